From an optimization exercise on the open Yosys and OpenROAD flow, aimed at a short achievable clock period and few clock cycles; shortcuts taken in it are not production practice. Function was checked by simulation only, so behaviour that the tests miss may differ from the original. The runs stand in the order in which they began. Some may have run side by side, so a run need not build on the results above it, and the first need not be the original design. Some runs may be left out. An edit can pass the tests and still lose a function that they never use. Power figures rest on the tool's default switching activity, not on a simulated workload.

<file path="config.mk">
export PLATFORM = sky130hd
export DESIGN_NAME = BSV32I_SSC
export DESIGN_NICKNAME = BSV32I_SSC
export VERILOG_FILES = /design/flow/design.v
export SDC_FILE = /design/flow/constraint.sdc
export NUM_CORES = 4
export LEC_CHECK = 0
export CAP_MARGIN = 20
export CORE_MARGIN = 2
export CORE_UTILIZATION = 40
export SETUP_SLACK_MARGIN = 2.5
export SLEW_MARGIN = 20
</file>
<file path="constraint.sdc">
create_clock -name core_clock -period 9.0 [get_ports {clock}]
set_input_delay 1.8000 -clock core_clock [delete_from_list [all_inputs] [get_ports {clock}]]
set_output_delay 1.8000 -clock core_clock [all_outputs]
set_load 0.01 [all_outputs]
</file>
<file path="design.v">
`timescale 1ns / 1ps
module ALU#(parameter DataWidth=32)
(
    input [DataWidth-1:0]operand_A,
    input [DataWidth-1:0]operand_B,
    input [5:0]ALU_Control,
    output logic [DataWidth-1:0]ALU_result
);
wire [4:0]shamt = operand_B[4:0];
   assign ALU_result   = 
            (ALU_Control == 6'b000_000)? operand_A + operand_B:                 
            (ALU_Control == 6'b001_000)? operand_A - operand_B:                 
            (ALU_Control == 6'b000_100)? operand_A ^ operand_B:                 
            (ALU_Control == 6'b000_110)? operand_A | operand_B:                 
            (ALU_Control == 6'b000_111)? operand_A & operand_B:                 
            (ALU_Control == 6'b000_010)? {31'd0,($signed(operand_A) < $signed(operand_B))}:  
            (ALU_Control == 6'b000_011)? {31'd0,(operand_A < operand_B)}:                 
            (ALU_Control == 6'b000_001)? operand_A << shamt:                    
            (ALU_Control == 6'b000_101)? operand_A >> shamt:                    
            (ALU_Control == 6'b001_101)? $unsigned($signed(operand_A) >>> shamt):   
            (ALU_Control == 6'b011_111)? operand_A:                             
            (ALU_Control == 6'b010_000)? {31'd0,(operand_A == operand_B)}:              
            (ALU_Control == 6'b010_001)? {31'd0,(operand_A != operand_B)}:              
            (ALU_Control == 6'b010_100)? {31'd0,(operand_A < operand_B)}:               
            (ALU_Control == 6'b010_101)? {31'd0,(operand_A >= operand_B)}:              
            (ALU_Control == 6'b010_110)? {31'd0,(operand_A < operand_B)}:               
            (ALU_Control == 6'b010_111)? {31'd0,(operand_A >= operand_B)}: 32'd0;           
endmodule
`timescale 1ns / 1ps
module ALU_Control
(
    input [2:0]func3,
    input [1:0] func7,
    input [2:0]ALU_Operation,
    output logic [5:0]ALU_Control
);
always_comb begin   
     ALU_Control = (ALU_Operation == 3'b011)? 
               6'b011_111 :       
               (ALU_Operation == 3'b010)? 
               {3'b010,func3} :  
               ({ALU_Operation, func7} == {3'b000, 2'b00})? 
               {3'b000,func3} : 
               ({ALU_Operation, func7} == {3'b000, 2'b01})? 
               {3'b001,func3} :
               ({ALU_Operation, func3, func7} == {3'b001, 3'b101, 2'b00})? 
               {3'b000,func3} : 
               ({ALU_Operation, func3, func7} == {3'b001, 3'b101, 2'b01})? 
               {3'b001,func3} : 
               ({ALU_Operation, func3} == {3'b001, 3'b101})? 
               {3'b000,func3} : 
               (ALU_Operation == 3'b001)?                  
               {3'b000,func3} : 
               6'b000_000;       
 end
endmodule
`timescale 1ns / 1ps
module Branch_Controller_Unit#(parameter DataWidth=32)
(
    input [2:0]function3,
    input [DataWidth-1:0]SRC_1,
    input [DataWidth-1:0]SRC_2,
    output logic Branch
);
always_comb begin
    if(function3 == 3'b000) 
       if (SRC_1 == SRC_2)                             
          Branch = 1'b1;
       else
          Branch = 1'b0;
    else
    if((function3 == 3'b001) && (SRC_1 != SRC_2))                             
        Branch = 1'b1;
    else
    if((function3 == 3'b100) && ($signed(SRC_1) <  $signed(SRC_2)))           
        Branch = 1'b1;
    else
    if((function3 == 3'b101) && ($signed(SRC_1) >= $signed(SRC_2)))           
        Branch = 1'b1;
    else
    if((function3 == 3'b110) && ($unsigned(SRC_1) <  $unsigned(SRC_2)))       
        Branch =1'b1;
    else
    if((function3 == 3'b111) && ($unsigned(SRC_1) >= $unsigned(SRC_2)))       
        Branch =1'b1;
    else
        Branch =1'b0;
end
endmodule
`timescale 1ns / 1ps
module control_unit (
    input [6:0] opcode,
    output logic branch_op,memRead,memtoReg,memWrite,regWriteEn,operand_B_sel,
    output logic [1:0] next_PC_sel,operand_A_sel, 
    output logic [2:0] ALUOp,
    output logic [1:0] extend_sel
);
    localparam      R_TYPE  = 7'b0110011, 
                    I_TYPE  = 7'b0010011, 
                    STORE   = 7'b0100011,
                    LOAD    = 7'b0000011,
                    BRANCH  = 7'b1100011,
                    JALR    = 7'b1100111,
                    JAL     = 7'b1101111,
                    AUIPC   = 7'b0010111,
                    LUI     = 7'b0110111;
    assign regWriteEn    = ((opcode == R_TYPE) | (opcode == I_TYPE) | (opcode == LOAD)
                            | (opcode == JALR) | (opcode == JAL) | (opcode == AUIPC) 
                            | (opcode == LUI))? 1'b1 : 1'b0; 
    assign memWrite      = (opcode == STORE)?   1'b1 : 1'b0; 
    assign branch_op     = (opcode == BRANCH)?  1'b1 : 1'b0; 
    assign memRead       = (opcode == LOAD)?    1'b1 : 1'b0; 
    assign memtoReg      = (opcode == LOAD)?    1'b1 : 1'b0; 
    assign ALUOp         = (opcode == R_TYPE)?  3'b000 : 
                           (opcode == I_TYPE)?  3'b001 :
                           (opcode == STORE)?   3'b101 :   
                           (opcode == LOAD)?    3'b100 : 
                           (opcode == BRANCH)?  3'b010 : 
                           ((opcode == JALR)  | (opcode == JAL))? 3'b011 :
                           ((opcode == AUIPC) | (opcode == LUI))? 3'b110 : 3'b000; 
    assign operand_A_sel = (opcode == AUIPC)?  2'b01 : 
                           (opcode == LUI)?    2'b11 : 
                           ((opcode == JALR)  | (opcode == JAL))?  2'b10 : 2'b00; 
    assign operand_B_sel = ((opcode == I_TYPE) | (opcode == STORE)| 
                           (opcode == LOAD) | (opcode == AUIPC) | | 
			   (opcode == JALR) | 
                           (opcode == LUI))? 1'b1 : 1'b0; 
    assign extend_sel    = ((opcode == I_TYPE)  | (opcode == JALR) | (opcode == LOAD))?  2'b00 : 
                           (opcode == STORE)?   2'b01  : 
                           ((opcode == AUIPC) | (opcode == LUI))? 2'b10 : 2'b00;
    assign next_PC_sel   =(opcode == BRANCH)?  2'b01  : 
                           (opcode == JAL)?     2'b10 : 
                           (opcode == JALR)?    2'b11 : 2'b00; 
endmodule
`timescale 1ns / 1ps
module ImmGen#(
parameter DataWidth=32
)
(
    input [DataWidth-1:0]pc,
    input [(DataWidth-1)-7:0]instruction,
    output logic [DataWidth-1:0]i_type,
    output logic [DataWidth-1:0]u_type,
    output logic [DataWidth-1:0]s_type,
    output logic [DataWidth-1:0]sb_type,
    output logic [DataWidth-1:0]uj_type
);
logic [11:0] I_type;
logic [19:0] U_type;
logic [11:0] S_type;
logic [12:0] SB_type;
logic [20:0] UJ_type;
always_comb begin
    I_type  = instruction[24:13];
    U_type  = instruction[24:5];
    S_type  = {instruction[24:18],instruction[4:0]};
    SB_type = {instruction[24],instruction[0],instruction[23:18],instruction[4:1],1'b0};
    UJ_type = {instruction[24],instruction[12:5],instruction[13],instruction[23:14],1'b0};
    u_type  = {U_type ,12'b0 };
    i_type  = {I_type [11]  ? 20'hFFFFF : 20'd0,I_type };
    s_type  = {S_type [11]  ? 20'hFFFFF : 20'd0,S_type };
    sb_type = {SB_type[12]  ? 19'h7FFFF : 19'd0,SB_type} + pc;
    uj_type = {UJ_type[20]  ? 11'h7FF   : 11'd0,UJ_type} + pc;
end
endmodule
`timescale 1ns / 1ps
module Forwarding_Unit#
(
parameter DataWidth = 32, 
parameter RegAddrWidth = 5
)
(   
    input Reg_File_EN_Memory_stage,
    input Reg_File_EN_WrBk_stage,
    input Reg_File_EN_EXE_stage,
    input Mem_Read_EN,
    input [RegAddrWidth-1:0]WriteBack_reg_Memory_stage,
    input [RegAddrWidth-1:0]WriteBack_reg_WrBk_stage,
    input [RegAddrWidth-1:0]WriteBack_reg_EXE_stage,
    input [RegAddrWidth-1:0]ID_EX_RS1,
    input [RegAddrWidth-1:0]ID_EX_RS2,
    output logic [2:0]Operand_A_control,
    output logic [2:0]Operand_B_control   
);
always_comb begin
    if ((WriteBack_reg_EXE_stage == ID_EX_RS1) && Reg_File_EN_EXE_stage == 1'b1 && ID_EX_RS1 != 5'd0)
        Operand_A_control = 3'b011;
    else
    if((WriteBack_reg_Memory_stage == ID_EX_RS1) && (Reg_File_EN_Memory_stage == 1'b1) && (Mem_Read_EN == 1'b0) && ID_EX_RS1 != 5'd0)
        Operand_A_control = 3'b001;
    else
    if ((WriteBack_reg_Memory_stage == ID_EX_RS1) && (Reg_File_EN_Memory_stage == 1'b1) && (Mem_Read_EN == 1'b1) && ID_EX_RS1 != 5'd0)
        Operand_A_control = 3'b110;
    else
    if ((WriteBack_reg_WrBk_stage == ID_EX_RS1) && Reg_File_EN_WrBk_stage == 1'b1 && ID_EX_RS1 != 5'd0)
        Operand_A_control = 3'b010;
    else
        Operand_A_control = 3'b000;
end
always_comb begin
    if ((WriteBack_reg_EXE_stage == ID_EX_RS2) && Reg_File_EN_EXE_stage == 1'b1 && ID_EX_RS2 != 5'd0)
        Operand_B_control = 3'b011;
    else
    if((WriteBack_reg_Memory_stage == ID_EX_RS2) && (Reg_File_EN_Memory_stage == 1'b1) && (Mem_Read_EN == 1'b0) && ID_EX_RS2 != 5'd0)
        Operand_B_control = 3'b001;
    else
    if ((WriteBack_reg_Memory_stage == ID_EX_RS2) && (Reg_File_EN_Memory_stage == 1'b1) && (Mem_Read_EN == 1'b1) && ID_EX_RS2 != 5'd0)
        Operand_B_control = 3'b110;
    else
    if ((WriteBack_reg_WrBk_stage == ID_EX_RS2) && Reg_File_EN_WrBk_stage == 1'b1 && ID_EX_RS2 != 5'd0)
        Operand_B_control = 3'b010;
    else
        Operand_B_control = 3'b000;
end
endmodule
`timescale 1ns / 1ps
module regFile#(
parameter DataWidth=32,
parameter Registers=32,
parameter AddrRegWidth=5
)
(
    input clock,
    input reset,
    input writeEn,
    input [AddrRegWidth-1:0]source1,
    input [AddrRegWidth-1:0]source2,
    input [AddrRegWidth-1:0]writeDataSel,
    input [DataWidth-1:0]writeData,
    output logic [DataWidth-1:0]readData1,
    output logic [DataWidth-1:0]readData2 ,
    output logic [DataWidth-1:0]Reg_Out
);
localparam number_of_registers = 2**AddrRegWidth;
logic [DataWidth-1:0]regs [0:(number_of_registers)-1];
integer i;
always @ (posedge clock)begin
    if (reset==1'b1) begin
        for (i=0;i<(number_of_registers);i=i+1)
            regs[i]<=0;
        end
    else if (reset==1'b0 && writeEn==1'b1)begin
            if (writeDataSel==5'd0)
                regs[0]<=32'h00000000;
            else
                regs[writeDataSel]<=writeData;       
        end
end
assign readData1 = regs[source1];
assign readData2 = regs[source2];
assign Reg_Out   = regs[7];
endmodule
`timescale 1ns / 1ps
module Fetch#(
parameter DataWidth=32,
parameter AddrWidth=10
)
(
    input clock,
    input reset,
    input [1:0]next_PC_sel,
    input Branch,flush,stall,
    input [DataWidth-1:0]Branch_target,
    input [DataWidth-1:0]Jal_target,
    input [DataWidth-1:0]Jalr_target,
    output [AddrWidth-1:0]Inst_mem_address,
    output logic [DataWidth-1:0]PC_OUT 
);
logic [DataWidth-1:0]PC_reg;
logic [DataWidth-1:0]PC;
always @ (posedge clock)begin
    if (reset)
        PC_reg <= 32'b0;  
    else if (stall)
        PC_reg <= PC_reg;           
    else begin
        if (next_PC_sel == 2'b10) begin                
            PC_reg <=  Jal_target;
	end
        else if (next_PC_sel == 2'b11)begin            
            PC_reg <=  Jalr_target;
	end
        else if (next_PC_sel == 2'b01) begin      
                  if (Branch == 1'b1) begin
                      PC_reg <= Branch_target;
		  end
                  else begin
                      PC_reg <= PC_reg + 32'd4;
		  end 
        end
        else if (next_PC_sel == 2'b00)begin       
                  PC_reg <= PC_reg + 32'd4;
        end
	else begin
		  PC_reg <= PC_reg + 32'd4;
	end
    end
end
assign PC = PC_reg;
assign Inst_mem_address  = PC[11:2];
    always@(posedge clock)begin
        if(flush)begin
            PC_OUT <= 32'd0;
        end
	else if(reset)begin
	    PC_OUT <= 32'd0;
	end
        else if(stall)begin
            PC_OUT <= PC_OUT;
        end
        else begin
            PC_OUT <= PC;
        end    
    end  
endmodule
`timescale 1ns / 1ps
module Decode#(
parameter DataWidth=32,
parameter RegAddrWidth=5
)
(
    input clock,
    input reset,
    input regEN_EX,regEN_MEM,regEN_WB,Memory_Read_EN,
    input [RegAddrWidth-1:0]destReg_EX,destReg_MEM,destReg_WB,
    input [DataWidth-1:0]Forwarded_Data_EX,Forwarded_Data_MEM1,Forwarded_Data_MEM2,Forwarded_Data_WB,
    input [DataWidth-1:0]Instruction_IN,
    input [DataWidth-1:0]PC,
    input [DataWidth-1:0]writeBackData,                  
    output logic Branch,
    output logic regWriteEn,
    output logic [RegAddrWidth-1:0]writeBackReg,    
    output logic memRead,memtoReg,memWrite,FLUSH_REG,
    output logic stall,                             
    output logic [2:0] ALUOp,
    output logic [1:0]next_PC_sel,
    output logic [2:0]function3,
    output logic [1:0]function7,
    output logic [DataWidth-1:0]BRANCH_TARGET,JAL_TARGET,JALR_TARGET,
    output logic [DataWidth-1:0]alu_src1,
    output logic [DataWidth-1:0]alu_src2,
    output logic [DataWidth-1:0]Mem_Data,
    output logic [DataWidth-1:0]RegOut
);
logic [DataWidth-1:0]Instruction;
logic [DataWidth-1:0]ImmOUT;
logic Branch_controller;
logic Branch_control_unit;
logic [DataWidth-1:0]readData1;
logic [DataWidth-1:0]readData2;
logic [RegAddrWidth-1:0]SRC_Reg_1;
logic [RegAddrWidth-1:0]SRC_Reg_2;
logic [1:0]ImmSel;
logic [31:0]SOURCE_A;
logic [31:0]SOURCE_B;
logic [31:0]Forwarded_SOURCE_A;
logic [31:0]Forwarded_SOURCE_B;
logic [1:0]OPERAND_A_SEL;
logic OPERAND_B_SEL;
logic [2:0]func3;
logic [1:0]func7;
logic mem_Read,mem_write;
logic regFileWriteEn,memtoRegister;
logic [2:0]ALU_Op;
logic [RegAddrWidth-1:0]destReg;
logic [6:0]opcode;
logic [DataWidth-1:0]I_imm;
logic [DataWidth-1:0]S_imm;
logic [DataWidth-1:0]U_imm;
logic [(DataWidth-1)-7:0]instruction_imm;  
logic [2:0]op_A_sel;
logic [2:0]op_B_sel;
logic [1:0]next_PC_sel_dec;
assign opcode    = Instruction[6:0];
assign destReg   = Instruction[11:7];
assign SRC_Reg_1 = Instruction[19:15];
assign SRC_Reg_2 = Instruction[24:20];
assign func3     = Instruction[14:12];
assign func7     = Instruction[31:30];
localparam No_of_registers = 32;
 always_comb begin
    if (next_PC_sel == 2'b10 || next_PC_sel == 2'b11)
        FLUSH_REG = 1'b1;
    else if (next_PC_sel == 2'b01 && Branch == 1'b1)
	FLUSH_REG = 1'b1;
    else 
	FLUSH_REG = 1'b0;
 end
assign stall = memRead & regWriteEn & (writeBackReg != 5'd0) &
               ((writeBackReg == SRC_Reg_1) | (writeBackReg == SRC_Reg_2));
assign next_PC_sel = stall ? 2'b00 : next_PC_sel_dec;
always @(posedge clock)begin
	if (reset)
	      Instruction <=32'd0;
	else if (stall)
	      Instruction <= Instruction;
	else if (FLUSH_REG == 1'b1)
	      Instruction <=32'd0;
        else
	      Instruction <= Instruction_IN;
end
always @(posedge clock)begin
    if (reset)begin
        function3         <= 3'b0;
        function7         <= 2'b0;
        regWriteEn        <= 1'b0;
        memRead           <= 1'b0;
        memWrite          <= 1'b0;
        memtoReg          <= 1'b0;
        ALUOp		  <= 3'b0;
        writeBackReg      <= 5'b0;
        alu_src1          <= 32'b0;
        alu_src2          <= 32'b0; 
        Mem_Data          <= 32'b0;
    end
    else begin
        writeBackReg      <= destReg;
        function3         <= func3;
        function7         <= func7;
        regWriteEn        <= regFileWriteEn & ~stall;
        memRead           <= mem_Read & ~stall;
        memWrite          <= mem_write & ~stall;
        memtoReg          <= memtoRegister;
        ALUOp		  <= ALU_Op;
        alu_src1          <= SOURCE_A;
        alu_src2          <= SOURCE_B;
        Mem_Data          <= Forwarded_SOURCE_B;
    end
end
regFile #(DataWidth,No_of_registers,RegAddrWidth) RegisterFile
     (
        .clock(clock),
        .reset(reset),
        .writeEn(regEN_WB),
        .source1(SRC_Reg_1),
        .source2(SRC_Reg_2),
        .writeDataSel(destReg_WB),
        .writeData(writeBackData),
        .readData1(readData1),
        .readData2(readData2),
        .Reg_Out(RegOut)
     );
control_unit Control (
        .opcode(opcode),
        .branch_op(Branch_control_unit),
        .memRead(mem_Read),
        .memtoReg(memtoRegister),
        .memWrite(mem_write),
        .regWriteEn(regFileWriteEn),
        .next_PC_sel(next_PC_sel_dec),
        .operand_A_sel(OPERAND_A_SEL),
        .operand_B_sel(OPERAND_B_SEL),
        .ALUOp(ALU_Op),
        .extend_sel(ImmSel)
    );
ImmGen #(DataWidth) ImmediateGeneration
    (
        .pc(PC),
        .instruction(instruction_imm),
        .i_type(I_imm),
        .u_type(U_imm),
        .s_type(S_imm),
        .sb_type(BRANCH_TARGET),
        .uj_type(JAL_TARGET)        
    );
assign ImmOUT = (ImmSel==2'b00) ? I_imm:
                (ImmSel==2'b01) ? S_imm:
                (ImmSel==2'b10) ? U_imm: 32'd0 ;
assign instruction_imm = Instruction[31:7];
assign JALR_TARGET = (ImmOUT + Forwarded_SOURCE_A) & 32'hfffffffe;
Forwarding_Unit#(DataWidth,RegAddrWidth) Forwarding_For_Data_Hazard
(   
     .Reg_File_EN_Memory_stage(regEN_MEM),
     .Reg_File_EN_WrBk_stage(regEN_WB),
     .Reg_File_EN_EXE_stage(regEN_EX),
     .Mem_Read_EN(Memory_Read_EN),
     .WriteBack_reg_EXE_stage(destReg_EX),
     .WriteBack_reg_Memory_stage(destReg_MEM),
     .WriteBack_reg_WrBk_stage(destReg_WB),
     .ID_EX_RS1(SRC_Reg_1),
     .ID_EX_RS2(SRC_Reg_2),
     .Operand_A_control(op_A_sel),
     .Operand_B_control(op_B_sel)  
);
always_comb begin
    SOURCE_A = (OPERAND_A_SEL==2'b01)? PC :
               (OPERAND_A_SEL==2'b10)? PC + 32'd4 :
               (OPERAND_A_SEL==2'b11)? 32'd0 : Forwarded_SOURCE_A;    
    SOURCE_B = (OPERAND_B_SEL==1'b1)?ImmOUT : Forwarded_SOURCE_B;          
end
always_comb begin
	Forwarded_SOURCE_A = op_A_sel == 3'b001 ?  Forwarded_Data_MEM1:
                             op_A_sel == 3'b010 ?  Forwarded_Data_WB  :
                             op_A_sel == 3'b011 ?  Forwarded_Data_EX  :
		             op_A_sel == 3'b110 ?  Forwarded_Data_MEM2:
                             readData1;
        Forwarded_SOURCE_B = op_B_sel == 3'b001 ?  Forwarded_Data_MEM1:
                             op_B_sel == 3'b010 ?  Forwarded_Data_WB  :
                             op_B_sel == 3'b011 ?  Forwarded_Data_EX  : 
		             op_B_sel == 3'b110 ?  Forwarded_Data_MEM2:
                             readData2;
end
Branch_Controller_Unit#(DataWidth) Branch_Controller_Unit
( 
    .function3(func3),
    .SRC_1(Forwarded_SOURCE_A),
    .SRC_2(Forwarded_SOURCE_B),
    .Branch(Branch_controller)
);
assign Branch = Branch_control_unit & Branch_controller;
endmodule
`timescale 1ns / 1ps
module Execute #(
parameter DataWidth=32,
parameter AddrWidth=10,
parameter RegAddrWidth=5
)
(	
    input   clock,reset,
    input  [DataWidth-1:0]DataMemDataIn,
    input  [DataWidth-1:0]Operand_A,
    input  [DataWidth-1:0]Operand_B,
    input  [2:0]Func3,
    input  [1:0]Func7,
    input  [2:0]ALU_op,
    input  memtoreg,writeEn,readEn,regfileEN,
    input  [RegAddrWidth-1:0]writeBack_reg,
    output logic [2:0]Func_3,
    output logic Reg_EN,MEM_READ,MEM_WRITE,MEM_to_REG,
    output logic [RegAddrWidth-1:0]WB_REG,
    output logic [DataWidth-1:0]ALU_Result,
    output logic [DataWidth-1:0]ALU_result_delay,
    output logic [AddrWidth-1:0]D_MEM_ADDR,
    output logic [DataWidth-1:0]DataIN_MEM
);
logic [5:0]ALU_MUX_CONTROL;
logic [AddrWidth-1:0]Mem_addr;
ALU #(DataWidth)alu
(
    .operand_A(Operand_A),  
    .operand_B(Operand_B),
    .ALU_Control(ALU_MUX_CONTROL),
    .ALU_result(ALU_Result)
);
ALU_Control aluControl
(
    .func3(Func3),
    .func7(Func7),
    .ALU_Operation(ALU_op),
    .ALU_Control(ALU_MUX_CONTROL)
);
assign Mem_addr = ALU_Result[9:0] ;   
always @(posedge clock)begin
    if(reset)begin
        Reg_EN    	 <= 1'b0;
        WB_REG    	 <= 5'b0;
        MEM_READ  	 <= 1'b0;
        MEM_WRITE 	 <= 1'b0;
        MEM_to_REG	 <= 1'b0;
        ALU_result_delay <= 32'd0;
        D_MEM_ADDR	 <= 10'd0;
        DataIN_MEM	 <= 32'd0;
        Func_3           <= 3'd0;
    end
    else begin
        Reg_EN           <= regfileEN;
        WB_REG     	 <= writeBack_reg;
        MEM_READ    	 <= readEn;
        MEM_WRITE  	 <= writeEn;
        MEM_to_REG 	 <= memtoreg;
        ALU_result_delay <= ALU_Result;
        D_MEM_ADDR	 <= Mem_addr;
        DataIN_MEM	 <= DataMemDataIn;
        Func_3           <= Func3;
    end
end
endmodule
`timescale 1ns / 1ps
module MEM_WB#(
parameter DataWidth = 32,
parameter RegAddrWidth = 5
)
(
    input clock,
    input reset,
    input RegEn_IN,
    input [DataWidth-1:0]ALU_result_IN,
    input [DataWidth-1:0]Mem_Data_IN,
    input [RegAddrWidth-1:0]WB_REG_IN,
    input Mem_to_Reg_IN,
    output logic RegEn_OUT,
    output logic [DataWidth-1:0]ALU_result_OUT,
    output logic [DataWidth-1:0]Mem_Data_OUT,
    output logic [RegAddrWidth-1:0]WB_REG_OUT,
    output logic Mem_to_Reg_OUT
 );
always @ (posedge clock)begin
    if (reset)begin
        ALU_result_OUT  <= 32'd0;
        Mem_Data_OUT    <= 32'd0;
        WB_REG_OUT      <= 5'd0;
        Mem_to_Reg_OUT  <= 1'b0;
        RegEn_OUT       <= 1'b0;      
    end
    else begin
        ALU_result_OUT  <= ALU_result_IN;
        Mem_Data_OUT    <= Mem_Data_IN;
        WB_REG_OUT      <= WB_REG_IN;
        Mem_to_Reg_OUT  <= Mem_to_Reg_IN;
        RegEn_OUT       <= RegEn_IN;
    end
end
endmodule
`timescale 1ns / 1ps
module WriteBack#(
parameter DataWidth=32,
parameter RegAddrWidth=10
)
(
    input [RegAddrWidth-1:0]writeback_reg,
    input memtoreg,
    input [DataWidth-1:0]Data_from_ALU,
    input [DataWidth-1:0]Data_from_Mem,
    output logic [DataWidth-1:0]WriteBackData,
    output logic [RegAddrWidth-1:0]writeBack_reg
);
always_comb begin
    if(memtoreg)
        WriteBackData = Data_from_Mem;
    else
        WriteBackData = Data_from_ALU;
end
assign writeBack_reg = writeback_reg;
endmodule
`timescale 1ns / 1ps
module BSV32I_SSC#(
parameter DataWidth=32,
parameter AddrWidth=10,
parameter RegAddrWidth=5
)
(
    input  clock,
    input  reset,
    input  [DataWidth-1:0]program_in,
    input  [AddrWidth-1:0]address_in,
    input  [DataWidth-1:0]Inst_mem_dataOut,Data_mem_dataOut,
    output logic [DataWidth-1:0]Inst_mem_dataIn,Data_mem_dataIn,
    output logic [AddrWidth-1:0]Inst_mem_address,Data_mem_address,
    output logic Inst_mem_read_en,Data_mem_read_en,
    output logic Inst_mem_write_en,Data_mem_write_en,
    output logic [2:0]func3,
    output logic [DataWidth-1:0]reg_out
);
logic [DataWidth-1:0]Mem_WB_Data;
logic [1:0]NEXT_PC_SEL;
logic  BRANCH;
logic [DataWidth-1:0]ALUresult;
logic [DataWidth-1:0]PROGRAM_COUNTER;
logic [DataWidth-1:0]BRANCH_TARG;
logic [DataWidth-1:0]JAL_TARG;
logic [DataWidth-1:0]JALR_TARG;
logic [DataWidth-1:0]WB_DATA;
logic [RegAddrWidth-1:0]WB_REG;
logic [RegAddrWidth-1:0]DEST_REG;
logic [RegAddrWidth-1:0]DEST_REGISTER;
logic [DataWidth-1:0]SOURCE1;
logic [DataWidth-1:0]SOURCE2;
logic MEM_TO_REG_DEC_EX;
logic MEM_READ_EN_DEC_EX;
logic MEM_WRITE_EN_DEC_EX;
logic [DataWidth-1:0]aluOutput;
logic [2:0]ALU_OPCODE;
logic [2:0]FUNC_3;
logic [1:0]FUNC_7;
logic RF_EN_DEC_to_EX;           
logic RF_EN_EX_to_WB;            
logic FLUSH;
logic mem_to_register;
logic [DataWidth-1:0]Mem_Data_WB;
logic [DataWidth-1:0]ALU_RESULT;
logic [RegAddrWidth-1:0]reg_WB;
logic EN_reg_file;
logic Mem2Reg;
logic STALL;
Fetch #(DataWidth,AddrWidth) Fetch_unit
(
     .clock(clock),
     .reset(reset),
     .next_PC_sel(NEXT_PC_SEL),
     .Branch(BRANCH),
     .flush(FLUSH),
     .stall(STALL),
     .Branch_target(BRANCH_TARG),
     .Jal_target(JAL_TARG),
     .Jalr_target(JALR_TARG),
     .Inst_mem_address(Inst_mem_address),
     .PC_OUT(PROGRAM_COUNTER) 
);
Decode #(DataWidth,RegAddrWidth) Decode_unit
(
     .clock(clock),
     .reset(reset),
     .regEN_EX(RF_EN_DEC_to_EX),
     .regEN_MEM(RF_EN_EX_to_WB),
     .regEN_WB(EN_reg_file),
     .Instruction_IN(Inst_mem_dataOut),
     .Memory_Read_EN(Data_mem_read_en),
     .destReg_EX(DEST_REG),
     .destReg_MEM(DEST_REGISTER),
     .destReg_WB(reg_WB),
     .Forwarded_Data_EX(ALU_RESULT),
     .Forwarded_Data_MEM1(aluOutput),    
     .Forwarded_Data_MEM2(Data_mem_dataOut),
     .Forwarded_Data_WB(WB_DATA),
     .PC(PROGRAM_COUNTER),
     .writeBackData(WB_DATA),      
     .writeBackReg(DEST_REG),      
     .alu_src1(SOURCE1),
     .alu_src2(SOURCE2),
     .memRead(MEM_READ_EN_DEC_EX),
     .memtoReg(MEM_TO_REG_DEC_EX),
     .memWrite(MEM_WRITE_EN_DEC_EX),
     .FLUSH_REG(FLUSH),
     .stall(STALL),
     .Branch(BRANCH),
     .next_PC_sel(NEXT_PC_SEL),
     .ALUOp(ALU_OPCODE),
     .BRANCH_TARGET(BRANCH_TARG),
     .JAL_TARGET(JAL_TARG),
     .JALR_TARGET(JALR_TARG),
     .function3(FUNC_3),
     .function7(FUNC_7),
     .regWriteEn(RF_EN_DEC_to_EX),
     .Mem_Data(Mem_WB_Data),
     .RegOut(reg_out)
);
Execute #(DataWidth,AddrWidth,RegAddrWidth) Execute_unit
(
     .clock(clock),
     .reset(reset),
     .DataMemDataIn(Mem_WB_Data),
     .Operand_A(SOURCE1), 
     .Operand_B(SOURCE2),
     .Func3(FUNC_3),
     .Func7(FUNC_7),
     .ALU_op(ALU_OPCODE),
     .memtoreg(MEM_TO_REG_DEC_EX),
     .writeEn(MEM_WRITE_EN_DEC_EX),
     .readEn(MEM_READ_EN_DEC_EX),
     .regfileEN(RF_EN_DEC_to_EX),
     .writeBack_reg(DEST_REG), 
     .Func_3(func3),
     .MEM_to_REG(mem_to_register),
     .MEM_WRITE(Data_mem_write_en),
     .MEM_READ(Data_mem_read_en),
     .Reg_EN(RF_EN_EX_to_WB),
     .D_MEM_ADDR(Data_mem_address),            
     .ALU_Result(ALU_RESULT),
     .ALU_result_delay(aluOutput),
     .WB_REG(DEST_REGISTER),
     .DataIN_MEM(Data_mem_dataIn)
);
MEM_WB#(DataWidth,RegAddrWidth)MEM_WB_REG       
(
     .clock(clock),
     .reset(reset),
     .ALU_result_IN(aluOutput),
     .Mem_Data_IN(Data_mem_dataOut),
     .WB_REG_IN(DEST_REGISTER),
     .Mem_to_Reg_IN(mem_to_register),
     .RegEn_IN(RF_EN_EX_to_WB),
     .ALU_result_OUT(ALUresult),
     .Mem_Data_OUT(Mem_Data_WB),
     .WB_REG_OUT(reg_WB),
     .Mem_to_Reg_OUT(Mem2Reg),
     .RegEn_OUT(EN_reg_file)
);
WriteBack#(DataWidth,RegAddrWidth) WriteBack_unit
( 
     .writeback_reg(reg_WB),
     .memtoreg(Mem2Reg),
     .Data_from_ALU(ALUresult),
     .Data_from_Mem(Mem_Data_WB), 
     .WriteBackData(WB_DATA),
     .writeBack_reg(WB_REG)
);
assign Inst_mem_read_en  =  1'b1;
assign Inst_mem_write_en =  1'b0;
assign Inst_mem_dataIn   =  32'd0;
endmodule
</file>
<file path="run.sh">
#!/bin/bash
# synth_recipe.tcl (not shown) runs the flow's synth.tcl, then flattens the netlist and writes it again
# the make line also repeats each setting of config.mk as NAME=value (left out here)
make -C /OpenROAD-flow-scripts/flow DESIGN_CONFIG=/design/flow/config.mk WORK_HOME=/design/flow/orfs CLKGATE_MAP_FILE= SYNTH_SCRIPT=/design/flow/synth_recipe.tcl finish
</file>
==> summary.txt, run 1 <==
* Placer congestion estimate at 0.990
* Maximum number of pins on one net before global-route repair at 80
* Pin slew with the least headroom to its limit at 1460 ps
* Reported leakage power at 33.3 nW
* Summed negative setup slack over all endpoints at 0 ps
* Commonest cells in the synthesized netlist: 1439 x nor2_1, 1024 x edfxtp_1, 682 x mux4_2
* Antenna violation net count after detailed routing at 0
* Kind of start point of the critical path: register
* Cell chosen for the clock root: clkbuf_16
* Floorplan row count at 166
* Via count of the first global-routing pass at 64072
* Maximum clock frequency at 0.147 GHz
* CTS sink cnt at 1390
* Height of the die at 456 um
* Flip-flop count of the largest register after layout at 1024
* Worst-path fanout max at 8
* Total iterations of the first detailed-routing run at 8
* Post-synthesis cell type with the largest combined area: edfxtp_1
* First-pass GRT wire length at 474000 um
* Path category of the worst min-delay check: register to register
* Critical path's slowest cell: dfxtp_4
* Cts-stage hold buffer count at 0
* Result of the run: finished clean
* Post-Route Skew at 89.6 ps
* Area share of the leading cell type in the synthesized netlist at 37.5%
* Post-Synth XOR/XNOR Area at 1.76%
* Power per Cell Area at 182 nW/um^2
* Maximum root-to-sink buffer count at 3
* Most frequent cell after synthesis: nor2_1
* Syn Inst Count at 7252
* Htree depth at 4
* Final-report setup violation count at 0
* Total Nets Final at 7684
* Routed WL per cell at 33.3 um
* Dominant cells by area after synthesis: edfxtp_1 38%, mux4_2 19%, dfxtp_1 8.9%, nor2_1 6.6%, ha_1 3.1%
* Antenna violations before repair at 13
* Multiplexer share of the synthesized area at 20.8%
* Final global-route overflow total at 0
* Fraction of the mapped netlist area in compound gates at 10.9%
* Max Transition Viols Final at 0
* Crit share post-route at 75.7%
* Distinct cell type count after synthesis at 94
* Area of the multi-input gates at 43500 sq um
* Starting Density at 40.1%
* Die Area at 208000 sq um
* Register cell area after layout at 38200 sq um
* Max Cap Viol at 0
* Number of vias per cell at 6.44
* Largest family of logic cells by synthesized area: multiplexers
* Register ranked first by flip-flop count: Decode_unit.RegisterFile.regs
* Total CTS buffers at 154
* EDFF count, synth at 1024
* Simple-gate share of the synthesized area at 12.7%
* Adder-cell area share of the yosys netlist at 3.24%
* Average size of a mapped cell at 11.3 sq um
* Dominant cell type by count on the critical path: buf_12
* Total power consumption of the routed design at 0.0175 W
* Relative slew slack at 1.89%
* Width of the die at 456 um
* Max VDD drop at 0.214 mV
* Post-detailed-routing wire length at 338000 um
* Min Tclk post-route at 6820 ps
* Share of post-route cells with drive strength above 1 at 25.0%
* Required @ worst endpoint at 9770 ps
* Area grow syn2layout at 17.9%
* Category of the worst setup path capture point: register
* Overall routing resource usage at 31.7%
* Slowest stage delay, CP at 490 ps
* Total via count in the routed design at 65566
* RSZ-0062 raised after global routing: yes
* Skew-Pair Late Insertion Delay at 870 ps
* Post-CTS clock slew at the launch and capture registers of the worst setup and hold paths at 70 ps
* CTS tree: yes
* Syn. warnings at 10
* Flip-flop cell with the highest count after synthesis: edfxtp_1
* Number of inserted filler cells in the final layout at 18288
* Post-synthesis register bit count at 1390
* Crit path kind: register to register
* Port-buffer cells at 154
* Standard cell core area at 204000 sq um
* Proportion of synthesized chip area in sequential cells at 46.5%
* Boundary Pins at 231
* Worst Path Arrival at 7590 ps
* Initial detailed-routing violation count at 8403
* Summed instance area of the synthesized netlist at 81900 sq um
* Hold violation count in the final report at 0
* DRC viols at 0
* Async set or reset register ratio after synthesis at 0%
* Total half-perimeter wirelength after legalization and detailed placement at 218000 um
==> layer usage <==
metal	vias up	part of all wire, %	global-route usage, %
met5	-	0.025	0
met4	10	7.4	20.2
met3	950	10	6.59
met2	4161	47	50.7
met1	33144	36	39.1
li1	27301	-	-
==> worst max-delay path, delay by kind of cell, from the launching register on <==
family                     cells  cell delay, ps
buffers and inverters          6            1030
adders and majority gates      1             310
and+or+nand+nor                6             810
DFF                            1             490
AOI/OAI and AO/OA             12            3380
muxes                          3             690
==> stage by stage <==
stage / instances / utilization [%] / hold slack (ps) / setup slack [ps] / cell area (sq um)
detailed placement: 9723 / 42.8 / 426 / 886 / 87400
global placement: 9723 / 42.8 / 420 / 767 / 87400
CTS: 10099 / 46.3 / 422 / 2360 / 94500
global route: 10177 / 47.3 / 458 / 2030 / 96500
finish: 10179 / 47.3 / 435 / 2180 / 96500
floorplan: 7316 / - / 414 / 2510 / 82300
==> layout by cell type (no fill, tap or decap), types with 66 or more instances in the layout <==
cell	netlist	final
nor3_1	95	83
nand2_1	454	372
mux4_2	682	682
buf_4	54	330
mux2i_1	141	98
o211ai_1	81	81
edfxtp_1	1024	1024
nor2_1	1439	1422
clkbuf_16	0	167
inv_1	137	129
nand3_1	76	67
ha_1	204	169
a21o_1	82	79
a21oi_2	0	75
clkdlybuf4s50_1	0	153
dfxtp_1	366	321
a211oi_1	135	111
xnor2_1	98	98
a21oi_1	404	320
o21ai_0	283	229
nor2b_1	153	153
conb_1	2	66
==> where the power goes <==
part           switching [W]  internal, W  leakage [nW]  total [W]
Sequential          0.000272      0.00714          13.6    0.00741
Combinational        0.00230      0.00152          17.3    0.00382
Clock                0.00284      0.00347          2.41    0.00632
Total                0.00541       0.0121          33.3     0.0175
==> kinds of logic after synthesis <==
kind of cell    count (synthesis)
compound gates               1375
xor+xnor                      165
fa+ha+maj                     209
buf+inv                       830
flops                        1390
mux                           845
other cells                     2
simple gates                 2436
==> final timing paths <==
| check | from | cells past startpoint | slack [ps] | end |
|---|---|---|---|---|
| worst max-delay path | Decode_unit.alu_src2[1]$_SDFF_PP0_ | 28 | 2180 | register |
| worst min-delay path | Decode_unit.Mem_Data[21]$_SDFF_PP0_ | 1 | 440 | Execute_unit.DataIN_MEM[21]$_SDFF_PP0_ |
| worst max register to register | Decode_unit.alu_src2[1]$_SDFF_PP0_ | 28 | 2180 | register |
| worst min register to register | Decode_unit.Mem_Data[21]$_SDFF_PP0_ | 1 | 440 | Execute_unit.DataIN_MEM[21]$_SDFF_PP0_ |
==> final cells by class <==
cell class                 instances  area share (%)
antenna                            5          0.0130
clock buffer                     192            4.25
clock inverter                    83           0.889
inverter                         140           0.554
multi-input combinational       5097            45.0
sequential                      1390            39.6
tap                             2688            3.48
timing repair buffer             584            6.21
==> what timing repair did <==
item	CTS	global route
endpoints found under the setup margin	106	106
pin swaps	68	128
buffers inserted	94	47
gates resized for setup	294	247
cloned	7	9
Testbench counts, summed over its fixed seeds: cycles 63,016.
==> inputs of run 2 (changes only) <==
==> design.v (replaced) <==
`timescale 1ns / 1ps
module ALU (
    input  logic [31:0] a,
    input  logic [31:0] b_x,
    input  logic        sub,
    input  logic        s_add, s_xor, s_or, s_and, s_slt, s_sltu, s_sll, s_sr, s_link,
    input  logic        sra,
    input  logic [31:0] link,
    output logic [31:0] result,
    output logic [31:0] sum,
    output logic        eq, lt, ltu
);
logic [32:0] sum33;
logic [31:0] sll_r, sr_r;
logic [32:0] sr33;
logic [4:0]  sh;
assign sum33 = {1'b0, a} + {1'b0, b_x} + {32'd0, sub};
assign sum   = sum33[31:0];
assign ltu   = ~sum33[32];
assign lt    = (a[31] == b_x[31]) ? a[31] : sum33[31];
assign eq    = &(a ^ b_x);
assign sh    = b_x[4:0];
assign sll_r = a << sh;
assign sr33  = $signed({sra & a[31], a}) >>> sh;
assign sr_r  = sr33[31:0];
assign result = ({32{s_add}}  & sum)
              | ({32{s_xor}}  & (a ^ b_x))
              | ({32{s_or}}   & (a | b_x))
              | ({32{s_and}}  & (a & b_x))
              | ({32{s_slt}}  & {31'd0, lt})
              | ({32{s_sltu}} & {31'd0, ltu})
              | ({32{s_sll}}  & sll_r)
              | ({32{s_sr}}   & sr_r)
              | ({32{s_link}} & link);
endmodule
`timescale 1ns / 1ps
module BSV32I_SSC#(
parameter DataWidth=32,
parameter AddrWidth=10,
parameter RegAddrWidth=5
)
(
    input  clock,
    input  reset,
    input  [DataWidth-1:0]program_in,
    input  [AddrWidth-1:0]address_in,
    input  [DataWidth-1:0]Inst_mem_dataOut,Data_mem_dataOut,
    output logic [DataWidth-1:0]Inst_mem_dataIn,Data_mem_dataIn,
    output logic [AddrWidth-1:0]Inst_mem_address,Data_mem_address,
    output logic Inst_mem_read_en,Data_mem_read_en,
    output logic Inst_mem_write_en,Data_mem_write_en,
    output logic [2:0]func3,
    output logic [DataWidth-1:0]reg_out
);
localparam [4:0] OP_LUI   = 5'b01101,
                 OP_AUIPC = 5'b00101,
                 OP_JAL   = 5'b11011,
                 OP_JALR  = 5'b11001,
                 OP_BR    = 5'b11000,
                 OP_LD    = 5'b00000,
                 OP_ST    = 5'b01000,
                 OP_OPI   = 5'b00100,
                 OP_OP    = 5'b01100;
logic [9:0]  pcF;                        
logic [31:0] IR;                         
logic [9:0]  pcD;
logic        validD, predD;
logic [31:0] aE, bxE, sdE, linkE;        
logic [9:0]  altE;
logic [4:0]  rdE;
logic [2:0]  f3E;
logic        rwE, ldE, stE, brE, jalrE, predE, subE, sraE;
logic        s_addE, s_xorE, s_orE, s_andE, s_sltE, s_sltuE, s_sllE, s_srE, s_linkE;
logic [31:0] resM;                       
logic [4:0]  rdM;
logic        rwM;
logic [31:0] regs [1:31];
logic [31:0] resE, sumE;
logic        eqE, ltE, ltuE, takenE, redirect;
logic [9:0]  redirPC;
ALU alu (
    .a(aE), .b_x(bxE), .sub(subE),
    .s_add(s_addE), .s_xor(s_xorE), .s_or(s_orE), .s_and(s_andE),
    .s_slt(s_sltE), .s_sltu(s_sltuE), .s_sll(s_sllE), .s_sr(s_srE), .s_link(s_linkE),
    .sra(sraE), .link(linkE),
    .result(resE), .sum(sumE), .eq(eqE), .lt(ltE), .ltu(ltuE)
);
assign takenE   = f3E[2] ? ((f3E[1] ? ltuE : ltE) ^ f3E[0]) : (eqE ^ f3E[0]);
assign redirect = (brE & (takenE ^ predE)) | jalrE;
assign redirPC  = jalrE ? sumE[11:2] : altE;
logic [31:0] wdataM;
assign wdataM = Data_mem_read_en ? Data_mem_dataOut : resM;
logic [4:0]  opc, rs1, rs2, rd;
logic [2:0]  f3;
logic        isLUI, isAUIPC, isJAL, isJALR, isBR, isLD, isST, isOPI, isOP;
logic        uses1, uses2, writes, stall, subD, useImmB;
logic [31:0] immI, immS, immU, imm;
logic [31:0] rf1, rf2, fw1, fw2, aBase, aNext, bNext;
logic        fE1, fE2, fM1, fM2;
logic [9:0]  offB, brTgtD, pcD1;
logic [10:0] link11;
assign opc = IR[6:2];
assign rd  = IR[11:7];
assign rs1 = IR[19:15];
assign rs2 = IR[24:20];
assign f3  = IR[14:12];
assign isLUI   = (opc == OP_LUI);
assign isAUIPC = (opc == OP_AUIPC);
assign isJAL   = (opc == OP_JAL);
assign isJALR  = (opc == OP_JALR);
assign isBR    = (opc == OP_BR);
assign isLD    = (opc == OP_LD);
assign isST    = (opc == OP_ST);
assign isOPI   = (opc == OP_OPI);
assign isOP    = (opc == OP_OP);
assign uses1  = isJALR | isBR | isLD | isST | isOPI | isOP;
assign uses2  = isBR | isST | isOP;
assign writes = (isLUI | isAUIPC | isJAL | isJALR | isLD | isOPI | isOP) & (rd != 5'd0);
assign immI = {{20{IR[31]}}, IR[31:20]};
assign immS = {{20{IR[31]}}, IR[31:25], IR[11:7]};
assign immU = {IR[31:12], 12'd0};
assign imm  = (isLUI | isAUIPC) ? immU : isST ? immS : immI;
assign useImmB = ~(isOP | isBR);
assign stall = validD & ldE & rwE & (((rdE == rs1) & uses1) | ((rdE == rs2) & uses2));
assign rf1 = (rs1 == 5'd0) ? 32'd0 : regs[rs1];
assign rf2 = (rs2 == 5'd0) ? 32'd0 : regs[rs2];
assign fE1 = rwE & (rdE == rs1);
assign fE2 = rwE & (rdE == rs2);
assign fM1 = rwM & (rdM == rs1);
assign fM2 = rwM & (rdM == rs2);
assign fw1 = fE1 ? resE : fM1 ? wdataM : rf1;
assign fw2 = fE2 ? resE : fM2 ? wdataM : rf2;
assign pcD1   = pcD + 10'd1;
assign link11 = {1'b0, pcD} + 11'd1;
assign offB   = {IR[7], IR[30:25], IR[11:9]};
assign brTgtD = pcD + offB;
assign aBase = isLUI ? 32'd0 : {20'd0, pcD, 2'b00};
assign aNext = (isLUI | isAUIPC) ? aBase : fw1;
assign bNext = useImmB ? imm : fw2;
assign subD = isBR | ((isOP | isOPI) & ((f3 == 3'b010) | (f3 == 3'b011)))
                   | (isOP & (f3 == 3'b000) & IR[30]);
always_ff @(posedge clock) begin
    aE    <= aNext;
    bxE   <= bNext ^ {32{subD}};
    sdE   <= fw2;
    linkE <= {19'd0, link11, 2'b00};
    altE  <= predD ? pcD1 : brTgtD;
    f3E   <= f3;
    rdE   <= rd;
    subE  <= subD;
    sraE  <= IR[30];
    s_addE  <= ((isOP | isOPI) & (f3 == 3'b000)) | isLD | isST | isLUI | isAUIPC;
    s_xorE  <= (isOP | isOPI) & (f3 == 3'b100);
    s_orE   <= (isOP | isOPI) & (f3 == 3'b110);
    s_andE  <= (isOP | isOPI) & (f3 == 3'b111);
    s_sltE  <= (isOP | isOPI) & (f3 == 3'b010);
    s_sltuE <= (isOP | isOPI) & (f3 == 3'b011);
    s_sllE  <= (isOP | isOPI) & (f3 == 3'b001);
    s_srE   <= (isOP | isOPI) & (f3 == 3'b101);
    s_linkE <= isJAL | isJALR;
    predE   <= predD;
    if (reset | redirect | stall | ~validD) begin
        rwE   <= 1'b0;
        ldE   <= 1'b0;
        stE   <= 1'b0;
        brE   <= 1'b0;
        jalrE <= 1'b0;
    end else begin
        rwE   <= writes;
        ldE   <= isLD;
        stE   <= isST;
        brE   <= isBR;
        jalrE <= isJALR;
    end
end
logic [31:0] inst;
logic        predF;
logic [9:0]  offJ, offBF, tgtJ, tgtB, pcF1;
assign inst  = Inst_mem_dataOut;
assign offJ  = {inst[20], inst[30:22]};
assign offBF = {inst[7], inst[30:25], inst[11:9]};
assign tgtJ  = pcF + offJ;
assign tgtB  = pcF + offBF;
assign pcF1  = pcF + 10'd1;
assign predF = (inst[6:2] == OP_JAL) | ((inst[6:2] == OP_BR) & inst[31]);
always_ff @(posedge clock) begin
    if (reset)
        pcF <= 10'd0;
    else if (redirect)
        pcF <= redirPC;
    else if (stall)
        pcF <= pcF;
    else if (predF)
        pcF <= inst[2] ? tgtJ : tgtB;
    else
        pcF <= pcF1;
end
always_ff @(posedge clock) begin
    if (reset | redirect)
        validD <= 1'b0;
    else if (!stall)
        validD <= 1'b1;
    if (!stall) begin
        IR    <= inst;
        pcD   <= pcF;
        predD <= predF;
    end
end
always_ff @(posedge clock) begin
    if (reset) begin
        Data_mem_write_en <= 1'b0;
        Data_mem_read_en  <= 1'b0;
        Data_mem_address  <= 10'd0;
        Data_mem_dataIn   <= 32'd0;
        func3             <= 3'd0;
        rwM               <= 1'b0;
    end else begin
        Data_mem_write_en <= stE;
        Data_mem_read_en  <= ldE;
        Data_mem_address  <= sumE[9:0];
        Data_mem_dataIn   <= sdE;
        func3             <= f3E;
        rwM               <= rwE;
    end
    rdM  <= rdE;
    resM <= resE;
end
integer i;
always_ff @(posedge clock) begin
    if (reset) begin
        for (i = 1; i < 32; i = i + 1)
            regs[i] <= 32'd0;
    end else if (rwM) begin
        regs[rdM] <= wdataM;
    end
end
assign reg_out = regs[7];
assign Inst_mem_address  = pcF;
assign Inst_mem_read_en  = 1'b1;
assign Inst_mem_write_en = 1'b0;
assign Inst_mem_dataIn   = 32'd0;
endmodule
--- a/config.mk
+++ b/config.mk
@@ -7,2 +7,3 @@
 export LEC_CHECK = 0
+export ABC_CLOCK_PERIOD_IN_PS = 3000
 export CAP_MARGIN = 20
@@ -10,3 +11,3 @@
 export CORE_UTILIZATION = 40
-export SETUP_SLACK_MARGIN = 2.5
+export SETUP_SLACK_MARGIN = 5
 export SLEW_MARGIN = 20
==> run 2 against run 1 <==
Non-clock buffer count fell by 258. Via count shrank 26%. Clock skew fell by 48 ps. Clock power shrank 5.5%. Largest cell class is now flip-flops and latches. Highest routed layer unchanged.
==> summary.txt, run 2 <==
* Maximum root-to-sink buffer count at 3
* Area grow syn2layout at 13.9%
* Required @ worst endpoint at 9430 ps
* Post-Synth XOR/XNOR Area at 1.12%
* Most frequent standard cell in the layout excluding fill and tap cells: nor2_1
* Async set or reset register ratio after synthesis at 0%
* Total half-perimeter wirelength after legalization and detailed placement at 161000 um
* Antenna violation net count after detailed routing at 0
* Depth of the worst hold-timing path at 0
* Min Tclk post-route at 4010 ps
* Crit share post-route at 44.5%
* EDFF count, synth at 1065
* Floorplan row count at 153
* Most frequent cell after synthesis: nor2_1
* Maximum number of pins on one net before global-route repair at 112
* Reported leakage power at 27.4 nW
* CTS tree: yes
* Cell chosen for the clock root: clkbuf_16
* Starting Density at 40.2%
* Antenna violations before repair at 6
* Commonest cells in the synthesized netlist: 1174 x nor2_1, 1065 x edfxtp_1, 715 x mux4_2
* Proportion of synthesized chip area in sequential cells at 52.9%
* Final global-route overflow total at 0
* Overall routing resource usage at 27.8%
* Largest family of logic cells by synthesized area: multiplexers
* Distinct cell type count after synthesis at 83
* Routed WL per cell at 32.9 um
* CTS sink cnt at 1313
* Post-route worst setup slack at 4990 ps
* Path category of the worst min-delay check: register to register
* Via count of the first global-routing pass at 47503
* Max Transition Viols Final at 0
* Cells along the critical path: buf_2 -> nor2b_1 -> nand2_1 -> nor2_1 -> buf_4 -> nand2_2 -> buf_4 -> nand2_2 -> buf_4
* Max VDD drop at 0.172 mV
* Adder-cell area share of the yosys netlist at 1.62%
* Worst Path Arrival at 4440 ps
* Area share of the leading cell type in the synthesized netlist at 45.8%
* Port-buffer cells at 152
* Total CTS buffers at 143
* Kind of start point of the critical path: input pin
* Dominant cell type by count on the critical path: buf_4
* Skew-Pair Late Insertion Delay at 810 ps
* Post-Route Skew at 42.1 ps
* Height of the die at 422 um
* Max Cap Viol at 0
* Final-report setup violation count at 0
* Total iterations of the first detailed-routing run at 7
* First-pass GRT wire length at 354000 um
* Logic depth of the worst register-to-register path at 10
* Syn. warnings at 1
* Fraction of the mapped netlist area in compound gates at 5.23%
* Post-synthesis register bit count at 1313
* Multiplexer share of the synthesized area at 25.6%
* Slowest stage delay, CP at 580 ps
* Syn Inst Count at 5222
* Number of inserted filler cells in the final layout at 15324
* Total via count in the routed design at 48227
* Hold violation count in the final report at 0
* Average size of a mapped cell at 13.4 sq um
* Most frequent cells in the layout: 1172 x nor2_1, 1065 x edfxtp_1, 715 x mux4_2, 227 x dfxtp_1, 148 x clkdlybuf4s50_1
* Final antenna diode count at 0
* Post-detailed-routing wire length at 251000 um
* Flip-flop cell with the highest count after synthesis: edfxtp_1
* Relative slew slack at 27.6%
* Boundary Pins at 231
* Summed negative setup slack over all endpoints at 0 ps
* Simple-gate share of the synthesized area at 9.60%
* Worst R2R Setup Slack at 5030 ps
* Placer congestion estimate at 0.985
* Logic depth of the worst path, buffers included at 9
* RSZ-0062 raised after global routing: no
* Standard cell core area at 174000 sq um
* Critical path's slowest cell: nand2_2
* Flip-flop count of the largest register after layout at 1024
* Share of post-route cells with drive strength above 1 at 24.9%
* Post-synthesis cell type with the largest combined area: edfxtp_1
* Number of vias per cell at 6.31
* Htree depth at 4
* Dominant cells by area after synthesis: edfxtp_1 46%, mux4_2 23%, dfxtp_1 7.1%, nor2_1 6.3%, mux2i_1 2.1%
* Result of the run: finished clean
* Crit path kind: input pin to register
* Power per Cell Area at 200 nW/um^2
* Width of the die at 422 um
* Register ranked first by flip-flop count: regs
* Category of the worst setup path capture point: register
* Buffer and inverter count on the worst path at 4
* Initial detailed-routing violation count at 6631
* Summed instance area of the synthesized netlist at 69800 sq um
* Total Nets Final at 5397
* Largest delay share family, worst path: simple AND/OR/NAND/NOR gates
* DRC viols at 0
* Die Area at 178000 sq um
* Post-CTS clock slew at the launch and capture registers of the worst setup and hold paths at 60 ps
* Maximum clock frequency at 0.250 GHz
* Dpl ws at 3750 ps
* Pin slew with the least headroom to its limit at 1080 ps
* Worst-path fanout max at 33
[run 2: changes by cell type after synthesis, moves of 60 or more]
cell and change:
a211oi_1 -99, ha_1 -120, o21ai_0 -174, clkbuf_1 -147, o211ai_1 -60, a21oi_1 -286, nor2b_1 -98, nor2_1 -265
nand2_1 -247, dfxtp_1 -118, a21o_1 -64
[run 2: final cells by class]
type / count / area [sq um] / area share, %
flip-flops and latches: 1313 / 37000 / 46.5
repair buffers: 326 / 3210 / 4.04
multi-input cells: 3275 / 31200 / 39.2
inverters: 142 / 533 / 0.670
clock inverters: 76 / 851 / 1.07
clock buffers: 182 / 3850 / 4.84
well taps: 2325 / 2910 / 3.66
[run 2: timing repair]
item	in CTS	in global routing
setup buffers	8	4
pin swaps	2	9
cloned	0	1
gates resized for setup	42	36
hold buffers	0	0
setup endpoints to repair	144	35
[run 2: power by group]
group / leakage (nW) / internal [W] / switching (W) / total (W)
sequential: 13.0 / 0.00684 / 0.000302 / 0.00714
clock: 2.28 / 0.00338 / 0.00259 / 0.00597
combinational: 12.1 / 0.00110 / 0.00166 / 0.00276
total: 27.4 / 0.0113 / 0.00455 / 0.0159
[run 2: cells by family (layout without fill, tap and decap cells)]
family | Yosys count | in the layout
buffers and inverters | 666 | 726
XOR/XNOR | 89 | 89
multiplexers | 887 | 887
other | 2 | 34
AO/OA/AOI/OAI | 546 | 546
adder cells (fa/ha/maj) | 88 | 88
AND/OR/NAND/NOR | 1631 | 1631
flip-flops | 1313 | 1313
[run 2: layer usage]
metal / vias up / global-route usage [%] / part of all wire (%)
li1: 19672 / - / -
met1: 24959 / 35.0 / 36
met2: 2968 / 45.5 / 48
met3: 622 / 5.57 / 9.5
met4: 6 / 14.9 / 6.3
met5: - / 0 / 0.014
[run 2: final timing paths]
path / to / start
max: regs[1][16]$_SDFFCE_PN0P_ / reset
min: rdM[4]$_DFF_P_ / rdE[4]$_DFF_P_
min reg2reg: rdM[4]$_DFF_P_ / rdE[4]$_DFF_P_
max reg2reg: bxE[0]$_DFF_P_ / bxE[1]$_DFF_P_
[run 2: metrics by stage]
stage | util, % | power [W] | instances | hold slack, ps | area (sq um)
6_report | 45.8 | 0.0159 | 7639 | 395 | 79500
5_1_grt | 45.8 | 0.0163 | 7639 | 386 | 79500
4_1_cts | 45.5 | 0.0158 | 7624 | 385 | 79100
3_5_place_dp | 42.7 | 0.00988 | 7358 | 383 | 74100
3_3_place_gp | 42.6 | 0.00986 | 7357 | 380 | 74000
2_1_floorplan | - | 0.00879 | 5254 | 362 | 70000
Testbench counts for the RTL of run 2, summed over its fixed seeds: cycles 63,072.
==> inputs of run 3 (changes only) <==
--- a/design.v
+++ b/design.v
@@ -12,2 +12,14 @@
 );
+function automatic [32:0] add32(input [31:0] x, input [31:0] y, input cin);
+    logic [31:0] g, p, G, P;
+    g = x & y;
+    p = x ^ y;
+    G = {g[31:1], g[0] | (p[0] & cin)};
+    P = p;
+    for (int d = 1; d < 32; d = d * 2) begin
+        G = G | (P & (G << d));
+        P = P & ((P << d) | ((32'd1 << d) - 32'd1));
+    end
+    add32 = {G[31], p ^ {G[30:0], cin}};
+endfunction
 logic [32:0] sum33;
@@ -16,3 +28,3 @@
 logic [4:0]  sh;
-assign sum33 = {1'b0, a} + {1'b0, b_x} + {32'd0, sub};
+assign sum33 = add32(a, b_x, sub);
 assign sum   = sum33[31:0];
@@ -67,2 +79,4 @@
 logic        validD, predD;
+logic [31:0] rf1D, rf2D;
+logic        fE1D, fE2D, fM1D, fM2D;
 logic [31:0] aE, bxE, sdE, linkE;        
@@ -75,3 +89,3 @@
 logic [4:0]  rdM;
-logic        rwM;
+logic        rwM, ldM;            
 logic [31:0] regs [1:31];
@@ -91,3 +105,3 @@
 logic [31:0] wdataM;
-assign wdataM = Data_mem_read_en ? Data_mem_dataOut : resM;
+assign wdataM = ldM ? Data_mem_dataOut : resM;
 logic [4:0]  opc, rs1, rs2, rd;
@@ -124,8 +138,8 @@
 assign stall = validD & ldE & rwE & (((rdE == rs1) & uses1) | ((rdE == rs2) & uses2));
-assign rf1 = (rs1 == 5'd0) ? 32'd0 : regs[rs1];
-assign rf2 = (rs2 == 5'd0) ? 32'd0 : regs[rs2];
-assign fE1 = rwE & (rdE == rs1);
-assign fE2 = rwE & (rdE == rs2);
-assign fM1 = rwM & (rdM == rs1);
-assign fM2 = rwM & (rdM == rs2);
+assign rf1 = rf1D;
+assign rf2 = rf2D;
+assign fE1 = fE1D;
+assign fE2 = fE2D;
+assign fM1 = fM1D;
+assign fM2 = fM2D;
 assign fw1 = fE1 ? resE : fM1 ? wdataM : rf1;
@@ -139,2 +153,55 @@
 assign bNext = useImmB ? imm : fw2;
+function automatic addeq(input [31:0] a, input [31:0] b, input cin, input [31:0] k);
+    logic [31:0] c;
+    c = {((a[30:0] & b[30:0]) | ((a[30:0] | b[30:0]) & ~k[30:0])), cin};
+    addeq = &(~(a ^ b ^ k ^ c));
+endfunction
+function automatic ltu32(input [31:0] x, input [31:0] y);
+    logic [31:0] g, p, G, P;
+    g = x & ~y;
+    p = x ^ ~y;
+    G = {g[31:1], g[0] | p[0]};
+    P = p;
+    for (int d = 1; d < 32; d = d * 2) begin
+        G = G | (P & (G << d));
+        P = P & ((P << d) | ((32'd1 << d) - 32'd1));
+    end
+    ltu32 = ~G[31];
+endfunction
+logic [9:0]  altD;
+logic        earlyOK, eqD, ltD, ltuD, takenD, redirectD;
+logic        early1, early2, earlyEq;
+logic        eqRR, eqMR, eqRM, luRR, luMR, luRM, ltRR, ltMR, ltRM, aeR1, aeR2, aeM;
+logic        m1, m2;
+assign early1  = ~fE1 & ~(ldM & fM1);          
+assign early2  = ~fE2 & ~(ldM & fM2);
+assign earlyEq = validD & isBR & ~f3[2] & ~f3[1] & s_addE & ~stall &
+                 ((fE1 & early2) | (fE2 & early1) | (fE1 & fE2));
+assign earlyOK = (validD & isBR & early1 & early2) | earlyEq;
+assign eqRR = (rf1D == rf2D);
+assign eqMR = (resM == rf2D);
+assign eqRM = (rf1D == resM);
+assign luRR = ltu32(rf1D, rf2D);
+assign luMR = ltu32(resM, rf2D);
+assign luRM = ltu32(rf1D, resM);
+assign ltRR = (rf1D[31] != rf2D[31]) ? rf1D[31] : luRR;
+assign ltMR = (resM[31] != rf2D[31]) ? resM[31] : luMR;
+assign ltRM = (rf1D[31] != resM[31]) ? rf1D[31] : luRM;
+assign aeR1 = addeq(aE, bxE, subE, rf1D);
+assign aeR2 = addeq(aE, bxE, subE, rf2D);
+assign aeM  = addeq(aE, bxE, subE, resM);
+assign m1 = fM1 & ~fE1;
+assign m2 = fM2 & ~fE2;
+always_comb begin
+    if (fE1 & fE2)    begin eqD = 1'b1;  ltuD = 1'b0; ltD = 1'b0; end
+    else if (fE1)     begin eqD = m2 ? aeM : aeR2; ltuD = 1'b0; ltD = 1'b0; end
+    else if (fE2)     begin eqD = m1 ? aeM : aeR1; ltuD = 1'b0; ltD = 1'b0; end
+    else if (m1 & m2) begin eqD = 1'b1;  ltuD = 1'b0; ltD = 1'b0; end
+    else if (m1)      begin eqD = eqMR;  ltuD = luMR; ltD = ltMR; end
+    else if (m2)      begin eqD = eqRM;  ltuD = luRM; ltD = ltRM; end
+    else              begin eqD = eqRR;  ltuD = luRR; ltD = ltRR; end
+end
+assign takenD = f3[2] ? ((f3[1] ? ltuD : ltD) ^ f3[0]) : (eqD ^ f3[0]);
+assign redirectD = earlyOK & (takenD ^ predD) & ~redirect;
+assign altD = predD ? pcD1 : brTgtD;
 assign subD = isBR | ((isOP | isOPI) & ((f3 == 3'b010) | (f3 == 3'b011)))
@@ -146,3 +213,3 @@
     linkE <= {19'd0, link11, 2'b00};
-    altE  <= predD ? pcD1 : brTgtD;
+    altE  <= altD;
     f3E   <= f3;
@@ -171,3 +238,3 @@
         stE   <= isST;
-        brE   <= isBR;
+        brE   <= isBR & ~earlyOK;
         jalrE <= isJALR;
@@ -175,5 +242,18 @@
 end
+function automatic [9:0] add10(input [9:0] x, input [9:0] y);
+    logic [9:0] g, p, g1, p1, g2, p2, g3, p3, g4;
+    g = x & y;
+    p = x ^ y;
+    g1 = g | (p & {g[8:0], 1'b0});
+    p1 = p & {p[8:0], 1'b0};
+    g2 = g1 | (p1 & {g1[7:0], 2'b0});
+    p2 = p1 & {p1[7:0], 2'b0};
+    g3 = g2 | (p2 & {g2[5:0], 4'b0});
+    p3 = p2 & {p2[5:0], 4'b0};
+    g4 = g3 | (p3 & {g3[1:0], 8'b0});
+    add10 = p ^ {g4[8:0], 1'b0};
+endfunction
 logic [31:0] inst;
-logic        predF;
-logic [9:0]  offJ, offBF, tgtJ, tgtB, pcF1;
+logic        predF, predTake;
+logic [9:0]  offJ, offBF, tgtJ, tgtB, pcF1, tgtF, pcSeq;
 assign inst  = Inst_mem_dataOut;
@@ -181,6 +261,9 @@
 assign offBF = {inst[7], inst[30:25], inst[11:9]};
-assign tgtJ  = pcF + offJ;
-assign tgtB  = pcF + offBF;
+assign tgtJ  = add10(pcF, offJ);
+assign tgtB  = add10(pcF, offBF);
+assign tgtF  = inst[2] ? tgtJ : tgtB;
 assign pcF1  = pcF + 10'd1;
 assign predF = (inst[6:2] == OP_JAL) | ((inst[6:2] == OP_BR) & inst[31]);
+assign predTake = predF & ~redirect & ~redirectD & ~stall;
+assign pcSeq = redirect ? redirPC : redirectD ? altD : stall ? pcF : pcF1;
 always_ff @(posedge clock) begin
@@ -188,13 +271,35 @@
         pcF <= 10'd0;
-    else if (redirect)
-        pcF <= redirPC;
-    else if (stall)
-        pcF <= pcF;
-    else if (predF)
-        pcF <= inst[2] ? tgtJ : tgtB;
     else
-        pcF <= pcF1;
+        pcF <= predTake ? tgtF : pcSeq;
 end
+logic [4:0]  rs1F, rs2F;
+logic [31:0] rdF1, rdF2;
+assign rs1F = inst[19:15];
+assign rs2F = inst[24:20];
+assign rdF1 = (rs1F == 5'd0) ? 32'd0 : regs[rs1F];
+assign rdF2 = (rs2F == 5'd0) ? 32'd0 : regs[rs2F];
 always_ff @(posedge clock) begin
-    if (reset | redirect)
+    if (!stall) begin
+        fE1D <= validD & writes & (rd == rs1F);
+        fE2D <= validD & writes & (rd == rs2F);
+        fM1D <= rwE & (rdE == rs1F);
+        fM2D <= rwE & (rdE == rs2F);
+    end else begin
+        fE1D <= 1'b0;
+        fE2D <= 1'b0;
+        fM1D <= rwE & (rdE == rs1);
+        fM2D <= rwE & (rdE == rs2);
+    end
+end
+always_ff @(posedge clock) begin
+    if (!stall) begin
+        rf1D <= (rwM & (rdM == rs1F)) ? wdataM : rdF1;
+        rf2D <= (rwM & (rdM == rs2F)) ? wdataM : rdF2;
+    end else begin
+        if (fM1) rf1D <= wdataM;
+        if (fM2) rf2D <= wdataM;
+    end
+end
+always_ff @(posedge clock) begin
+    if (reset | redirect | redirectD)
         validD <= 1'b0;
@@ -216,2 +321,3 @@
         rwM               <= 1'b0;
+        ldM               <= 1'b0;
     end else begin
@@ -223,2 +329,3 @@
         rwM               <= rwE;
+        ldM               <= ldE & rwE;
     end
@@ -236,3 +343,12 @@
 end
-assign reg_out = regs[7];
+logic [31:0] x7_out;
+always_ff @(posedge clock) begin
+    if (reset)
+        x7_out <= 32'd0;
+    else if (rwM & (rdM == 5'd7))
+        x7_out <= wdataM;
+    else
+        x7_out <= regs[7];
+end
+assign reg_out = x7_out;
 assign Inst_mem_address  = pcF;
==> flow/run.sh (new file) <==
#!/bin/bash
set -o pipefail
bash standard.sh SETUP_SLACK_MARGIN=7 finish > make_flow.log 2>&1
==> standard.sh (new file) <==
#!/bin/bash
# synth_recipe.tcl (not shown) runs the flow's synth.tcl, then flattens the netlist and writes it again
# the make line also repeats each setting of config.mk as NAME=value (left out here)
make -C /OpenROAD-flow-scripts/flow DESIGN_CONFIG=/design/flow/config.mk WORK_HOME=/design/flow/orfs CLKGATE_MAP_FILE= SYNTH_SCRIPT=/design/flow/synth_recipe.tcl "${@:-finish}"
--- a/config.mk
+++ b/config.mk
@@ -7,3 +7,3 @@
 export LEC_CHECK = 0
-export ABC_CLOCK_PERIOD_IN_PS = 3000
+export ABC_CLOCK_PERIOD_IN_PS = 2500
 export CAP_MARGIN = 20
@@ -13 +13,2 @@
 export SLEW_MARGIN = 20
+export TNS_END_PERCENT = 20
removed: run.sh
==> run 3 against run 2 <==
The layout now fails its checks (capacitance limit, slew limit). Worst setup slack got worse by 200 ps. Sequential share of layout area fell by 11 points. Maximum frequency shrank 4.7%. Via count increased by 54%. Clock skew up 65 ps. Combinational power increased by 130%. Clock-buffer cell count is 23 higher. Synthesized cell count is 41% higher. Design area up 40%. Critical endpoint is now rf2D[26]$_DFF_P_. Largest power group unchanged.
==> summary.txt, run 3 <==
* EDFF count, synth at 1065
* Final global-route overflow total at 0
* Die Area at 206000 sq um
* Area share of the leading cell type in the synthesized netlist at 39.5%
* Reasons for failing layout checks: capacitance limit, slew limit
* Kind of start point of the critical path: input pin
* Post-Route Skew at 107 ps
* Cell chosen for the clock root: clkbuf_16
* Antenna violations before repair at 12
* Cts-stage hold buffer count at 0
* Total power consumption of the routed design at 0.0204 W
* Most frequent cell after synthesis: nor2_1
* Number of inserted filler cells in the final layout at 16230
* Routed WL per cell at 38.9 um
* Average size of a mapped cell at 11.0 sq um
* Summed negative setup slack over all endpoints at 0 ps
* Flip-flop count of the largest register after layout at 1024
* Flip-flop cell with the highest count after synthesis: edfxtp_1
* Port-buffer cells at 152
* Simple-gate share of the synthesized area at 10.7%
* Min Tclk post-route at 4210 ps
* Power per Cell Area at 183 nW/um^2
* Initial detailed-routing violation count at 12735
* Fraction of the mapped netlist area in compound gates at 12.1%
* Path category of the worst min-delay check: register to register
* Busiest grt layer: met2
* Async set or reset register ratio after synthesis at 0%
* Post-synthesis cell type with the largest combined area: edfxtp_1
* Summed instance area of the synthesized netlist at 81000 sq um
* Pin slew with the least headroom to its limit at 1700 ps
* Skew-Pair Late Insertion Delay at 900 ps
* Most frequent standard cell in the layout excluding fill and tap cells: nor2_1
* Met3 Use GR at 11.7%
* Max Transition Viols Final at 4
* Syn Inst Count at 7344
* Number of vias per cell at 6.77
* Result of the run: complete, but fails checks
* Relative slew slack at -14.1%
* Htree depth at 4
* Register ranked first by flip-flop count: regs
* Post-CTS clock slew at the launch and capture registers of the worst setup and hold paths at 60 ps
* RSZ-0062 raised after global routing: yes
* Dominant cells by area after synthesis: edfxtp_1 39%, mux4_2 9.0%, dfxtp_1 8.4%, mux2i_1 6.8%, nor2_1 6.8%
* Post-detailed-routing wire length at 426000 um
* Height of the die at 454 um
* Floorplan row count at 165
* Maximum root-to-sink buffer count at 3
* Max VDD drop at 0.219 mV
* Hold violation count in the final report at 0
* CTS tree: yes
* Syn. warnings at 2
* Category of the worst setup path capture point: register
* Final-report setup violation count at 0
* Total Nets Final at 8546
* GRT met1 Usage at 44.0%
* Multiplexer share of the synthesized area at 16.8%
* Worst Path Arrival at 5030 ps
* Via count of the first global-routing pass at 68330
* Post-synthesis register bit count at 1404
* CTS sink cnt at 1404
* Area grow syn2layout at 37.6%
* Max Cap Viol at 2
* Worst-path fanout max at 18
* Boundary Pins at 231
* Distinct cell type count after synthesis at 93
* Met2 Use GR at 57.8%
* Total iterations of the first detailed-routing run at 7
* Placer congestion estimate at 1.01
* Post-Synth XOR/XNOR Area at 2.65%
* Antenna violation net count after detailed routing at 0
* Overall routing resource usage at 38.0%
* Crit share post-route at 46.7%
* Standard cell core area at 202000 sq um
* Total CTS buffers at 155
* Most frequent cells in the layout: 1402 x nor2_1, 1065 x edfxtp_1, 527 x buf_4, 466 x mux2i_1, 322 x mux4_2
* Crit path kind: input pin to register
* Starting Density at 40.1%
* Required @ worst endpoint at 9820 ps
* Reported leakage power at 42.2 nW
* Maximum number of pins on one net before global-route repair at 90
* DRC viols at 0
* Width of the die at 454 um
* Share of post-route cells with drive strength above 1 at 35.3%
* Adder-cell area share of the yosys netlist at 5.24%
* Proportion of synthesized chip area in sequential cells at 47.9%
* Maximum clock frequency at 0.238 GHz
* Total half-perimeter wirelength after legalization and detailed placement at 219000 um
* Commonest cells in the synthesized netlist: 1457 x nor2_1, 1065 x edfxtp_1, 550 x mux2i_1
* First-pass GRT wire length at 544000 um
* Largest family of logic cells by synthesized area: multiplexers
* Total via count in the routed design at 74218
-- run 3: cell types whose count changed after synthesis, moves of 107 or more --
| cell | delta |
|---|---|
| a22oi_1 | +120 |
| mux4_2 | -393 |
| o21ai_0 | +206 |
| clkbuf_1 | +107 |
| a221oi_1 | +214 |
| nor2_1 | +283 |
| inv_1 | +123 |
| mux2i_1 | +407 |
| a21oi_1 | +253 |
-- run 3: final cells by class --
cell class | count | area, sq um | area share, %
antenna | 11 | 27.5 | 0.0247
clock buffer | 205 | 4310 | 3.87
clock inverter | 70 | 626 | 0.562
inverter | 269 | 1120 | 1.01
multi-input combinational | 5071 | 45900 | 41.2
sequential | 1404 | 39100 | 35.1
tap | 2672 | 3340 | 3.00
timing repair buffer | 1252 | 16900 | 15.2
timing repair inverter | 5 | 43.8 | 0.0393
-- run 3: per-stage QoR --
step	cell area, sq um	utilization, %	hold slack (ps)	worst slack (ps)	instances
5_1_grt	111000	55.2	440	4860	10950
3_5_place_dp	86100	42.7	421	3230	9726
2_1_floorplan	83000	-	346	4740	7376
3_3_place_gp	86100	42.7	423	3280	9725
6_report	111000	55.2	433	4790	10959
4_1_cts	105000	52.3	436	5280	10602
-- run 3: final timing paths --
check                                          start                             end  slack, ps  cells past startpoint
worst max-delay path            Inst_mem_dataOut[21]                rf2D[26]$_DFF_P_       4790                     12
worst min-delay path                 sdE[25]$_DFF_P_  Data_mem_dataIn[25]$_SDFF_PP0_        430                      1
worst max register to register         aE[7]$_DFF_P_             pcF[8]$_SDFFE_PP0P_       5130                     13
worst min register to register       sdE[25]$_DFF_P_  Data_mem_dataIn[25]$_SDFF_PP0_        430                      1
-- run 3: report_power, final --
part	leakage [nW]	total (W)	switching [W]	internal, W
sequential	13.9	0.00774	0.000428	0.00731
combinational	25.9	0.00624	0.00371	0.00253
clock	2.42	0.00640	0.00291	0.00349
-- run 3: layer usage --
layer / part of all wire (%) / routed length [um] / up-vias
li1: - / - / 28890
met1: 32 / 136000 / 36243
met2: 42 / 179000 / 6779
met3: 14 / 61000 / 2293
met4: 12 / 50500 / 13
met5: 0.076 / 323 / -
-- run 3: kinds of logic (layout without fill, tap and decap cells) --
family                     after synthesis  count (layout)
xor gates and xnor gates               245             245
other                                    2              45
AOI/OAI and AO/OA                     1488            1490
and+or+nand+nor                       2060            2073
buffers and inverters                  916            1801
adders and majority gates              280             280
DFF                                   1404            1404
muxes                                  949             949
-- run 3: critical path, cell delays in order --
cell and delay [ps]:
buf_16 130, nor2b_4 160, buf_12 160, buf_12 140, buf_16 220, a221oi_4 310, nor2_1 80, o211ai_1 1320
o21ai_1 220, o22ai_1 240, nor2_2 100, a21oi_2 100
-- run 3: timing repair --
item,in CTS,in global routing
gates cloned,141,50
setup endpoints to repair,2479,2478
setup buffers,460,293
pin swaps,300,337
gates resized for setup,1388,918
Testbench counts for the RTL of run 3, summed over its fixed seeds: cycles 59,681.
==> inputs of run 4 (changes only) <==
--- a/design.v
+++ b/design.v
@@ -81,2 +81,3 @@
 logic        fE1D, fE2D, fM1D, fM2D;
+logic        bE1D, bE2D, bM1D, bM2D;     
 logic [31:0] aE, bxE, sdE, linkE;        
@@ -175,6 +176,6 @@
 logic        m1, m2;
-assign early1  = ~fE1 & ~(ldM & fM1);          
-assign early2  = ~fE2 & ~(ldM & fM2);
+assign early1  = ~bE1D & ~(ldM & bM1D);          
+assign early2  = ~bE2D & ~(ldM & bM2D);
 assign earlyEq = validD & isBR & ~f3[2] & ~f3[1] & s_addE & ~stall &
-                 ((fE1 & early2) | (fE2 & early1) | (fE1 & fE2));
+                 ((bE1D & early2) | (bE2D & early1) | (bE1D & bE2D));
 assign earlyOK = (validD & isBR & early1 & early2) | earlyEq;
@@ -192,8 +193,8 @@
 assign aeM  = addeq(aE, bxE, subE, resM);
-assign m1 = fM1 & ~fE1;
-assign m2 = fM2 & ~fE2;
+assign m1 = bM1D & ~bE1D;
+assign m2 = bM2D & ~bE2D;
 always_comb begin
-    if (fE1 & fE2)    begin eqD = 1'b1;  ltuD = 1'b0; ltD = 1'b0; end
-    else if (fE1)     begin eqD = m2 ? aeM : aeR2; ltuD = 1'b0; ltD = 1'b0; end
-    else if (fE2)     begin eqD = m1 ? aeM : aeR1; ltuD = 1'b0; ltD = 1'b0; end
+    if (bE1D & bE2D)    begin eqD = 1'b1;  ltuD = 1'b0; ltD = 1'b0; end
+    else if (bE1D)     begin eqD = m2 ? aeM : aeR2; ltuD = 1'b0; ltD = 1'b0; end
+    else if (bE2D)     begin eqD = m1 ? aeM : aeR1; ltuD = 1'b0; ltD = 1'b0; end
     else if (m1 & m2) begin eqD = 1'b1;  ltuD = 1'b0; ltD = 1'b0; end
@@ -275,4 +276,6 @@
 logic [4:0]  rs1F, rs2F;
+logic        brF;
 logic [31:0] rdF1, rdF2;
 assign rs1F = inst[19:15];
+assign brF  = (inst[6:2] == OP_BR);
 assign rs2F = inst[24:20];
@@ -286,3 +289,11 @@
         fM2D <= rwE & (rdE == rs2F);
+        bE1D <= validD & writes & (rd == rs1F) & brF;
+        bE2D <= validD & writes & (rd == rs2F) & brF;
+        bM1D <= rwE & (rdE == rs1F) & brF;
+        bM2D <= rwE & (rdE == rs2F) & brF;
     end else begin
+        bE1D <= 1'b0;
+        bE2D <= 1'b0;
+        bM1D <= rwE & (rdE == rs1) & isBR;
+        bM2D <= rwE & (rdE == rs2) & isBR;
         fE1D <= 1'b0;
--- a/config.mk
+++ b/config.mk
@@ -8,3 +8,3 @@
 export ABC_CLOCK_PERIOD_IN_PS = 2500
-export CAP_MARGIN = 20
+export CAP_MARGIN = 40
 export CORE_MARGIN = 2
@@ -12,3 +12,2 @@
 export SETUP_SLACK_MARGIN = 5
-export SLEW_MARGIN = 20
-export TNS_END_PERCENT = 20
+export SLEW_MARGIN = 40
==> run 4 against run 3 <==
The run now fails in global routing (5_1_grt). Synthesized cell count shrank 4.1%. Synthesized area is essentially flat.
==> summary.txt, run 4 <==
* Height of the die at 454 um
* Most frequent cell after synthesis: nor2_1
* Post-synthesis cell type with the largest combined area: edfxtp_1
* Async set or reset register ratio after synthesis at 0%
* Area share of the leading cell type in the synthesized netlist at 39.5%
* Total CTS buffers at 156
* Maximum root-to-sink buffer count at 3
* Summed instance area of the synthesized netlist at 81000 sq um
* Proportion of synthesized chip area in sequential cells at 48.0%
* Final global-route overflow total at 8
* Flip-flop cell with the highest count after synthesis: edfxtp_1
* Cts-stage hold buffer count at 0
* First error: [ERROR GRT-0232] Routing congestion too high. Check the congestion heatmap in the GUI.
* Starting Density at 40.2%
* Syn Inst Count at 7044
* Boundary Pins at 231
* Htree depth at 4
* Cell chosen for the clock root: clkbuf_16
* Result of the run: did not finish
* CTS sink cnt at 1408
* Overall routing resource usage at 60.4%
* Post-synthesis register bit count at 1408
* Port-buffer cells at 152
* Placer congestion estimate at 1.03
* Last flow stage reached: global routing (5_1_grt)
* Average size of a mapped cell at 11.5 sq um
* Total half-perimeter wirelength after legalization and detailed placement at 225000 um
* Maximum number of pins on one net before global-route repair at 87
* Width of the die at 454 um
* Syn. warnings at 2
* Floorplan row count at 165
* Dominant cells by area after synthesis: edfxtp_1 39%, mux4_2 12%, dfxtp_1 8.5%, nor2_1 6.6%, mux2i_1 5.8%
* Distinct cell type count after synthesis at 101
* Commonest cells in the synthesized netlist: 1420 x nor2_1, 1065 x edfxtp_1, 466 x mux2i_1
* EDFF count, synth at 1065
-- run 4: cell types whose count changed after synthesis, sizes merged, moves of 27 or more --
cell    change
a22oi      -64
mux4      +112
o21ai     -125
o211ai     -31
mux2i      -84
o221ai     +27
clkbuf     -34
nor2       -38
a21oi      -72
a221oi     -42
-- run 4: logic make-up after synthesis --
logic type	count (synthesis)	synth area share, %
buffers and inverters	878	4.44
AO/OA/AOI/OAI	1226	10.4
flip-flops	1408	48.0
AND/OR/NAND/NOR	2054	10.7
XOR/XNOR	244	2.64
other	2	0.00927
multiplexers	952	18.5
adder cells (fa/ha/maj)	280	5.23
-- run 4: per-layer routing --
layer	GRT usage [%]	GRT overflow
met1	58.7	0
met2	72.8	3
met3	51.5	2
met4	58.0	3
met5	34.7	0
-- run 4: what timing repair did --
item | 4_1_cts
pin swaps | 341
resized for setup | 3081
buffers inserted | 856
cloned | 331
endpoints found under the setup margin | 2483
-- run 4: worst max-delay path by stage --
stage	start	to	slack, ps	depth (start not counted)
after detailed placement	Inst_mem_dataOut[15]	rf1D[8]$_DFF_P_	3470	10
after floorplan	Inst_mem_dataOut[23]	pcF[8]$_SDFFE_PP0P_	4680	15
after CTS	bxE[25]$_DFF_P_	pcF[5]$_SDFFE_PP0P_	5310	11
after global placement	Inst_mem_dataOut[15]	rf1D[8]$_DFF_P_	3440	10
-- run 4: power groups by stage --
stage               clock network [W]  registers (W)  logic (W)
floorplan                           0        0.00769    0.00268
global placement                    0        0.00786    0.00409
detailed placement                  0        0.00788    0.00412
CTS                           0.00652        0.00773    0.00636
-- run 4: metrics by stage --
stage,cell area (sq um),setup slack (ps),hold slack [ps],cells,utilization (%)
after floorplan,85700,4680,346,7076,-
after global placement,87000,3440,421,9457,43.1
after detailed placement,87100,3470,421,9458,43.2
after CTS,119000,5310,436,10926,59.1
Testbench counts for the RTL of run 4, summed over its fixed seeds: cycles 59,681.
==> inputs of run 5 (changes only) <==
==> run.sh (new file) <==
#!/bin/bash
# synth_recipe.tcl (not shown) runs the flow's synth.tcl, then flattens the netlist and writes it again
# the make line also repeats each setting of config.mk as NAME=value (left out here)
make -C /OpenROAD-flow-scripts/flow DESIGN_CONFIG=/design/flow/config.mk WORK_HOME=/design/flow/orfs CLKGATE_MAP_FILE= SYNTH_SCRIPT=/design/flow/synth_recipe.tcl finish
--- a/config.mk
+++ b/config.mk
@@ -8,3 +8,3 @@
 export ABC_CLOCK_PERIOD_IN_PS = 2500
-export CAP_MARGIN = 40
+export CAP_MARGIN = 30
 export CORE_MARGIN = 2
@@ -12,2 +12,2 @@
 export SETUP_SLACK_MARGIN = 5
-export SLEW_MARGIN = 40
+export SLEW_MARGIN = 30
removed: flow/run.sh
removed: standard.sh
==> run 5 against run 4 <==
The run now finishes clean. Synthesized area unchanged. Synthesized cell count unchanged.
==> summary.txt, run 5 <==
* Flip-flop cell with the highest count after synthesis: edfxtp_1
* Post-Route Skew at 76.4 ps
* Most frequent cell after synthesis: nor2_1
* Placed instance count at 9467
* DRC viols at 0
* Post-CTS clock slew at the launch and capture registers of the worst setup and hold paths at 60 ps
* Syn Inst Count at 7044
* Area grow syn2layout at 14.5%
* CTS tree: yes
* R2R Path End: bxE[22]$_DFF_P_
* Crit share post-route at 47.0%
* Cell area after layout at 92800 sq um
* Via count of the first global-routing pass at 60717
* First-pass GRT wire length at 463000 um
* Proportion of synthesized chip area in sequential cells at 48.0%
* Capture endpoint of the worst hold path: Data_mem_dataIn[27]$_SDFF_PP0_
* Maximum number of pins on one net before global-route repair at 107
* Multiplexer share of the synthesized area at 18.5%
* Number of vias per cell at 6.45
* Boundary Pins at 231
* Die Area at 206000 sq um
* Register ranked first by flip-flop count: regs
* Distinct cell type count after synthesis at 101
* Post-synthesis register bit count at 1408
* Reported leakage power at 33.8 nW
* Simple-gate share of the synthesized area at 10.7%
* Flip-flop count of the largest register after layout at 1024
* Path category of the worst min-delay check: register to register
* CTS sink cnt at 1408
* Total CTS buffers at 156
* Min Tclk post-route at 4230 ps
* Max Transition Viols Final at 0
* Port-buffer cells at 152
* Area of the multi-input gates at 40200 sq um
* Syn. warnings at 2
* Summed instance area of the synthesized netlist at 81000 sq um
* Cts-stage hold buffer count at 0
* Cell chosen for the clock root: clkbuf_16
* Most frequent cells in the layout: 1413 x nor2_1, 1065 x edfxtp_1, 434 x mux4_2, 428 x mux2i_1, 304 x dfxtp_1
* Width of the die at 454 um
* Share of post-route cells with drive strength above 1 at 17.6%
* Dominant cells by area after synthesis: edfxtp_1 39%, mux4_2 12%, dfxtp_1 8.5%, nor2_1 6.6%, mux2i_1 5.8%
* Worst Path Arrival at 4910 ps
* Depth of the worst hold-timing path at 1
* Required @ worst endpoint at 9680 ps
* Most frequent standard cell in the layout excluding fill and tap cells: nor2_1
* Placer congestion estimate at 1.02
* Overall routing resource usage at 31.8%
* Total placed instance area at 85600 sq um
* Floorplan row count at 165
* Number of inserted filler cells in the final layout at 18315
* Standard cell core area at 202000 sq um
* Total power consumption of the routed design at 0.0186 W
* Final non-filler cell total at 9800
* Register cell area after layout at 38900 sq um
* Largest family of logic cells by synthesized area: multiplexers
* Commonest cells in the synthesized netlist: 1420 x nor2_1, 1065 x edfxtp_1, 466 x mux2i_1
* Max VDD drop at 0.204 mV
* Power per Cell Area at 201 nW/um^2
* Antenna violations before repair at 7
* Crit path kind: register to register
* Logic depth of the worst register-to-register path at 11
* Total half-perimeter wirelength after legalization and detailed placement at 215000 um
* Pin slew with the least headroom to its limit at 954 ps
* Htree depth at 4
* Relative slew slack at 36.4%
* Post-synthesis cell type with the largest combined area: edfxtp_1
* Kind of start point of the critical path: register
* Final-report setup violation count at 0
* Initial detailed-routing violation count at 9092
* Worst reg2reg startpoint: bxE[0]$_DFF_P_
* Average size of a mapped cell at 11.5 sq um
* Skew-Pair Late Insertion Delay at 860 ps
* Result of the run: finished clean
* Post-detailed-routing wire length at 336000 um
* Final global-route overflow total at 0
* Routed WL per cell at 34.3 um
* Summed negative setup slack over all endpoints at 0 ps
* Starting Density at 40.2%
* RSZ-0062 raised after global routing: yes
* Worst-path fanout max at 24
* Height of the die at 454 um
* Maximum root-to-sink buffer count at 3
* Adder-cell area share of the yosys netlist at 5.23%
* Post-Synth XOR/XNOR Area at 2.64%
* Category of the worst setup path capture point: register
* Worst R2R Setup Slack at 4770 ps
* Total Nets Final at 7384
* Max Cap Viol at 0
* Total iterations of the first detailed-routing run at 6
* EDFF count, synth at 1065
* Area share of the leading cell type in the synthesized netlist at 39.5%
* Async set or reset register ratio after synthesis at 0%
* Worst Hold Launch: sdE[27]$_DFF_P_
* Antenna violation net count after detailed routing at 0
* Total via count in the routed design at 63178
* Fraction of the mapped netlist area in compound gates at 10.4%
* Final Hold Slack at 428 ps
* Hold violation count in the final report at 0
* Maximum clock frequency at 0.236 GHz
[run 5: cell counts after synthesis]
Identical to the previous run, type by type.
[run 5: layer usage]
layer	track usage (%)	vias to the layer above	share of wire, %
li1	-	26013	-
met1	39.5	31740	36
met2	50.0	4462	46
met3	7.19	961	11
met4	20.6	2	7.7
met5	0	-	0.0036
[run 5: worst max-delay path by stage]
stage / to / cells after the start / from
floorplan: pcF[8]$_SDFFE_PP0P_ / 15 / Inst_mem_dataOut[23]
global placement: rf2D[14]$_DFF_P_ / 10 / Inst_mem_dataOut[20]
detailed placement: rf2D[14]$_DFF_P_ / 10 / Inst_mem_dataOut[20]
CTS: bxE[22]$_DFF_P_ / 11 / bxE[1]$_DFF_P_
global route: bxE[22]$_DFF_P_ / 11 / bxE[0]$_DFF_P_
finish: bxE[22]$_DFF_P_ / 11 / bxE[0]$_DFF_P_
[run 5: kinds of logic (layout without fill, tap and decap cells)]
logic type | Yosys count | after routing
other cells | 2 | 42
compound gates | 1226 | 1226
xor+xnor | 244 | 244
simple gates | 2054 | 2055
mux | 952 | 952
fa+ha+maj | 280 | 280
flops | 1408 | 1408
buf+inv | 878 | 921
[run 5: final cells by class]
cell class / instances / share of cell area [%]
Clock inverter: 86 / 1.10
Sequential cell: 1408 / 42.0
Tap cell: 2672 / 3.60
Multi-Input combinational cell: 4791 / 43.3
Timing Repair Buffer: 380 / 4.44
Antenna cell: 8 / 0.0216
Clock buffer: 196 / 4.49
Inverter: 259 / 1.05
[run 5: report_power, final]
part / leakage, nW / switching, W / total, W / internal, W
Combinational: 17.4 / 0.00271 / 0.00429 / 0.00158
Clock: 2.51 / 0.00283 / 0.00659 / 0.00376
Sequential: 13.8 / 0.000417 / 0.00773 / 0.00731
Total: 33.8 / 0.00595 / 0.0186 / 0.0127
[run 5: repair_timing]
item | CTS | global route
cloned | 8 | 8
setup buffers | 13 | 13
resized for setup | 181 | 106
pin swaps | 19 | 24
setup endpoints to repair | 388 | 277
[run 5: critical path: stages, from the launching register on]
cell       delay, ps
dfxtp_4          450
buf_8            280
mux4_2           550
mux2_2           290
nand2_1           60
o21ai_0          130
o21ai_0          610
o2111ai_1        250
a221oi_2         510
mux2i_1          340
a221oi_2         450
xnor2_1          120
[run 5: metrics by stage]
step,setup slack (ps),utilization [%]
2_1_floorplan,4680,-
3_3_place_gp,3300,42.4
3_5_place_dp,3330,42.5
4_1_cts,4820,45.6
5_1_grt,4860,46.0
6_report,4770,46.0
==> inputs of run 6 (changes only) <==
--- a/design.v
+++ b/design.v
@@ -205,4 +205,13 @@
 assign takenD = f3[2] ? ((f3[1] ? ltuD : ltD) ^ f3[0]) : (eqD ^ f3[0]);
-assign redirectD = earlyOK & (takenD ^ predD) & ~redirect;
-assign altD = predD ? pcD1 : brTgtD;
+logic [11:0] jS, jC, jT, jTR, jTM, jTE;
+logic        jalrOK;
+assign jalrOK = validD & isJALR & ~stall & (bE1D ? s_addE : ~(ldM & bM1D));
+assign jS  = aE[11:0] ^ bxE[11:0] ^ immI[11:0];
+assign jC  = {(aE[10:0] & bxE[10:0]) | (aE[10:0] & immI[10:0]) | (bxE[10:0] & immI[10:0]), subE};
+assign jTE = jS + jC;
+assign jTM = resM[11:0] + immI[11:0];
+assign jTR = rf1D[11:0] + immI[11:0];
+assign jT  = bE1D ? jTE : bM1D ? jTM : jTR;
+assign redirectD = ((earlyOK & (takenD ^ predD)) | jalrOK) & ~redirect;
+assign altD = isJALR ? jT[11:2] : predD ? pcD1 : brTgtD;
 assign subD = isBR | ((isOP | isOPI) & ((f3 == 3'b010) | (f3 == 3'b011)))
@@ -240,3 +249,3 @@
         brE   <= isBR & ~earlyOK;
-        jalrE <= isJALR;
+        jalrE <= isJALR & ~jalrOK;
     end
@@ -279,3 +288,3 @@
 assign rs1F = inst[19:15];
-assign brF  = (inst[6:2] == OP_BR);
+assign brF  = (inst[6:2] == OP_BR) | (inst[6:2] == OP_JALR);
 assign rs2F = inst[24:20];
@@ -296,4 +305,4 @@
         bE2D <= 1'b0;
-        bM1D <= rwE & (rdE == rs1) & isBR;
-        bM2D <= rwE & (rdE == rs2) & isBR;
+        bM1D <= rwE & (rdE == rs1) & (isBR | isJALR);
+        bM2D <= rwE & (rdE == rs2) & (isBR | isJALR);
         fE1D <= 1'b0;
==> flow/run.sh (new file) <==
#!/bin/bash
set -o pipefail
bash standard.sh SETUP_SLACK_MARGIN=6 finish > make_flow.log 2>&1
==> standard.sh (new file) <==
#!/bin/bash
# synth_recipe.tcl (not shown) runs the flow's synth.tcl, then flattens the netlist and writes it again
# the make line also repeats each setting of config.mk as NAME=value (left out here)
make -C /OpenROAD-flow-scripts/flow DESIGN_CONFIG=/design/flow/config.mk WORK_HOME=/design/flow/orfs CLKGATE_MAP_FILE= SYNTH_SCRIPT=/design/flow/synth_recipe.tcl "${@:-finish}"
--- a/config.mk
+++ b/config.mk
@@ -10,3 +10,3 @@
 export CORE_MARGIN = 2
-export CORE_UTILIZATION = 40
+export CORE_UTILIZATION = 35
 export SETUP_SLACK_MARGIN = 5
removed: run.sh
==> run 6 against run 5 <==
Global-route usage rose by 0.19 points. Design area rose by 18%. Wire length rose by 17%. Combinational power rose by 44%. Clock-buffer cell count rose by 11. Hold slack got worse by 10 ps. Maximum frequency rose by 3.3%. Synthesized area rose by 1.2%. Worst setup slack improved by 130 ps. Clock power rose by 0.9%. Critical endpoint is now pcF[2]$_SDFFE_PP0P_.
==> summary.txt, run 6 <==
* Worst Path Arrival at 4800 ps
* Critical path's slowest cell: nor4_4
* Cell chosen for the clock root: clkbuf_16
* Total half-perimeter wirelength after legalization and detailed placement at 226000 um
* Post-CTS clock slew at the launch and capture registers of the worst setup and hold paths at 70 ps
* CTS sink cnt at 1408
* Crit share post-route at 45.5%
* Min Tclk post-route at 4100 ps
* DRC viols at 0
* Number of vias per cell at 6.28
* Routed WL per cell at 34.9 um
* Required @ worst endpoint at 9700 ps
* Commonest cells in the synthesized netlist: 1472 x nor2_1, 1065 x edfxtp_1, 586 x mux2i_1
* Post-route worst setup slack at 4900 ps
* Reported leakage power at 40.4 nW
* Final-report setup violation count at 0
* Depth of the worst hold-timing path at 1
* Logic depth of the worst register-to-register path at 15
* Category of the worst setup path capture point: register
* Post-synthesis register bit count at 1408
* Dominant cells by area after synthesis: edfxtp_1 39%, dfxtp_1 8.4%, mux4_2 8.1%, mux2i_1 7.2%, nor2_1 6.7%
* R2R Path End: pcF[2]$_SDFFE_PP0P_
* Boundary Pins at 231
* Most frequent cell after synthesis: nor2_1
* Port-buffer cells at 152
* Max Transition Viols Final at 0
* Post-detailed-routing wire length at 394000 um
* EDFF count, synth at 1065
* Final global-route overflow total at 0
* Overall routing resource usage at 32.0%
* Number of inserted filler cells in the final layout at 20507
* Antenna violation net count after detailed routing at 0
* First-pass GRT wire length at 534000 um
* Flip-flop count of the largest register after layout at 1024
* Post-layout utilization of the core at 46.8%
* Hold violation count in the final report at 0
* Placer congestion estimate at 0.980
* Maximum root-to-sink buffer count at 3
* Maximum clock frequency at 0.244 GHz
* Standard cell core area at 233000 sq um
* Starting Density at 35.2%
* Die Area at 238000 sq um
* Width of the die at 488 um
* Worst R2R Setup Slack at 4900 ps
* Antenna violations before repair at 15
* Most frequent cells in the layout: 1428 x nor2_1, 1065 x edfxtp_1, 511 x mux2i_1, 332 x buf_4, 295 x mux4_2
* Maximum number of pins on one net before global-route repair at 100
* Post-synthesis cell type with the largest combined area: edfxtp_1
* Flip-flop cell with the highest count after synthesis: edfxtp_1
* Async set or reset register ratio after synthesis at 0%
* Crit path kind: register to register
* Total CTS buffers at 156
* Worst-path fanout max at 5
* Buffer and inverter count on the worst path at 4
* Total iterations of the first detailed-routing run at 6
* Summed negative setup slack over all endpoints at 0 ps
* Max VDD drop at 0.196 mV
* Height of the die at 488 um
* Worst reg2reg startpoint: resM[31]$_DFF_P_
* Register ranked first by flip-flop count: regs
* Cell area after layout at 109000 sq um
* Cts-stage hold buffer count at 0
* Average size of a mapped cell at 10.9 sq um
* Area share of the leading cell type in the synthesized netlist at 39.0%
* Total via count in the routed design at 71039
* RSZ-0062 raised after global routing: yes
* Total placed instance area at 88200 sq um
* Distinct cell type count after synthesis at 93
* Total Nets Final at 8461
* Dpl ws at 3290 ps
* Worst Hold Launch: sdE[6]$_DFF_P_
* Syn. warnings at 2
* Max Cap Viol at 0
* Cells along the critical path: inv_1 -> ha_1 -> nand4_1 -> nor4_4 -> o2111ai_1 -> a31oi_1 -> o31ai_4 -> a21oi_4 -> buf_12 -> buf_12 -> mux2i_4 -> buf_4 -> nand2_4 -> a311oi_1 -> a31oi_1
* Capture endpoint of the worst hold path: Data_mem_dataIn[6]$_SDFF_PP0_
* Summed instance area of the synthesized netlist at 82000 sq um
* Power per Cell Area at 189 nW/um^2
* Share of post-route cells with drive strength above 1 at 33.4%
* Slowest stage delay, CP at 550 ps
* Pin slew with the least headroom to its limit at 1290 ps
* Floorplan row count at 177
* Relative slew slack at 13.4%
* Result of the run: finished clean
* Most frequent standard cell in the layout excluding fill and tap cells: nor2_1
* Skew-Pair Late Insertion Delay at 880 ps
* Path category of the worst min-delay check: register to register
* Largest delay share family, worst path: compound AO/OA/AOI/OAI gates
* Kind of start point of the critical path: register
* Htree depth at 4
* Initial detailed-routing violation count at 9652
* Area grow syn2layout at 33.0%
* Proportion of synthesized chip area in sequential cells at 47.4%
* Syn Inst Count at 7536
* Post-Route Skew at 75.0 ps
* CTS tree: yes
* Via count of the first global-routing pass at 68575
==> run 6: changes by cell type in the layout (fill, tap and decap cells not counted), moves of 95 or more <==
cell,previous run,this run
buf_6,19,263
buf_4,170,332
dfxtp_1,304,154
mux4_2,434,295
a21oi_2,9,104
clkdlybuf4s50_1,137,42
==> run 6: cell type report <==
type / count / area [sq um] / share of cell area (%)
diodes: 8 / 20.0 / 0.0184
clock buffers: 207 / 4280 / 3.92
clock inverters: 82 / 943 / 0.865
inverters: 256 / 1030 / 0.947
multi-input cells: 5285 / 47300 / 43.4
flip-flops and latches: 1408 / 39300 / 36.0
well taps: 3132 / 3920 / 3.59
repair buffers: 934 / 12200 / 11.2
repair inverters: 1 / 8.76 / 0.00803
==> run 6: worst max-delay path by stage <==
stage,from,endpoint,slack [ps],cells after the start
5_1_grt,rf1D[22]$_DFF_P_,pcF[7]$_SDFFE_PP0P_,4940,17
4_1_cts,rf1D[20]$_DFF_P_,pcF[1]$_SDFFE_PP0P_,5000,16
3_5_place_dp,Inst_mem_dataOut[16],rf1D[12]$_DFF_P_,3290,10
3_3_place_gp,Inst_mem_dataOut[16],rf1D[14]$_DFF_P_,3300,10
6_report,resM[31]$_DFF_P_,pcF[2]$_SDFFE_PP0P_,4900,15
2_1_floorplan,Inst_mem_dataOut[23],pcF[8]$_SDFFE_PP0P_,5010,17
==> run 6: cells by family after synthesis <==
group	count (synthesis)	synth area share, %
other	2	0.00916
multiplexers	975	16.6
XOR/XNOR	260	2.78
buffers and inverters	901	4.34
AO/OA/AOI/OAI	1549	12.3
flip-flops	1408	47.4
adder cells (fa/ha/maj)	311	5.74
AND/OR/NAND/NOR	2130	10.9
==> run 6: routing by layer <==
metal  up-vias  routed length (um)  track usage, %
li1      28926                   -               -
met1     35421              137000            37.9
met2      5206              172000            48.4
met3      1472               44800            8.89
met4        14               39900            26.6
met5         -                 202               0
==> run 6: power by group <==
group,leakage [nW],switching (W),internal [W]
Combinational,24.0,0.00367,0.00251
Sequential,13.9,0.000433,0.00734
Clock,2.53,0.00295,0.00371
==> run 6: timing repair <==
item,CTS,global route
resized for setup,1806,574
pin swaps,345,389
setup endpoints to repair,1681,446
cloned,106,10
buffers inserted,380,149
==> run 6: stage by stage <==
stage	hold slack [ps]	total power (W)	cells
final	418	0.0206	11313
after global routing	441	0.0211	11305
after CTS	427	0.0200	11146
after detailed placement	420	0.0123	10371
after global placement	430	0.0122	10371
after floorplan	346	0.0105	7568
Testbench counts for the RTL of run 6, summed over its fixed seeds: cycles 59,379.
==> inputs of run 7 (changes only) <==
--- a/design.v
+++ b/design.v
@@ -275,3 +275,4 @@
 assign pcF1  = pcF + 10'd1;
-assign predF = (inst[6:2] == OP_JAL) | ((inst[6:2] == OP_BR) & inst[31]);
+assign predF = (inst[6:2] == OP_JAL) |
+               ((inst[6:2] == OP_BR) & (inst[31] | (inst[14:12] == 3'b001)));
 assign predTake = predF & ~redirect & ~redirectD & ~stall;
--- a/config.mk
+++ b/config.mk
@@ -8,6 +8,6 @@
 export ABC_CLOCK_PERIOD_IN_PS = 2500
-export CAP_MARGIN = 30
+export CAP_MARGIN = 40
 export CORE_MARGIN = 2
-export CORE_UTILIZATION = 35
+export CORE_UTILIZATION = 40
 export SETUP_SLACK_MARGIN = 5
-export SLEW_MARGIN = 30
+export SLEW_MARGIN = 40
==> run 7 against run 6 <==
Still clean on timing, DRC and antenna. Power rose by 1.6%. Critical path depth fell by 1. Final cell count fell by 3.2%. Highest routed layer unchanged.
==> summary.txt, run 7 <==
* Result of the run: finished clean
* Most frequent cells in the layout: 1402 x nor2_1, 1065 x edfxtp_1, 491 x mux2i_1, 428 x buf_4, 326 x mux4_2
* Post-detailed-routing wire length at 416000 um
* Summed instance area of the synthesized netlist at 81800 sq um
* Number of inserted filler cells in the final layout at 16484
* Min Tclk post-route at 4070 ps
* Crit path kind: input pin to register
* Syn Inst Count at 7439
* Overall routing resource usage at 36.9%
* Width of the die at 456 um
* Commonest cells in the synthesized netlist: 1450 x nor2_1, 1065 x edfxtp_1, 568 x mux2i_1
* Cell area after layout at 111000 sq um
* Floorplan row count at 165
* Cells along the critical path: buf_16 -> buf_16 -> nor2_4 -> buf_12 -> buf_12 -> buf_16 -> buf_12 -> a221oi_4 -> nor2_1 -> o211ai_1 -> o21ai_4 -> o22ai_2 -> nor2_1 -> a21oi_1
* Maximum root-to-sink buffer count at 3
* Dominant cells by area after synthesis: edfxtp_1 39%, mux4_2 9.0%, dfxtp_1 8.4%, mux2i_1 7.0%, nor2_1 6.7%
* Most frequent standard cell in the layout excluding fill and tap cells: nor2_1
* Die Area at 208000 sq um
* Crit share post-route at 45.2%
* Average size of a mapped cell at 11.0 sq um
* Relative slew slack at 15.5%
* Total placed instance area at 87400 sq um
* Power per Cell Area at 188 nW/um^2
* Crit. Startpoint: Inst_mem_dataOut[17]
* Max Transition Viols Final at 0
* Total iterations of the first detailed-routing run at 10
* Largest delay share family, worst path: compound AO/OA/AOI/OAI gates
* Summed negative setup slack over all endpoints at 0 ps
* Worst Path Arrival at 4780 ps
* Area grow syn2layout at 36.3%
* Number of vias per cell at 6.67
* Cell chosen for the clock root: clkbuf_16
* Starting Density at 40.3%
* Antenna violations before repair at 15
* Initial detailed-routing violation count at 11602
* Total Nets Final at 8553
* Register ranked first by flip-flop count: regs
* Flip-flop cell with the highest count after synthesis: edfxtp_1
* Total via count in the routed design at 72980
* Async set or reset register ratio after synthesis at 0%
* Boundary Pins at 231
* Skew-Pair Late Insertion Delay at 870 ps
* Post-synthesis cell type with the largest combined area: edfxtp_1
* Total CTS buffers at 157
* Maximum clock frequency at 0.246 GHz
* Critical path's slowest cell: o211ai_1
* Proportion of synthesized chip area in sequential cells at 47.5%
* Final-report setup violation count at 0
* Syn. warnings at 2
* Kind of start point of the critical path: input pin
* CTS tree: yes
* Hold violation count in the final report at 0
* Height of the die at 456 um
* Flip-flop count of the largest register after layout at 1024
* Area share of the leading cell type in the synthesized netlist at 39.1%
* Max VDD drop at 0.218 mV
* Most frequent cell after synthesis: nor2_1
* Via count of the first global-routing pass at 68304
* Worst-path fanout max at 6
* First-pass GRT wire length at 539000 um
* Htree depth at 4
* Maximum number of pins on one net before global-route repair at 97
* Distinct cell type count after synthesis at 80
* Category of the worst setup path capture point: register
* Post-CTS clock slew at the launch and capture registers of the worst setup and hold paths at 60 ps
* Worst Hold Launch: sdE[0]$_DFF_P_
* Slowest stage delay, CP at 990 ps
* CTS sink cnt at 1408
* Cts-stage hold buffer count at 0
* Post-synthesis register bit count at 1408
* EDFF count, synth at 1065
* Standard cell core area at 203000 sq um
* Reported leakage power at 42.0 nW
* Post-Route Skew at 88.6 ps
* Required @ worst endpoint at 9720 ps
* Routed WL per cell at 38.0 um
* Placer congestion estimate at 0.981
* Final global-route overflow total at 0
* Max Cap Viol at 0
* Path category of the worst min-delay check: register to register
* Port-buffer cells at 152
* Worst reg2reg startpoint: aE[0]$_SDFF_PP0_
* RSZ-0062 raised after global routing: yes
* Buffer and inverter count on the worst path at 6
* Antenna violation net count after detailed routing at 0
* DRC viols at 0
* Share of post-route cells with drive strength above 1 at 33.9%
* Total half-perimeter wirelength after legalization and detailed placement at 221000 um
* Pin slew with the least headroom to its limit at 1260 ps
==> run 7: cell count changes in the layout (fill, tap and decap cells not counted), moves of 29 or more <==
cell	change
a21oi_1	+37
buf_6	-39
dfxtp_1	+46
a221oi_2	-38
a21oi_2	-38
inv_1	+29
buf_12	+50
xor2_1	+37
mux4_2	+31
a221oi_4	+59
buf_4	+96
dfxtp_4	-44
==> run 7: timing repair <==
item / in CTS / in global routing
gates cloned: 120 / 51
pin swaps: 331 / 389
gates resized for setup: 1749 / 615
endpoints found under the setup margin: 2137 / 1265
setup buffers: 398 / 255
hold endpoints to repair: 0 / 0
==> run 7: per-layer routing <==
layer / global-route usage, % / share of wire (%) / vias up
li1: - / - / 29012
met2: 56.4 / 43 / 6094
met5: 0.505 / 0.084 / -
met4: 31.2 / 12 / 16
met1: 42.5 / 33 / 35892
met3: 11.0 / 13 / 1966
==> run 7: through the flow <==
stage / hold slack, ps / util, % / setup WS, ps / std cells / total power, W
after floorplan: 346 / - / 4820 / 7471 / 0.0105
final: 413 / 55.0 / 4930 / 10949 / 0.0209
after global placement: 427 / 43.1 / 3150 / 9820 / 0.0122
after detailed placement: 422 / 43.1 / 3140 / 9822 / 0.0123
after CTS: 413 / 52.0 / 4970 / 10634 / 0.0201
after global routing: 429 / 55.0 / 4880 / 10942 / 0.0214
==> run 7: kinds of logic after synthesis <==
group | count (synthesis) | synth area share, %
AND/OR/NAND/NOR | 2081 | 10.6
AO/OA/AOI/OAI | 1487 | 11.9
flip-flops | 1408 | 47.5
multiplexers | 965 | 16.9
buffers and inverters | 911 | 4.40
adder cells (fa/ha/maj) | 311 | 5.76
XOR/XNOR | 274 | 2.93
other | 2 | 0.00918
==> run 7: layout make-up <==
cell class / count / area [sq um] / area share, %
Timing Repair inverter: 2 / 17.5 / 0.0157
Inverter: 267 / 1100 / 0.991
Sequential cell: 1408 / 39100 / 35.1
Timing Repair Buffer: 1091 / 14500 / 13.0
Antenna cell: 8 / 20.0 / 0.0180
Multi-Input combinational cell: 5207 / 48000 / 43.0
Clock buffer: 219 / 4410 / 3.95
Clock inverter: 75 / 978 / 0.878
Tap cell: 2672 / 3340 / 3.00
==> run 7: report_power, final <==
part	switching (W)	internal [W]	leakage [nW]	total (W)
Combinational	0.00378	0.00258	25.5	0.00636
Sequential	0.000424	0.00733	13.9	0.00775
Clock	0.00295	0.00387	2.61	0.00682
Total	0.00716	0.0138	42.0	0.0209
==> run 7: worst paths after layout <==
kind | endpoint | slack (ps) | depth (start not counted)
hold reg to reg | Data_mem_dataIn[0]$_SDFF_PP0_ | 410 | 1
setup / recovery | rf1D[15]$_DFF_P_ | 4930 | 14
hold / removal | Data_mem_dataIn[0]$_SDFF_PP0_ | 410 | 1
setup reg to reg | pcF[6]$_SDFFE_PP0P_ | 4940 | 18
Testbench counts for the RTL of run 7, summed over its fixed seeds: cycles 58,910.
==> inputs of run 8 (changes only) <==
==> flow/run.sh (replaced) <==
#!/bin/bash
set -o pipefail
bash standard.sh SETUP_SLACK_MARGIN=7 finish > make_flow.log 2>&1
--- a/config.mk
+++ b/config.mk
@@ -8,6 +8,6 @@
 export ABC_CLOCK_PERIOD_IN_PS = 2500
-export CAP_MARGIN = 40
+export CAP_MARGIN = 30
 export CORE_MARGIN = 2
-export CORE_UTILIZATION = 40
+export CORE_UTILIZATION = 35
 export SETUP_SLACK_MARGIN = 5
-export SLEW_MARGIN = 40
+export SLEW_MARGIN = 30
==> run 8 against run 7 <==
The flow now stops in global routing (5_1_grt). Synthesized area did not move. Synthesized cell count did not move.
==> summary.txt, run 8 <==
* Dominant cells by area after synthesis: edfxtp_1 39%, mux4_2 9.0%, dfxtp_1 8.4%, mux2i_1 7.0%, nor2_1 6.7%
* Total half-perimeter wirelength after legalization and detailed placement at 222000 um
* Worst endpoint after global-route timing repair: pcF[6]$_SDFFE_PP0P_/D
* Floorplan row count at 177
* Total CTS buffers at 158
* Cell chosen for the clock root: clkbuf_16
* Htree depth at 4
* Result of the run: did not finish
* Average size of a mapped cell at 11.0 sq um
* Maximum root-to-sink buffer count at 3
* Overall routing resource usage at 60.4%
* Syn. warnings at 2
* Placer congestion estimate at 0.961
* Most frequent cell after synthesis: nor2_1
* Summed instance area of the synthesized netlist at 81800 sq um
* Kind of pin the worst path terminates on: register data pin
* Syn Inst Count at 7439
* Final global-route overflow total at 136
* First error: [ERROR GRT-0232] Routing congestion too high. Check the congestion heatmap in the GUI.
* Total placed instance area at 88400 sq um
* Maximum number of pins on one net before global-route repair at 96
* Commonest cells in the synthesized netlist: 1450 x nor2_1, 1065 x edfxtp_1, 568 x mux2i_1
* Flip-flop cell with the highest count after synthesis: edfxtp_1
* Distinct cell type count after synthesis at 80
* Antenna violations before repair at 74
* Post-synthesis cell type with the largest combined area: edfxtp_1
* Height of the die at 487 um
* Boundary Pins at 231
* Port-buffer cells at 152
* Placed instance count at 10166
* Last flow stage reached: global routing (5_1_grt)
* Starting Density at 35.2%
* Proportion of synthesized chip area in sequential cells at 47.5%
* EDFF count, synth at 1065
* Async set or reset register ratio after synthesis at 0%
* Post-synthesis register bit count at 1408
* Area share of the leading cell type in the synthesized netlist at 39.1%
* Width of the die at 487 um
* CTS sink cnt at 1408
-- run 8: layer usage --
layer / GRT usage (%) / GRT overflow
met4: 56.8 / 61
met3: 53.9 / 5
met2: 71.1 / 65
met1: 58.5 / 5
met5: 41.2 / 0
-- run 8: worst max-delay path by stage --
stage | startpoint | endpoint | slack, ps | cells past startpoint
4_1_cts | aE[0]$_SDFF_PP0_ | bxE[18]$_DFF_P_ | 5110 | 15
3_5_place_dp | Inst_mem_dataOut[15] | rf1D[1]$_DFF_P_ | 3230 | 11
3_3_place_gp | Inst_mem_dataOut[17] | rf1D[21]$_DFF_P_ | 3170 | 11
2_1_floorplan | Inst_mem_dataOut[23] | pcF[6]$_SDFFE_PP0P_ | 4820 | 16
-- run 8: repair_timing --
action,4_1_cts
hold buffers,0
setup endpoints to repair,2479
resized for setup,3269
gates cloned,367
buffers inserted,804
pin swaps,423
-- run 8: metrics by stage --
| step | setup WS [ps] | hold slack [ps] | total power [W] |
|---|---|---|---|
| 4_1_cts | 5110 | 388 | 0.0209 |
| 3_3_place_gp | 3170 | 432 | 0.0123 |
| 2_1_floorplan | 4820 | 346 | 0.0106 |
| 3_5_place_dp | 3230 | 426 | 0.0123 |
-- run 8: power groups by stage --
stage	Combinational, W	Sequential (W)	Clock, W
2_1_floorplan	0.00289	0.00771	0
3_3_place_gp	0.00438	0.00790	0
3_5_place_dp	0.00440	0.00792	0
4_1_cts	0.00648	0.00774	0.00670
-- run 8: kinds of logic after synthesis --
kind of cell    after synthesis  share of synthesized area (%)
compound gates             1487                           11.9
xor+xnor                    274                           2.93
fa+ha+maj                   311                           5.76
buf+inv                     911                           4.40
flops                      1408                           47.5
mux                         965                           16.9
other cells                   2                        0.00918
simple gates               2081                           10.6
==> inputs of run 9 (changes only) <==
==> flow/run.sh (replaced) <==
#!/bin/bash
set -o pipefail
bash standard.sh SETUP_SLACK_MARGIN=6 finish > make_flow.log 2>&1
--- a/config.mk
+++ b/config.mk
@@ -8,6 +8,7 @@
 export ABC_CLOCK_PERIOD_IN_PS = 2500
-export CAP_MARGIN = 30
+export CAP_MARGIN = 40
 export CORE_MARGIN = 2
-export CORE_UTILIZATION = 35
+export CORE_UTILIZATION = 45
+export PLACE_DENSITY = 0.65
 export SETUP_SLACK_MARGIN = 5
-export SLEW_MARGIN = 30
+export SLEW_MARGIN = 40
==> run 9 against run 8 <==
The run now finishes clean. Synthesized cell count unchanged. Synthesized area stayed put.
==> summary.txt, run 9 <==
* Dominant cells by area after synthesis: edfxtp_1 39%, mux4_2 9.0%, dfxtp_1 8.4%, mux2i_1 7.0%, nor2_1 6.7%
* Number of vias per cell at 6.92
* Worst Path Arrival at 4840 ps
* Distinct cell type count after synthesis at 80
* Net Switching at 0.00705 W
* Summed negative setup slack over all endpoints at 0 ps
* Summed instance area of the synthesized netlist at 81800 sq um
* Kind of start point of the critical path: input pin
* Placer congestion estimate at 1.04
* Maximum clock frequency at 0.246 GHz
* Power per Cell Area at 190 nW/um^2
* Final-report setup violation count at 0
* Internal at 0.0136 W
* Max Cap Viol at 0
* Antenna violations before repair at 10
* Pin slew with the least headroom to its limit at 1220 ps
* Overall routing resource usage at 40.6%
* Met2 Use GR at 61.1%
* Standard cell core area at 181000 sq um
* GRT met1 Usage at 45.8%
* Antenna violation net count after detailed routing at 0
* Initial detailed-routing violation count at 12127
* Via count of the first global-routing pass at 68705
* Post-synthesis register bit count at 1408
* Syn Inst Count at 7439
* EDFF count, synth at 1065
* Share of post-route cells with drive strength above 1 at 32.3%
* DRC viols at 0
* Total half-perimeter wirelength after legalization and detailed placement at 212000 um
* Busiest grt layer: met2
* Total via count in the routed design at 72684
* Syn. warnings at 2
* Port-buffer cells at 152
* Most frequent cells in the layout: 1413 x nor2_1, 1065 x edfxtp_1, 497 x mux2i_1, 381 x buf_4, 326 x mux4_2
* Cell chosen for the clock root: clkbuf_16
* Total placed instance area at 86900 sq um
* Height of the die at 430 um
* Most frequent standard cell in the layout excluding fill and tap cells: nor2_1
* Path category of the worst min-delay check: register to register
* Area grow syn2layout at 32.4%
* Flip-flop cell with the highest count after synthesis: edfxtp_1
* Htree depth at 4
* Area share of the leading cell type in the synthesized netlist at 39.1%
* First-pass GRT wire length at 527000 um
* Max Transition Viols Final at 0
* Die Area at 185000 sq um
* Skew-Pair Late Insertion Delay at 880 ps
* Total Nets Final at 8414
* Met3 Use GR at 13.3%
* CTS tree: yes
* Clock power frac at 32.7%
* Worst-path fanout max at 4
* Width of the die at 430 um
* Post-Route Skew at 116 ps
* Category of the worst setup path capture point: register
* Required @ worst endpoint at 9770 ps
* Min Tclk post-route at 4070 ps
* CTS sink cnt at 1408
* Sequential share of power at 37.6%
* Total CTS buffers at 157
* Hold violation count in the final report at 0
* Total iterations of the first detailed-routing run at 8
* Maximum number of pins on one net before global-route repair at 102
* Crit share post-route at 45.2%
* Average size of a mapped cell at 11.0 sq um
* Max VDD drop at 0.202 mV
* Number of inserted filler cells in the final layout at 13916
* Flip-flop count of the largest register after layout at 1024
* Final global-route overflow total at 0
* Crit path kind: input pin to register
* Cts-stage hold buffer count at 0
* Register ranked first by flip-flop count: regs
* Reported leakage power at 40.6 nW
* Combinational fraction of design power at 29.7%
* Proportion of total power due to net switching at 34.2%
* Most frequent cell after synthesis: nor2_1
* Post-CTS clock slew at the launch and capture registers of the worst setup and hold paths at 60 ps
* Result of the run: finished clean
* Floorplan row count at 156
* Proportion of synthesized chip area in sequential cells at 47.5%
* Relative slew slack at 18.5%
* Boundary Pins at 231
* Post-synthesis cell type with the largest combined area: edfxtp_1
* Async set or reset register ratio after synthesis at 0%
* Worst R2R Setup Slack at 4990 ps
* Routed WL per cell at 37.9 um
* Commonest cells in the synthesized netlist: 1450 x nor2_1, 1065 x edfxtp_1, 568 x mux2i_1
* Maximum root-to-sink buffer count at 3
* Starting Density at 45.3%
* RSZ-0062 raised after global routing: yes
* Post-detailed-routing wire length at 398000 um
* Cell area after layout at 108000 sq um
[run 9: cell counts after synthesis]
No cell type changed its count.
[run 9: cell type report]
type	count	area [sq um]	area share (%)
well taps	2370	2970	2.74
multi-input cells	5189	46900	43.3
repair buffers	971	12800	11.8
clock inverters	76	933	0.862
inverters	267	1090	1.01
clock buffers	211	4360	4.03
diodes	12	30.0	0.0277
flip-flops and latches	1408	39200	36.2
repair inverters	1	6.26	0.00578
[run 9: worst paths after layout]
check	startpoint	to	cells past startpoint
setup reg to reg	bE2D$_SDFF_PP0_	pcF[2]$_SDFFE_PP0P_	15
setup / recovery	Inst_mem_dataOut[22]	rf2D[10]$_DFF_P_	15
hold / removal	sdE[17]$_DFF_P_	Data_mem_dataIn[17]$_SDFF_PP0_	1
hold reg to reg	sdE[17]$_DFF_P_	Data_mem_dataIn[17]$_SDFF_PP0_	1
[run 9: power by group through the flow]
stage | logic [W] | registers, W | clock network, W
finish | 0.00611 | 0.00776 | 0.00674
global route | 0.00626 | 0.00777 | 0.00695
CTS | 0.00532 | 0.00773 | 0.00667
detailed placement | 0.00431 | 0.00789 | 0
global placement | 0.00425 | 0.00787 | 0
floorplan | 0.00279 | 0.00769 | 0
[run 9: cells by family (layout without fill, tap and decap cells)]
| family | after synthesis | count (layout) | share of synthesized area, % |
|---|---|---|---|
| and+or+nand+nor | 2081 | 2118 | 10.6 |
| AOI/OAI and AO/OA | 1487 | 1487 | 11.9 |
| DFF | 1408 | 1408 | 47.5 |
| muxes | 965 | 965 | 16.9 |
| buffers and inverters | 911 | 1526 | 4.40 |
| adders and majority gates | 311 | 311 | 5.76 |
| xor gates and xnor gates | 274 | 274 | 2.93 |
| other | 2 | 46 | 0.00918 |
[run 9: per-stage QoR]
stage               utilization (%)  instances  worst slack (ps)  hold slack (ps)  power, W
CTS                            56.9      10237              5090              421    0.0197
finish                         59.9      10505              4930              417    0.0206
detailed placement             48.1       9490              3220              428    0.0122
floorplan                         -       7471              4820              346    0.0105
global route                   59.9      10494              4920              430    0.0210
global placement               48.0       9489              3180              428    0.0121
[run 9: repair_timing]
item                        CTS  global route
buffers inserted            342           224
gates cloned                118            27
gates resized for setup    1526           649
pin swaps                   297           343
setup endpoints to repair  2350           637
[run 9: worst max-delay path, cell delays in order]
cell and delay [ps]:
buf_12 80, buf_12 120, buf_16 130, nor2b_4 50
buf_6 110, buf_12 130, buf_12 130, buf_6 130
a221oi_4 300, nor2_1 90, o211ai_1 950, o21ai_4 280
o22ai_1 250, nor2_1 110, a21oi_1 130
[run 9: metal layers]
| layer | part of all wire [%] | vias up | wire (um) |
|---|---|---|---|
| met5 | 0.17 | - | 683 |
| li1 | - | 28653 | - |
| met4 | 12 | 16 | 48500 |
| met2 | 43 | 6414 | 170000 |
| met3 | 14 | 2144 | 53800 |
| met1 | 31 | 35457 | 125000 |
==> inputs of run 10 (changes only) <==
--- a/design.v
+++ b/design.v
@@ -214,3 +214,3 @@
 assign jT  = bE1D ? jTE : bM1D ? jTM : jTR;
-assign redirectD = ((earlyOK & (takenD ^ predD)) | jalrOK) & ~redirect;
+assign redirectD = (earlyOK & (takenD ^ predD)) | jalrOK;    
 assign altD = isJALR ? jT[11:2] : predD ? pcD1 : brTgtD;
@@ -266,4 +266,4 @@
 logic [31:0] inst;
-logic        predF, predTake;
-logic [9:0]  offJ, offBF, tgtJ, tgtB, pcF1, tgtF, pcSeq;
+logic        predF;
+logic [9:0]  offJ, offBF, tgtJ, tgtB, pcF1, tgtF, fetchNext;
 assign inst  = Inst_mem_dataOut;
@@ -277,4 +277,3 @@
                ((inst[6:2] == OP_BR) & (inst[31] | (inst[14:12] == 3'b001)));
-assign predTake = predF & ~redirect & ~redirectD & ~stall;
-assign pcSeq = redirect ? redirPC : redirectD ? altD : stall ? pcF : pcF1;
+assign fetchNext = stall ? pcF : predF ? tgtF : pcF1;
 always_ff @(posedge clock) begin
@@ -283,3 +282,3 @@
     else
-        pcF <= predTake ? tgtF : pcSeq;
+        pcF <= redirect ? redirPC : redirectD ? altD : fetchNext;
 end
--- a/config.mk
+++ b/config.mk
@@ -10,4 +10,3 @@
 export CORE_MARGIN = 2
-export CORE_UTILIZATION = 45
-export PLACE_DENSITY = 0.65
+export CORE_UTILIZATION = 40
 export SETUP_SLACK_MARGIN = 5
==> run 10 against run 9 <==
Now fails the layout checks on capacitance limit, slew limit. Flip-flop and latch count unchanged. Hold slack better by 5.4 ps. Synthesized cell count up 0.97%. Sequential power about the same. Final cell count up 3.5%. Critical path depth down 2. Clock skew down 30 ps. Clock power about the same. Largest cell class unchanged.
==> summary.txt, run 10 <==
* Logic depth of the worst register-to-register path at 16
* Total CTS buffers at 160
* Starting Density at 40.1%
* Proportion of synthesized chip area in sequential cells at 47.5%
* Area share of the leading cell type in the synthesized netlist at 39.1%
* Post-synthesis register bit count at 1408
* Antenna violation net count after detailed routing at 0
* Htree depth at 4
* Worst R2R Setup Slack at 5070 ps
* Antenna violations before repair at 12
* Distinct cell type count after synthesis at 91
* Port-buffer cells at 152
* Standard cell core area at 204000 sq um
* Final non-filler cell total at 10869
* R2R Path End: pcF[1]$_SDFFE_PP0P_
* Clock power frac at 32.3%
* Summed instance area of the synthesized netlist at 81900 sq um
* Crit path kind: input pin to register
* Worst-path fanout max at 7
* Proportion of total power due to net switching at 34.4%
* Net Switching at 0.00715 W
* Skew-Pair Late Insertion Delay at 850 ps
* Flip-flop cell with the highest count after synthesis: edfxtp_1
* Required @ worst endpoint at 9740 ps
* Reported leakage power at 40.7 nW
* Total via count in the routed design at 71954
* Die Area at 208000 sq um
* Async set or reset register ratio after synthesis at 0%
* Via count of the first global-routing pass at 68439
* Height of the die at 456 um
* Result of the run: complete, but fails checks
* Post-CTS clock slew at the launch and capture registers of the worst setup and hold paths at 60 ps
* Worst reg2reg startpoint: bxE[0]$_DFF_P_
* Post-synthesis cell type with the largest combined area: edfxtp_1
* Cts-stage hold buffer count at 0
* Crit path capture: rf2D[2]$_DFF_P_
* Dominant cells by area after synthesis: edfxtp_1 39%, dfxtp_1 8.4%, mux4_2 8.1%, mux2i_1 7.2%, nor2_1 6.7%
* Routed WL per cell at 38.3 um
* EDFF count, synth at 1065
* Combinational fraction of design power at 30.1%
* Area grow syn2layout at 33.3%
* Overall routing resource usage at 37.9%
* Final global-route overflow total at 0
* Total Nets Final at 8460
* Syn. warnings at 2
* Power per Cell Area at 190 nW/um^2
* Kind of start point of the critical path: input pin
* Commonest cells in the synthesized netlist: 1460 x nor2_1, 1065 x edfxtp_1, 592 x mux2i_1
* Hold violation count in the final report at 0
* Crit. Startpoint: Inst_mem_dataOut[22]
* Max VDD drop at 0.156 mV
* Final-report setup violation count at 0
* Max Cap Viol at 1
* Average size of a mapped cell at 10.9 sq um
* Most frequent cell after synthesis: nor2_1
* CTS tree: yes
* Crit share post-route at 49.8%
* CTS sink cnt at 1408
* Initial detailed-routing violation count at 10561
* Maximum root-to-sink buffer count at 3
* Syn Inst Count at 7511
* Min Tclk post-route at 4480 ps
* Post-Route Skew at 85.5 ps
* Most frequent cells in the layout: 1420 x nor2_1, 1065 x edfxtp_1, 512 x mux2i_1, 375 x buf_4, 293 x mux4_2
* Register ranked first by flip-flop count: regs
* Maximum clock frequency at 0.223 GHz
* Summed negative setup slack over all endpoints at 0 ps
* Worst Path Arrival at 5220 ps
* Boundary Pins at 231
* First-pass GRT wire length at 550000 um
* RSZ-0062 raised after global routing: yes
* Reasons for failing layout checks: capacitance limit, slew limit
* Most frequent standard cell in the layout excluding fill and tap cells: nor2_1
* Sequential share of power at 37.5%
* Cell chosen for the clock root: clkbuf_16
* Maximum number of pins on one net before global-route repair at 94
* Share of post-route cells with drive strength above 1 at 32.4%
* Pin slew with the least headroom to its limit at 2140 ps
* Total half-perimeter wirelength after legalization and detailed placement at 230000 um
* DRC viols at 0
* Number of vias per cell at 6.62
* Relative slew slack at -43.2%
* Width of the die at 456 um
* Dpl ws at 3420 ps
* Post-route worst setup slack at 4520 ps
* Max Transition Viols Final at 2
* Placed instance count at 9897
* Flip-flop count of the largest register after layout at 1024
* Total iterations of the first detailed-routing run at 7
* Post-detailed-routing wire length at 416000 um
* Path category of the worst min-delay check: register to register
* Placer congestion estimate at 0.983
* Category of the worst setup path capture point: register
* Internal at 0.0136 W
* Floorplan row count at 166
run 10: routing by layer:
layer / share of wire (%) / GRT usage (%)
met5: 0.015 / 0.115
met3: 12 / 11.3
met1: 33 / 43.4
met4: 11 / 32.8
met2: 44 / 58.0
run 10: cell families after synthesis:
kind of cell,share of synthesized area (%)
multiplexers,16.3
other,0.00917
buffers and inverters,4.40
XOR/XNOR,2.91
AO/OA/AOI/OAI,12.4
adder cells (fa/ha/maj),5.75
flip-flops,47.5
AND/OR/NAND/NOR,10.7
run 10: power groups by stage:
stage	logic (W)	clock network, W	registers (W)
2_1_floorplan	0.00280	0	0.00769
3_3_place_gp	0.00437	0	0.00792
3_5_place_dp	0.00441	0	0.00793
4_1_cts	0.00548	0.00670	0.00776
5_1_grt	0.00644	0.00695	0.00781
6_report	0.00626	0.00671	0.00779
run 10: worst max-delay path, cell delays in order:
cell and delay (ps):
buf_16 130, buf_16 130, nor2_4 40, buf_12 140, buf_16 170, buf_4 160, a221oi_4 300, nor2_1 80
o211ai_1 1620, o21ai_2 190, o22ai_1 220, nor2_1 60, a21oi_1 130
run 10: how the worst min path moves through the flow:
stage / from / endpoint / slack (ps) / cells past startpoint
5_1_grt: sdE[1]$_DFF_P_ / Data_mem_dataIn[1]$_SDFF_PP0_ / 430 / 1
3_5_place_dp: sdE[20]$_DFF_P_ / Data_mem_dataIn[20]$_SDFF_PP0_ / 430 / 1
4_1_cts: sdE[25]$_DFF_P_ / Data_mem_dataIn[25]$_SDFF_PP0_ / 420 / 1
2_1_floorplan: IR[12]$_DFFE_PN_ / f3E[0]$_DFF_P_ / 350 / 0
6_report: sdE[4]$_DFF_P_ / Data_mem_dataIn[4]$_SDFF_PP0_ / 420 / 1
3_3_place_gp: sdE[6]$_DFF_P_ / Data_mem_dataIn[6]$_SDFF_PP0_ / 430 / 1
run 10: metrics by stage:
step	hold WS (ps)	total power [W]	area (sq um)	util, %
global placement	431	0.0123	87400	42.8
detailed placement	426	0.0123	87500	42.9
finish	423	0.0208	109000	53.5
CTS	420	0.0199	104000	50.9
global route	433	0.0212	109000	53.5
floorplan	346	0.0105	85100	-
run 10: cell type report:
type / count / area (sq um)
fill: 17002 / 94900
multi-input combinational: 5238 / 47200
timing repair inverter: 3 / 26.3
clock inverter: 67 / 676
inverter: 274 / 1160
sequential: 1408 / 39200
clock buffer: 228 / 4650
timing repair buffer: 956 / 12700
antenna: 7 / 17.5
tap: 2688 / 3360
run 10: repair_timing:
item,in CTS,in global routing
resized for setup,1609,639
endpoints found under the setup margin,1600,1028
setup buffers,317,208
pin swaps,300,349
gates cloned,116,23
hold endpoints to repair,0,0
Testbench counts for the RTL of run 10, summed over its fixed seeds: cycles 58,910.
==> inputs of run 11 (changes only) <==
--- a/config.mk
+++ b/config.mk
@@ -8,6 +8,7 @@
 export ABC_CLOCK_PERIOD_IN_PS = 2500
-export CAP_MARGIN = 40
+export CAP_MARGIN = 45
 export CORE_MARGIN = 2
-export CORE_UTILIZATION = 40
+export CORE_UTILIZATION = 45
+export PLACE_DENSITY = 0.65
 export SETUP_SLACK_MARGIN = 5
-export SLEW_MARGIN = 40
+export SLEW_MARGIN = 45
==> run 11 against run 10 <==
The run now finishes clean. First-iteration DRC count grew 18%. Synthesized cell count is the same. Critical endpoint is now bxE[20]$_DFF_P_. Via count grew 3.0%. Synthesized area did not move. Register-to-register slack worse by 120 ps.
==> summary.txt, run 11 <==
* Result of the run: finished clean
* Worst-path fanout max at 2
* Placed instance count at 9583
* Commonest cells in the synthesized netlist: 1460 x nor2_1, 1065 x edfxtp_1, 592 x mux2i_1
* RSZ-0062 raised after global routing: yes
* Final global-route overflow total at 0
* Logic depth of the worst register-to-register path at 16
* Crit path kind: register to register
* Distinct cell type count after synthesis at 91
* Area share of the leading cell type in the synthesized netlist at 39.1%
* Number of inserted filler cells in the final layout at 13893
* Cts-stage hold buffer count at 0
* Max Cap Viol at 0
* Syn. warnings at 2
* Port-buffer cells at 152
* Via count of the first global-routing pass at 70009
* Final-report setup violation count at 0
* Register ranked first by flip-flop count: regs
* Category of the worst setup path capture point: register
* Total Nets Final at 8476
* First-pass GRT wire length at 543000 um
* CTS sink cnt at 1408
* Maximum root-to-sink buffer count at 3
* Relative slew slack at 31.8%
* Worst reg2reg startpoint: subE$_DFF_P_
* Total half-perimeter wirelength after legalization and detailed placement at 227000 um
* Total CTS buffers at 156
* Hold violation count in the final report at 0
* Max Transition Viols Final at 0
* Placer congestion estimate at 1.03
* Final Hold Slack at 437 ps
* Initial detailed-routing violation count at 12496
* Number of vias per cell at 7.01
* Share of post-route cells with drive strength above 1 at 33.4%
* Standard cell core area at 181000 sq um
* Worst Hold Launch: sdE[3]$_DFF_P_
* Average size of a mapped cell at 10.9 sq um
* Kind of start point of the critical path: register
* Path category of the worst min-delay check: register to register
* Register cell area after layout at 39200 sq um
* CTS tree: yes
* Post-layout utilization of the core at 59.9%
* Area grow syn2layout at 32.2%
* Async set or reset register ratio after synthesis at 0%
* Area of the multi-input gates at 46900 sq um
* Flip-flop cell with the highest count after synthesis: edfxtp_1
* Height of the die at 431 um
* Depth of the worst hold-timing path at 1
* Pin slew with the least headroom to its limit at 1020 ps
* Htree depth at 4
* Post-synthesis register bit count at 1408
* Maximum number of pins on one net before global-route repair at 87
* Die Area at 185000 sq um
* Post-detailed-routing wire length at 413000 um
* Most frequent cell after synthesis: nor2_1
* Capture endpoint of the worst hold path: Data_mem_dataIn[3]$_SDFF_PP0_
* Skew-Pair Late Insertion Delay at 870 ps
* Post-Route Skew at 95.8 ps
* Power per Cell Area at 190 nW/um^2
* Worst R2R Setup Slack at 4950 ps
* Worst Path Arrival at 4700 ps
* Maximum clock frequency at 0.247 GHz
* Proportion of synthesized chip area in sequential cells at 47.5%
* Cell chosen for the clock root: clkbuf_16
* Total iterations of the first detailed-routing run at 13
* Summed negative setup slack over all endpoints at 0 ps
* Reported leakage power at 40.7 nW
* Post-CTS clock slew at the launch and capture registers of the worst setup and hold paths at 60 ps
* Most frequent standard cell in the layout excluding fill and tap cells: nor2_1
* Most frequent cells in the layout: 1411 x nor2_1, 1065 x edfxtp_1, 496 x mux2i_1, 392 x buf_4, 293 x mux4_2
* Boundary Pins at 231
* R2R Path End: bxE[20]$_DFF_P_
* Overall routing resource usage at 42.1%
* Total via count in the routed design at 74111
* DRC viols at 0
* Final non-filler cell total at 10566
* Min Tclk post-route at 4050 ps
* EDFF count, synth at 1065
* Total power consumption of the routed design at 0.0206 W
* Post-synthesis cell type with the largest combined area: edfxtp_1
* Dominant cells by area after synthesis: edfxtp_1 39%, dfxtp_1 8.4%, mux4_2 8.1%, mux2i_1 7.2%, nor2_1 6.7%
* Max VDD drop at 0.166 mV
* Starting Density at 45.3%
* Antenna violations before repair at 16
* Summed instance area of the synthesized netlist at 81900 sq um
* Width of the die at 431 um
* Antenna violation net count after detailed routing at 0
* Floorplan row count at 156
* Crit share post-route at 45.0%
* Routed WL per cell at 39.1 um
* Required @ worst endpoint at 9650 ps
* Syn Inst Count at 7511
* Flip-flop count of the largest register after layout at 1024
## run 11: per-stage QoR
step | worst slack, ps | instance area, sq um
floorplan | 4930 | 85100
global placement | 3460 | 87000
detailed placement | 3480 | 87200
CTS | 5020 | 103000
global route | 4960 | 108000
finish | 4950 | 108000
## run 11: power by group
group	switching [W]	internal (W)
clock	0.00294	0.00356
sequential	0.000454	0.00733
combinational	0.00380	0.00248
total	0.00719	0.0134
## run 11: cell type report
class	count	area share [%]
Clock inverter	78	0.641
Timing Repair inverter	3	0.0243
Timing Repair Buffer	973	11.9
Sequential cell	1408	36.2
Antenna cell	10	0.0231
Tap cell	2370	2.74
Multi-Input combinational cell	5241	43.3
Clock buffer	209	4.08
Inverter	274	1.06
## run 11: worst max-delay path by stage
| stage | end | slack (ps) | cells past startpoint | from |
|---|---|---|---|---|
| finish | bxE[20]$_DFF_P_ | 4950 | 16 | subE$_DFF_P_ |
| global route | bxE[20]$_DFF_P_ | 4960 | 16 | subE$_DFF_P_ |
| CTS | bxE[20]$_DFF_P_ | 5020 | 16 | subE$_DFF_P_ |
| detailed placement | rf1D[5]$_DFF_P_ | 3480 | 10 | Inst_mem_dataOut[16] |
| global placement | rf2D[24]$_DFF_P_ | 3460 | 11 | Inst_mem_dataOut[21] |
| floorplan | pcF[8]$_SDFFE_PP0P_ | 4930 | 17 | Inst_mem_dataOut[23] |
## run 11: logic make-up (layout without fill, tap and decap cells)
logic type | count (synthesis) | after routing | share of synthesized area [%]
and+or+nand+nor | 2087 | 2109 | 10.7
xor gates and xnor gates | 272 | 272 | 2.91
muxes | 960 | 960 | 16.3
other | 2 | 44 | 0.00917
buffers and inverters | 916 | 1537 | 4.40
adders and majority gates | 311 | 311 | 5.75
AOI/OAI and AO/OA | 1555 | 1555 | 12.4
DFF | 1408 | 1408 | 47.5
## run 11: timing repair
item	4_1_cts	5_1_grt
endpoints found under the setup margin	1522	749
endpoints found under the hold margin	0	0
resized for setup	1610	616
cloned	116	23
setup buffers	354	188
pin swaps	337	438
## run 11: worst max-delay path: stages, from the launching register on
cell and delay (ps):
dfxtp_4 370, fa_2 410, inv_2 70, fa_2 190, nand2b_4 140, a211oi_4 60
or3_1 350, a21oi_2 230, nand2b_1 130, nand3b_1 230, a211oi_4 410, xnor2_2 120
a221oi_4 400, mux2i_1 130, buf_4 220, a221oi_2 250, xnor2_1 90
## run 11: per-layer routing
metal | track usage (%) | vias to the layer above | wire length [um]
li1 | - | 28881 | -
met1 | 47.5 | 36046 | 130000
met2 | 62.7 | 6863 | 175000
met3 | 14.4 | 2291 | 57900
met4 | 38.9 | 30 | 50000
met5 | 0.442 | - | 586
==> inputs of run 12 (changes only) <==
--- a/design.v
+++ b/design.v
@@ -214,3 +214,3 @@
 assign jT  = bE1D ? jTE : bM1D ? jTM : jTR;
-assign redirectD = (earlyOK & (takenD ^ predD)) | jalrOK;    
+assign redirectD = ((earlyOK & (takenD ^ predD)) | jalrOK) & ~redirect;
 assign altD = isJALR ? jT[11:2] : predD ? pcD1 : brTgtD;
@@ -266,4 +266,4 @@
 logic [31:0] inst;
-logic        predF;
-logic [9:0]  offJ, offBF, tgtJ, tgtB, pcF1, tgtF, fetchNext;
+logic        predF, predTake;
+logic [9:0]  offJ, offBF, tgtJ, tgtB, pcF1, tgtF, pcSeq;
 assign inst  = Inst_mem_dataOut;
@@ -277,3 +277,4 @@
                ((inst[6:2] == OP_BR) & (inst[31] | (inst[14:12] == 3'b001)));
-assign fetchNext = stall ? pcF : predF ? tgtF : pcF1;
+assign predTake = predF & ~redirect & ~redirectD & ~stall;
+assign pcSeq = redirect ? redirPC : redirectD ? altD : stall ? pcF : pcF1;
 always_ff @(posedge clock) begin
@@ -282,3 +283,3 @@
     else
-        pcF <= redirect ? redirPC : redirectD ? altD : fetchNext;
+        pcF <= predTake ? tgtF : pcSeq;
 end
--- a/config.mk
+++ b/config.mk
@@ -8,7 +8,8 @@
 export ABC_CLOCK_PERIOD_IN_PS = 2500
-export CAP_MARGIN = 45
+export CAP_MARGIN = 40
 export CORE_MARGIN = 2
 export CORE_UTILIZATION = 45
+export GPL_ROUTABILITY_DRIVEN = 0
 export PLACE_DENSITY = 0.65
 export SETUP_SLACK_MARGIN = 5
-export SLEW_MARGIN = 45
+export SLEW_MARGIN = 40
==> run 12 against run 11 <==
Still clean on timing, DRC and antenna. Register-to-register slack better by 60 ps. Die area about the same. Final cell count down 0.27%. Global-route usage down 2.7 points. Sequential power about the same. First-iteration DRC count up 5.1%.
==> summary.txt, run 12 <==
* Result of the run: finished clean
* Worst-path fanout max at 5
* Syn Inst Count at 7439
* Post-synthesis register bit count at 1408
* Maximum root-to-sink buffer count at 3
* Height of the die at 430 um
* First-pass GRT wire length at 516000 um
* Share of post-route cells with drive strength above 1 at 33.0%
* Proportion of synthesized chip area in sequential cells at 47.5%
* Skew-Pair Late Insertion Delay at 860 ps
* Worst R2R Setup Slack at 5000 ps
* Power per Cell Area at 187 nW/um^2
* CTS sink cnt at 1408
* Cts-stage hold buffer count at 0
* Distinct cell type count after synthesis at 80
* Flip-flop count of the largest register after layout at 1024
* Final global-route overflow total at 0
* Internal at 0.0134 W
* Proportion of total power due to net switching at 34.0%
* CTS tree: yes
* Worst Hold Launch: sdE[25]$_DFF_P_
* Area share of the leading cell type in the synthesized netlist at 39.1%
* Max VDD drop at 0.173 mV
* Most frequent standard cell in the layout excluding fill and tap cells: nor2_1
* Post-CTS clock slew at the launch and capture registers of the worst setup and hold paths at 60 ps
* Die Area at 185000 sq um
* Relative slew slack at 30.5%
* Capture endpoint of the worst hold path: Data_mem_dataIn[25]$_SDFF_PP0_
* Dominant cells by area after synthesis: edfxtp_1 39%, mux4_2 9.0%, dfxtp_1 8.4%, mux2i_1 7.0%, nor2_1 6.7%
* Post-Route Skew at 100 ps
* Antenna violation net count after detailed routing at 0
* Summed negative setup slack over all endpoints at 0 ps
* Crit share post-route at 44.4%
* Category of the worst setup path capture point: register
* Total CTS buffers at 153
* Most frequent cell after synthesis: nor2_1
* Initial detailed-routing violation count at 13132
* Maximum number of pins on one net before global-route repair at 68
* Overall routing resource usage at 39.4%
* Htree depth at 4
* RSZ-0062 raised after global routing: yes
* Clock power frac at 32.1%
* Port-buffer cells at 152
* Standard cell core area at 181000 sq um
* Max Transition Viols Final at 0
* Number of vias per cell at 7.04
* Average size of a mapped cell at 11.0 sq um
* Worst Path Arrival at 4630 ps
* R2R Path End: bxE[18]$_DFF_P_
* Combinational fraction of design power at 29.6%
* Floorplan row count at 156
* EDFF count, synth at 1065
* Async set or reset register ratio after synthesis at 0%
* Starting Density at 45.3%
* Total placed instance area at 86800 sq um
* Worst reg2reg startpoint: bxE[0]$_DFF_P_
* Width of the die at 430 um
* Min Tclk post-route at 4000 ps
* Kind of start point of the critical path: register
* Final-report setup violation count at 0
* Logic depth of the worst register-to-register path at 16
* Register ranked first by flip-flop count: regs
* Area grow syn2layout at 32.9%
* Maximum clock frequency at 0.250 GHz
* Total iterations of the first detailed-routing run at 12
* Antenna violations before repair at 15
* Cell chosen for the clock root: clkbuf_16
* Hold violation count in the final report at 0
* Via count of the first global-routing pass at 69117
* Reported leakage power at 40.8 nW
* Syn. warnings at 2
* DRC viols at 0
* Depth of the worst hold-timing path at 1
* Sequential share of power at 38.3%
* Path category of the worst min-delay check: register to register
* Total via count in the routed design at 74205
* Net Switching at 0.00692 W
* Cell area after layout at 109000 sq um
* Total Nets Final at 8446
* Post-detailed-routing wire length at 392000 um
* Boundary Pins at 231
* Total half-perimeter wirelength after legalization and detailed placement at 201000 um
* Flip-flop cell with the highest count after synthesis: edfxtp_1
* Crit path kind: register to register
* Most frequent cells in the layout: 1400 x nor2_1, 1065 x edfxtp_1, 476 x mux2i_1, 394 x buf_4, 326 x mux4_2
* Pin slew with the least headroom to its limit at 1040 ps
* Summed instance area of the synthesized netlist at 81800 sq um
* Routed WL per cell at 37.2 um
* Required @ worst endpoint at 9630 ps
* Max Cap Viol at 0
* Commonest cells in the synthesized netlist: 1450 x nor2_1, 1065 x edfxtp_1, 568 x mux2i_1
* Post-synthesis cell type with the largest combined area: edfxtp_1
## run 12: cell types whose count changed in the layout (fill, tap and decap cells not counted), moves of 20 or more
| cell | before | now |
|---|---|---|
| nand2_8 | 48 | 73 |
| buf_6 | 210 | 238 |
| o21ai_1 | 89 | 47 |
| mux4_2 | 293 | 326 |
| mux2i_1 | 496 | 476 |
| dfxtp_2 | 106 | 83 |
| a221oi_4 | 25 | 51 |
| a221oi_1 | 85 | 62 |
| inv_2 | 34 | 13 |
| inv_1 | 221 | 243 |
| a21oi_1 | 246 | 287 |
## run 12: worst max-delay path by stage
stage,from,to,slack (ps),cells after the start
finish,bxE[0]$_DFF_P_,bxE[18]$_DFF_P_,5000,16
detailed placement,Inst_mem_dataOut[17],rf1D[14]$_DFF_P_,3190,12
floorplan,Inst_mem_dataOut[23],pcF[6]$_SDFFE_PP0P_,4820,16
global route,resM[13]$_DFF_P_,pcF[3]$_SDFFE_PP0P_,4960,17
global placement,Inst_mem_dataOut[17],rf1D[28]$_DFF_P_,3150,12
CTS,subE$_DFF_P_,bxE[18]$_DFF_P_,5100,16
## run 12: timing repair
item | CTS | global route
resized for setup | 1572 | 736
pin swaps | 357 | 434
gates cloned | 132 | 28
setup endpoints to repair | 1375 | 1002
setup buffers | 324 | 266
## run 12: kinds of logic after synthesis
kind of cell,count (synthesis),share of synthesized area [%]
XOR/XNOR,274,2.93
adder cells (fa/ha/maj),311,5.76
buffers and inverters,911,4.40
other,2,0.00918
multiplexers,965,16.9
AO/OA/AOI/OAI,1487,11.9
flip-flops,1408,47.5
AND/OR/NAND/NOR,2081,10.6
## run 12: metrics by stage
step                hold slack, ps  setup slack [ps]  utilization (%)  power, W  std cells
floorplan                      346              4820                -    0.0105       7471
global placement               427              3150             47.9    0.0119       9473
detailed placement             425              3190             48.0    0.0120       9477
CTS                            439              5100             56.7    0.0193      10215
global route                   444              4960             60.1    0.0207      10526
finish                         437              5000             60.2    0.0203      10538
## run 12: final cells by class
| type | instances | area [sq um] |
|---|---|---|
| clock buffer | 212 | 4320 |
| fill | 13518 | 72000 |
| clock inverter | 70 | 759 |
| inverter | 267 | 1090 |
| antenna | 14 | 35.0 |
| tap | 2370 | 2970 |
| multi-input combinational | 5189 | 47100 |
| timing repair buffer | 1008 | 13200 |
| sequential | 1408 | 39200 |
## run 12: critical path: stages (launching register included)
cell	delay (ps)
dfxtp_4	400
fa_2	410
inv_2	60
fa_2	230
nor2b_4	50
o31a_1	280
o32ai_4	320
o31ai_4	120
buf_12	150
o41a_1	420
a21oi_2	150
xnor2_1	150
a21oi_2	80
buf_6	170
mux2i_4	280
a221oi_2	130
xnor2_2	350
## run 12: routing by layer
layer / up-vias / part of all wire [%] / GRT usage, %
met1: 35525 / 30 / 43.8
met5: - / 0.069 / 0.937
met3: 2428 / 16 / 15.3
met4: 14 / 12 / 35.6
li1: 28771 / - / -
met2: 7467 / 42 / 58.4
## run 12: power by group through the flow
stage / logic [W] / registers (W) / clock network, W
3_3_place_gp: 0.00403 / 0.00791 / 0
6_report: 0.00602 / 0.00780 / 0.00653
5_1_grt: 0.00616 / 0.00781 / 0.00672
4_1_cts: 0.00511 / 0.00775 / 0.00646
2_1_floorplan: 0.00279 / 0.00769 / 0
3_5_place_dp: 0.00410 / 0.00793 / 0
Testbench counts for the RTL of run 12, summed over its fixed seeds: cycles 58,910.

## what the ideal ports hide
The flow's constraints put no driver on any port. The routed layouts listed below were extracted and timed again, unchanged, in two steps. Step 1 assumes that a clkbuf_16 drives the clock port and a buf_2 every other input. Step 2 adds t to the input delays and takes it off the output delays; t is the mean of the earliest and latest rising clock arrival at the registers after step 1. Input paths then give back, and output paths get back, about the clock's delay inside the block. Three values: ideal ports, drivers, drivers and shift; two values: the first two.
run | t, ns | setup slack, ns | worst slew at a driven data input, ns | pins driven straight from the clock port
run 1 | 0.920 | 2.184 / 2.184 / 2.184 | 0.13 | 1
run 2 | 0.880 | 4.993 / 4.991 / 4.165 | 0.07 | 1
run 3 | 0.947 | 4.795 / 4.496 / 3.549 | 0.53 | 1
run 5 | 0.913 | 4.767 / 4.767 / 3.991 | 0.25 | 1
run 6 | 0.945 | 4.901 / 4.901 / 4.093 | 0.50 | 1
run 7 | 0.927 | 4.935 / 4.633 / 3.705 | 0.54 | 1
run 9 | 0.913 | 4.929 / 4.926 / 4.012 | 0.32 | 1
run 10 | 0.889 | 4.517 / 4.311 / 3.423 | 0.65 | 1
run 11 | 0.952 | 4.948 / 4.948 / 4.093 | 0.38 | 1
run 12 | 0.902 | 5.003 / 5.003 / 4.114 | 0.50 | 1
The setup slack of run 3, which loses most, moves by -0.299 ns with the drivers and by -1.246 ns with both steps.
